From an optimization exercise on the open Yosys and OpenROAD flow, aimed at small area and a short achievable clock period; shortcuts taken in it are not production practice.
At most, simulation tests tie the RTL to the original design; equivalence was not proved.
Order is by start time. A run may have started before the one above it ended, and the first run may already hold edits.
Not every run is shown, and edits may drop behaviour that the tests do not exercise.
No functional check of the RTL was part of runs 1 to 3.
Power is estimated from default activity; no workload was simulated.

==> config.mk <==
export PLATFORM = sky130hd
export DESIGN_NAME = CPU
export DESIGN_NICKNAME = CPU
export VERILOG_FILES = /design/flow/design.v
export SDC_FILE = /design/flow/constraint.sdc
export NUM_CORES = 4
export LEC_CHECK = 0
export CAP_MARGIN = 20
export CORE_MARGIN = 2
export CORE_UTILIZATION = 30
export PLACE_DENSITY = 0.5
export SETUP_SLACK_MARGIN = 0.5
export SLEW_MARGIN = 20
==> constraint.sdc <==
create_clock -name core_clock -period 12.0 [get_ports {clk}]
set_input_delay 2.4000 -clock core_clock [delete_from_list [all_inputs] [get_ports {clk}]]
set_output_delay 2.4000 -clock core_clock [all_outputs]
set_load 0.01 [all_outputs]
==> design.v <==
module ALU(func, op1, op2, result);
parameter DataWidth = 32;
input [3:0]func;
input [DataWidth-1:0] op1;
input [DataWidth-1:0] op2;
output reg [DataWidth-1:0] result;
localparam ZERO = 0,
        ADD = 1,
        SUB = 2,
        SLL = 3,
        SLT = 4,
        XOR = 5,
        OR = 6, 
        AND = 7,
        SRL = 8,
        SRA = 9,
        SLTU= 10;
always@(*)begin
        case(func)
            ADD:begin
                result <= op1 + op2;
            end
            SUB:begin
                result <= op1 - op2;
            end
            SLL:begin
                result <= (op1 << op2[4:0]);
            end
            SLT:begin
                result <= ($signed(op1) < $signed(op2));
            end
            XOR:begin
                result <= op1 ^ op2;
            end
            OR:begin
                result <= op1 | op2;
            end
            AND:begin
                result <= op1 & op2;
            end
            SRL:begin
               result <= (op1 >> op2[4:0]); 
            end
            SRA:begin
                result <= ({{32{op1[31]}}, op1} >> op2[4:0] );
            end
            SLTU:begin
                result <= op1 < op2;
            end
            default: result <= 0;
        endcase
    end
endmodule
module ALU_Ctrl(opcode, funct3, funct7, alu_funct);
input [6:0]opcode;
input [2:0]funct3;
input [6:0]funct7;
output reg [3:0]alu_funct;
localparam ZERO = 0,
        ADD = 1,
        SUB = 2,
        SLL = 3,
        SLT = 4,
        XOR = 5,
        OR = 6, 
        AND = 7,
        SRL = 8,
        SRA = 9,
        SLTU= 10;
always@(*)begin
    case(opcode)
        7'b0000011:begin     
            alu_funct <= ADD; 
        end                  
        7'b0010011:begin     
            case(funct3)
                0:  alu_funct <= ADD;
                1:  alu_funct <= SLL;
                2:  alu_funct <= SLT;
                3:  alu_funct <= SLTU;
                4:  alu_funct <= XOR;
                5:  alu_funct <= (funct7[5]) ? SRA : SRL;
                6:  alu_funct <= OR;
                7:  alu_funct <= AND;
                default: alu_funct <= ZERO;
            endcase
        end
        7'b1100111:begin     
            alu_funct <= ADD; 
        end
        7'b0100011:begin     
            alu_funct <= ADD; 
        end
        7'b0110011:begin     
            case(funct3)
                0:  alu_funct <= (funct7[5]) ? SUB : ADD;
                1:  alu_funct <= SLL;
                2:  alu_funct <= SLT;
                3:  alu_funct <= SLTU;
                4:  alu_funct <= XOR;
                5:  alu_funct <= (funct7[5]) ? SRA : SRL;
                6:  alu_funct <= OR;
                7:  alu_funct <= AND;
                default: alu_funct <= ZERO;
            endcase
        end
        7'b1100011:begin     
            alu_funct <= ADD;
        end                  
        7'b0110111:begin     
            alu_funct <= ADD; 
        end
        7'b0010111:begin     
            alu_funct <= ADD; 
        end
        7'b1101111:begin     
            alu_funct <= ADD; 
        end
        default: alu_funct <= ZERO;   
    endcase
end
endmodule
module EXE (instruction,instruction_address,reg1_data,reg2_data,immediate,aluop1_source,aluop2_source,mem_alu_result,if_jump_flag,if_jump_address);
input [31:0]instruction;
input [31:0]instruction_address;
input [31:0]reg1_data;
input [31:0]reg2_data;
input [31:0]immediate;
input aluop1_source;
input aluop2_source;
output [31:0]mem_alu_result;
output reg if_jump_flag;
output [31:0]if_jump_address;
wire [6:0] opcode;
wire [2:0] funct3;
wire [6:0] funct7;
wire [4:0] rd;
wire [4:0] uimm;
assign opcode = instruction[6:0];
assign funct3 = instruction[14:12];
assign funct7 = instruction[31:25];
assign rd = instruction[11:7];
assign uimm = instruction[19:15];
wire [3:0] func;
wire [31:0] op1;
wire [31:0] op2;
wire [31:0] result;
ALU u_ALU(.func(func), .op1(op1), .op2(op2), .result(result));
ALU_Ctrl u_ALU_Ctrl(.opcode(opcode), .funct3(funct3), .funct7(funct7), .alu_funct(func));
assign op1 = (aluop1_source == 0) ? reg1_data : instruction_address;
assign op2 = (aluop2_source == 0) ? reg2_data : immediate;
assign mem_alu_result = result;
assign if_jump_address = immediate + ((opcode == 7'b1100111) ? reg1_data : instruction_address);
always @(*)begin
        if((opcode == 7'b1101111) || 
           (opcode == 7'b1100111) || 
           ((opcode == 7'b1100011) && (
           (funct3 == 3'b000 && reg1_data == reg2_data) || 
           (funct3 == 3'b001 && reg1_data != reg2_data) ||
           (funct3 == 3'b100 && ($signed(reg1_data) < $signed(reg2_data)))  ||
           (funct3 == 3'b101 && ($signed(reg1_data) >= $signed(reg2_data))) ||
           (funct3 == 3'b110 && reg1_data < reg2_data) ||
           (funct3 == 3'b111 && reg1_data >= reg2_data)))
        )
        begin
            if_jump_flag <= 1'b1;
        end
        else 
            if_jump_flag <= 1'b0;
    end
endmodule
module ID (clk, rst, instruction,ex_immediate,ex_aluop1_source,ex_aluop2_source,memory_read_enable,memory_write_enable,wb_reg_write_source, read_data1, read_data2, write_data);
input clk, rst;
input  [31:0] instruction;
input [31:0]write_data;
reg [4:0] regs_reg1_read_address;
reg [4:0] regs_reg2_read_address;
output reg [31:0] ex_immediate;
output reg ex_aluop1_source;
output reg ex_aluop2_source;
output reg memory_read_enable;
output reg memory_write_enable;
output reg [1:0] wb_reg_write_source;
reg reg_write_enable;
reg [4:0] reg_write_address;
wire [6:0] opcode;
wire [2:0] funct3;
wire [6:0] funct7;
wire [4:0] rd;
wire [4:0] rs1;
wire [4:0] rs2;
assign opcode = instruction[6:0];
assign funct3 = instruction[14:12];
assign funct7 = instruction[31:25];
assign rd = instruction[11:7];
assign rs1 = instruction[19:15];
assign rs2 = instruction[24:20];
output [31:0]read_data1, read_data2;
reg [31:0]registers[0:31];
assign read_data1 = (regs_reg1_read_address == 0) ? 0 : registers[regs_reg1_read_address];
assign read_data2 = (regs_reg2_read_address == 0) ? 0 : registers[regs_reg2_read_address];
integer i;
always@(posedge clk or posedge rst)begin
    if(rst)begin
        for (i = 0;i < 32;i = i + 1) begin
            registers[i] <= 0;
        end
    end
    else begin
        if(reg_write_enable && reg_write_address != 0)begin
            registers[reg_write_address] <= write_data;
        end
    end
end
always @(*)begin
        regs_reg1_read_address <= (opcode == 7'b0110111)?5'd0:rs1;
        regs_reg2_read_address <= rs2;
        case (opcode)
            7'b0010011:ex_immediate <= {{21{instruction[31]}},instruction[30:20]};                    
            7'b0000011:ex_immediate <= {{21{instruction[31]}},instruction[30:20]};                    
            7'b1100111:ex_immediate <= {{21{instruction[31]}},instruction[30:20]};                    
            7'b0100011:ex_immediate <= {{21{instruction[31]}},instruction[30:25],instruction[11:7]};  
            7'b1100011:ex_immediate <= {{20{instruction[31]}},instruction[7],instruction[30:25],instruction[11:8],1'b0};  
            7'b0110111:ex_immediate <= {{{instruction[31:12]}},{12{1'b0}}};                             
            7'b0010111:ex_immediate <= {{{instruction[31:12]}},{12{1'b0}}};                             
            7'b1101111:ex_immediate <= {{12{instruction[31]}},instruction[19:12],instruction[20],instruction[30:21],1'b0};  
            default:   ex_immediate <= {{20{instruction[31]}},instruction[31:20]};
        endcase
        case (opcode)
            7'b1100011:ex_aluop1_source <= 1'b1;  
            7'b0010111:ex_aluop1_source <= 1'b1;  
            7'b1101111:ex_aluop1_source <= 1'b1;  
            default:   ex_aluop1_source <= 1'b0;
        endcase
        ex_aluop2_source <= (opcode == 7'b0110011)?1'b0:1'b1;  
        memory_read_enable <= (opcode == 7'b0000011);        
        memory_write_enable <= (opcode == 7'b0100011);       
        case (opcode)
            7'b0000011 : wb_reg_write_source <= 2'd1;        
            7'b1101111 : wb_reg_write_source <= 2'd3;        
            7'b1100111 : wb_reg_write_source <= 2'd3;        
            default:     wb_reg_write_source <= 2'd0;        
        endcase
        case (opcode)
            7'b0110011:reg_write_enable <= 1'b1;  
            7'b0010011:reg_write_enable <= 1'b1;  
            7'b0000011:reg_write_enable <= 1'b1;  
            7'b0010111:reg_write_enable <= 1'b1;  
            7'b0110111:reg_write_enable <= 1'b1;  
            7'b1101111:reg_write_enable <= 1'b1;  
            7'b1100111:reg_write_enable <= 1'b1;  
            default:   reg_write_enable <= 1'b0;
        endcase
        reg_write_address <= rd;
    end
endmodule
module IF (clk,rst,jump_flag_id,jump_address_id,instruction_read_data,instruction_address);
input clk,rst;
input jump_flag_id;
input [31:0] jump_address_id;
input [31:0] instruction_read_data;
output reg [31:0] instruction_address;
reg [31:0] pre_instruction_address;
reg [31:0] instruction_count;
always @(posedge clk or posedge rst)begin
    if(rst)begin
        instruction_address <= 32'h0;
        pre_instruction_address <= 32'h0;
        instruction_count <= 0;
    end
    else begin
        pre_instruction_address <= (jump_flag_id) ? jump_address_id: pre_instruction_address + 32'd4;
        instruction_address <= (jump_flag_id) ? jump_address_id: pre_instruction_address + 32'd4;
        instruction_count <= instruction_count + 1;
    end
end
endmodule
module MemoryAccess(alu_result, reg2_data, memory_read_enable, memory_write_enable, funct3, wb_memory_read_data, address, write_data, write_strobe, read_data); 
parameter DataWidth = 32;
parameter AddrWidth = 32;
parameter WordSize = 4;
parameter ByteBits = 8;
input [DataWidth-1:0]alu_result;
input [DataWidth-1:0]reg2_data;
input memory_read_enable;
input memory_write_enable;
input [2:0]funct3;
output reg [DataWidth-1:0]wb_memory_read_data;
output [AddrWidth-1:0]address;
output reg [DataWidth-1:0]write_data;
output reg [WordSize-1:0]write_strobe;
input [DataWidth-1:0]read_data;
wire [1:0]mem_address_index = alu_result[1:0];
wire [DataWidth-1:0]data = read_data;
assign address = alu_result;
wire [DataWidth-1:0]index_shift = (mem_address_index << 3);
integer i;
always@(*)begin
    write_data <= 0;
    write_strobe <= 0;
    wb_memory_read_data <= 0;
    if(memory_read_enable)begin
        case(funct3)
            3'b000:begin
                case(mem_address_index)
                    0:begin
                        wb_memory_read_data <= {{24{data[7]}}, data[7:0]};
                    end
                    1:begin
                        wb_memory_read_data <= {{24{data[15]}}, data[15:8]};
                    end
                    2:begin
                        wb_memory_read_data <= {{24{data[23]}}, data[23:16]};
                    end
                    default: wb_memory_read_data <= {{24{data[31]}}, data[31:24]};
                endcase
            end
            3'b100:begin
                case(mem_address_index)
                    0:begin
                        wb_memory_read_data <= {{24'd0}, data[7:0]};
                    end
                    1:begin
                        wb_memory_read_data <= {{24'd0}, data[15:8]};
                    end
                    2:begin
                        wb_memory_read_data <= {{24'd0}, data[23:16]};
                    end
                    default: wb_memory_read_data <= {{24'd0}, data[31:24]};
                endcase
            end
            3'b001:begin
                if(mem_address_index == 0)
                    wb_memory_read_data <= {{16{data[15]}}, data[15:0]};
                else
                    wb_memory_read_data <= {{16{data[31]}}, data[31:16]};
            end
            3'b101:begin
                if(mem_address_index == 0)
                    wb_memory_read_data <= {{16'd0}, data[15:0]};
                else
                    wb_memory_read_data <= {{16'd0}, data[31:16]};
            end
            3'b010:begin
                wb_memory_read_data <= data;
            end
            default: wb_memory_read_data <= 0;
        endcase
      end
      else if(memory_write_enable)begin
        write_data <= reg2_data;
        write_strobe <= 0;
        if(funct3 == 3'b000)begin
            write_strobe[mem_address_index] <= 1;
            write_data <= (reg2_data[ByteBits-1:0] << index_shift);
        end
        else if(funct3 == 3'b001)begin
            if(mem_address_index == 0)begin
                for(i=0;i<2;i=i+1)
                    write_strobe[i] <= 1;
                write_data <= reg2_data[15:0];
            end
            else begin
                for(i=2;i<4;i=i+1)begin
                    write_strobe[i] <= 1;
                end
                write_data <= (reg2_data[15:0] << 16);
            end
        end
        else if(funct3 == 3'b010)begin
            for(i=0;i<4;i=i+1)
                write_strobe[i] <= 1;
        end
      end
    end
endmodule
module WriteBack(instruction_address, alu_result, memory_read_data, regs_write_source, regs_write_data);
parameter DataWidth = 32;
parameter AddrWidth = 32;
input [AddrWidth-1:0]instruction_address;
input [DataWidth-1:0]alu_result;
input [DataWidth-1:0]memory_read_data;
input [1:0]regs_write_source;
output reg [DataWidth-1:0]regs_write_data;
always@(*)begin
    if(regs_write_source == 2'd1)
        regs_write_data <= memory_read_data;
    else if(regs_write_source == 2'd3)
        regs_write_data <= instruction_address + 4;
    else 
        regs_write_data <= alu_result;
end
endmodule
module CPU(clk,rst,data_out,instr_out,instr_read,data_read,instr_addr,data_addr,data_write,data_in);
parameter PhysicalRegisterAddrWidth = 5;
parameter DataWidth = 32;
parameter AddrWidth = 32;
parameter WordSize = 4;
parameter ByteBits = 8;
input             clk;                               
input             rst;                               
input      [31:0] data_out;   
input      [31:0] instr_out;  
output            instr_read; 
output     [31:0] instr_addr; 
output            data_read;  
output [31:0] data_addr;  
output [3:0]  data_write; 
output [31:0] data_in;    
wire [11:0] real_data_addr;
assign real_data_addr = data_addr[13:2];
assign instr_read = 1;
wire write_enable;
wire [PhysicalRegisterAddrWidth-1:0]write_address;
wire [DataWidth-1:0]write_data;
wire [PhysicalRegisterAddrWidth-1:0]read_address1;
wire [PhysicalRegisterAddrWidth-1:0]read_address2;
wire [DataWidth-1:0]read_data1;
wire [DataWidth-1:0]read_data2;
wire [31:0] instruction = instr_out;
wire jump_flag_id;
wire [31:0] jump_address_id;
wire [31:0] instruction_address;
assign instr_addr = instruction_address;
IF U_IF(
    .clk(clk),
    .rst(rst),
    .jump_flag_id(jump_flag_id),
    .jump_address_id(jump_address_id),
    .instruction_read_data(instr_out), 
    .instruction_address(instruction_address)
    );
wire [31:0] ex_immediate;
wire ex_aluop1_source;
wire ex_aluop2_source;
wire memory_read_enable;
assign data_read = memory_read_enable;
wire memory_write_enable;
wire [1:0] wb_reg_write_source;
ID U_ID(
    .clk(clk),
    .rst(rst),
    .instruction(instr_out),
    .ex_immediate(ex_immediate),
    .ex_aluop1_source(ex_aluop1_source),
    .ex_aluop2_source(ex_aluop2_source),
    .memory_read_enable(memory_read_enable),
    .memory_write_enable(memory_write_enable),
    .wb_reg_write_source(wb_reg_write_source),
    .read_data1(read_data1),
    .read_data2(read_data2),
    .write_data(write_data)
    );
wire [31:0]mem_alu_result;
EXE U_EXE(
    .instruction(instr_out),
    .instruction_address(instruction_address),
    .reg1_data(read_data1),
    .reg2_data(read_data2),
    .immediate(ex_immediate),
    .aluop1_source(ex_aluop1_source),
    .aluop2_source(ex_aluop2_source),
    .mem_alu_result(mem_alu_result),
    .if_jump_flag(jump_flag_id),
    .if_jump_address(jump_address_id)
    );
wire [DataWidth-1:0]memory_read_data;
WriteBack U_WB(
    .instruction_address(instruction_address), 
    .alu_result(mem_alu_result), 
    .memory_read_data(memory_read_data), 
    .regs_write_source(wb_reg_write_source),
    .regs_write_data(write_data)
    );
wire [2:0]funct3;
assign funct3 = instruction[14:12];
MemoryAccess U_MemoryAccess(
    .alu_result(mem_alu_result), 
    .reg2_data(read_data2), 
    .memory_read_enable(memory_read_enable),
    .memory_write_enable(memory_write_enable), 
    .funct3(funct3), 
    .wb_memory_read_data(memory_read_data),
    .address(data_addr),
    .write_data(data_in),
    .write_strobe(data_write),
    .read_data(data_out)
    ); 
endmodule
==> run.sh <==
#!/bin/bash
# synth_recipe.tcl (not shown) runs the flow's synth.tcl, then flattens the netlist and writes it again
# the make line also repeats each setting of config.mk as NAME=value (left out here)
make -C /OpenROAD-flow-scripts/flow DESIGN_CONFIG=/design/flow/config.mk WORK_HOME=/design/flow/orfs CLKGATE_MAP_FILE= SYNTH_SCRIPT=/design/flow/synth_recipe.tcl finish
==> impl_metrics.json, run 1 <==
{
  "fp.dieW_um": 480,
  "crit_family": "buffers and inverters",
  "synth_top_area_cell": "dfrtp_1",
  "clk_pin_slew_ps": 60,
  "comb_power_share_pct": 25.5,
  "hold_start": "U_ID.registers[1][18]",
  "synth_top_area_share_pct": 37.7,
  "cellLeakagePower_nw": 39.2,
  "syn_area_um2": 68000,
  "finalCriticalPeriod_ps": 11670,
  "fin_skew_ps": 134,
  "portBuffers": 166,
  "finalHoldViolations": 0,
  "htreeDepth": 3,
  "total_power_mw": 10.9,
  "p_sw_share_pct": 35.6,
  "nets": 9309,
  "fillers": 23163,
  "synth_commonest_cells": "1118 x nand2_1, 1024 x dfrtp_1, 713 x o21ai_0",
  "finalSetupViolations": 0,
  "power.switching_mw": 3.87,
  "start_util_pct": 30.2,
  "die_h_um": 480,
  "die_area_um2": 231000,
  "syn_area_per_cell_um2": 8.37,
  "critPathLaunchType": "input port",
  "grt_pass1_vias": 75073,
  "crit_top_cell": "buf_4",
  "fin_ws_ps": 332,
  "firstDrtPassIters": 7,
  "async_flop_share_pct": 100,
  "r2r_start": "U_ID.registers[27][3]",
  "worst-path-buf-inv": 13,
  "hp-class": "reg2reg",
  "ys_seq_elements": 1024,
  "num_rows": 174,
  "postCtsHoldBufs": 0,
  "wl_per_cell_um": 42.4,
  "rrSetupSlack_ps": 4750,
  "crit_slowest_cell": "a211oi_2",
  "dp_slack_ps": -509,
  "cts_tree": "yes",
  "synth_edf_count": 0,
  "clock_path_buffers": 3,
  "hold_depth": 2,
  "tightest_slew_ps": 1300,
  "core_area_um2": 225000,
  "relSlewSlack_pct": 12.9,
  "drv_cap": 0,
  "area_growth_pct": 31.5,
  "power.share.clock_pct": 37.5,
  "finalCritPeriodShare_pct": 97.2,
  "max_stage_delay_ps": 690,
  "synth_area_leaders": "dfrtp_1 38%, nand2_1 6.2%, o21ai_0 5.2%",
  "gp_congestion": 1.05,
  "clkLatencyLatePin_ps": 870,
  "ioPinCount": 168,
  "synth-seq-area-share_pct": 37.7,
  "drt-initial-drc-count": 12064,
  "r2r_cells": 29,
  "yosysMostFrequentCell": "nand2_1",
  "worstSetupPathType": "in2out",
  "yosysWarningCount": 8,
  "synth.distinct_cells": 119,
  "critical_path_required_ps": 9600,
  "postRouteAntennaNets": 0,
  "slew_viol_final": 0,
  "numCtsBuffers": 121,
  "antenna_found_initial": 49,
  "vias_per_cell": 6.61,
  "ir_drop_v": 0.000138,
  "track_usage_pct": 43.5,
  "drive_gt1_share_pct": 23.0,
  "netlist_instances": 8126,
  "fmax_ghz": 0.0857,
  "grt_pass1_wl_um": 688000,
  "yosys_most_used_dff": "dfrtp_1",
  "internal_power_mw": 7.00,
  "cts_root_buf": "clkbuf_16",
  "r2r-end": "U_ID.registers[10][24]",
  "status": "complete, no violations",
  "p_seq_share_pct": 37.0,
  "cp_max_fo": 10,
  "end_kind": "primary output",
  "rsz0062_at_grt": "yes",
  "drcViolationCount": 0,
  "via_count": 80704,
  "holdPathEnd": "U_ID.registers[1][18]",
  "overflow": 0,
  "clock-sinks": 1024,
  "power_density_nw_per_um2": 122,
  "worstPathArrival_ps": 9270,
  "wl_um": 518000,
  "dp_hpwl_um": 383000,
  "grt_max_degree": 150
}
## power groups by stage
stage / registers (mW) / logic (mW) / clock network (mW)
after floorplan: 3.88 / 1.30 / 0
after global placement: 4.07 / 2.61 / 0
after detailed placement: 4.06 / 2.62 / 0
after CTS: 4.00 / 2.66 / 4.09
after global routing: 4.03 / 2.89 / 4.22
final: 4.02 / 2.77 / 4.07
## kinds of logic (layout without fill, tap and decap cells)
family | count (synthesis) | count (layout) | synth area share [%]
buffers and inverters | 970 | 2024 | 5.83
AOI/OAI and AO/OA | 3050 | 3050 | 31.1
and+or+nand+nor | 2593 | 2594 | 17.4
adders and majority gates | 165 | 165 | 3.06
DFF | 1024 | 1024 | 37.7
xor gates and xnor gates | 66 | 66 | 0.850
muxes | 257 | 257 | 4.09
other | 1 | 42 | 0.00551
## routing by layer
metal | part of all wire (%) | up-vias | track usage, %
li1 | - | 32341 | -
met1 | 39 | 40118 | 54.7
met2 | 41 | 6396 | 62.9
met3 | 12 | 1823 | 13.8
met4 | 8.6 | 26 | 30.3
met5 | 0.088 | - | 0.787
## state kept, by name, summed over array words and instances, names as in the netlist
name and count:
U_IF.pre_instruction_address 32, U_ID.registers 992
## worst max-delay path by stage
| stage | start | to | slack (ps) | cells past startpoint |
|---|---|---|---|---|
| detailed placement | instr_out[4] | data_in[31] | -510 | 31 |
| finish | instr_out[15] | data_write[3] | 330 | 27 |
| global placement | instr_out[4] | data_in[31] | -540 | 32 |
| global route | instr_out[23] | data_in[0] | 310 | 30 |
| floorplan | rst | U_ID.registers[10][0] | -4510 | 1 |
| CTS | instr_out[0] | data_addr[28] | 480 | 32 |
## layout make-up
class | instances | area [um^2] | share of cell area (%)
multi-input cells | 6133 | 40400 | 45.1
flip-flops and latches | 1024 | 25600 | 28.6
repair buffers | 1623 | 14600 | 16.3
well taps | 2992 | 3740 | 4.19
clock buffers | 162 | 3460 | 3.87
clock inverters | 63 | 863 | 0.965
inverters | 176 | 664 | 0.743
diodes | 41 | 103 | 0.115
## stage by stage
stage / utilization, % / setup TNS (ps) / cell area (um^2) / hold WS (ps) / cells
floorplan: - / -4622270 / 68000 / 458 / 8126
global placement: 37.1 / -13650 / 83400 / 481 / 11890
detailed placement: 37.1 / -14290 / 83400 / 482 / 11890
CTS: 39.4 / 0 / 88700 / 495 / 12152
global route: 39.7 / 0 / 89300 / 527 / 12175
finish: 39.7 / 0 / 89400 / 494 / 12214
## worst register-to-register path: cells and delay by family, from the launching register on
| kind | cells | cell delay, ps |
|---|---|---|
| AND/OR/NAND/NOR | 4 | 1280 |
| flip-flops | 1 | 460 |
| adder cells (fa/ha/maj) | 1 | 330 |
| AO/OA/AOI/OAI | 13 | 2770 |
| buffers and inverters | 8 | 1320 |
| multiplexers | 3 | 1000 |
## cells in the final DEF (no fill, tap or decap), types with 55 or more instances in the layout
cell type and n:
nand4_1 107, a22oi_1 463, nand2_1 1089, a21oi_1 556, dfrtp_1 1024, buf_12 147
o2111a_1 228, buf_4 1273, nor3_1 87, a221oi_1 59, inv_1 160, mux2_2 55
o21ai_1 172, and3_1 86, clkdlybuf4s50_1 121, clkbuf_16 122, a211oi_1 83, o2111ai_1 68
mux2i_1 185, ha_1 159, o21ai_0 707, a22o_1 56, nor2_1 602, nand3_1 168
## repair_timing
item	in CTS	in global routing
cloned	4	1
resized for setup	172	120
setup buffers	33	20
endpoints found under the setup margin	62	54
pin swaps	38	30
==> inputs of run 2 (changes only) <==
==> design.v (replaced) <==
module CPU(clk,rst,data_out,instr_out,instr_read,data_read,instr_addr,data_addr,data_write,data_in);
input             clk;
input             rst;
input      [31:0] data_out;
input      [31:0] instr_out;
output            instr_read;
output     [31:0] instr_addr;
output            data_read;
output     [31:0] data_addr;
output     [3:0]  data_write;
output     [31:0] data_in;
assign instr_read = 1'b1;
wire [31:0] ins = instr_out;
wire [6:0]  op  = ins[6:0];
wire [2:0]  f3  = ins[14:12];
wire [4:0]  rd  = ins[11:7];
wire [4:0]  rs1 = ins[19:15];
wire [4:0]  rs2 = ins[24:20];
wire is_lui   = (op == 7'b0110111);
wire is_auipc = (op == 7'b0010111);
wire is_jal   = (op == 7'b1101111);
wire is_jalr  = (op == 7'b1100111);
wire is_br    = (op == 7'b1100011);
wire is_ld    = (op == 7'b0000011);
wire is_st    = (op == 7'b0100011);
wire is_opi   = (op == 7'b0010011);
wire is_op    = (op == 7'b0110011);
wire [31:0] imm_i = {{20{ins[31]}}, ins[31:20]};
wire [31:0] imm_s = {{20{ins[31]}}, ins[31:25], ins[11:7]};
wire [31:0] imm_b = {{20{ins[31]}}, ins[7], ins[30:25], ins[11:8], 1'b0};
wire [31:0] imm_u = {ins[31:12], 12'b0};
wire [31:0] imm_j = {{12{ins[31]}}, ins[19:12], ins[20], ins[30:21], 1'b0};
reg  [31:0] pc;
reg  [31:0] rf [1:31];    
reg  [31:1] valid;        
assign instr_addr = pc;
reg [31:0] r1, r2;
integer i;
always @(*) begin
    r1 = 32'd0;
    r2 = 32'd0;
    for (i = 1; i < 32; i = i + 1) begin
        r1 = r1 | ({32{valid[i] && rs1 == i}} & rf[i]);
        r2 = r2 | ({32{valid[i] && rs2 == i}} & rf[i]);
    end
end
wire [31:0] addr = r1 + (is_st ? imm_s : imm_i);
assign data_addr = addr;
wire [1:0] idx = addr[1:0];
wire [31:0] pc_imm = is_jal ? imm_j : (is_br ? imm_b : imm_u);
wire [31:0] pc_rel = pc + pc_imm;       
wire [31:0] pc4    = pc + 32'd4;
wire [31:0] b   = is_opi ? imm_i : r2;
wire        sub = is_br | (f3 != 3'd0) | (is_op & ins[30]);
wire [32:0] as  = {1'b0, r1} + {1'b0, b ^ {32{sub}}} + {32'd0, sub};
wire [31:0] sum = as[31:0];
wire        ltu = ~as[32];
wire        lt  = (r1[31] ^ b[31]) ? r1[31] : sum[31];
wire        eq  = (sum == 32'd0);
wire [4:0]  shamt = b[4:0];
wire        shl   = ~f3[2];
wire        sfill = ins[30] & r1[31] & f3[2];
reg  [31:0] sh_in, sh_out_r;
always @(*) begin
    for (i = 0; i < 32; i = i + 1) sh_in[i] = shl ? r1[31-i] : r1[i];
end
wire [31:0] sh_r = $signed({sfill, sh_in}) >>> shamt;
always @(*) begin
    for (i = 0; i < 32; i = i + 1) sh_out_r[i] = shl ? sh_r[31-i] : sh_r[i];
end
reg [31:0] alu;
always @(*) begin
    case (f3)
        3'd0: alu = sum;
        3'd1: alu = sh_out_r;
        3'd2: alu = {31'd0, lt};
        3'd3: alu = {31'd0, ltu};
        3'd4: alu = r1 ^ b;
        3'd5: alu = sh_out_r;
        3'd6: alu = r1 | b;
        default: alu = r1 & b;
    endcase
end
reg cond;
always @(*) begin
    case (f3)
        3'd0: cond = eq;
        3'd1: cond = ~eq;
        3'd4: cond = lt;
        3'd5: cond = ~lt;
        3'd6: cond = ltu;
        3'd7: cond = ~ltu;
        default: cond = 1'b0;
    endcase
end
wire take = is_jal | is_jalr | (is_br & cond);
wire [31:0] target = is_jalr ? addr : pc_rel;
always @(posedge clk or posedge rst) begin
    if (rst) pc <= 32'd0;
    else     pc <= take ? target : pc4;
end
assign data_read = is_ld;
reg [3:0] strobe;
always @(*) begin
    strobe = 4'd0;
    if (is_st) begin
        case (f3)
            3'd0: strobe = 4'd1 << idx;
            3'd1: strobe = (idx == 2'd0) ? 4'b0011 : 4'b1100;
            3'd2: strobe = 4'b1111;
            default: strobe = 4'd0;
        endcase
    end
end
assign data_write = strobe;
assign data_in[7:0]   = r2[7:0];
assign data_in[15:8]  = (f3[1] | f3[0]) ? r2[15:8] : r2[7:0];
assign data_in[23:16] = f3[1] ? r2[23:16] : r2[7:0];
assign data_in[31:24] = f3[1] ? r2[31:24] : (f3[0] ? r2[15:8] : r2[7:0]);
reg [31:0] ldata;
reg [7:0]  lbyte;
reg [15:0] lhalf;
always @(*) begin
    case (idx)
        2'd0: lbyte = data_out[7:0];
        2'd1: lbyte = data_out[15:8];
        2'd2: lbyte = data_out[23:16];
        default: lbyte = data_out[31:24];
    endcase
    lhalf = (idx == 2'd0) ? data_out[15:0] : data_out[31:16];
    case (f3)
        3'd0: ldata = {{24{lbyte[7]}}, lbyte};
        3'd4: ldata = {24'd0, lbyte};
        3'd1: ldata = {{16{lhalf[15]}}, lhalf};
        3'd5: ldata = {16'd0, lhalf};
        3'd2: ldata = data_out;
        default: ldata = 32'd0;
    endcase
end
wire we = is_op | is_opi | is_ld | is_auipc | is_lui | is_jal | is_jalr;
reg [31:0] wd;
always @(*) begin
    if (is_ld)                wd = ldata;
    else if (is_jal | is_jalr) wd = pc4;
    else if (is_lui)          wd = imm_u;
    else if (is_auipc)        wd = pc_rel;
    else                      wd = alu;
end
always @(posedge clk) begin
    for (i = 1; i < 32; i = i + 1)
        if (we && rd == i) rf[i] <= wd;
end
always @(posedge clk or posedge rst) begin
    if (rst) valid <= 31'd0;
    else begin
        for (i = 1; i < 32; i = i + 1)
            if (we && rd == i) valid[i] <= 1'b1;
    end
end
endmodule
==> run 2 against run 1 <==
- final area decreased by 21%
- largest cell class is now registers
- combinational power decreased by 19%
- clock skew decreased by 59 ps
- critical path depth decreased by 3
- critical path type unchanged
- critical endpoint is now data_addr[31]
- maximum frequency increased by 2.8%
- synthesized area decreased by 13%
- still clean
==> impl_metrics.json, run 2 <==
{
  "ys_seq_elements": 1055,
  "synth.distinct_cells": 91,
  "htreeDepth": 3,
  "r2r_cells": 26,
  "largest_register_ff_count": 992,
  "cts_tree": "yes",
  "synth_area_leaders": "edfxtp_1 50%, a22oi_1 6.4%, and3_1 3.4%",
  "comb_power_share_pct": 21.3,
  "clk_pin_slew_ps": 60,
  "nets": 5789,
  "power.switching_mw": 3.28,
  "start_util_pct": 30.2,
  "synth_top_area_share_pct": 50.5,
  "gp_congestion": 1.04,
  "num_rows": 162,
  "yosysWarningCount": 2,
  "slew_viol_final": 0,
  "fp.dieW_um": 448,
  "grt_pass1_vias": 53352,
  "worstPathArrival_ps": 8950,
  "drive_gt1_share_pct": 15.9,
  "worst_hold_slack_ps": 558,
  "rsz0062_at_grt": "yes",
  "grt_max_degree": 49,
  "status": "complete, no violations",
  "async_flop_share_pct": 5.97,
  "dp_hpwl_um": 271000,
  "rrSetupSlack_ps": 3800,
  "worstSetupPathType": "in2out",
  "total_power_mw": 10.5,
  "hold_depth": 1,
  "placed_area_um2": 66400,
  "tightest_slew_ps": 1300,
  "clkLatencyLatePin_ps": 830,
  "fillers": 19313,
  "clock-sinks": 1055,
  "ir_drop_v": 0.000114,
  "final_cell_mix": "992 x edfxtp_1, 506 x a22oi_1, 433 x buf_4",
  "clock_path_buffers": 3,
  "finalHoldViolations": 0,
  "finish.utilization_pct": 36.3,
  "wl_um": 391000,
  "firstDrtPassIters": 11,
  "syn_area_um2": 59000,
  "finalSetupViolations": 0,
  "synth_top_area_cell": "edfxtp_1",
  "area_growth_pct": 19.9,
  "cts_root_buf": "clkbuf_16",
  "synth_edf_count": 992,
  "via_count": 57550,
  "die_h_um": 448,
  "fin_skew_ps": 75.8,
  "postCtsHoldBufs": 0,
  "netlist_instances": 5262,
  "p_seq_share_pct": 41.0,
  "mostFrequentLayoutCell": "edfxtp_1",
  "p_sw_share_pct": 31.4,
  "core_area_um2": 195000,
  "portBuffers": 166,
  "vias_per_cell": 6.90,
  "end_kind": "primary output",
  "postRouteAntennaNets": 0,
  "track_usage_pct": 37.9,
  "syn_area_per_cell_um2": 11.2,
  "yosysMostFrequentCell": "edfxtp_1",
  "drv_cap": 0,
  "numCtsBuffers": 117,
  "finalCriticalPeriod_ps": 11350,
  "internal_power_mw": 7.18,
  "critPathLaunchType": "input port",
  "yosys_most_used_dff": "edfxtp_1",
  "synth-seq-area-share_pct": 53.1,
  "power_density_nw_per_um2": 148,
  "antenna_found_initial": 45,
  "relSlewSlack_pct": 12.6,
  "placed_cells": 8067,
  "grt_pass1_wl_um": 508000,
  "overflow": 0,
  "finalCritPeriodShare_pct": 94.6,
  "critical_path_required_ps": 9600,
  "cp_max_fo": 22,
  "fin_cells": 8338,
  "setup_tns_ps": 0,
  "drt-initial-drc-count": 11130,
  "synth_commonest_cells": "992 x edfxtp_1, 506 x a22oi_1, 339 x clkbuf_1",
  "die_area_um2": 200000,
  "power.share.clock_pct": 37.6,
  "dp_slack_ps": 90.4,
  "hp-class": "reg2reg",
  "fin_ws_ps": 646,
  "wl_per_cell_um": 46.9,
  "top_regs": "rf: 992 flops, pc: 32 flops, valid: 31 flops",
  "drcViolationCount": 0,
  "fin_area_um2": 70800,
  "cellLeakagePower_nw": 26.1,
  "ioPinCount": 168,
  "top_register": "rf",
  "fmax_ghz": 0.0881
}
[run 2: changes by cell type after synthesis, sizes merged, moves of 144 or more]
cell    change
and3      +234
a21oi     -369
o21ai     -748
o2111a    -224
clkbuf    -214
edfxtp    +992
nand2     -784
nor2      -378
dfrtp     -961
buf       -144
[run 2: what timing repair did]
item / CTS / global route
setup endpoints to repair: 11 / 5
pin swaps: 0 / 1
setup buffers: 0 / 1
gates resized for setup: 7 / 14
[run 2: layout make-up]
type	instances	area [um^2]	share of cell area, %
Sequential cell	1055	31400	44.3
Multi-Input combinational cell	3669	26200	37.0
Timing Repair Buffer	618	5270	7.44
Tap cell	2624	3280	4.64
Clock buffer	135	3060	4.32
Clock inverter	89	1120	1.58
Inverter	102	384	0.543
Antenna cell	46	115	0.163
[run 2: logic make-up (layout without fill, tap and decap cells)]
kind of cell / after synthesis / after routing / share of synthesized area [%]
and+or+nand+nor: 1718 / 1718 / 15.4
other: 1 / 47 / 0.00635
AOI/OAI and AO/OA: 1452 / 1452 / 18.1
buffers and inverters: 538 / 944 / 3.55
DFF: 1055 / 1055 / 53.1
xor gates and xnor gates: 137 / 137 / 2.03
adders and majority gates: 160 / 160 / 3.43
muxes: 201 / 201 / 4.37
[run 2: worst paths after layout]
check | start | to
min reg2reg | valid[24] | valid[24]
max | instr_out[19] | data_addr[31]
max in group asynchronous | rst | pc[11]
min in group asynchronous | rst | valid[30]
min | valid[24] | valid[24]
max reg2reg | valid[30] | pc[3]
[run 2: per-layer routing]
metal	routed length, um	track usage [%]	part of all wire [%]	vias to the layer above
met2	166000	56.3	42	5317
met3	47000	10.8	12	1615
met4	37600	29.7	9.6	20
met1	141000	46.2	36	28857
li1	-	-	-	21741
met5	223	0.342	0.057	-
[run 2: critical path, cell delays in order]
cell and delay [ps]:
clkdlybuf4s50_1 450, buf_4 310, and3_2 690, and2_1 780, a22oi_1 260, nand4_1 170, or3_1 230, ha_1 300
o21a_1 140, a2111oi_0 430, buf_4 190, o311a_1 210, o21ai_2 130, buf_4 170, a21oi_1 150, buf_4 140
o211ai_1 130, a211oi_1 400, o31ai_2 150, a21oi_1 170, nor2b_1 60, nor2_1 110, xnor2_1 150, clkdlybuf4s50_1 570
[run 2: power by group through the flow]
stage                     combinational, mW  clock, mW  sequential [mW]
final                                  2.23       3.94             4.29
after global placement                 2.17          0             4.37
after CTS                              2.17       3.96             4.29
after global routing                   2.31       4.09             4.30
after floorplan                        1.09          0             4.33
after detailed placement               2.16          0             4.36
==> inputs of run 3 (changes only) <==
--- a/design.v
+++ b/design.v
@@ -35,51 +35,37 @@
 reg  [31:1] valid;        
 assign instr_addr = pc;
-reg [31:0] r1, r2;
 integer i;
-always @(*) begin
-    r1 = 32'd0;
-    r2 = 32'd0;
+reg [30:0] sel1, sel2;
+always @(*) begin
     for (i = 1; i < 32; i = i + 1) begin
-        r1 = r1 | ({32{valid[i] && rs1 == i}} & rf[i]);
-        r2 = r2 | ({32{valid[i] && rs2 == i}} & rf[i]);
-    end
-end
-wire [31:0] addr = r1 + (is_st ? imm_s : imm_i);
+        sel1[i-1] = valid[i] & (rs1 == i);
+        sel2[i-1] = valid[i] & (rs2 == i);
+    end
+end
+wire [31:0] r1, r2;
+genvar gb, ge;
+generate for (gb = 0; gb < 32; gb = gb + 1) begin : rdbit
+    wire [30:0] col;
+    for (ge = 1; ge < 32; ge = ge + 1) begin : ent
+        assign col[ge-1] = rf[ge][gb];
+    end
+    rdmux m1(.sel(sel1), .d(col), .y(r1[gb]));
+    rdmux m2(.sel(sel2), .d(col), .y(r2[gb]));
+end endgenerate
+wire [31:0] addr;
+add32 u_addr(.a(r1), .b(is_st ? imm_s : imm_i), .y(addr));
 assign data_addr = addr;
 wire [1:0] idx = addr[1:0];
-wire [31:0] pc_imm = is_jal ? imm_j : (is_br ? imm_b : imm_u);
-wire [31:0] pc_rel = pc + pc_imm;       
-wire [31:0] pc4    = pc + 32'd4;
+wire [31:0] pc_rel;                      
+add32s u_pcrel(.a(pc), .b(is_jal ? imm_j : (is_br ? imm_b : imm_u)), .y(pc_rel));
+wire [31:0] pc4;
+inc30 u_pc4(.a(pc[31:2]), .y(pc4[31:2]));
+assign pc4[1:0] = pc[1:0];
 wire [31:0] b   = is_opi ? imm_i : r2;
 wire        sub = is_br | (f3 != 3'd0) | (is_op & ins[30]);
-wire [32:0] as  = {1'b0, r1} + {1'b0, b ^ {32{sub}}} + {32'd0, sub};
-wire [31:0] sum = as[31:0];
-wire        ltu = ~as[32];
-wire        lt  = (r1[31] ^ b[31]) ? r1[31] : sum[31];
-wire        eq  = (sum == 32'd0);
-wire [4:0]  shamt = b[4:0];
-wire        shl   = ~f3[2];
-wire        sfill = ins[30] & r1[31] & f3[2];
-reg  [31:0] sh_in, sh_out_r;
-always @(*) begin
-    for (i = 0; i < 32; i = i + 1) sh_in[i] = shl ? r1[31-i] : r1[i];
-end
-wire [31:0] sh_r = $signed({sfill, sh_in}) >>> shamt;
-always @(*) begin
-    for (i = 0; i < 32; i = i + 1) sh_out_r[i] = shl ? sh_r[31-i] : sh_r[i];
-end
-reg [31:0] alu;
-always @(*) begin
-    case (f3)
-        3'd0: alu = sum;
-        3'd1: alu = sh_out_r;
-        3'd2: alu = {31'd0, lt};
-        3'd3: alu = {31'd0, ltu};
-        3'd4: alu = r1 ^ b;
-        3'd5: alu = sh_out_r;
-        3'd6: alu = r1 | b;
-        default: alu = r1 & b;
-    endcase
-end
+wire [31:0] alu;
+wire        lt, ltu, eq;
+alu u_alu(.a(r1), .b(b), .sub(sub), .f3(f3), .arith(ins[30]),
+          .y(alu), .lt(lt), .ltu(ltu), .eq(eq));
 reg cond;
 always @(*) begin
@@ -118,32 +104,14 @@
 assign data_in[23:16] = f3[1] ? r2[23:16] : r2[7:0];
 assign data_in[31:24] = f3[1] ? r2[31:24] : (f3[0] ? r2[15:8] : r2[7:0]);
-reg [31:0] ldata;
-reg [7:0]  lbyte;
-reg [15:0] lhalf;
-always @(*) begin
-    case (idx)
-        2'd0: lbyte = data_out[7:0];
-        2'd1: lbyte = data_out[15:8];
-        2'd2: lbyte = data_out[23:16];
-        default: lbyte = data_out[31:24];
-    endcase
-    lhalf = (idx == 2'd0) ? data_out[15:0] : data_out[31:16];
-    case (f3)
-        3'd0: ldata = {{24{lbyte[7]}}, lbyte};
-        3'd4: ldata = {24'd0, lbyte};
-        3'd1: ldata = {{16{lhalf[15]}}, lhalf};
-        3'd5: ldata = {16'd0, lhalf};
-        3'd2: ldata = data_out;
-        default: ldata = 32'd0;
-    endcase
-end
+wire [31:0] ldata;
+ldalign u_ld(.d(data_out), .idx(idx), .f3(f3), .y(ldata));
 wire we = is_op | is_opi | is_ld | is_auipc | is_lui | is_jal | is_jalr;
 reg [31:0] wd;
 always @(*) begin
-    if (is_ld)                wd = ldata;
+    if (is_ld)                 wd = ldata;
     else if (is_jal | is_jalr) wd = pc4;
-    else if (is_lui)          wd = imm_u;
-    else if (is_auipc)        wd = pc_rel;
-    else                      wd = alu;
+    else if (is_lui)           wd = imm_u;
+    else if (is_auipc)         wd = pc_rel;
+    else                       wd = alu;
 end
 always @(posedge clk) begin
@@ -159,2 +127,103 @@
 end
 endmodule
+module alu(a, b, sub, f3, arith, y, lt, ltu, eq);
+input  [31:0] a, b;
+input         sub;
+input  [2:0]  f3;
+input         arith;
+output reg [31:0] y;
+output        lt, ltu, eq;
+wire [32:0] as  = {1'b0, a} + {1'b0, b ^ {32{sub}}} + {32'd0, sub};
+wire [31:0] sum = as[31:0];
+assign ltu = ~as[32];
+assign lt  = (a[31] ^ b[31]) ? a[31] : sum[31];
+assign eq  = (sum == 32'd0);
+wire [31:0] sh;
+shifter u_sh(.a(a), .shamt(b[4:0]), .left(~f3[2]), .arith(arith), .y(sh));
+always @(*) begin
+    case (f3)
+        3'd0: y = sum;
+        3'd1: y = sh;
+        3'd2: y = {31'd0, lt};
+        3'd3: y = {31'd0, ltu};
+        3'd4: y = a ^ b;
+        3'd5: y = sh;
+        3'd6: y = a | b;
+        default: y = a & b;
+    endcase
+end
+endmodule
+module shifter(a, shamt, left, arith, y);
+input  [31:0] a;
+input  [4:0]  shamt;
+input         left, arith;
+output reg [31:0] y;
+reg [31:0] x;
+integer i;
+wire fill = arith & a[31] & ~left;
+always @(*) begin
+    for (i = 0; i < 32; i = i + 1) x[i] = left ? a[31-i] : a[i];
+end
+wire [31:0] r = $signed({fill, x}) >>> shamt;
+always @(*) begin
+    for (i = 0; i < 32; i = i + 1) y[i] = left ? r[31-i] : r[i];
+end
+endmodule
+module add32(a, b, y);
+input  [31:0] a, b;
+output [31:0] y;
+assign y = a + b;
+endmodule
+module add32s(a, b, y);
+input  [31:0] a, b;
+output [31:0] y;
+assign y = a + b;
+endmodule
+module inc30(a, y);
+input  [29:0] a;
+output [29:0] y;
+assign y = a + 30'd1;
+endmodule
+module ldalign(d, idx, f3, y);
+input  [31:0] d;
+input  [1:0]  idx;
+input  [2:0]  f3;
+output reg [31:0] y;
+reg [7:0]  lbyte;
+reg [15:0] lhalf;
+always @(*) begin
+    case (idx)
+        2'd0: lbyte = d[7:0];
+        2'd1: lbyte = d[15:8];
+        2'd2: lbyte = d[23:16];
+        default: lbyte = d[31:24];
+    endcase
+    lhalf = (idx == 2'd0) ? d[15:0] : d[31:16];
+    case (f3)
+        3'd0: y = {{24{lbyte[7]}}, lbyte};
+        3'd4: y = {24'd0, lbyte};
+        3'd1: y = {{16{lhalf[15]}}, lhalf};
+        3'd5: y = {16'd0, lhalf};
+        3'd2: y = d;
+        default: y = 32'd0;
+    endcase
+end
+endmodule
+module rdmux(sel, d, y);
+input  [30:0] sel;
+input  [30:0] d;
+output        y;
+wire [10:0] n;
+genvar k;
+generate for (k = 0; k < 10; k = k + 1) begin : grp
+    aoi3 u(.a0(sel[3*k]), .b0(d[3*k]), .a1(sel[3*k+1]), .b1(d[3*k+1]),
+           .a2(sel[3*k+2]), .b2(d[3*k+2]), .y(n[k]));
+end endgenerate
+assign n[10] = ~(sel[30] & d[30]);
+assign y = ~(&n);
+endmodule
+module aoi3(a0, b0, a1, b1, a2, b2, y);
+input a0, b0, a1, b1, a2, b2;
+output y;
+assign y = ~((a0 & b0) | (a1 & b1) | (a2 & b2));
+endmodule
--- a/config.mk
+++ b/config.mk
@@ -10,4 +10,5 @@
 export CORE_UTILIZATION = 30
 export PLACE_DENSITY = 0.5
-export SETUP_SLACK_MARGIN = 0.5
+export SETUP_SLACK_MARGIN = 4
 export SLEW_MARGIN = 20
+export SYNTH_HIERARCHICAL = 1
==> run 3 against run 2 <==
- still clean
- synthesized cell count shrank 16%
- via count shrank 5.7%
- global-route usage shrank 7.2 points
- clock power shrank 13%
- non-clock buffer count grew 191
- critical path depth shrank 8
- combinational power grew 11%
- critical path type unchanged
- highest routed layer unchanged
==> impl_metrics.json, run 3 <==
{
  "internal_power_mw": 7.02,
  "finalCritPeriodShare_pct": 78.7,
  "overflow": 0,
  "die_area_um2": 194000,
  "ir_drop_v": 0.000125,
  "p_seq_share_pct": 42.2,
  "slew_viol_final": 0,
  "placed_area_um2": 63100,
  "synth.distinct_cells": 113,
  "cp_max_fo": 8,
  "vias_per_cell": 6.93,
  "numCtsBuffers": 113,
  "hold_depth": 1,
  "r2r_cells": 25,
  "power_density_nw_per_um2": 136,
  "top_regs": "rf: 992 flops, pc: 32 flops, valid: 31 flops",
  "die_h_um": 440,
  "p_sw_share_pct": 31.3,
  "synth-seq-area-share_pct": 54.9,
  "yosys_most_used_dff": "edfxtp_1",
  "fmax_ghz": 0.106,
  "r2r-end": "pc[4]",
  "clock-sinks": 1055,
  "firstDrtPassIters": 15,
  "m1WireLength_um": 115000,
  "hold_start": "valid[31]",
  "track_usage_pct": 30.7,
  "num_rows": 160,
  "area_growth_pct": 31.9,
  "relSlewSlack_pct": 26.9,
  "final_cell_mix": "992 x edfxtp_1, 661 x a222oi_1, 452 x buf_4",
  "synth_top_area_cell": "edfxtp_1",
  "worstPathArrival_ps": 7050,
  "cellLeakagePower_nw": 27.1,
  "ys_seq_elements": 1055,
  "r2r_start": "valid[18]",
  "postCtsHoldBufs": 0,
  "yosysMostFrequentCell": "edfxtp_1",
  "netlist_instances": 4401,
  "wl_per_cell_um": 40.9,
  "postRouteAntennaNets": 0,
  "fin_skew_ps": 76.6,
  "tightest_slew_ps": 1100,
  "comb_power_share_pct": 24.3,
  "top_register": "rf",
  "dp_hpwl_um": 181000,
  "top_layer_used": "met5",
  "via_count": 54265,
  "clock_path_buffers": 3,
  "fp.dieW_um": 440,
  "largest_register_ff_count": 992,
  "synth_commonest_cells": "992 x edfxtp_1, 661 x a222oi_1, 291 x nand2_1",
  "finalHoldViolations": 0,
  "met2WireLength_um": 130000,
  "cts_root_buf": "clkbuf_16",
  "finalSetupViolations": 0,
  "power.share.clock_pct": 33.5,
  "setup_tns_ps": 0,
  "async_flop_share_pct": 5.97,
  "drcViolationCount": 0,
  "clkLatencyLatePin_ps": 790,
  "yosysWarningCount": 11,
  "gp_congestion": 0.999,
  "synth_area_leaders": "edfxtp_1 52%, a222oi_1 12%, ha_1 3.5%",
  "crit_start": "instr_out[15]",
  "start_util_pct": 30.1,
  "core_area_um2": 190000,
  "power.switching_mw": 3.20,
  "worstSetupPathType": "in2out",
  "antenna_found_initial": 39,
  "status": "complete, no violations",
  "wl_um": 320000,
  "synth_top_area_share_pct": 52.1,
  "rsz0062_at_grt": "yes",
  "syn_area_per_cell_um2": 13.0,
  "hp-class": "reg2reg",
  "critical_path_required_ps": 9600,
  "nets": 5420,
  "syn_area_um2": 57100,
  "grt_max_degree": 82,
  "clk_pin_slew_ps": 50,
  "grt_pass1_wl_um": 413000,
  "mostFrequentLayoutCell": "edfxtp_1",
  "critPathLaunchType": "input port",
  "grt_pass1_vias": 48920,
  "htreeDepth": 3,
  "holdPathEnd": "valid[31]",
  "cts_tree": "yes",
  "met3WireLength_um": 48600,
  "finalCriticalPeriod_ps": 9450,
  "drive_gt1_share_pct": 30.2,
  "ioPinCount": 168,
  "drt-initial-drc-count": 13303,
  "portBuffers": 166,
  "fin_area_um2": 75300,
  "drv_cap": 0,
  "synth_edf_count": 992,
  "rrSetupSlack_ps": 4790,
  "end_kind": "primary output"
}
[run 3: cell types whose count changed in the layout (fill, tap and decap cells not counted), moves of 89 or more]
cell and delta:
nor2_1 -104, buf_6 +95, nand3_1 -115, a2111oi_0 -89, nor3_1 -103, a222oi_1 +540
a22oi_1 -477, a21oi_1 -121, and3_1 -273, and3_4 +93
[run 3: per-module statistics from Yosys, one instance, submodules excluded]
module / flip-flops and latches / cell area [um^2] / times used / cells inside
CPU: 1055 / 35900 / 1 / 1691
alu: 0 / 4540 / 1 / 683
shifter: 0 / 3690 / 1 / 466
add32: 0 / 1740 / 1 / 241
add32s: 0 / 1740 / 1 / 241
ldalign: 0 / 831 / 1 / 102
inc30: 0 / 566 / 1 / 81
rdmux: 0 / 27.5 / 64 / 4
aoi3: 0 / 10.0 / 640 / 1
[run 3: worst max-delay path by stage]
stage	to	slack, ps	cells past startpoint
final	data_addr[26]	2550	16
after global routing	data_addr[31]	2680	18
after CTS	data_addr[31]	2870	17
after detailed placement	data_addr[18]	1000	16
after global placement	data_addr[18]	1110	16
after floorplan	data_addr[31]	3820	14
[run 3: cell type report]
cell class                 instances  area, um^2
antenna                           34        85.1
clock buffer                     134        2930
clock inverter                    76         631
fill                           17818      114000
inverter                         108         407
multi-input combinational       3103       28400
sequential                      1055       31400
tap                             2511        3140
timing repair buffer             809        8370
[run 3: critical path, stage by stage]
cell and delay [ps]:
buf_16 120, nor3b_4 200, buf_4 180, and3_2 340
a222oi_1 450, nand4_1 590, a2111o_2 790, ha_4 300
a211oi_2 270, o21ai_4 110, o311ai_4 250, o21ai_0 140
a311oi_1 280, o21bai_1 130, xor2_1 270, buf_2 200
[run 3: kinds of logic after synthesis]
family	share of synthesized area, %
simple gates	9.01
flops	54.9
fa+ha+maj	3.63
xor+xnor	2.24
compound gates	21.9
mux	5.99
buf+inv	2.37
other cells	0.0131
[run 3: layer usage]
layer  global-route usage, %  vias to the layer above
met1                    38.3                    27063
met3                    13.1                     1206
met5                   0.571                        -
met4                    20.2                       32
li1                        -                    20993
met2                    43.1                     4971
[run 3: stage by stage]
step	hold WS [ps]	setup slack, ps	total power [mW]	utilization (%)	std cells
2_1_floorplan	442	3820	5.42	-	4401
3_3_place_gp	490	1110	6.27	33.3	7048
3_5_place_dp	488	1000	6.26	33.3	7049
4_1_cts	546	2870	9.87	38.0	7635
5_1_grt	549	2680	10.4	39.7	7811
6_report	553	2550	10.2	39.7	7830
[run 3: power by group through the flow]
stage          Sequential (mW)  Combinational (mW)  Clock, mW
2_1_floorplan             4.32                1.10          0
3_3_place_gp              4.36                1.90          0
3_5_place_dp              4.36                1.90          0
4_1_cts                   4.30                2.14       3.43
5_1_grt                   4.31                2.55       3.56
6_report                  4.31                2.48       3.43
[run 3: repair_timing]
action                                  in CTS  in global routing
pin swaps                                  255                257
buffers inserted                           314                132
endpoints found under the setup margin    1092               1050
cloned                                      62                 29
resized for setup                          672                341
==> inputs of run 4 (changes only) <==
--- a/design.v
+++ b/design.v
@@ -1,2 +1,528 @@
+module addr_add(a, imm, y);
+input  [31:0] a;
+input  [11:0] imm;
+output [31:0] y;
+wire g1;
+wire t2;
+wire x3;
+wire g7;
+wire t8;
+wire x9;
+wire g13;
+wire t14;
+wire x15;
+wire g19;
+wire t20;
+wire x21;
+wire g25;
+wire t26;
+wire x27;
+wire g31;
+wire t32;
+wire x33;
+wire g37;
+wire t38;
+wire x39;
+wire g43;
+wire t44;
+wire x45;
+wire g49;
+wire t50;
+wire x51;
+wire g55;
+wire t56;
+wire x57;
+wire g61;
+wire t62;
+wire x63;
+wire g67;
+wire t68;
+wire x69;
+wire G73;
+wire T75;
+wire G77;
+wire T79;
+wire G81;
+wire T83;
+wire G85;
+wire T87;
+wire G89;
+wire T91;
+wire G93;
+wire T95;
+wire n97;
+wire n99;
+wire G101;
+wire T103;
+wire G105;
+wire T107;
+wire n109;
+wire n111;
+wire G113;
+wire T115;
+wire G117;
+wire T119;
+wire n121;
+wire n123;
+wire G125;
+wire T127;
+wire G129;
+wire T131;
+wire G133;
+wire T135;
+wire n137;
+wire n139;
+wire G141;
+wire T143;
+wire n145;
+wire n147;
+wire G149;
+wire T151;
+wire G153;
+wire T155;
+wire n157;
+wire n159;
+wire G161;
+wire T163;
+wire G165;
+wire T167;
+wire G169;
+wire T171;
+wire n173;
+wire n175;
+wire G177;
+wire T179;
+wire n192;
+wire sn194;
+wire inc196;
+wire dec198;
+wire incn200;
+wire decn202;
+wire p204;
+wire p206;
+wire p208;
+wire p210;
+wire p212;
+wire p214;
+wire p216;
+wire p218;
+wire p220;
+wire n222;
+wire p224;
+wire p226;
+wire n228;
+wire p230;
+wire p232;
+wire n234;
+wire p236;
+wire p238;
+wire n240;
+wire p242;
+wire p244;
+wire n246;
+wire p248;
+wire p250;
+wire n252;
+wire p254;
+wire n256;
+wire p258;
+wire p260;
+wire p262;
+wire n264;
+wire p266;
+wire n268;
+wire p270;
+wire p272;
+wire n274;
+wire p276;
+wire p278;
+wire p280;
+wire n282;
+wire p284;
+wire p286;
+wire n288;
+wire p290;
+wire n292;
+wire p294;
+wire p296;
+wire p298;
+wire n300;
+wire p302;
+wire n304;
+wire p306;
+wire p308;
+wire p310;
+wire p312;
+wire p314;
+wire p316;
+wire p318;
+wire p320;
+wire p322;
+wire p324;
+wire n326;
+wire p328;
+wire p330;
+wire n332;
+wire p334;
+wire p336;
+wire n338;
+wire p340;
+wire p342;
+wire n344;
+wire p346;
+wire p348;
+wire n350;
+wire p352;
+wire p354;
+wire n356;
+wire p358;
+wire n360;
+wire p362;
+wire p364;
+wire p366;
+wire n368;
+wire p370;
+wire n372;
+wire p374;
+wire p376;
+wire n378;
+wire p380;
+wire p382;
+wire p384;
+wire n386;
+wire p388;
+wire p390;
+wire n392;
+wire p394;
+wire n396;
+wire p398;
+wire p400;
+wire p402;
+wire n404;
+wire p406;
+wire n408;
+wire p410;
+wire f412;
+wire n415;
+wire f417;
+wire n420;
+wire f422;
+wire n425;
+wire f427;
+wire n430;
+wire f432;
+wire n435;
+wire f437;
+wire n440;
+wire f442;
+wire n445;
+wire f447;
+wire n450;
+wire f452;
+wire n455;
+wire f457;
+wire n460;
+wire f462;
+wire n465;
+wire f467;
+wire n470;
+wire f472;
+wire n475;
+wire f477;
+wire n480;
+wire f482;
+wire n485;
+wire f487;
+wire n490;
+wire f492;
+wire n495;
+wire f497;
+wire n500;
+wire f502;
+wire n505;
+wire f507;
+c_nand2 u4(a[0], imm[0], g1);
+c_nor2 u5(a[0], imm[0], t2);
+c_xor2 u6(a[0], imm[0], x3);
+c_nand2 u10(a[1], imm[1], g7);
+c_nor2 u11(a[1], imm[1], t8);
+c_xor2 u12(a[1], imm[1], x9);
+c_nand2 u16(a[2], imm[2], g13);
+c_nor2 u17(a[2], imm[2], t14);
+c_xor2 u18(a[2], imm[2], x15);
+c_nand2 u22(a[3], imm[3], g19);
+c_nor2 u23(a[3], imm[3], t20);
+c_xor2 u24(a[3], imm[3], x21);
+c_nand2 u28(a[4], imm[4], g25);
+c_nor2 u29(a[4], imm[4], t26);
+c_xor2 u30(a[4], imm[4], x27);
+c_nand2 u34(a[5], imm[5], g31);
+c_nor2 u35(a[5], imm[5], t32);
+c_xor2 u36(a[5], imm[5], x33);
+c_nand2 u40(a[6], imm[6], g37);
+c_nor2 u41(a[6], imm[6], t38);
+c_xor2 u42(a[6], imm[6], x39);
+c_nand2 u46(a[7], imm[7], g43);
+c_nor2 u47(a[7], imm[7], t44);
+c_xor2 u48(a[7], imm[7], x45);
+c_nand2 u52(a[8], imm[8], g49);
+c_nor2 u53(a[8], imm[8], t50);
+c_xor2 u54(a[8], imm[8], x51);
+c_nand2 u58(a[9], imm[9], g55);
+c_nor2 u59(a[9], imm[9], t56);
+c_xor2 u60(a[9], imm[9], x57);
+c_nand2 u64(a[10], imm[10], g61);
+c_nor2 u65(a[10], imm[10], t62);
+c_xor2 u66(a[10], imm[10], x63);
+c_nand2 u70(a[11], imm[11], g67);
+c_nor2 u71(a[11], imm[11], t68);
+c_xor2 u72(a[11], imm[11], x69);
+c_oai21 u74(t8, g1, g7, G73);
+c_nor2 u76(t8, t2, T75);
+c_oai21 u78(t20, g13, g19, G77);
+c_nor2 u80(t20, t14, T79);
+c_oai21 u82(t32, g25, g31, G81);
+c_nor2 u84(t32, t26, T83);
+c_oai21 u86(t44, g37, g43, G85);
+c_nor2 u88(t44, t38, T87);
+c_oai21 u90(t56, g49, g55, G89);
+c_nor2 u92(t56, t50, T91);
+c_oai21 u94(t68, g61, g67, G93);
+c_nor2 u96(t68, t62, T95);
+c_inv u98(G73, n97);
+c_inv u100(T75, n99);
+c_oai21 u102(t14, n97, g13, G101);
+c_nor2 u104(t14, n99, T103);
+c_aoi21 u106(T79, G73, G77, G105);
+c_nand2 u108(T79, T75, T107);
+c_inv u110(G81, n109);
+c_inv u112(T83, n111);
+c_oai21 u114(t38, n109, g37, G113);
+c_nor2 u116(t38, n111, T115);
+c_aoi21 u118(T87, G81, G85, G117);
+c_nand2 u120(T87, T83, T119);
+c_inv u122(G89, n121);
+c_inv u124(T91, n123);
+c_oai21 u126(t62, n121, g61, G125);
+c_nor2 u128(t62, n123, T127);
+c_aoi21 u130(T95, G89, G93, G129);
+c_nand2 u132(T95, T91, T131);
+c_oai21 u134(t26, G105, g25, G133);
+c_nor2 u136(t26, T107, T135);
+c_inv u138(G105, n137);
+c_inv u140(T107, n139);
+c_aoi21 u142(T83, n137, G81, G141);
+c_nand2 u144(T83, n139, T143);
+c_inv u146(G105, n145);
+c_inv u148(T107, n147);
+c_aoi21 u150(T115, n145, G113, G149);
+c_nand2 u152(T115, n147, T151);
+c_oai21 u154(T119, G105, G117, G153);
+c_nor2 u156(T119, T107, T155);
+c_inv u158(G153, n157);
+c_inv u160(T155, n159);
+c_oai21 u162(t50, n157, g49, G161);
+c_nor2 u164(t50, n159, T163);
+c_aoi21 u166(T91, G153, G89, G165);
+c_nand2 u168(T91, T155, T167);
+c_aoi21 u170(T127, G153, G125, G169);
+c_nand2 u172(T127, T155, T171);
+c_inv u174(G153, n173);
+c_inv u176(T155, n175);
+c_oai21 u178(T131, n173, G129, G177);
+c_nor2 u180(T131, n175, T179);
+assign y[0] = x3;
+c_xnor2 u181(x9, g1, y[1]);
+c_xor2 u182(x15, G73, y[2]);
+c_xor2 u183(x21, G101, y[3]);
+c_xnor2 u184(x27, G105, y[4]);
+c_xor2 u185(x33, G133, y[5]);
+c_xnor2 u186(x39, G141, y[6]);
+c_xnor2 u187(x45, G149, y[7]);
+c_xor2 u188(x51, G153, y[8]);
+c_xor2 u189(x57, G161, y[9]);
+c_xnor2 u190(x63, G165, y[10]);
+c_xnor2 u191(x69, G169, y[11]);
+c_inv u193(G177, n192);
+c_inv u195(imm[11], sn194);
+c_nor2 u197(n192, imm[11], inc196);
+c_nor2 u199(G177, sn194, dec198);
+c_inv u201(inc196, incn200);
+c_inv u203(dec198, decn202);
+c_nand2 u205(a[13], a[12], p204);
+c_nand2 u207(a[15], a[14], p206);
+c_nand2 u209(a[17], a[16], p208);
+c_nand2 u211(a[19], a[18], p210);
+c_nand2 u213(a[21], a[20], p212);
+c_nand2 u215(a[23], a[22], p214);
+c_nand2 u217(a[25], a[24], p216);
+c_nand2 u219(a[27], a[26], p218);
+c_nand2 u221(a[29], a[28], p220);
+c_inv u223(p204, n222);
+c_nand2 u225(a[14], n222, p224);
+c_nor2 u227(p206, p204, p226);
+c_inv u229(p208, n228);
+c_nand2 u231(a[18], n228, p230);
+c_nor2 u233(p210, p208, p232);
+c_inv u235(p212, n234);
+c_nand2 u237(a[22], n234, p236);
+c_nor2 u239(p214, p212, p238);
+c_inv u241(p216, n240);
+c_nand2 u243(a[26], n240, p242);
+c_nor2 u245(p218, p216, p244);
+c_inv u247(p220, n246);
+c_nand2 u249(a[30], n246, p248);
+c_nand2 u251(a[16], p226, p250);
+c_inv u253(p226, n252);
+c_nor2 u255(p208, n252, p254);
+c_inv u257(p226, n256);
+c_nor2 u259(p230, n256, p258);
+c_nand2 u261(p232, p226, p260);
+c_nand2 u263(a[24], p238, p262);
+c_inv u265(p238, n264);
+c_nor2 u267(p216, n264, p266);
+c_inv u269(p238, n268);
+c_nor2 u271(p242, n268, p270);
+c_nand2 u273(p244, p238, p272);
+c_inv u275(p260, n274);
+c_nand2 u277(a[20], n274, p276);
+c_nor2 u279(p212, p260, p278);
+c_nor2 u281(p236, p260, p280);
+c_inv u283(p260, n282);
+c_nand2 u285(p238, n282, p284);
+c_nor2 u287(p262, p260, p286);
+c_inv u289(p260, n288);
+c_nand2 u291(p266, n288, p290);
+c_inv u293(p260, n292);
+c_nand2 u295(p270, n292, p294);
+c_nor2 u297(p272, p260, p296);
+c_nand2 u299(a[28], p296, p298);
+c_inv u301(p296, n300);
+c_nor2 u303(p220, n300, p302);
+c_inv u305(p296, n304);
+c_nor2 u307(p248, n304, p306);
+c_nor2 u309(a[13], a[12], p308);
+c_nor2 u311(a[15], a[14], p310);
+c_nor2 u313(a[17], a[16], p312);
+c_nor2 u315(a[19], a[18], p314);
+c_nor2 u317(a[21], a[20], p316);
+c_nor2 u319(a[23], a[22], p318);
+c_nor2 u321(a[25], a[24], p320);
+c_nor2 u323(a[27], a[26], p322);
+c_nor2 u325(a[29], a[28], p324);
+c_inv u327(p308, n326);
+c_nor2 u329(a[14], n326, p328);
+c_nand2 u331(p310, p308, p330);
+c_inv u333(p312, n332);
+c_nor2 u335(a[18], n332, p334);
+c_nand2 u337(p314, p312, p336);
+c_inv u339(p316, n338);
+c_nor2 u341(a[22], n338, p340);
+c_nand2 u343(p318, p316, p342);
+c_inv u345(p320, n344);
+c_nor2 u347(a[26], n344, p346);
+c_nand2 u349(p322, p320, p348);
+c_inv u351(p324, n350);
+c_nor2 u353(a[30], n350, p352);
+c_nor2 u355(a[16], p330, p354);
+c_inv u357(p330, n356);
+c_nand2 u359(p312, n356, p358);
+c_inv u361(p330, n360);
+c_nand2 u363(p334, n360, p362);
+c_nor2 u365(p336, p330, p364);
+c_nor2 u367(a[24], p342, p366);
+c_inv u369(p342, n368);
+c_nand2 u371(p320, n368, p370);
+c_inv u373(p342, n372);
+c_nand2 u375(p346, n372, p374);
+c_nor2 u377(p348, p342, p376);
+c_inv u379(p364, n378);
+c_nor2 u381(a[20], n378, p380);
+c_nand2 u383(p316, p364, p382);
+c_nand2 u385(p340, p364, p384);
+c_inv u387(p364, n386);
+c_nor2 u389(p342, n386, p388);
+c_nand2 u391(p366, p364, p390);
+c_inv u393(p364, n392);
+c_nor2 u395(p370, n392, p394);
+c_inv u397(p364, n396);
+c_nor2 u399(p374, n396, p398);
+c_nand2 u401(p376, p364, p400);
+c_nor2 u403(a[28], p400, p402);
+c_inv u405(p400, n404);
+c_nand2 u407(p324, n404, p406);
+c_inv u409(p400, n408);
+c_nand2 u411(p352, n408, p410);
+c_nor2 u413(inc196, dec198, f412);
+c_xnor2 u414(a[12], f412, y[12]);
+c_inv u416(a[12], n415);
+c_aoi22 u418(inc196, a[12], dec198, n415, f417);
+c_xnor2 u419(a[13], f417, y[13]);
+c_inv u421(p308, n420);
+c_oai22 u423(p204, incn200, n420, decn202, f422);
+c_xor2 u424(a[14], f422, y[14]);
+c_inv u426(p328, n425);
+c_oai22 u428(p224, incn200, n425, decn202, f427);
+c_xor2 u429(a[15], f427, y[15]);
+c_inv u431(p330, n430);
+c_aoi22 u433(inc196, p226, dec198, n430, f432);
+c_xnor2 u434(a[16], f432, y[16]);
+c_inv u436(p354, n435);
+c_oai22 u438(p250, incn200, n435, decn202, f437);
+c_xor2 u439(a[17], f437, y[17]);
+c_inv u441(p358, n440);
+c_aoi22 u443(inc196, p254, dec198, n440, f442);
+c_xnor2 u444(a[18], f442, y[18]);
+c_inv u446(p362, n445);
+c_aoi22 u448(inc196, p258, dec198, n445, f447);
+c_xnor2 u449(a[19], f447, y[19]);
+c_inv u451(p364, n450);
+c_oai22 u453(p260, incn200, n450, decn202, f452);
+c_xor2 u454(a[20], f452, y[20]);
+c_inv u456(p380, n455);
+c_oai22 u458(p276, incn200, n455, decn202, f457);
+c_xor2 u459(a[21], f457, y[21]);
+c_inv u461(p382, n460);
+c_aoi22 u463(inc196, p278, dec198, n460, f462);
+c_xnor2 u464(a[22], f462, y[22]);
+c_inv u466(p384, n465);
+c_aoi22 u468(inc196, p280, dec198, n465, f467);
+c_xnor2 u469(a[23], f467, y[23]);
+c_inv u471(p388, n470);
+c_oai22 u473(p284, incn200, n470, decn202, f472);
+c_xor2 u474(a[24], f472, y[24]);
+c_inv u476(p390, n475);
+c_aoi22 u478(inc196, p286, dec198, n475, f477);
+c_xnor2 u479(a[25], f477, y[25]);
+c_inv u481(p394, n480);
+c_oai22 u483(p290, incn200, n480, decn202, f482);
+c_xor2 u484(a[26], f482, y[26]);
+c_inv u486(p398, n485);
+c_oai22 u488(p294, incn200, n485, decn202, f487);
+c_xor2 u489(a[27], f487, y[27]);
+c_inv u491(p400, n490);
+c_aoi22 u493(inc196, p296, dec198, n490, f492);
+c_xnor2 u494(a[28], f492, y[28]);
+c_inv u496(p402, n495);
+c_oai22 u498(p298, incn200, n495, decn202, f497);
+c_xor2 u499(a[29], f497, y[29]);
+c_inv u501(p406, n500);
+c_aoi22 u503(inc196, p302, dec198, n500, f502);
+c_xnor2 u504(a[30], f502, y[30]);
+c_inv u506(p410, n505);
+c_aoi22 u508(inc196, p306, dec198, n505, f507);
+c_xnor2 u509(a[31], f507, y[31]);
+endmodule
+module c_inv(a, y);             input a; output y;             assign y = ~a; endmodule
+module c_nand2(a, b, y);        input a, b; output y;          assign y = ~(a & b); endmodule
+module c_nor2(a, b, y);         input a, b; output y;          assign y = ~(a | b); endmodule
+module c_xor2(a, b, y);         input a, b; output y;          assign y = a ^ b; endmodule
+module c_xnor2(a, b, y);        input a, b; output y;          assign y = ~(a ^ b); endmodule
+module c_aoi21(a, b, c, y);     input a, b, c; output y;       assign y = ~((a & b) | c); endmodule
+module c_oai21(a, b, c, y);     input a, b, c; output y;       assign y = ~((a | b) & c); endmodule
+module c_aoi22(a, b, c, d, y);  input a, b, c, d; output y;    assign y = ~((a & b) | (c & d)); endmodule
+module c_oai22(a, b, c, d, y);  input a, b, c, d; output y;    assign y = ~((a | b) & (c | d)); endmodule
+module c_mxi2(a, b, s, y);      input a, b, s; output y;       assign y = ~(s ? b : a); endmodule
+module c_mx4(a, b, c, d, s0, s1, y); input a, b, c, d, s0, s1; output y; assign y = s1 ? (s0 ? d : c) : (s0 ? b : a); endmodule
 module CPU(clk,rst,data_out,instr_out,instr_read,data_read,instr_addr,data_addr,data_write,data_in);
 input             clk;
@@ -54,5 +580,5 @@
 end endgenerate
 wire [31:0] addr;
-add32 u_addr(.a(r1), .b(is_st ? imm_s : imm_i), .y(addr));
+addr_add u_addr(.a(r1), .imm(is_st ? {ins[31:25], ins[11:7]} : ins[31:20]), .y(addr));
 assign data_addr = addr;
 wire [1:0] idx = addr[1:0];
@@ -139,6 +665,7 @@
 assign lt  = (a[31] ^ b[31]) ? a[31] : sum[31];
 assign eq  = (sum == 32'd0);
-wire [31:0] sh;
-shifter u_sh(.a(a), .shamt(b[4:0]), .left(~f3[2]), .arith(arith), .y(sh));
+wire [31:0] shn;
+shifter u_sh(.a(a), .shamt(b[4:0]), .left(~f3[2]), .arith(arith), .yn(shn));
+wire [31:0] sh = ~shn;
 always @(*) begin
     case (f3)
@@ -154,24 +681,28 @@
 end
 endmodule
-module shifter(a, shamt, left, arith, y);
+module shifter(a, shamt, left, arith, yn);
 input  [31:0] a;
 input  [4:0]  shamt;
 input         left, arith;
-output reg [31:0] y;
-reg [31:0] x;
-integer i;
-wire fill = arith & a[31] & ~left;
-always @(*) begin
-    for (i = 0; i < 32; i = i + 1) x[i] = left ? a[31-i] : a[i];
-end
-wire [31:0] r = $signed({fill, x}) >>> shamt;
-always @(*) begin
-    for (i = 0; i < 32; i = i + 1) y[i] = left ? r[31-i] : r[i];
-end
-endmodule
-module add32(a, b, y);
-input  [31:0] a, b;
-output [31:0] y;
-assign y = a + b;
+output [31:0] yn;   
+wire fill  = arith & a[31] & ~left;
+wire filln = ~fill;
+wire [31:0] xn, l2n, l4n, r;
+genvar i;
+generate for (i = 0; i < 32; i = i + 1) begin : g
+    c_mxi2 rin(.a(a[i]), .b(a[31-i]), .s(left), .y(xn[i]));
+    c_mx4  s01(.a(xn[i]),
+               .b(i + 1 < 32 ? xn[i+1] : filln),
+               .c(i + 2 < 32 ? xn[i+2] : filln),
+               .d(i + 3 < 32 ? xn[i+3] : filln),
+               .s0(shamt[0]), .s1(shamt[1]), .y(l2n[i]));
+    c_mx4  s23(.a(l2n[i]),
+               .b(i + 4  < 32 ? l2n[i+4]  : filln),
+               .c(i + 8  < 32 ? l2n[i+8]  : filln),
+               .d(i + 12 < 32 ? l2n[i+12] : filln),
+               .s0(shamt[2]), .s1(shamt[3]), .y(l4n[i]));
+    c_mxi2 s4(.a(l4n[i]), .b(i + 16 < 32 ? l4n[i+16] : filln), .s(shamt[4]), .y(r[i]));
+    c_mxi2 rout(.a(r[i]), .b(r[31-i]), .s(left), .y(yn[i]));
+end endgenerate
 endmodule
 module add32s(a, b, y);
--- a/config.mk
+++ b/config.mk
@@ -10,5 +10,5 @@
 export CORE_UTILIZATION = 30
 export PLACE_DENSITY = 0.5
-export SETUP_SLACK_MARGIN = 4
+export SETUP_SLACK_MARGIN = 3
 export SLEW_MARGIN = 20
 export SYNTH_HIERARCHICAL = 1
==> run 4 against run 3 <==
- still clean
- combinational power decreased by 18%
- routed wire length decreased by 12%
- clock skew decreased by 9.1 ps
- via count decreased by 11%
- synthesized cell count decreased by 6.7%
- clock-buffer cell count increased by 13
- first-iteration DRC count decreased by 18%
- sequential share of layout area increased by 4.3 points
- global-route usage decreased by 2.2 points
- worst hold slack got worse by 43 ps
- die area decreased by 3.1%
- critical endpoint is now data_addr[21]
- highest routed layer unchanged
==> impl_metrics.json, run 4 <==
{
  "core_area_um2": 183000,
  "grt_pass1_wl_um": 373000,
  "overflow": 0,
  "yosys_most_used_dff": "edfxtp_1",
  "comb_power_share_pct": 20.7,
  "postCtsHoldBufs": 0,
  "cts_root_buf": "clkbuf_16",
  "synth_top_area_cell": "edfxtp_1",
  "placed_area_um2": 61800,
  "yosysWarningCount": 10,
  "synth_edf_count": 992,
  "power.switching_mw": 3.01,
  "wl_per_cell_um": 38.9,
  "top_register": "rf",
  "die_area_um2": 188000,
  "clk_pin_slew_ps": 60,
  "synth_area_leaders": "edfxtp_1 54%, a222oi_1 12%, ha_1 2.9%",
  "netlist_instances": 4105,
  "clock_path_buffers": 3,
  "cp_max_fo": 12,
  "power.share.clock_pct": 36.0,
  "finalSetupViolations": 0,
  "vias_per_cell": 6.64,
  "synth_commonest_cells": "992 x edfxtp_1, 661 x a222oi_1, 275 x nand2_1",
  "synth_top_area_share_pct": 53.8,
  "nets": 4881,
  "critical_path_required_ps": 9600,
  "tightest_slew_ps": 1170,
  "fin_skew_ps": 67.5,
  "drcViolationCount": 0,
  "gp_congestion": 1.03,
  "dp_slack_ps": 906,
  "start_util_pct": 30.2,
  "area_growth_pct": 23.3,
  "relSlewSlack_pct": 22.3,
  "postRouteAntennaNets": 0,
  "dp_hpwl_um": 184000,
  "track_usage_pct": 28.5,
  "syn_area_per_cell_um2": 13.5,
  "cts_tree": "yes",
  "status": "complete, no violations",
  "portBuffers": 166,
  "critPathLaunchType": "input port",
  "die_h_um": 433,
  "fillers": 17654,
  "finalCriticalPeriod_ps": 9200,
  "rsz0062_at_grt": "yes",
  "finalHoldViolations": 0,
  "worstSetupPathType": "in2out",
  "worstPathArrival_ps": 6800,
  "yosysMostFrequentCell": "edfxtp_1",
  "setup_tns_ps": 0,
  "drt-initial-drc-count": 10850,
  "ioPinCount": 168,
  "final_cell_mix": "992 x edfxtp_1, 661 x a222oi_1, 357 x buf_4",
  "drv_cap": 0,
  "fp.dieW_um": 433,
  "finalCritPeriodShare_pct": 76.7,
  "p_sw_share_pct": 30.5,
  "total_power_mw": 9.87,
  "ir_drop_v": 0.000121,
  "end_kind": "primary output",
  "clock-sinks": 1055,
  "mostFrequentLayoutCell": "edfxtp_1",
  "grt_pass1_vias": 44238,
  "num_rows": 157,
  "ys_seq_elements": 1055,
  "via_count": 48183,
  "grt_max_degree": 56,
  "internal_power_mw": 6.86,
  "clkLatencyLatePin_ps": 800,
  "fmax_ghz": 0.109,
  "cellLeakagePower_nw": 24.2,
  "largest_register_ff_count": 992,
  "syn_area_um2": 55300,
  "p_seq_share_pct": 43.3,
  "numCtsBuffers": 113,
  "fin_ws_ps": 2800,
  "synth.distinct_cells": 103,
  "antenna_found_initial": 32,
  "firstDrtPassIters": 13,
  "async_flop_share_pct": 5.97,
  "hp-class": "reg2reg",
  "wl_um": 282000,
  "htreeDepth": 3,
  "power_density_nw_per_um2": 145,
  "synth-seq-area-share_pct": 56.7,
  "fin_area_um2": 68200,
  "drive_gt1_share_pct": 22.6,
  "slew_viol_final": 0,
  "top_regs": "rf: 992 flops, pc: 32 flops, valid: 31 flops"
}
## run 4: routing by layer
metal  GRT usage [%]  vias up  wire [um]
met2            41.6     3711     119000
met1            37.7    24586     107000
li1                -    19184          -
met5               0        -        127
met3            8.66      684      37600
met4            15.2       18      17800
## run 4: final cells by class
type	instances	area (um^2)	share of cell area (%)
flip-flops and latches	1055	31400	46.0
multi-input cells	2794	24400	35.8
clock inverters	66	704	1.03
repair buffers	563	5010	7.34
diodes	15	37.5	0.0550
inverters	155	593	0.869
well taps	2464	3080	4.52
repair inverters	1	8.76	0.0128
clock buffers	147	3000	4.39
## run 4: worst max-delay path: stages
cell,delay (ps)
buf_6,190
nor2_4,120
buf_4,190
and3_4,270
buf_4,250
a222oi_1,400
nand4_1,620
a2111o_1,670
nor2_2,190
o21ai_2,130
a21oi_2,210
o21ai_4,130
nor2_4,210
buf_6,140
inv_6,40
o22ai_2,150
xor2_2,240
buf_2,180
## run 4: logic make-up after synthesis
group	Yosys count	share of synthesized area [%]
compound gates	1245	19.9
xor+xnor	160	2.53
fa+ha+maj	132	3.01
buf+inv	287	2.20
other cells	2	0.0136
flops	1055	56.7
mux	306	7.36
simple gates	918	8.33
## run 4: Yosys stat by module, one instance, submodules excluded, a selection
| module | cell area (um^2) | copies in the design | cells |
|---|---|---|---|
| CPU | 35900 | 1 | 1691 |
| c_oai21 | 5.00 | 13 | 1 |
| c_aoi21 | 8.76 | 7 | 1 |
| shifter | 7.51 | 1 | 1 |
| rdmux | 27.5 | 64 | 4 |
| c_inv | 3.75 | 62 | 1 |
| add32s | 1740 | 1 | 241 |
| c_mxi2 | 10.0 | 96 | 1 |
| c_oai22 | 6.26 | 9 | 1 |
| c_nand2 | 3.75 | 51 | 1 |
| addr_add | 7.51 | 1 | 1 |
| alu | 4470 | 1 | 685 |
| ldalign | 774 | 1 | 96 |
| inc30 | 566 | 1 | 81 |
| c_aoi22 | 12.5 | 10 | 1 |
| c_xnor2 | 8.76 | 17 | 1 |
## run 4: timing repair
| item | CTS | global route |
|---|---|---|
| endpoints found under the setup margin | 991 | 155 |
| cloned | 23 | 13 |
| pin swaps | 65 | 124 |
| gates resized for setup | 262 | 145 |
| setup buffers | 73 | 86 |
## run 4: path summary, 6_finish.rpt
kind | to | from | slack [ps] | cells after the start
setup / recovery | data_addr[21] | instr_out[16] | 2800 | 18
hold / removal | valid[5] | valid[5] | 510 | 1
setup reg to reg | pc[21] | valid[30] | 4610 | 25
hold reg to reg | valid[5] | valid[5] | 510 | 1
max in group asynchronous | valid[10] | rst | 8880 | 3
min in group asynchronous | pc[0] | rst | 1840 | 2
## run 4: power by group through the flow
stage               logic [mW]  clock network (mW)  registers, mW
finish                    2.04                3.55           4.28
global route              2.12                3.72           4.28
global placement          1.90                   0           4.33
CTS                       1.93                3.57           4.27
floorplan                 1.03                   0           4.31
detailed placement        1.88                   0           4.33
## run 4: stage by stage
stage / hold WS (ps) / util (%) / cells
global placement: 463 / 33.8 / 6837
finish: 511 / 37.3 / 7260
global route: 513 / 37.3 / 7250
floorplan: 433 / - / 4105
CTS: 508 / 36.6 / 7146
detailed placement: 460 / 33.8 / 6837
==> inputs of run 5 (changes only) <==
--- a/config.mk
+++ b/config.mk
@@ -9,6 +9,7 @@
 export CORE_MARGIN = 2
 export CORE_UTILIZATION = 30
+export CTS_BUF_LIST = sky130_fd_sc_hd__clkbuf_8
 export PLACE_DENSITY = 0.5
-export SETUP_SLACK_MARGIN = 3
+export SETUP_SLACK_MARGIN = 4.5
 export SLEW_MARGIN = 20
 export SYNTH_HIERARCHICAL = 1
==> run 5 against run 4 <==
- combinational power increased by 39%
- sequential share of layout area fell by 5.2 points
- die area did not move
- critical endpoint is now data_addr[29]
- global-route usage up 2.7 points
- highest routed layer unchanged
- sequential power about the same
- setup slack better by 250 ps
- register-to-register slack hardly changed
- maximum frequency is 2.8% higher
- synthesized cell count unchanged
- critical path type unchanged
- clock-buffer cell count grew 29
- cell count is 7.8% higher
==> impl_metrics.json, run 5 <==
{
  "finalSetupViolations": 0,
  "core_area_um2": 183000,
  "drcViolationCount": 0,
  "slew_viol_final": 0,
  "cts_tree": "yes",
  "finalCritPeriodShare_pct": 74.6,
  "numCtsBuffers": 173,
  "fin_cells": 7829,
  "grt_pass1_wl_um": 404000,
  "largest_register_ff_count": 992,
  "drv_cap": 0,
  "wl_um": 318000,
  "track_usage_pct": 31.2,
  "finalHoldViolations": 0,
  "fp.dieW_um": 433,
  "wl_per_cell_um": 40.6,
  "critPathLaunchType": "input port",
  "clock_path_buffers": 3,
  "synth_commonest_cells": "992 x edfxtp_1, 661 x a222oi_1, 275 x nand2_1",
  "yosysWarningCount": 10,
  "via_count": 53421,
  "top_register": "rf",
  "worstPathArrival_ps": 6550,
  "final_cell_mix": "992 x edfxtp_1, 661 x a222oi_1, 476 x buf_4",
  "mostFrequentLayoutCell": "edfxtp_1",
  "syn_area_per_cell_um2": 13.5,
  "crit_slowest_cell": "a2111o_2",
  "htreeDepth": 4,
  "setup_tns_ps": 0,
  "drive_gt1_share_pct": 36.1,
  "vias_per_cell": 6.82,
  "cp_cell_sequence": "buf_16 > and2_4 > buf_4 > and3_4 > buf_12 > a222oi_1 > nand4_1 > a2111o_2 > buf_6 > nor2_1 > nand2_1 > nor2_4 > buf_4 > nand2_2 > nor2_1 > inv_1 > o22ai_4 > xor2_2 > buf_2",
  "hp-class": "reg2reg",
  "ir_drop_v": 0.000109,
  "end_kind": "primary output",
  "synth_area_leaders": "edfxtp_1 54%, a222oi_1 12%, ha_1 2.9%",
  "ioPinCount": 168,
  "rsz0062_at_grt": "yes",
  "gp_congestion": 0.978,
  "cp_max_fo": 8,
  "synth_top_area_cell": "edfxtp_1",
  "synth-seq-area-share_pct": 56.7,
  "die_area_um2": 188000,
  "yosys_most_used_dff": "edfxtp_1",
  "die_h_um": 433,
  "syn_area_um2": 55300,
  "dp_hpwl_um": 168000,
  "fillers": 16693,
  "drt-initial-drc-count": 13771,
  "yosysMostFrequentCell": "edfxtp_1",
  "firstDrtPassIters": 15,
  "postRouteAntennaNets": 0,
  "grt_pass1_vias": 47913,
  "max_stage_delay_ps": 750,
  "clk_pin_slew_ps": 70,
  "tightest_slew_ps": 1320,
  "worst-path-buf-inv": 7,
  "synth_top_area_share_pct": 53.8,
  "placed_cells": 6741,
  "synth_edf_count": 992,
  "synth.distinct_cells": 103,
  "crit_family": "simple AND/OR/NAND/NOR gates",
  "top_regs": "rf: 992 flops, pc: 32 flops, valid: 31 flops",
  "antenna_found_initial": 37,
  "fin_skew_ps": 113,
  "ys_seq_elements": 1055,
  "critical_path_required_ps": 9600,
  "clkLatencyLatePin_ps": 1010,
  "netlist_instances": 4105,
  "overflow": 0,
  "power_density_nw_per_um2": 133,
  "grt_max_degree": 64,
  "portBuffers": 166,
  "start_util_pct": 30.2,
  "worstSetupPathType": "in2out",
  "relSlewSlack_pct": 11.7,
  "fmax_ghz": 0.112,
  "cellLeakagePower_nw": 28.0,
  "async_flop_share_pct": 5.97,
  "num_rows": 157,
  "area_growth_pct": 39.2,
  "finalCriticalPeriod_ps": 8950,
  "nets": 5408,
  "cts_root_buf": "clkbuf_8",
  "postCtsHoldBufs": 0,
  "clock-sinks": 1055,
  "status": "complete, no violations"
}
==> run 5: cell counts after synthesis <==
No cell type changed its count.
==> run 5: report_power, final <==
part	total, mW	switching [mW]	internal (mW)
logic	2.84	1.68	1.16
registers	4.29	0.133	4.15
clock network	3.14	1.58	1.56
==> run 5: layout make-up <==
type                    instances  area (um^2)  area share (%)
diodes                         29         72.6          0.0942
repair buffers                977        10800            14.0
repair inverters                1         7.51         0.00975
well taps                    2464         3080            4.00
clock inverters               125          885            1.15
clock buffers                 176         2420            3.15
flip-flops and latches       1055        31400            40.7
inverters                     155          597           0.775
multi-input cells            2847        27800            36.1
==> run 5: final timing paths <==
path	from	to	slack [ps]	cells after the start
worst max-delay path	instr_out[17]	data_addr[29]	3050	19
worst min-delay path	valid[10]	valid[10]	550	1
worst max register to register	valid[25]	pc[1]	4610	26
worst min register to register	valid[10]	valid[10]	550	1
max in group asynchronous	rst	pc[27]	9240	3
min in group asynchronous	rst	valid[8]	2100	3
==> run 5: layer usage <==
| layer | share of wire (%) | GRT usage [%] | routed length [um] | vias to the layer above |
|---|---|---|---|---|
| met4 | 9.7 | 22.0 | 31000 | 34 |
| met3 | 15 | 12.3 | 48900 | 1400 |
| met2 | 41 | 44.6 | 130000 | 5069 |
| li1 | - | - | - | 20401 |
| met5 | 0.26 | 2.60 | 830 | - |
| met1 | 34 | 37.9 | 108000 | 26517 |
==> run 5: cell families after synthesis <==
| family | count (synthesis) | synth area share (%) |
|---|---|---|
| xor+xnor | 160 | 2.53 |
| simple gates | 918 | 8.33 |
| mux | 306 | 7.36 |
| flops | 1055 | 56.7 |
| other cells | 2 | 0.0136 |
| compound gates | 1245 | 19.9 |
| buf+inv | 287 | 2.20 |
| fa+ha+maj | 132 | 3.01 |
==> run 5: metrics by stage <==
stage | worst slack (ps) | power, mW | area, um^2 | hold WS, ps | util, %
6_report | 3050 | 10.3 | 77000 | 546 | 42.1
5_1_grt | 3020 | 10.5 | 77000 | 559 | 42.0
4_1_cts | 3410 | 9.74 | 72800 | 517 | 39.7
3_5_place_dp | 1030 | 6.24 | 61700 | 469 | 33.7
3_3_place_gp | 1090 | 6.25 | 61700 | 474 | 33.7
2_1_floorplan | 3780 | 5.39 | 56300 | 432 | -
==> run 5: modules after synthesis (local to each module, per instance), a selection <==
module	flip-flops and latches	times used	cells inside	cell area (um^2)
c_nor2	0	58	1	3.75
shifter	0	1	1	7.51
rdmux	0	64	4	27.5
c_mx4	0	64	1	22.5
aoi3	0	640	1	10.0
alu	0	1	685	4470
c_oai22	0	9	1	6.26
c_mxi2	0	96	1	10.0
c_aoi21	0	7	1	8.76
CPU	1055	1	1691	35900
c_inv	0	62	1	3.75
==> run 5: timing repair <==
action / 4_1_cts / 5_1_grt
gates resized for setup: 1011 / 382
setup buffers: 460 / 156
endpoints found under the setup margin: 1092 / 1092
pin swaps: 345 / 237
cloned: 92 / 44
==> inputs of run 6 (changes only) <==
--- a/design.v
+++ b/design.v
@@ -525,4 +525,421 @@
 module c_mxi2(a, b, s, y);      input a, b, s; output y;       assign y = ~(s ? b : a); endmodule
 module c_mx4(a, b, c, d, s0, s1, y); input a, b, c, d, s0, s1; output y; assign y = s1 ? (s0 ? d : c) : (s0 ? b : a); endmodule
+module c_nand3(a, b, c, y);     input a, b, c; output y;       assign y = ~(a & b & c); endmodule
+module c_nand4(a, b, c, d, y);  input a, b, c, d; output y;    assign y = ~(a & b & c & d); endmodule
+module c_or3(a, b, c, y);       input a, b, c; output y;       assign y = a | b | c; endmodule
+module add32s(a, b, y);
+input  [31:0] a, b;
+output [31:0] y;
+wire g1;
+wire t2;
+wire x3;
+wire g7;
+wire t8;
+wire x9;
+wire g13;
+wire t14;
+wire x15;
+wire g19;
+wire t20;
+wire x21;
+wire g25;
+wire t26;
+wire x27;
+wire g31;
+wire t32;
+wire x33;
+wire g37;
+wire t38;
+wire x39;
+wire g43;
+wire t44;
+wire x45;
+wire g49;
+wire t50;
+wire x51;
+wire g55;
+wire t56;
+wire x57;
+wire g61;
+wire t62;
+wire x63;
+wire g67;
+wire t68;
+wire x69;
+wire g73;
+wire t74;
+wire x75;
+wire g79;
+wire t80;
+wire x81;
+wire g85;
+wire t86;
+wire x87;
+wire g91;
+wire t92;
+wire x93;
+wire g97;
+wire t98;
+wire x99;
+wire g103;
+wire t104;
+wire x105;
+wire g109;
+wire t110;
+wire x111;
+wire g115;
+wire t116;
+wire x117;
+wire g121;
+wire t122;
+wire x123;
+wire g127;
+wire t128;
+wire x129;
+wire g133;
+wire t134;
+wire x135;
+wire g139;
+wire t140;
+wire x141;
+wire g145;
+wire t146;
+wire x147;
+wire g151;
+wire t152;
+wire x153;
+wire g157;
+wire t158;
+wire x159;
+wire g163;
+wire t164;
+wire x165;
+wire g169;
+wire t170;
+wire x171;
+wire g175;
+wire t176;
+wire x177;
+wire g181;
+wire t182;
+wire x183;
+wire g187;
+wire t188;
+wire x189;
+wire G193;
+wire G195;
+wire T197;
+wire G199;
+wire T201;
+wire G203;
+wire T205;
+wire G207;
+wire T209;
+wire G211;
+wire T213;
+wire G215;
+wire T217;
+wire G219;
+wire T221;
+wire G223;
+wire T225;
+wire G227;
+wire T229;
+wire G231;
+wire T233;
+wire G235;
+wire T237;
+wire G239;
+wire T241;
+wire G243;
+wire T245;
+wire G247;
+wire T249;
+wire G251;
+wire T253;
+wire G255;
+wire G257;
+wire T259;
+wire G261;
+wire T263;
+wire G265;
+wire T267;
+wire G269;
+wire T271;
+wire G273;
+wire T275;
+wire G277;
+wire T279;
+wire G281;
+wire T283;
+wire G285;
+wire G287;
+wire T289;
+wire G291;
+wire T293;
+wire G295;
+wire T297;
+wire G299;
+wire G301;
+wire T303;
+wire G305;
+wire n307;
+wire G309;
+wire n311;
+wire G313;
+wire G315;
+wire G317;
+wire n319;
+wire G321;
+wire G323;
+wire G325;
+wire n327;
+wire G329;
+wire G331;
+wire n333;
+wire G335;
+wire G337;
+wire n339;
+wire G341;
+wire G343;
+wire G345;
+wire n347;
+wire G349;
+wire G351;
+wire n353;
+wire G355;
+wire G357;
+wire G359;
+wire G361;
+wire n363;
+wire G365;
+wire G367;
+wire G369;
+wire G371;
+wire n373;
+wire G375;
+wire G377;
+c_nand2 u4(a[0], b[0], g1);
+c_nor2 u5(a[0], b[0], t2);
+c_xor2 u6(a[0], b[0], x3);
+c_nand2 u10(a[1], b[1], g7);
+c_nor2 u11(a[1], b[1], t8);
+c_xor2 u12(a[1], b[1], x9);
+c_nand2 u16(a[2], b[2], g13);
+c_nor2 u17(a[2], b[2], t14);
+c_xor2 u18(a[2], b[2], x15);
+c_nand2 u22(a[3], b[3], g19);
+c_nor2 u23(a[3], b[3], t20);
+c_xor2 u24(a[3], b[3], x21);
+c_nand2 u28(a[4], b[4], g25);
+c_nor2 u29(a[4], b[4], t26);
+c_xor2 u30(a[4], b[4], x27);
+c_nand2 u34(a[5], b[5], g31);
+c_nor2 u35(a[5], b[5], t32);
+c_xor2 u36(a[5], b[5], x33);
+c_nand2 u40(a[6], b[6], g37);
+c_nor2 u41(a[6], b[6], t38);
+c_xor2 u42(a[6], b[6], x39);
+c_nand2 u46(a[7], b[7], g43);
+c_nor2 u47(a[7], b[7], t44);
+c_xor2 u48(a[7], b[7], x45);
+c_nand2 u52(a[8], b[8], g49);
+c_nor2 u53(a[8], b[8], t50);
+c_xor2 u54(a[8], b[8], x51);
+c_nand2 u58(a[9], b[9], g55);
+c_nor2 u59(a[9], b[9], t56);
+c_xor2 u60(a[9], b[9], x57);
+c_nand2 u64(a[10], b[10], g61);
+c_nor2 u65(a[10], b[10], t62);
+c_xor2 u66(a[10], b[10], x63);
+c_nand2 u70(a[11], b[11], g67);
+c_nor2 u71(a[11], b[11], t68);
+c_xor2 u72(a[11], b[11], x69);
+c_nand2 u76(a[12], b[12], g73);
+c_nor2 u77(a[12], b[12], t74);
+c_xor2 u78(a[12], b[12], x75);
+c_nand2 u82(a[13], b[13], g79);
+c_nor2 u83(a[13], b[13], t80);
+c_xor2 u84(a[13], b[13], x81);
+c_nand2 u88(a[14], b[14], g85);
+c_nor2 u89(a[14], b[14], t86);
+c_xor2 u90(a[14], b[14], x87);
+c_nand2 u94(a[15], b[15], g91);
+c_nor2 u95(a[15], b[15], t92);
+c_xor2 u96(a[15], b[15], x93);
+c_nand2 u100(a[16], b[16], g97);
+c_nor2 u101(a[16], b[16], t98);
+c_xor2 u102(a[16], b[16], x99);
+c_nand2 u106(a[17], b[17], g103);
+c_nor2 u107(a[17], b[17], t104);
+c_xor2 u108(a[17], b[17], x105);
+c_nand2 u112(a[18], b[18], g109);
+c_nor2 u113(a[18], b[18], t110);
+c_xor2 u114(a[18], b[18], x111);
+c_nand2 u118(a[19], b[19], g115);
+c_nor2 u119(a[19], b[19], t116);
+c_xor2 u120(a[19], b[19], x117);
+c_nand2 u124(a[20], b[20], g121);
+c_nor2 u125(a[20], b[20], t122);
+c_xor2 u126(a[20], b[20], x123);
+c_nand2 u130(a[21], b[21], g127);
+c_nor2 u131(a[21], b[21], t128);
+c_xor2 u132(a[21], b[21], x129);
+c_nand2 u136(a[22], b[22], g133);
+c_nor2 u137(a[22], b[22], t134);
+c_xor2 u138(a[22], b[22], x135);
+c_nand2 u142(a[23], b[23], g139);
+c_nor2 u143(a[23], b[23], t140);
+c_xor2 u144(a[23], b[23], x141);
+c_nand2 u148(a[24], b[24], g145);
+c_nor2 u149(a[24], b[24], t146);
+c_xor2 u150(a[24], b[24], x147);
+c_nand2 u154(a[25], b[25], g151);
+c_nor2 u155(a[25], b[25], t152);
+c_xor2 u156(a[25], b[25], x153);
+c_nand2 u160(a[26], b[26], g157);
+c_nor2 u161(a[26], b[26], t158);
+c_xor2 u162(a[26], b[26], x159);
+c_nand2 u166(a[27], b[27], g163);
+c_nor2 u167(a[27], b[27], t164);
+c_xor2 u168(a[27], b[27], x165);
+c_nand2 u172(a[28], b[28], g169);
+c_nor2 u173(a[28], b[28], t170);
+c_xor2 u174(a[28], b[28], x171);
+c_nand2 u178(a[29], b[29], g175);
+c_nor2 u179(a[29], b[29], t176);
+c_xor2 u180(a[29], b[29], x177);
+c_nand2 u184(a[30], b[30], g181);
+c_nor2 u185(a[30], b[30], t182);
+c_xor2 u186(a[30], b[30], x183);
+c_nand2 u190(a[31], b[31], g187);
+c_nor2 u191(a[31], b[31], t188);
+c_xor2 u192(a[31], b[31], x189);
+c_oai21 u194(t8, g1, g7, G193);
+c_oai21 u196(t20, g13, g19, G195);
+c_nor2 u198(t20, t14, T197);
+c_oai21 u200(t32, g25, g31, G199);
+c_nor2 u202(t32, t26, T201);
+c_oai21 u204(t44, g37, g43, G203);
+c_nor2 u206(t44, t38, T205);
+c_oai21 u208(t56, g49, g55, G207);
+c_nor2 u210(t56, t50, T209);
+c_oai21 u212(t68, g61, g67, G211);
+c_nor2 u214(t68, t62, T213);
+c_oai21 u216(t80, g73, g79, G215);
+c_nor2 u218(t80, t74, T217);
+c_oai21 u220(t92, g85, g91, G219);
+c_nor2 u222(t92, t86, T221);
+c_oai21 u224(t104, g97, g103, G223);
+c_nor2 u226(t104, t98, T225);
+c_oai21 u228(t116, g109, g115, G227);
+c_nor2 u230(t116, t110, T229);
+c_oai21 u232(t128, g121, g127, G231);
+c_nor2 u234(t128, t122, T233);
+c_oai21 u236(t140, g133, g139, G235);
+c_nor2 u238(t140, t134, T237);
+c_oai21 u240(t152, g145, g151, G239);
+c_nor2 u242(t152, t146, T241);
+c_oai21 u244(t164, g157, g163, G243);
+c_nor2 u246(t164, t158, T245);
+c_oai21 u248(t176, g169, g175, G247);
+c_nor2 u250(t176, t170, T249);
+c_oai21 u252(t188, g181, g187, G251);
+c_nor2 u254(t188, t182, T253);
+c_aoi21 u256(T197, G193, G195, G255);
+c_aoi21 u258(T205, G199, G203, G257);
+c_nand2 u260(T205, T201, T259);
+c_aoi21 u262(T213, G207, G211, G261);
+c_nand2 u264(T213, T209, T263);
+c_aoi21 u266(T221, G215, G219, G265);
+c_nand2 u268(T221, T217, T267);
+c_aoi21 u270(T229, G223, G227, G269);
+c_nand2 u272(T229, T225, T271);
+c_aoi21 u274(T237, G231, G235, G273);
+c_nand2 u276(T237, T233, T275);
+c_aoi21 u278(T245, G239, G243, G277);
+c_nand2 u280(T245, T241, T279);
+c_aoi21 u282(T253, G247, G251, G281);
+c_nand2 u284(T253, T249, T283);
+c_oai21 u286(T259, G255, G257, G285);
+c_oai21 u288(T267, G261, G265, G287);
+c_nor2 u290(T267, T263, T289);
+c_oai21 u292(T275, G269, G273, G291);
+c_nor2 u294(T275, T271, T293);
+c_oai21 u296(T283, G277, G281, G295);
+c_nor2 u298(T283, T279, T297);
+c_aoi21 u300(T289, G285, G287, G299);
+c_aoi21 u302(T297, G291, G295, G301);
+c_nand2 u304(T297, T293, T303);
+c_oai21 u306(T303, G299, G301, G305);
+c_inv u308(G299, n307);
+c_aoi21 u310(T293, n307, G291, G309);
+c_inv u312(G285, n311);
+c_oai21 u314(T263, n311, G261, G313);
+c_oai21 u316(T271, G299, G269, G315);
+c_oai21 u318(T279, G309, G277, G317);
+c_inv u320(G255, n319);
+c_aoi21 u322(T201, n319, G199, G321);
+c_aoi21 u324(T209, G285, G207, G323);
+c_aoi21 u326(T217, G313, G215, G325);
+c_inv u328(G299, n327);
+c_aoi21 u330(T225, n327, G223, G329);
+c_aoi21 u332(T233, G315, G231, G331);
+c_inv u334(G309, n333);
+c_aoi21 u336(T241, n333, G239, G335);
+c_aoi21 u338(T249, G317, G247, G337);
+c_inv u340(G193, n339);
+c_oai21 u342(t14, n339, g13, G341);
+c_oai21 u344(t26, G255, g25, G343);
+c_oai21 u346(t38, G321, g37, G345);
+c_inv u348(G285, n347);
+c_oai21 u350(t50, n347, g49, G349);
+c_oai21 u352(t62, G323, g61, G351);
+c_inv u354(G313, n353);
+c_oai21 u356(t74, n353, g73, G355);
+c_oai21 u358(t86, G325, g85, G357);
+c_oai21 u360(t98, G299, g97, G359);
+c_oai21 u362(t110, G329, g109, G361);
+c_inv u364(G315, n363);
+c_oai21 u366(t122, n363, g121, G365);
+c_oai21 u368(t134, G331, g133, G367);
+c_oai21 u370(t146, G309, g145, G369);
+c_oai21 u372(t158, G335, g157, G371);
+c_inv u374(G317, n373);
+c_oai21 u376(t170, n373, g169, G375);
+c_oai21 u378(t182, G337, g181, G377);
+assign y[0] = x3;
+c_xnor2 u379(x9, g1, y[1]);
+c_xor2 u380(x15, G193, y[2]);
+c_xor2 u381(x21, G341, y[3]);
+c_xnor2 u382(x27, G255, y[4]);
+c_xor2 u383(x33, G343, y[5]);
+c_xnor2 u384(x39, G321, y[6]);
+c_xor2 u385(x45, G345, y[7]);
+c_xor2 u386(x51, G285, y[8]);
+c_xor2 u387(x57, G349, y[9]);
+c_xnor2 u388(x63, G323, y[10]);
+c_xor2 u389(x69, G351, y[11]);
+c_xor2 u390(x75, G313, y[12]);
+c_xor2 u391(x81, G355, y[13]);
+c_xnor2 u392(x87, G325, y[14]);
+c_xor2 u393(x93, G357, y[15]);
+c_xnor2 u394(x99, G299, y[16]);
+c_xor2 u395(x105, G359, y[17]);
+c_xnor2 u396(x111, G329, y[18]);
+c_xor2 u397(x117, G361, y[19]);
+c_xor2 u398(x123, G315, y[20]);
+c_xor2 u399(x129, G365, y[21]);
+c_xnor2 u400(x135, G331, y[22]);
+c_xor2 u401(x141, G367, y[23]);
+c_xnor2 u402(x147, G309, y[24]);
+c_xor2 u403(x153, G369, y[25]);
+c_xnor2 u404(x159, G335, y[26]);
+c_xor2 u405(x165, G371, y[27]);
+c_xor2 u406(x171, G317, y[28]);
+c_xor2 u407(x177, G375, y[29]);
+c_xnor2 u408(x183, G337, y[30]);
+c_xor2 u409(x189, G377, y[31]);
+endmodule
 module CPU(clk,rst,data_out,instr_out,instr_read,data_read,instr_addr,data_addr,data_write,data_in);
 input             clk;
@@ -588,10 +1005,11 @@
 inc30 u_pc4(.a(pc[31:2]), .y(pc4[31:2]));
 assign pc4[1:0] = pc[1:0];
-wire [31:0] b   = is_opi ? imm_i : r2;
-wire        sub = is_br | (f3 != 3'd0) | (is_op & ins[30]);
+wire        eq, lt, ltu, lti, ltiu;
+brcmp  u_cmp(.a(r1), .b(r2), .eq(eq), .lt(lt), .ltu(ltu));
+immcmp u_icmp(.a(r1), .imm(ins[31:20]), .lt(lti), .ltu(ltiu));
 wire [31:0] alu;
-wire        lt, ltu, eq;
-alu u_alu(.a(r1), .b(b), .sub(sub), .f3(f3), .arith(ins[30]),
-          .y(alu), .lt(lt), .ltu(ltu), .eq(eq));
+alu u_alu(.a(r1), .r2(r2), .imm(imm_i), .addi(addr), .isimm(is_opi),
+          .sub(is_op & ins[30]), .f3(f3), .arith(ins[30]),
+          .lt(is_opi ? lti : lt), .ltu(is_opi ? ltiu : ltu), .y(alu));
 reg cond;
 always @(*) begin
@@ -653,16 +1071,12 @@
 end
 endmodule
-module alu(a, b, sub, f3, arith, y, lt, ltu, eq);
-input  [31:0] a, b;
-input         sub;
+module alu(a, r2, imm, addi, isimm, sub, f3, arith, lt, ltu, y);
+input  [31:0] a, r2, imm, addi;
+input         isimm, sub;
 input  [2:0]  f3;
-input         arith;
+input         arith, lt, ltu;
 output reg [31:0] y;
-output        lt, ltu, eq;
-wire [32:0] as  = {1'b0, a} + {1'b0, b ^ {32{sub}}} + {32'd0, sub};
-wire [31:0] sum = as[31:0];
-assign ltu = ~as[32];
-assign lt  = (a[31] ^ b[31]) ? a[31] : sum[31];
-assign eq  = (sum == 32'd0);
+wire [31:0] b   = isimm ? imm : r2;
+wire [31:0] sum = a + (r2 ^ {32{sub}}) + {31'd0, sub};
 wire [31:0] shn;
 shifter u_sh(.a(a), .shamt(b[4:0]), .left(~f3[2]), .arith(arith), .yn(shn));
@@ -670,5 +1084,5 @@
 always @(*) begin
     case (f3)
-        3'd0: y = sum;
+        3'd0: y = isimm ? addi : sum;
         3'd1: y = sh;
         3'd2: y = {31'd0, lt};
@@ -681,4 +1095,23 @@
 end
 endmodule
+module brcmp(a, b, eq, lt, ltu);
+input  [31:0] a, b;
+output        eq, lt, ltu;
+assign eq  = (a == b);
+assign ltu = (a < b);
+assign lt  = (a[31] ^ b[31]) ? a[31] : ltu;
+endmodule
+module immcmp(a, imm, lt, ltu);
+input  [31:0] a;
+input  [11:0] imm;
+output        lt, ltu;
+wire s     = imm[11];
+wire ones  = &a[30:11];
+wire zeros = ~|a[30:11];
+wire lo    = (a[10:0] < imm[10:0]);
+wire hi_eq = s ? (a[31] & ones) : (~a[31] & zeros);
+assign lt  = s ? (a[31] & (~ones | lo)) : (a[31] | (zeros & lo));
+assign ltu = s ? (~(a[31] & ones) | lo) : (~a[31] & zeros & lo);
+endmodule
 module shifter(a, shamt, left, arith, yn);
 input  [31:0] a;
@@ -706,9 +1139,4 @@
 end endgenerate
 endmodule
-module add32s(a, b, y);
-input  [31:0] a, b;
-output [31:0] y;
-assign y = a + b;
-endmodule
 module inc30(a, y);
 input  [29:0] a;
@@ -746,4 +1174,5 @@
 output        y;
 wire [10:0] n;
+wire [2:0]  x;
 genvar k;
 generate for (k = 0; k < 10; k = k + 1) begin : grp
@@ -751,6 +1180,9 @@
            .a2(sel[3*k+2]), .b2(d[3*k+2]), .y(n[k]));
 end endgenerate
-assign n[10] = ~(sel[30] & d[30]);
-assign y = ~(&n);
+c_nand2 u10(.a(sel[30]), .b(d[30]), .y(n[10]));
+c_nand4 c0(.a(n[0]), .b(n[1]), .c(n[2]), .d(n[3]), .y(x[0]));
+c_nand4 c1(.a(n[4]), .b(n[5]), .c(n[6]), .d(n[7]), .y(x[1]));
+c_nand3 c2(.a(n[8]), .b(n[9]), .c(n[10]), .y(x[2]));
+c_or3   c3(.a(x[0]), .b(x[1]), .c(x[2]), .y(y));
 endmodule
 module aoi3(a0, b0, a1, b1, a2, b2, y);
--- a/config.mk
+++ b/config.mk
@@ -9,7 +9,6 @@
 export CORE_MARGIN = 2
 export CORE_UTILIZATION = 30
-export CTS_BUF_LIST = sky130_fd_sc_hd__clkbuf_8
 export PLACE_DENSITY = 0.5
-export SETUP_SLACK_MARGIN = 4.5
+export SETUP_SLACK_MARGIN = 3
 export SLEW_MARGIN = 20
 export SYNTH_HIERARCHICAL = 1
==> run 6 against run 5 <==
- critical path type unchanged
- critical endpoint is now data_addr[15]
- largest power group unchanged
- routed wire length is 14% lower
- synthesized cell count is 6.8% higher
- highest routed layer unchanged
- sequential cell count stayed put
- sequential share of layout area is 4.8 points higher
- maximum frequency is 4.0% lower
- worst hold slack worse by 47 ps
- combinational power is 29% lower
==> impl_metrics.json, run 6 <==
{
  "worstSetupPathType": "in2out",
  "critPathLaunchType": "input port",
  "cp_cell_sequence": "buf_2 > buf_6 > nand2_1 > nor2_4 > and3_4 > buf_4 > a222oi_1 > nand4_1 > or3_4 > buf_6 > nand2_1 > o21ai_1 > a21oi_2 > o21ai_4 > nor2_4 > inv_4 > o22ai_1 > xor2_1 > buf_4 > clkdlybuf4s50_1",
  "status": "complete, no violations",
  "postRouteAntennaNets": 0,
  "placed_area_um2": 63500,
  "netlist_instances": 4383,
  "synth_top_area_share_pct": 52.7,
  "async_flop_share_pct": 5.97,
  "cellLeakagePower_nw": 24.2,
  "antenna_found_initial": 28,
  "clkLatencyLatePin_ps": 800,
  "top_register": "rf",
  "yosys_most_used_dff": "edfxtp_1",
  "drcViolationCount": 0,
  "num_rows": 159,
  "synth_top_area_cell": "edfxtp_1",
  "fin_area_um2": 68800,
  "die_area_um2": 192000,
  "htreeDepth": 3,
  "drive_gt1_share_pct": 19.6,
  "vias_per_cell": 6.48,
  "cp_max_fo": 10,
  "rsz0062_at_grt": "yes",
  "finalCriticalPeriod_ps": 9320,
  "hold_depth": 1,
  "r2r_cells": 21,
  "track_usage_pct": 27.3,
  "final_cell_mix": "992 x edfxtp_1, 656 x a222oi_1, 327 x buf_4",
  "cts_tree": "yes",
  "ys_seq_elements": 1055,
  "end_kind": "primary output",
  "r2r-end": "rf[24][0]",
  "synth-seq-area-share_pct": 55.5,
  "grt_pass1_wl_um": 370000,
  "worst_hold_slack_ps": 499,
  "syn_area_um2": 56500,
  "rrSetupSlack_ps": 4690,
  "finalCritPeriodShare_pct": 77.7,
  "start_util_pct": 30.2,
  "die_h_um": 438,
  "tightest_slew_ps": 1250,
  "top_regs": "rf: 992 flops, pc: 32 flops, valid: 31 flops",
  "finish.utilization_pct": 36.7,
  "relSlewSlack_pct": 16.5,
  "yosysWarningCount": 10,
  "overflow": 0,
  "synth_edf_count": 992,
  "setup_tns_ps": 0,
  "holdPathEnd": "valid[26]",
  "slew_viol_final": 0,
  "firstDrtPassIters": 14,
  "worst-path-buf-inv": 7,
  "ir_drop_v": 0.000122,
  "grt_max_degree": 64,
  "fp.dieW_um": 438,
  "finalHoldViolations": 0,
  "fmax_ghz": 0.107,
  "postCtsHoldBufs": 0,
  "hp-class": "reg2reg",
  "area_growth_pct": 21.8,
  "yosysMostFrequentCell": "edfxtp_1",
  "drt-initial-drc-count": 11541,
  "core_area_um2": 187000,
  "largest_register_ff_count": 992,
  "nets": 5115,
  "ioPinCount": 168,
  "critical_path_required_ps": 9600,
  "cts_root_buf": "clkbuf_16",
  "drv_cap": 0,
  "clock_path_buffers": 3,
  "gp_congestion": 0.970,
  "r2r_start": "valid[1]",
  "numCtsBuffers": 114,
  "crit_family": "simple AND/OR/NAND/NOR gates",
  "dp_hpwl_um": 188000,
  "finalSetupViolations": 0,
  "synth_area_leaders": "edfxtp_1 53%, a222oi_1 12%, ha_1 3.1%",
  "grt_pass1_vias": 45305,
  "portBuffers": 166,
  "synth.distinct_cells": 100,
  "fin_skew_ps": 99.7,
  "via_count": 48761,
  "syn_area_per_cell_um2": 12.9,
  "hold_start": "valid[26]",
  "synth_commonest_cells": "992 x edfxtp_1, 656 x a222oi_1, 292 x nand2_1",
  "wl_per_cell_um": 36.3,
  "crit_slowest_cell": "or3_4",
  "wl_um": 273000,
  "clock-sinks": 1055,
  "power_density_nw_per_um2": 144,
  "clk_pin_slew_ps": 60,
  "max_stage_delay_ps": 610,
  "mostFrequentLayoutCell": "edfxtp_1",
  "worstPathArrival_ps": 6920
}
[run 6: cell types whose count changed after synthesis, moves of 29 or more]
cell and change:
a2111o_1 -65, a21o_1 -33, inv_1 +59, nand3_1 +67, nor2_1 +39, o21ai_0 +32, or3_1 +62, xor2_1 +29
[run 6: worst max-delay path by stage]
| stage | slack, ps | from | cells after the start | to |
|---|---|---|---|---|
| after floorplan | 3010 | instr_out[16] | 18 | data_addr[26] |
| after global placement | 820 | instr_out[16] | 18 | data_addr[21] |
| after detailed placement | 560 | instr_out[16] | 18 | data_addr[21] |
| after CTS | 2910 | instr_out[15] | 19 | data_addr[21] |
| after global routing | 2720 | instr_out[15] | 19 | data_addr[14] |
| final | 2680 | instr_out[15] | 20 | data_addr[15] |
[run 6: worst reg2reg max path: stages (launching register included)]
cell	delay [ps]
dfrtp_1	460
and3_4	260
buf_4	180
a222oi_1	730
nand4_1	440
or3_1	810
buf_4	330
ha_1	370
nand4_1	160
or4_4	600
nor3_2	270
nor4_1	90
buf_4	170
mux2_2	260
nor2b_1	130
a211oi_1	380
a21oi_1	160
mux2_2	310
o21ai_0	320
o311a_1	320
o2bb2ai_2	90
buf_12	170
[run 6: timing repair]
| item | CTS | global route |
|---|---|---|
| gates cloned | 8 | 0 |
| setup buffers | 85 | 8 |
| pin swaps | 72 | 27 |
| gates resized for setup | 200 | 44 |
| endpoints found under the setup margin | 1089 | 465 |
[run 6: logic make-up after synthesis]
logic type | count (synthesis) | synth area share [%]
other | 2 | 0.0133
AO/OA/AOI/OAI | 1230 | 18.6
flip-flops | 1055 | 55.5
AND/OR/NAND/NOR | 1097 | 9.76
adder cells (fa/ha/maj) | 143 | 3.18
buffers and inverters | 352 | 2.71
XOR/XNOR | 185 | 2.87
multiplexers | 319 | 7.42
[run 6: cell type report]
class | instances | area, um^2
Antenna cell | 29 | 72.6
Sequential cell | 1055 | 31400
Timing Repair Buffer | 535 | 4840
Inverter | 216 | 826
Clock buffer | 141 | 3010
Fill cell | 18138 | 119000
Multi-Input combinational cell | 2984 | 24800
Tap cell | 2495 | 3120
Clock inverter | 75 | 773
[run 6: modules after synthesis (local to each module, per instance), a selection]
module	cells	times used	cell area [um^2]	flip-flops and latches
ldalign	96	1	774	0
inc30	81	1	566	0
shifter	1	1	7.51	0
c_aoi21	1	23	8.76	0
c_nor2	1	104	3.75	0
addr_add	1	1	7.51	0
c_nand2	1	152	3.75	0
c_oai22	1	9	6.26	0
c_nand3	1	64	5.00	0
immcmp	55	1	394	0
alu	739	1	5070	0
brcmp	120	1	843	0
CPU	1708	1	35700	1055
[run 6: metrics by stage]
| stage | power, mW | instances | setup WS [ps] |
|---|---|---|---|
| after floorplan | 5.26 | 4384 | 3010 |
| final | 9.90 | 7530 | 2680 |
| after detailed placement | 6.28 | 7183 | 561 |
| after global placement | 6.28 | 7183 | 824 |
| after CTS | 9.85 | 7492 | 2910 |
| after global routing | 10.1 | 7512 | 2720 |
[run 6: power breakdown]
group	internal (mW)	switching [mW]
Clock	2.04	1.55
Combinational	0.716	1.32
Sequential	4.13	0.143
[run 6: routing by layer]
| metal | global-route usage, % | vias to the layer above | part of all wire, % |
|---|---|---|---|
| met5 | 0.174 | - | 0.049 |
| met4 | 16.5 | 14 | 7.4 |
| met3 | 5.57 | 610 | 12 |
| met2 | 42.2 | 3840 | 44 |
| met1 | 35.1 | 24464 | 37 |
| li1 | - | 19833 | - |
==> inputs of run 7 (changes only) <==
--- a/config.mk
+++ b/config.mk
@@ -8,6 +8,7 @@
 export CAP_MARGIN = 20
 export CORE_MARGIN = 2
-export CORE_UTILIZATION = 30
-export PLACE_DENSITY = 0.5
+export CORE_UTILIZATION = 35
+export CTS_BUF_LIST = sky130_fd_sc_hd__clkbuf_8
+export PLACE_DENSITY = 0.6
 export SETUP_SLACK_MARGIN = 3
 export SLEW_MARGIN = 20
==> run 7 against run 6 <==
- still clean
- setup slack improved by 150 ps
- core utilization rose by 5.5 points
- first-iteration DRC count is 7.9% higher
- cell count shrank 4.2%
- clock power fell by 11%
- clock-buffer cell count increased by 40
- critical path depth increased by 2
- routed wire length fell by 4.2%
- clock skew down 40 ps
- maximum frequency increased by 1.6%
- register-to-register slack worse by 110 ps
- synthesized cell count unchanged
- critical endpoint is now rf[27][25]
- largest cell class unchanged
- highest routed layer unchanged
==> impl_metrics.json, run 7 <==
{
  "cp_cell_sequence": "clkdlybuf4s15_1 > buf_4 > nor2b_1 > and3_2 > buf_4 > a222oi_1 > nand4_1 > or3_1 > mux2i_2 > clkinvlp_4 > buf_12 > mux4_2 > mux4_2 > mux2i_1 > mux2i_1 > o21ai_0 > a222oi_1 > o32ai_1 > a211o_1 > o211ai_1 > a31oi_4 > buf_4",
  "fin_skew_ps": 59.2,
  "dp_hpwl_um": 179000,
  "comb_power_share_pct": 22.3,
  "clk_pin_slew_ps": 70,
  "synth_area_leaders": "edfxtp_1 53%, a222oi_1 12%, ha_1 3.1%",
  "ys_seq_elements": 1055,
  "die_h_um": 406,
  "final_cell_mix": "992 x edfxtp_1, 656 x a222oi_1, 288 x nand2_1",
  "synth_edf_count": 992,
  "r2r_start": "valid[7]",
  "power.share.clock_pct": 33.3,
  "grt_max_degree": 59,
  "drt-initial-drc-count": 12448,
  "worst-path-buf-inv": 6,
  "finalSetupViolations": 0,
  "relSlewSlack_pct": 11.2,
  "syn_area_per_cell_um2": 12.9,
  "htreeDepth": 4,
  "grt_pass1_wl_um": 355000,
  "cp_max_fo": 33,
  "setup_tns_ps": 0,
  "drv_cap": 0,
  "crit_top_cell": "buf_4",
  "clock-sinks": 1055,
  "dp_slack_ps": 661,
  "cts_root_buf": "clkbuf_8",
  "fin_area_um2": 67800,
  "clock_path_buffers": 3,
  "postCtsHoldBufs": 0,
  "fmax_ghz": 0.109,
  "rsz0062_at_grt": "yes",
  "power_density_nw_per_um2": 142,
  "max_stage_delay_ps": 570,
  "portBuffers": 166,
  "crit_slowest_cell": "or3_1",
  "area_growth_pct": 19.9,
  "critPathLaunchType": "input port",
  "numCtsBuffers": 172,
  "top_regs": "rf: 992 flops, pc: 32 flops, valid: 31 flops",
  "finish.utilization_pct": 42.2,
  "num_rows": 147,
  "largest_register_ff_count": 992,
  "critical_path_required_ps": 12620,
  "p_sw_share_pct": 32.5,
  "syn_area_um2": 56500,
  "fin_cells": 7213,
  "core_area_um2": 160000,
  "synth-seq-area-share_pct": 55.5,
  "p_seq_share_pct": 44.3,
  "synth_top_area_share_pct": 52.7,
  "worst_hold_slack_ps": 503,
  "crit_start": "instr_out[20]",
  "crit_family": "compound AO/OA/AOI/OAI gates",
  "vias_per_cell": 6.86,
  "placed_area_um2": 62700,
  "fillers": 14802,
  "fp.dieW_um": 406,
  "cellLeakagePower_nw": 24.0,
  "grt_pass1_vias": 45747,
  "internal_power_mw": 6.50,
  "overflow": 0,
  "top_register": "rf",
  "finalCritPeriodShare_pct": 76.5,
  "rrSetupSlack_ps": 4580,
  "start_util_pct": 35.2,
  "synth_top_area_cell": "edfxtp_1",
  "total_power_mw": 9.63,
  "cts_tree": "yes",
  "gp_congestion": 1.04,
  "clkLatencyLatePin_ps": 940,
  "hp-class": "reg2reg",
  "power.switching_mw": 3.13,
  "via_count": 49498,
  "worstSetupPathType": "in2reg",
  "yosysWarningCount": 10,
  "wl_per_cell_um": 36.3,
  "ioPinCount": 168,
  "finalHoldViolations": 0,
  "slew_viol_final": 0,
  "async_flop_share_pct": 5.97,
  "worstPathArrival_ps": 9800,
  "yosys_most_used_dff": "edfxtp_1",
  "drcViolationCount": 0,
  "wl_um": 262000,
  "die_area_um2": 165000,
  "end_kind": "register",
  "synth_commonest_cells": "992 x edfxtp_1, 656 x a222oi_1, 292 x nand2_1",
  "ir_drop_v": 0.000108,
  "postRouteAntennaNets": 0,
  "tightest_slew_ps": 1320,
  "netlist_instances": 4383,
  "yosysMostFrequentCell": "edfxtp_1",
  "finalCriticalPeriod_ps": 9180,
  "nets": 5101,
  "firstDrtPassIters": 19,
  "drive_gt1_share_pct": 19.8,
  "hold_start": "valid[26]",
  "antenna_found_initial": 27,
  "fin_ws_ps": 2820,
  "track_usage_pct": 30.5,
  "status": "complete, no violations",
  "mostFrequentLayoutCell": "edfxtp_1",
  "synth.distinct_cells": 100,
  "placed_cells": 6814
}
## run 7: cell counts after synthesis
No cell type changed its count.
## run 7: timing repair
item | in CTS | in global routing
buffers inserted | 37 | 22
gates resized for setup | 204 | 96
pin swaps | 56 | 45
gates cloned | 2 | 1
setup endpoints to repair | 847 | 571
## run 7: per-layer routing
| metal | wire [um] | vias to the layer above | GRT usage (%) |
|---|---|---|---|
| met5 | 272 | - | 0 |
| met4 | 23300 | 18 | 21.5 |
| met3 | 36800 | 934 | 9.32 |
| met2 | 110000 | 4461 | 44.6 |
| met1 | 91700 | 24279 | 38.5 |
| li1 | - | 19806 | - |
## run 7: final timing paths
kind / end / cells after the start
worst max register to register: rf[30][0] / 20
min in group asynchronous: pc[18] / 2
max in group asynchronous: valid[9] / 3
worst min-delay path: valid[26] / 1
worst min register to register: valid[26] / 1
worst max-delay path: rf[27][25] / 22
## run 7: logic make-up (layout without fill, tap and decap cells)
group                    after synthesis  count (layout)  share of synthesized area (%)
buffers and inverters                352            1005                           2.71
AND/OR/NAND/NOR                     1097            1098                           9.76
multiplexers                         319             319                           7.42
AO/OA/AOI/OAI                       1230            1231                           18.6
flip-flops                          1055            1055                           55.5
XOR/XNOR                             185             185                           2.87
other                                  2              17                         0.0133
adder cells (fa/ha/maj)              143             143                           3.18
## run 7: worst reg2reg max path, cell delays in order, from the launching register on
cell	delay, ps
dfrtp_1	450
and3_4	290
buf_6	200
a222oi_1	430
nand4_1	610
or3_1	1010
ha_1	520
nand4_1	100
or4_4	620
nor3_2	440
nor4_1	150
buf_4	200
mux2_2	260
nor2b_1	130
a211oi_1	350
a21oi_1	110
mux2_2	330
o21ai_0	240
o311a_1	290
o2bb2ai_2	70
buf_4	250
## run 7: layout make-up
cell class | instances | area (um^2) | area share, %
Timing Repair Buffer | 468 | 4290 | 6.33
Inverter | 216 | 826 | 1.22
Antenna cell | 14 | 35.0 | 0.0517
Sequential cell | 1055 | 31400 | 46.3
Tap cell | 2160 | 2700 | 3.99
Clock inverter | 140 | 1010 | 1.49
Clock buffer | 181 | 2490 | 3.68
Multi-Input combinational cell | 2979 | 25000 | 37.0
## run 7: power groups by stage
stage / Clock [mW] / Sequential [mW] / Combinational (mW)
2_1_floorplan: 0 / 4.32 / 0.943
3_3_place_gp: 0 / 4.34 / 1.96
3_5_place_dp: 0 / 4.34 / 1.96
4_1_cts: 3.24 / 4.27 / 2.00
5_1_grt: 3.39 / 4.28 / 2.18
6_report: 3.21 / 4.27 / 2.15
## run 7: modules after synthesis, one instance, submodules excluded, a selection
| module | times used | flops+latches | area [um^2] |
|---|---|---|---|
| c_inv | 72 | 0 | 3.75 |
| c_xnor2 | 28 | 0 | 8.76 |
| addr_add | 1 | 0 | 7.51 |
| c_nand2 | 152 | 0 | 3.75 |
| c_oai21 | 49 | 0 | 5.00 |
| aoi3 | 640 | 0 | 10.0 |
| add32s | 1 | 0 | 7.51 |
| immcmp | 1 | 0 | 394 |
| c_mxi2 | 96 | 0 | 10.0 |
| c_oai22 | 9 | 0 | 6.26 |
| c_aoi22 | 10 | 0 | 12.5 |
| c_aoi21 | 23 | 0 | 8.76 |
| c_or3 | 64 | 0 | 6.26 |
| shifter | 1 | 0 | 7.51 |
==> inputs of run 8 (changes only) <==
--- a/design.v
+++ b/design.v
@@ -1008,8 +1008,9 @@
 brcmp  u_cmp(.a(r1), .b(r2), .eq(eq), .lt(lt), .ltu(ltu));
 immcmp u_icmp(.a(r1), .imm(ins[31:20]), .lt(lti), .ltu(ltiu));
-wire [31:0] alu;
-alu u_alu(.a(r1), .r2(r2), .imm(imm_i), .addi(addr), .isimm(is_opi),
+wire [31:0] sum, sh, lg;
+alu u_alu(.a(r1), .r2(r2), .imm(imm_i), .isimm(is_opi),
           .sub(is_op & ins[30]), .f3(f3), .arith(ins[30]),
-          .lt(is_opi ? lti : lt), .ltu(is_opi ? ltiu : ltu), .y(alu));
+          .lt(is_opi ? lti : lt), .ltu(is_opi ? ltiu : ltu),
+          .sum(sum), .sh(sh), .lg(lg));
 reg cond;
 always @(*) begin
@@ -1051,12 +1052,15 @@
 ldalign u_ld(.d(data_out), .idx(idx), .f3(f3), .y(ldata));
 wire we = is_op | is_opi | is_ld | is_auipc | is_lui | is_jal | is_jalr;
-reg [31:0] wd;
-always @(*) begin
-    if (is_ld)                 wd = ldata;
-    else if (is_jal | is_jalr) wd = pc4;
-    else if (is_lui)           wd = imm_u;
-    else if (is_auipc)         wd = pc_rel;
-    else                       wd = alu;
-end
+wire is_alu = is_op | is_opi;
+wire s_sh   = is_alu & (f3 == 3'd1 || f3 == 3'd5);
+wire s_sum  = is_op  & (f3 == 3'd0);
+wire s_addi = is_opi & (f3 == 3'd0);
+wire s_lg   = is_alu & (f3 != 3'd0) & (f3 != 3'd1) & (f3 != 3'd5);
+wire [31:0] rest = ({32{is_ld}} & ldata) | ({32{is_jal | is_jalr}} & pc4) |
+                   ({32{is_lui}} & imm_u) | ({32{is_auipc}} & pc_rel) |
+                   ({32{s_lg}} & lg);
+wire [31:0] wd;
+wbsel u_wb(.s_sh(s_sh), .sh(sh), .s_sum(s_sum), .sum(sum), .s_addi(s_addi),
+           .addi(addr), .rest(rest), .y(wd));
 always @(posedge clk) begin
     for (i = 1; i < 32; i = i + 1)
@@ -1071,28 +1075,39 @@
 end
 endmodule
-module alu(a, r2, imm, addi, isimm, sub, f3, arith, lt, ltu, y);
-input  [31:0] a, r2, imm, addi;
+module alu(a, r2, imm, isimm, sub, f3, arith, lt, ltu, sum, sh, lg);
+input  [31:0] a, r2, imm;
 input         isimm, sub;
 input  [2:0]  f3;
 input         arith, lt, ltu;
-output reg [31:0] y;
-wire [31:0] b   = isimm ? imm : r2;
-wire [31:0] sum = a + (r2 ^ {32{sub}}) + {31'd0, sub};
+output [31:0] sum;       
+output [31:0] sh;        
+output reg [31:0] lg;    
+wire [31:0] b = isimm ? imm : r2;
+assign sum = a + (r2 ^ {32{sub}}) + {31'd0, sub};
 wire [31:0] shn;
 shifter u_sh(.a(a), .shamt(b[4:0]), .left(~f3[2]), .arith(arith), .yn(shn));
-wire [31:0] sh = ~shn;
+assign sh = ~shn;
 always @(*) begin
     case (f3)
-        3'd0: y = isimm ? addi : sum;
-        3'd1: y = sh;
-        3'd2: y = {31'd0, lt};
-        3'd3: y = {31'd0, ltu};
-        3'd4: y = a ^ b;
-        3'd5: y = sh;
-        3'd6: y = a | b;
-        default: y = a & b;
+        3'd2: lg = {31'd0, lt};
+        3'd3: lg = {31'd0, ltu};
+        3'd4: lg = a ^ b;
+        3'd6: lg = a | b;
+        default: lg = a & b;
     endcase
 end
 endmodule
+module wbsel(s_sh, sh, s_sum, sum, s_addi, addi, rest, y);
+input         s_sh, s_sum, s_addi;
+input  [31:0] sh, sum, addi, rest;
+output [31:0] y;
+wire [31:0] n1, n2, n3;
+genvar k;
+generate for (k = 0; k < 32; k = k + 1) begin : g
+    c_aoi22 a1(.a(s_sh), .b(sh[k]), .c(s_sum), .d(sum[k]), .y(n1[k]));
+    c_aoi21 a2(.a(s_addi), .b(addi[k]), .c(rest[k]), .y(n2[k]));
+    c_nand2 o(.a(n1[k]), .b(n2[k]), .y(y[k]));
+end endgenerate
+endmodule
 module brcmp(a, b, eq, lt, ltu);
 input  [31:0] a, b;
--- a/config.mk
+++ b/config.mk
@@ -8,7 +8,7 @@
 export CAP_MARGIN = 20
 export CORE_MARGIN = 2
-export CORE_UTILIZATION = 35
+export CORE_UTILIZATION = 30
 export CTS_BUF_LIST = sky130_fd_sc_hd__clkbuf_8
-export PLACE_DENSITY = 0.6
+export PLACE_DENSITY = 0.5
 export SETUP_SLACK_MARGIN = 3
 export SLEW_MARGIN = 20
==> run 8 against run 7 <==
- sequential cell count unchanged
- cell count rose by 4.5%
- synthesized area hardly changed
- largest cell class unchanged
- largest power group unchanged
- sequential share of layout area barely moved
- maximum frequency increased by 0.70%
- non-clock buffer count rose by 5
- clock power down 2%
- clock-buffer cell count is 1 higher
- sequential power fell by 2%
- critical endpoint is now data_addr[20]
==> impl_metrics.json, run 8 <==
{
  "ioPinCount": 168,
  "cts_tree": "yes",
  "fillers": 18096,
  "power_density_nw_per_um2": 136,
  "grt_max_degree": 64,
  "cts_root_buf": "clkbuf_8",
  "tightest_slew_ps": 1160,
  "placed_cells": 7099,
  "total_power_mw": 9.19,
  "gp_congestion": 0.981,
  "hp-class": "reg2reg",
  "start_util_pct": 30.1,
  "dp_slack_ps": 1040,
  "via_count": 48575,
  "fmax_ghz": 0.110,
  "synth_top_area_share_pct": 52.7,
  "drv_cap": 0,
  "numCtsBuffers": 180,
  "grt_pass1_wl_um": 359000,
  "synth_top_family_by_area": "compound AO/OA/AOI/OAI gates",
  "dp_hpwl_um": 177000,
  "top_regs": "rf: 992 flops, pc: 32 flops, valid: 31 flops",
  "worst_hold_slack_ps": 493,
  "syn_area_per_cell_um2": 13.1,
  "synth_commonest_cells": "992 x edfxtp_1, 660 x a222oi_1, 310 x nand2_1",
  "hold_depth": 1,
  "num_rows": 159,
  "status": "complete, no violations",
  "critical_path_required_ps": 9600,
  "fin_area_um2": 67800,
  "final_cell_mix": "992 x edfxtp_1, 660 x a222oi_1, 303 x nand2_1",
  "wl_per_cell_um": 35.1,
  "mostFrequentLayoutCell": "edfxtp_1",
  "critPathLaunchType": "input port",
  "worstSetupPathType": "in2out",
  "grt_pass1_vias": 45198,
  "synth-seq-area-share_pct": 55.5,
  "clkLatencyLatePin_ps": 990,
  "vias_per_cell": 6.44,
  "finalCriticalPeriod_ps": 9110,
  "rsz0062_at_grt": "yes",
  "clock_path_buffers": 3,
  "yosys.area_share.simple_pct": 9.43,
  "synth_area_leaders": "edfxtp_1 53%, a222oi_1 12%, ha_1 3.1%",
  "fp.dieW_um": 438,
  "area_growth_pct": 19.9,
  "die_h_um": 438,
  "async_flop_share_pct": 5.97,
  "antenna_found_initial": 33,
  "die_area_um2": 192000,
  "syn_area_um2": 56500,
  "yosysWarningCount": 10,
  "synth.mux.area_fraction_pct": 7.49,
  "fin_ws_ps": 2890,
  "placed_area_um2": 62800,
  "synth_top_area_cell": "edfxtp_1",
  "drive_gt1_share_pct": 21.9,
  "synth_edf_count": 992,
  "clk_pin_slew_ps": 60,
  "drt-initial-drc-count": 10669,
  "largest_register_ff_count": 992,
  "cellLeakagePower_nw": 24.2,
  "finish.utilization_pct": 36.1,
  "cp_max_fo": 11,
  "netlist_instances": 4329,
  "core_area_um2": 188000,
  "finalSetupViolations": 0,
  "wl_um": 265000,
  "clock-sinks": 1055,
  "worstPathArrival_ps": 6710,
  "fin_skew_ps": 120,
  "portBuffers": 166,
  "end_kind": "primary output",
  "synth_compound_area_share_pct": 18.9,
  "setup_tns_ps": 0,
  "top_register": "rf",
  "overflow": 0,
  "firstDrtPassIters": 17,
  "track_usage_pct": 26.4,
  "yosys.area_share.adder_pct": 3.13,
  "postCtsHoldBufs": 0,
  "fin_cells": 7538,
  "yosysMostFrequentCell": "edfxtp_1",
  "postRouteAntennaNets": 0,
  "yosys_most_used_dff": "edfxtp_1",
  "htreeDepth": 4,
  "drcViolationCount": 0,
  "r2r_cells": 20,
  "ys_seq_elements": 1055,
  "relSlewSlack_pct": 22.7,
  "synth_xor_area_share_pct": 2.96,
  "nets": 5093,
  "synth.distinct_cells": 90,
  "slew_viol_final": 0,
  "finalCritPeriodShare_pct": 75.9,
  "ir_drop_v": 0.000105,
  "finalHoldViolations": 0
}
## run 8: cell count changes after synthesis, moves of 25 or more
cell	before	now
mux2_2	70	103
a22oi_2	10	42
nor2_1	262	213
a31oi_1	31	2
nor3_1	19	49
a22oi_1	8	36
o21ai_0	134	49
o21bai_1	34	6
nand3_1	107	82
a21oi_2	27	60
## run 8: power breakdown
group / internal, mW / switching [mW] / total [mW]
Combinational: 0.737 / 1.11 / 1.85
Clock: 1.58 / 1.56 / 3.15
Sequential: 4.05 / 0.142 / 4.19
## run 8: logic make-up after synthesis
group / count (synthesis)
fa+ha+maj: 141
simple gates: 1058
flops: 1055
compound gates: 1209
other cells: 2
mux: 320
buf+inv: 353
xor+xnor: 191
## run 8: modules after synthesis (local to each module, per instance), a selection
| module | cells | times used |
|---|---|---|
| aoi3 | 1 | 640 |
| c_mx4 | 1 | 64 |
| addr_add | 1 | 1 |
| c_oai21 | 1 | 49 |
| c_aoi21 | 1 | 55 |
| brcmp | 120 | 1 |
## run 8: path summary, 6_finish.rpt
path | start | to | slack (ps)
max | instr_out[17] | data_addr[20] | 2890
min | valid[27] | valid[27] | 490
max in group asynchronous | rst | valid[14] | 9190
min reg2reg | valid[27] | valid[27] | 490
max reg2reg | valid[4] | rf[8][0] | 5000
min in group asynchronous | rst | pc[22] | 2060
## run 8: cell type report
type                    count  area, um^2  share of cell area (%)
diodes                     16        40.0                  0.0591
well taps                2495        3120                    4.61
clock inverters           141         891                    1.31
multi-input cells        2937       24800                    36.6
inverters                 238         901                    1.33
flip-flops and latches   1055       31400                    46.3
repair buffers            473        4120                    6.07
repair inverters            1        7.51                  0.0111
clock buffers             182        2500                    3.70
## run 8: repair_timing
action | CTS | global route
cloned | 11 | 5
setup endpoints to repair | 114 | 41
setup buffers | 60 | 24
gates resized for setup | 238 | 51
pin swaps | 70 | 41
## run 8: routing by layer
metal / vias up / routed length, um / global-route usage, %
li1: 19760 / - / -
met1: 24443 / 99500 / 34.2
met2: 3708 / 115000 / 40.0
met3: 652 / 30800 / 5.89
met4: 12 / 19000 / 16.3
met5: - / 78 / 0
## run 8: critical path, stage by stage
cell,delay (ps)
buf_4,180
nor3b_4,170
buf_4,180
and3_4,240
buf_4,170
a222oi_1,350
nand4_1,470
or3_4,590
nor2_1,230
o21ai_2,130
a21oi_2,210
o21ai_4,120
inv_1,110
nor2_4,70
buf_12,140
clkinvlp_4,80
o22ai_1,100
xor2_1,190
clkdlybuf4s50_1,560
==> inputs of run 9 (changes only) <==
--- a/config.mk
+++ b/config.mk
@@ -11,5 +11,5 @@
 export CTS_BUF_LIST = sky130_fd_sc_hd__clkbuf_8
 export PLACE_DENSITY = 0.5
-export SETUP_SLACK_MARGIN = 3
+export SETUP_SLACK_MARGIN = 3.5
 export SLEW_MARGIN = 20
 export SYNTH_HIERARCHICAL = 1
==> run 9 against run 8 <==
- setup slack better by 330 ps
- cell count increased by 2.0%
- non-clock buffer count grew 127
- global-route usage is 1.0 points higher
- sequential cell count unchanged
- critical endpoint is now data_addr[31]
- largest cell class unchanged
==> impl_metrics.json, run 9 <==
{
  "synth_top_area_cell": "edfxtp_1",
  "area_growth_pct": 24.1,
  "postRouteAntennaNets": 0,
  "fmax_ghz": 0.114,
  "numCtsBuffers": 180,
  "final_cell_mix": "992 x edfxtp_1, 660 x a222oi_1, 362 x buf_4",
  "worstSetupPathType": "in2out",
  "yosysMostFrequentCell": "edfxtp_1",
  "comb_power_share_pct": 20.6,
  "critical_path_required_ps": 9600,
  "num_rows": 159,
  "start_util_pct": 30.1,
  "grt_max_degree": 77,
  "internal_power_mw": 6.63,
  "drt-initial-drc-count": 11382,
  "cp_max_fo": 8,
  "wl_per_cell_um": 36.3,
  "antenna_found_initial": 25,
  "top_regs": "rf: 992 flops, pc: 32 flops, valid: 31 flops",
  "async_flop_share_pct": 5.97,
  "clk_pin_slew_ps": 70,
  "drive_gt1_share_pct": 26.0,
  "track_usage_pct": 27.4,
  "netlist_instances": 4329,
  "vias_per_cell": 6.52,
  "die_area_um2": 192000,
  "relSlewSlack_pct": 24.3,
  "synth_edf_count": 992,
  "synth_area_leaders": "edfxtp_1 53%, a222oi_1 12%, ha_1 3.1%",
  "portBuffers": 166,
  "finalSetupViolations": 0,
  "rsz0062_at_grt": "yes",
  "synth_top_area_share_pct": 52.7,
  "fin_area_um2": 70200,
  "clock-sinks": 1055,
  "syn_area_per_cell_um2": 13.1,
  "end_kind": "primary output",
  "cellLeakagePower_nw": 25.2,
  "grt_pass1_vias": 46031,
  "fp.dieW_um": 438,
  "via_count": 50165,
  "yosysWarningCount": 10,
  "top_register": "rf",
  "overflow": 0,
  "crit_slowest_cell": "or3_4",
  "status": "complete, no violations",
  "postCtsHoldBufs": 0,
  "mostFrequentLayoutCell": "edfxtp_1",
  "cts_root_buf": "clkbuf_8",
  "finalCriticalPeriod_ps": 8790,
  "die_h_um": 438,
  "clock_path_buffers": 3,
  "wl_um": 280000,
  "nets": 5248,
  "ir_drop_v": 0.0000957,
  "tightest_slew_ps": 1130,
  "worstPathArrival_ps": 6390,
  "finalCritPeriodShare_pct": 73.2,
  "drcViolationCount": 0,
  "gp_congestion": 0.978,
  "placed_area_um2": 62500,
  "power.switching_mw": 2.93,
  "critPathLaunchType": "input port",
  "ioPinCount": 168,
  "largest_register_ff_count": 992,
  "slew_viol_final": 0,
  "hp-class": "reg2reg",
  "synth-seq-area-share_pct": 55.5,
  "drv_cap": 0,
  "syn_area_um2": 56500,
  "ys_seq_elements": 1055,
  "firstDrtPassIters": 14,
  "htreeDepth": 4,
  "yosys_most_used_dff": "edfxtp_1",
  "power.share.clock_pct": 35.4,
  "finalHoldViolations": 0,
  "max_stage_delay_ps": 610,
  "dp_hpwl_um": 174000,
  "core_area_um2": 188000,
  "synth.distinct_cells": 90,
  "clkLatencyLatePin_ps": 970,
  "synth_commonest_cells": "992 x edfxtp_1, 660 x a222oi_1, 310 x nand2_1",
  "power_density_nw_per_um2": 136,
  "p_sw_share_pct": 30.7,
  "cts_tree": "yes",
  "fin_skew_ps": 97.6,
  "grt_pass1_wl_um": 371000,
  "cp_cell_sequence": "buf_16 > nor2b_4 > buf_6 > buf_4 > and3_4 > buf_4 > a222oi_1 > nand4_1 > or3_4 > nor2_4 > o21ai_4 > a21oi_2 > o21ai_4 > inv_2 > nor2_4 > clkbuf_16 > buf_6 > a22oi_2 > xnor2_2 > buf_2",
  "setup_tns_ps": 0,
  "p_seq_share_pct": 44.0
}
==> run 9: cell counts after synthesis <==
Identical to the previous run, type by type.
==> run 9: layout make-up <==
class                      instances  area, um^2
antenna                           15        37.5
clock buffer                     182        2500
clock inverter                   141        1160
fill                           17963      117000
inverter                         238         911
multi-input combinational       2966       25700
sequential                      1055       31400
tap                             2495        3120
timing repair buffer             600        5400
==> run 9: cells by family after synthesis <==
kind of cell	Yosys count	share of synthesized area, %
other	2	0.0133
and+or+nand+nor	1058	9.43
xor gates and xnor gates	191	2.96
adders and majority gates	141	3.13
DFF	1055	55.5
muxes	320	7.49
buffers and inverters	353	2.60
AOI/OAI and AO/OA	1209	18.9
==> run 9: power by group through the flow <==
stage               Sequential [mW]  Clock (mW)  Combinational, mW
CTS                            4.19        3.42               1.84
detailed placement             4.26           0               1.72
global placement               4.26           0               1.72
global route                   4.21        3.58               2.05
floorplan                      4.23           0              0.969
finish                         4.20        3.39               1.97
==> run 9: per-layer routing <==
layer	global-route usage (%)	part of all wire [%]
met5	0	0.023
met4	19.0	8.5
met3	6.62	12
met2	41.6	43
met1	34.3	36
==> run 9: Yosys stat by module, one instance, submodules excluded, excerpt <==
module / cells / flip-flops and latches / cell area [um^2] / times used
c_xnor2: 1 / 0 / 8.76 / 28
c_aoi21: 1 / 0 / 8.76 / 55
immcmp: 55 / 0 / 394 / 1
c_mx4: 1 / 0 / 22.5 / 64
c_oai22: 1 / 0 / 6.26 / 9
ldalign: 96 / 0 / 774 / 1
c_xor2: 1 / 0 / 8.76 / 78
c_nor2: 1 / 0 / 3.75 / 104
c_oai21: 1 / 0 / 5.00 / 49
c_mxi2: 1 / 0 / 10.0 / 96
==> run 9: path summary, 6_finish.rpt <==
| path | startpoint | to | slack [ps] | depth (start not counted) |
|---|---|---|---|---|
| min in group asynchronous | rst | pc[14] | 1710 | 2 |
| max reg2reg | valid[16] | rf[11][11] | 5150 | 14 |
| max | instr_out[18] | data_addr[31] | 3210 | 20 |
| min | valid[8] | valid[8] | 510 | 1 |
| max in group asynchronous | rst | valid[13] | 9080 | 3 |
| min reg2reg | valid[8] | valid[8] | 510 | 1 |
==> run 9: timing repair <==
action,CTS,global route
pin swaps,171,136
cloned,32,18
endpoints found under the setup margin,1031,196
hold endpoints to repair,0,0
resized for setup,389,150
buffers inserted,170,72
==> run 9: stage by stage <==
stage	hold slack, ps	total power [mW]	cells	utilization (%)	setup slack [ps]
6_report	512	9.56	7692	37.4	3210
3_5_place_dp	458	5.98	7061	33.3	1160
5_1_grt	540	9.84	7679	37.4	3260
2_1_floorplan	433	5.20	4330	-	3510
3_3_place_gp	462	5.98	7061	33.3	1220
4_1_cts	490	9.46	7586	36.7	3440
==> run 9: worst max-delay path: cells and delay by family <==
kind,cells,cell delay (ps)
simple gates,6,1780
buf+inv,8,1090
xor+xnor,1,150
compound gates,5,930
==> inputs of run 10 (changes only) <==
--- a/config.mk
+++ b/config.mk
@@ -8,8 +8,8 @@
 export CAP_MARGIN = 20
 export CORE_MARGIN = 2
-export CORE_UTILIZATION = 30
+export CORE_UTILIZATION = 35
 export CTS_BUF_LIST = sky130_fd_sc_hd__clkbuf_8
-export PLACE_DENSITY = 0.5
-export SETUP_SLACK_MARGIN = 3.5
+export PLACE_DENSITY = 0.6
+export SETUP_SLACK_MARGIN = 3
 export SLEW_MARGIN = 20
 export SYNTH_HIERARCHICAL = 1
==> run 10 against run 9 <==
- sequential power about the same
- clock skew shrank 33 ps
- largest power group unchanged
- first-iteration DRC count increased by 13%
- synthesized area unchanged
- largest cell class unchanged
- setup slack worse by 390 ps
- global-route usage up 3.4 points
==> impl_metrics.json, run 10 <==
{
  "finalCriticalPeriod_ps": 9180,
  "final_cell_mix": "992 x edfxtp_1, 660 x a222oi_1, 313 x buf_4",
  "drv_cap": 0,
  "ir_drop_v": 0.000105,
  "yosys.area_share.simple_pct": 9.43,
  "dp_hpwl_um": 173000,
  "grt_pass1_vias": 46122,
  "synth_top_area_share_pct": 52.7,
  "synth_compound_area_share_pct": 18.9,
  "firstDrtPassIters": 15,
  "critical_path_required_ps": 9600,
  "core_area_um2": 161000,
  "synth_edf_count": 992,
  "drcViolationCount": 0,
  "comb_power_share_pct": 20.4,
  "yosysWarningCount": 10,
  "clk_pin_slew_ps": 60,
  "finalSetupViolations": 0,
  "end_kind": "primary output",
  "globalRouteMet1Util_pct": 37.5,
  "total_power_mw": 9.04,
  "via_count": 50070,
  "wl_per_cell_um": 36.5,
  "antenna_found_initial": 32,
  "setup_tns_ps": 0,
  "drive_gt1_share_pct": 22.4,
  "top_regs": "rf: 992 flops, pc: 32 flops, valid: 31 flops",
  "synth_area_leaders": "edfxtp_1 53%, a222oi_1 12%, ha_1 3.1%",
  "hp-class": "reg2reg",
  "postRouteAntennaNets": 0,
  "largest_register_ff_count": 992,
  "fillers": 14779,
  "fmax_ghz": 0.109,
  "clock_path_buffers": 3,
  "num_rows": 147,
  "die_h_um": 406,
  "clock-sinks": 1055,
  "cellLeakagePower_nw": 24.2,
  "postCtsHoldBufs": 0,
  "area_growth_pct": 19.3,
  "fp.dieW_um": 406,
  "synth.distinct_cells": 90,
  "finalHoldViolations": 0,
  "drt-initial-drc-count": 12907,
  "async_flop_share_pct": 5.97,
  "cp_max_fo": 11,
  "finish.utilization_pct": 42.0,
  "ys_seq_elements": 1055,
  "track_usage_pct": 30.8,
  "syn_area_per_cell_um2": 13.1,
  "portBuffers": 166,
  "netlist_instances": 4329,
  "wl_um": 263000,
  "synth_xor_area_share_pct": 2.96,
  "p_seq_share_pct": 46.4,
  "status": "complete, no violations",
  "crit_start": "instr_out[16]",
  "yosys.area_share.adder_pct": 3.13,
  "power.share.clock_pct": 33.2,
  "ioPinCount": 168,
  "synth.mux.area_fraction_pct": 7.49,
  "internal_power_mw": 6.28,
  "yosysMostFrequentCell": "edfxtp_1",
  "slew_viol_final": 0,
  "synth-seq-area-share_pct": 55.5,
  "syn_area_um2": 56500,
  "p_sw_share_pct": 30.5,
  "vias_per_cell": 6.94,
  "numCtsBuffers": 172,
  "fin_skew_ps": 64.4,
  "cts_root_buf": "clkbuf_8",
  "gp_congestion": 1.01,
  "finalCritPeriodShare_pct": 76.5,
  "nets": 5111,
  "synth_commonest_cells": "992 x edfxtp_1, 660 x a222oi_1, 310 x nand2_1",
  "worstPathArrival_ps": 6780,
  "multiInputGateArea_um2": 25000,
  "die_area_um2": 165000,
  "tightest_slew_ps": 1240,
  "htreeDepth": 4,
  "met3_usage_pct": 9.91,
  "synth_top_area_cell": "edfxtp_1",
  "hold_start": "valid[30]",
  "grt_pass1_wl_um": 358000,
  "grt_max_degree": 64,
  "seq_area_um2": 31400,
  "top_register": "rf",
  "overflow": 0,
  "clkLatencyLatePin_ps": 950,
  "busiest_layer": "met2",
  "r2r_start": "valid[4]",
  "power_density_nw_per_um2": 134,
  "critPathLaunchType": "input port",
  "start_util_pct": 35.2,
  "synth_top_family_by_area": "compound AO/OA/AOI/OAI gates",
  "relSlewSlack_pct": 16.9,
  "worstSetupPathType": "in2out",
  "rsz0062_at_grt": "yes",
  "yosys_most_used_dff": "edfxtp_1",
  "mostFrequentLayoutCell": "edfxtp_1",
  "power.switching_mw": 2.76,
  "cts_tree": "yes",
  "dp_slack_ps": 869,
  "met2_usage_pct": 45.9,
  "fin_ws_ps": 2820
}
run 10: changes by cell type in the layout (fill, tap and decap cells not counted), moves of 13 or more:
cell / change
and3_4: -33
buf_2: -13
buf_4: -49
buf_6: -41
clkdlybuf4s50_1: +17
clkinv_1: -16
inv_1: +21
nand2_1: +13
nor2_1: +19
run 10: cell type report:
class                           instances  share of cell area [%]
Clock buffer                          175                    3.57
Antenna cell                           21                  0.0779
Inverter                              238                    1.34
Sequential cell                      1055                    46.5
Tap cell                             2160                    4.01
Timing Repair Buffer                  494                    6.26
Clock inverter                        133                    1.21
Multi-Input combinational cell       2943                    37.1
run 10: worst paths after layout:
check                                 to  slack (ps)  cells past startpoint
max in group asynchronous      valid[21]        9180                      3
max                        data_addr[14]        2820                     19
min                            valid[30]         500                      1
min reg2reg                    valid[30]         500                      1
max reg2reg                    rf[28][0]        4820                     20
min in group asynchronous         pc[14]        2070                      3
run 10: critical path, stage by stage:
cell and delay (ps):
buf_4 220, nor3b_4 380, and3_4 380, buf_4 240, a222oi_1 110, nand4_1 350
or3_4 230, buf_4 190, nor2_1 80, nor2_1 270, nand2_1 100, o21ai_2 300
inv_1 130, nor2_4 190, inv_4 100, o22ai_2 220, xor2_2 150, buf_4 170
clkdlybuf4s50_1 550
run 10: metal layers:
| metal | up-vias | routed length, um |
|---|---|---|
| li1 | 19796 | - |
| met5 | - | 198 |
| met3 | 1029 | 38800 |
| met4 | 22 | 24100 |
| met2 | 4723 | 112000 |
| met1 | 24500 | 87900 |
run 10: logic make-up after synthesis:
family	after synthesis
AOI/OAI and AO/OA	1209
and+or+nand+nor	1058
DFF	1055
buffers and inverters	353
muxes	320
xor gates and xnor gates	191
adders and majority gates	141
other	2
run 10: power by group through the flow:
stage / registers [mW] / clock network (mW) / logic, mW
2_1_floorplan: 4.23 / 0 / 0.968
3_3_place_gp: 4.25 / 0 / 1.69
5_1_grt: 4.20 / 3.20 / 1.92
3_5_place_dp: 4.25 / 0 / 1.70
4_1_cts: 4.18 / 3.03 / 1.77
6_report: 4.19 / 3.00 / 1.84
run 10: stage by stage:
stage / instances / hold slack, ps / cell area, um^2
3_3_place_gp: 6747 / 448 / 62200
2_1_floorplan: 4330 / 433 / 56600
3_5_place_dp: 6748 / 462 / 62200
5_1_grt: 7203 / 507 / 67400
6_report: 7219 / 496 / 67500
4_1_cts: 7149 / 481 / 66800
run 10: per-module statistics from Yosys (local to each module, per instance), a selection:
module / flip-flops and latches / cell area [um^2]
c_oai21: 0 / 5.00
c_nand2: 0 / 3.75
c_oai22: 0 / 6.26
c_or3: 0 / 6.26
inc30: 0 / 566
addr_add: 0 / 7.51
c_mx4: 0 / 22.5
CPU: 1055 / 35400
c_nand3: 0 / 5.00
alu: 0 / 4600
c_aoi22: 0 / 12.5
c_mxi2: 0 / 10.0
c_inv: 0 / 3.75
run 10: what timing repair did:
action,4_1_cts,5_1_grt
setup endpoints to repair,501,74
cloned,16,5
setup buffers,77,43
endpoints found under the hold margin,0,0
gates resized for setup,225,63
pin swaps,66,63
==> inputs of run 11 (changes only) <==
--- a/config.mk
+++ b/config.mk
@@ -8,8 +8,8 @@
 export CAP_MARGIN = 20
 export CORE_MARGIN = 2
-export CORE_UTILIZATION = 35
+export CORE_UTILIZATION = 30
 export CTS_BUF_LIST = sky130_fd_sc_hd__clkbuf_8
-export PLACE_DENSITY = 0.6
-export SETUP_SLACK_MARGIN = 3
+export PLACE_DENSITY = 0.5
+export SETUP_SLACK_MARGIN = 4
 export SLEW_MARGIN = 20
 export SYNTH_HIERARCHICAL = 1
==> run 11 against run 10 <==
- clock skew rose by 46 ps
- core utilization fell by 3.7 points
- clock power rose by 8.7%
- non-clock buffer count rose by 234
- sequential power barely moved
- setup slack improved by 480 ps
- sequential cell count did not move
- via count rose by 3.1%
- worst hold slack improved by 59 ps
- synthesized cell count did not move
- combinational power rose by 11%
- critical path type unchanged
- critical endpoint is now data_addr[27]
- largest cell class unchanged
- largest power group unchanged
==> impl_metrics.json, run 11 <==
{
  "status": "complete, no violations",
  "numCtsBuffers": 179,
  "end_kind": "primary output",
  "r2r-end": "pc[11]",
  "power_density_nw_per_um2": 133,
  "portBuffers": 166,
  "cp_max_fo": 6,
  "nets": 5400,
  "r2r_start": "valid[7]",
  "finalHoldViolations": 0,
  "drt-initial-drc-count": 11598,
  "core_area_um2": 188000,
  "postRouteAntennaNets": 0,
  "worstSetupPathType": "in2out",
  "die_h_um": 438,
  "wl_per_cell_um": 37.7,
  "finalCriticalPeriod_ps": 8690,
  "finalCritPeriodShare_pct": 72.5,
  "cts_tree": "yes",
  "drive_gt1_share_pct": 28.8,
  "ioPinCount": 168,
  "finalSetupViolations": 0,
  "start_util_pct": 30.1,
  "fmax_ghz": 0.115,
  "track_usage_pct": 29.2,
  "synth_area_leaders": "edfxtp_1 53%, a222oi_1 12%, ha_1 3.1%",
  "ir_drop_v": 0.0000980,
  "grt_pass1_wl_um": 391000,
  "via_count": 51623,
  "ys_seq_elements": 1055,
  "firstDrtPassIters": 17,
  "r2r_cells": 18,
  "tightest_slew_ps": 1140,
  "syn_area_um2": 56500,
  "grt_max_degree": 64,
  "synth_top_area_cell": "edfxtp_1",
  "area_growth_pct": 26.9,
  "clk_pin_slew_ps": 60,
  "grt_pass1_vias": 47340,
  "antenna_found_initial": 32,
  "synth-seq-area-share_pct": 55.5,
  "yosysWarningCount": 10,
  "hold_depth": 1,
  "hp-class": "reg2reg",
  "drcViolationCount": 0,
  "synth_commonest_cells": "992 x edfxtp_1, 660 x a222oi_1, 310 x nand2_1",
  "async_flop_share_pct": 5.97,
  "hold_start": "valid[31]",
  "dp_hpwl_um": 172000,
  "drv_cap": 0,
  "syn_area_per_cell_um2": 13.1,
  "vias_per_cell": 6.57,
  "clkLatencyLatePin_ps": 980,
  "worstPathArrival_ps": 6290,
  "htreeDepth": 4,
  "holdPathEnd": "valid[31]",
  "netlist_instances": 4329,
  "die_area_um2": 192000,
  "yosysMostFrequentCell": "edfxtp_1",
  "rrSetupSlack_ps": 5200,
  "synth_top_area_share_pct": 52.7,
  "synth_edf_count": 992,
  "mostFrequentLayoutCell": "edfxtp_1",
  "clock-sinks": 1055,
  "fin_skew_ps": 110,
  "total_power_mw": 9.53,
  "cellLeakagePower_nw": 26.3,
  "largest_register_ff_count": 992,
  "slew_viol_final": 0,
  "critical_path_required_ps": 9600,
  "yosys_most_used_dff": "edfxtp_1",
  "final_cell_mix": "992 x edfxtp_1, 660 x a222oi_1, 466 x buf_4",
  "wl_um": 296000,
  "synth.distinct_cells": 90,
  "fp.dieW_um": 438,
  "num_rows": 159,
  "clock_path_buffers": 3,
  "top_register": "rf",
  "overflow": 0,
  "gp_congestion": 0.956,
  "top_regs": "rf: 992 flops, pc: 32 flops, valid: 31 flops",
  "setup_tns_ps": 0,
  "critPathLaunchType": "input port",
  "relSlewSlack_pct": 24.2,
  "cts_root_buf": "clkbuf_8",
  "rsz0062_at_grt": "yes"
}
==> run 11: cell families after synthesis <==
family                     count (synthesis)  share of synthesized area, %
DFF                                     1055                          55.5
xor gates and xnor gates                 191                          2.96
AOI/OAI and AO/OA                       1209                          18.9
and+or+nand+nor                         1058                          9.43
other                                      2                        0.0133
buffers and inverters                    353                          2.60
adders and majority gates                141                          3.13
muxes                                    320                          7.49
==> run 11: power by group <==
part | internal [mW] | switching (mW)
Clock | 1.64 | 1.62
Combinational | 0.831 | 1.22
Sequential | 4.05 | 0.168
Total | 6.52 | 3.01
==> run 11: area by class of cell <==
cell class | count | area, um^2
diodes | 21 | 52.6
clock buffers | 179 | 2460
clock inverters | 146 | 1040
fillers | 17885 | 116000
inverters | 238 | 906
multi-input cells | 2990 | 26200
flip-flops and latches | 1055 | 31400
well taps | 2495 | 3120
repair buffers | 728 | 6600
repair inverters | 1 | 7.51
==> run 11: how the worst max path moves through the flow <==
stage / endpoint / from / cells past startpoint
5_1_grt: data_addr[27] / instr_out[15] / 20
3_3_place_gp: data_addr[14] / instr_out[17] / 19
3_5_place_dp: data_addr[14] / instr_out[17] / 19
4_1_cts: data_addr[14] / instr_out[15] / 21
6_report: data_addr[27] / instr_out[17] / 18
2_1_floorplan: data_addr[20] / instr_out[17] / 16
==> run 11: per-module statistics from Yosys (local to each module, per instance), a selection <==
module,cells,times used,flops+latches
brcmp,120,1,0
ldalign,96,1,0
inc30,81,1,0
immcmp,55,1,0
c_mx4,1,64,0
c_aoi22,1,42,0
c_mxi2,1,96,0
c_xor2,1,78,0
c_xnor2,1,28,0
addr_add,1,1,0
c_or3,1,64,0
c_nand4,1,128,0
c_oai21,1,49,0
c_nand3,1,64,0
c_nor2,1,104,0
c_nand2,1,184,0
==> run 11: worst max-delay path: stages <==
cell	delay (ps)
buf_16	130
nor3b_4	170
buf_6	140
buf_12	140
and3_4	210
buf_4	190
a222oi_1	430
nand4_1	390
or3_4	600
nand2_1	310
nor2_1	200
nand2_2	190
buf_12	140
inv_1	30
nand2_1	80
o22ai_2	80
xor2_1	250
buf_2	180
==> run 11: what timing repair did <==
item                                    in CTS  in global routing
endpoints found under the setup margin    1092                378
gates cloned                                64                  8
hold buffers                                 0                  0
pin swaps                                  231                140
resized for setup                          503                168
setup buffers                              286                105
==> run 11: metrics by stage <==
stage	util, %	setup WS (ps)	hold WS (ps)	cells	cell area [um^2]
detailed placement	33.4	1310	463	7044	62600
CTS	37.4	3640	515	7719	70200
global placement	33.3	1340	466	7043	62600
finish	38.3	3310	555	7853	71800
floorplan	-	4000	442	4330	56800
global route	38.2	3300	544	7836	71700
==> run 11: routing by layer <==
layer / vias up / global-route usage (%) / wire (um)
met5: - / 0.645 / 413
met4: 20 / 20.0 / 23900
met3: 980 / 10.4 / 40400
met2: 4485 / 44.0 / 128000
met1: 25652 / 35.0 / 104000
li1: 20486 / - / -

-- afterwards: timing with drivers on the ports --
The flow's constraints put no driver on any port. The routed layouts listed below were extracted and timed again, unchanged, in two steps.
Step 1 (the two cells are an assumption about what drives the block):
set clk [get_ports {clk}]
set_driving_cell -lib_cell sky130_fd_sc_hd__clkbuf_16 $clk
set_driving_cell -lib_cell sky130_fd_sc_hd__buf_2 [delete_from_list [all_inputs] $clk]
Step 2 also shifts input and output timing later by t, the mid clock arrival at the registers, as if the neighbouring blocks saw the same clock.
a / b / c = ideal / step 1 / step 2; a / b = the first two.
run	shift t [ns]	setup slack, ns	clock arrival spread, ns
run 1	0.908	0.332 / 0.305 / 0.305	0.135 / 0.134
run 2	0.875	0.646 / 0.624 / 0.624	0.076 / 0.075
run 3	0.836	2.555 / 2.414 / 2.414	0.077 / 0.077
run 4	0.851	2.797 / 2.715 / 2.112	0.067 / 0.067
run 5	1.030	3.046 / 2.845 / 2.388	0.112 / 0.113
run 6	0.837	2.676 / 2.636 / 2.045	0.099 / 0.100
run 7	0.984	2.824 / 2.758 / 1.870	0.059 / 0.060
run 8	1.006	2.888 / 2.778 / 2.249	0.120 / 0.120
run 9	0.998	3.214 / 3.039 / 2.664	0.097 / 0.097
run 10	0.997	2.822 / 2.681 / 2.148	0.065 / 0.064
run 11	1.014	3.306 / 3.124 / 2.813	0.110 / 0.110
After both steps setup and hold are still met in every run listed. For run 7, which loses most, drivers alone change the setup slack by -0.066 ns; drivers and shift together by -0.954 ns.
